This design comes from an exercise in tuning for small area and a short achievable clock period on the open sky130 flow, not from production work. Function was checked by simulation only, so behaviour that the tests miss may differ from the original. Order is by start time. A run may have started before the one above it ended, and the first run may already hold edits. The series may have gaps, and a smaller design here may also do less where the tests do not look.

==> flow/run.sh <==
#!/bin/bash
# synth_recipe.tcl (not shown) runs the flow's synth.tcl, then flattens the netlist and writes it again
# the make line also repeats each setting of config.mk as NAME=value (left out here)
make -C /OpenROAD-flow-scripts/flow DESIGN_CONFIG=/design/flow/config.mk WORK_HOME=/design/flow/orfs CLKGATE_MAP_FILE= SYNTH_SCRIPT=/design/flow/synth_recipe.tcl finish
==> flow/config.mk <==
export PLATFORM = sky130hd
export DESIGN_NAME = dit_fft_8
export DESIGN_NICKNAME = dit_fft_8
export VERILOG_FILES = /design/flow/design.v
export SDC_FILE = /design/flow/constraint.sdc
export NUM_CORES = 4
export LEC_CHECK = 0
export CAP_MARGIN = 20
export CORE_MARGIN = 2
export CORE_UTILIZATION = 40
export PLACE_DENSITY = 0.6
export SLEW_MARGIN = 20
==> flow/constraint.sdc <==
create_clock -name core_clock -period 10.0 [get_ports {clk}]
set_input_delay 2.0000 -clock core_clock [delete_from_list [all_inputs] [get_ports {clk}]]
set_output_delay 2.0000 -clock core_clock [all_outputs]
set_load 0.01 [all_outputs]
==> flow/design.v <==
`timescale 1ns/1ps
module dit_fft_8 (
    input [15:0] in0_r, in1_r, in2_r, in3_r, in4_r, in5_r, in6_r, in7_r,             
    input [15:0] in0_i, in1_i, in2_i, in3_i, in4_i, in5_i, in6_i, in7_i,             
    input clk, RST_N, write, start,                                                  
    output [15:0] out0_r, out1_r, out2_r, out3_r, out4_r, out5_r, out6_r, out7_r,    
    output [15:0] out0_i, out1_i, out2_i, out3_i, out4_i, out5_i, out6_i, out7_i,    
    output ready                                                                     
);
    reg [15:0] input_r[0:7];
    reg [15:0] input_i[0:7];
    reg [15:0] in_r[0:7];
    reg [15:0] in_i[0:7];
    wire [15:0] pp1o_r[0:7];
    wire [15:0] pp1o_i[0:7];
    reg [15:0] pp2i_r[0:7];
    reg [15:0] pp2i_i[0:7];
    wire [15:0] pp2o_r[0:7];
    wire [15:0] pp2o_i[0:7];
    reg [15:0] pp3i_r[0:7];
    reg [15:0] pp3i_i[0:7];
    reg ready_stage0, ready_stage1, ready_stage2, ready_stage3;
    wire [15:0] w_r[0:7];
    wire [15:0] w_i[0:7];
    reg [15:0] out_r[0:7];
    reg [15:0] out_i[0:7];
    wire [15:0] tmp_r1[0:7];
    wire [15:0] tmp_i1[0:7];
    wire [15:0] tmp_r2[0:7];
    wire [15:0] tmp_i2[0:7];
    integer i;
    always @(posedge clk) begin
      if (RST_N == 1'b0) begin
        ready_stage0 <= 0;
        ready_stage1 <= 0;
        ready_stage2 <= 0;
        ready_stage3 <= 0;
        for (i = 0; i < 8; i = i + 1) begin      
          in_r[i] <= 0;
          in_i[i] <= 0;
        end
      end 
      else begin                                       
        if (write == 1'b1) begin
          input_r[0] <= in0_r;
          input_r[1] <= in1_r;
          input_r[2] <= in2_r;
          input_r[3] <= in3_r;
          input_r[4] <= in4_r;
          input_r[5] <= in5_r;
          input_r[6] <= in6_r;
          input_r[7] <= in7_r;
          input_i[0] <= in0_i;
          input_i[1] <= in1_i;
          input_i[2] <= in2_i;
          input_i[3] <= in3_i;
          input_i[4] <= in4_i;
          input_i[5] <= in5_i;
          input_i[6] <= in6_i;
          input_i[7] <= in7_i;
        end
        if (start == 1'b0) begin
          ready_stage0 <= 0;
        end  
        else begin
          ready_stage0 <= 1;
        end
        ready_stage1 <= ready_stage0;
        ready_stage2 <= ready_stage1;
        ready_stage3 <= ready_stage2;
        for (i = 0; i < 8; i = i + 1) begin      
          in_r[i] <= input_r[i];
          in_i[i] <= input_i[i];
          pp2i_r[i] <= pp1o_r[i];
          pp2i_i[i] <= pp1o_i[i];
          pp3i_r[i] <= pp2o_r[i];
          pp3i_i[i] <= pp2o_i[i];
          out_r[i] <= w_r[i];
          out_i[i] <= w_i[i];
        end
      end
    end 
    assign out0_r = out_r[0];
    assign out1_r = out_r[1];
    assign out2_r = out_r[2];
    assign out3_r = out_r[3];
    assign out4_r = out_r[4];
    assign out5_r = out_r[5];
    assign out6_r = out_r[6];
    assign out7_r = out_r[7];
    assign out0_i = out_i[0];
    assign out1_i = out_i[1];
    assign out2_i = out_i[2];
    assign out3_i = out_i[3];
    assign out4_i = out_i[4];
    assign out5_i = out_i[5];
    assign out6_i = out_i[6];
    assign out7_i = out_i[7];
    assign ready = ready_stage3;
        butterfly_stage_1 B1(.in_r0(in_r[0]), .in_r1(in_r[4]), .in_r2(in_r[2]), .in_r3(in_r[6]), .in_r4(in_r[1]), .in_r5(in_r[5]), .in_r6(in_r[3]), .in_r7(in_r[7]), 
                          .in_i0(in_i[0]), .in_i1(in_i[4]), .in_i2(in_i[2]), .in_i3(in_i[6]), .in_i4(in_i[1]), .in_i5(in_i[5]), .in_i6(in_i[3]), .in_i7(in_i[7]), 
                          .out_r0(pp1o_r[0]), .out_r1(pp1o_r[1]), .out_r2(pp1o_r[2]), .out_r3(pp1o_r[3]), .out_r4(pp1o_r[4]), .out_r5(pp1o_r[5]), .out_r6(pp1o_r[6]), .out_r7(pp1o_r[7]),  
                          .out_i0(pp1o_i[0]), .out_i1(pp1o_i[1]), .out_i2(pp1o_i[2]), .out_i3(pp1o_i[3]), .out_i4(pp1o_i[4]), .out_i5(pp1o_i[5]), .out_i6(pp1o_i[6]), .out_i7(pp1o_i[7]));
        butterfly_stage_2 B2(.in_r0(pp2i_r[0]), .in_r1(pp2i_r[1]), .in_r2(pp2i_r[2]), .in_r3(pp2i_r[3]), .in_r4(pp2i_r[4]), .in_r5(pp2i_r[5]), .in_r6(pp2i_r[6]), .in_r7(pp2i_r[7]), 
                          .in_i0(pp2i_i[0]), .in_i1(pp2i_i[1]), .in_i2(pp2i_i[2]), .in_i3(pp2i_i[3]), .in_i4(pp2i_i[4]), .in_i5(pp2i_i[5]), .in_i6(pp2i_i[6]), .in_i7(pp2i_i[7]), 
                          .out_r0(pp2o_r[0]), .out_r1(pp2o_r[1]), .out_r2(pp2o_r[2]), .out_r3(pp2o_r[3]), .out_r4(pp2o_r[4]), .out_r5(pp2o_r[5]), .out_r6(pp2o_r[6]), .out_r7(pp2o_r[7]),  
                          .out_i0(pp2o_i[0]), .out_i1(pp2o_i[1]), .out_i2(pp2o_i[2]), .out_i3(pp2o_i[3]), .out_i4(pp2o_i[4]), .out_i5(pp2o_i[5]), .out_i6(pp2o_i[6]), .out_i7(pp2o_i[7]));
        butterfly_stage_3 B3(.in_r0(pp3i_r[0]), .in_r1(pp3i_r[1]), .in_r2(pp3i_r[2]), .in_r3(pp3i_r[3]), .in_r4(pp3i_r[4]), .in_r5(pp3i_r[5]), .in_r6(pp3i_r[6]), .in_r7(pp3i_r[7]), 
                          .in_i0(pp3i_i[0]), .in_i1(pp3i_i[1]), .in_i2(pp3i_i[2]), .in_i3(pp3i_i[3]), .in_i4(pp3i_i[4]), .in_i5(pp3i_i[5]), .in_i6(pp3i_i[6]), .in_i7(pp3i_i[7]), 
                          .out_r0(w_r[0]), .out_r1(w_r[1]), .out_r2(w_r[2]), .out_r3(w_r[3]), .out_r4(w_r[4]), .out_r5(w_r[5]), .out_r6(w_r[6]), .out_r7(w_r[7]),  
                          .out_i0(w_i[0]), .out_i1(w_i[1]), .out_i2(w_i[2]), .out_i3(w_i[3]), .out_i4(w_i[4]), .out_i5(w_i[5]), .out_i6(w_i[6]), .out_i7(w_i[7]));       
endmodule
module butterfly_stage_3(input [15:0] in_r0, in_r1, in_r2, in_r3, in_r4, in_r5, in_r6, in_r7, 
                         input [15:0] in_i0, in_i1, in_i2, in_i3, in_i4, in_i5, in_i6, in_i7, 
                         output [15:0] out_r0, out_r1, out_r2, out_r3, out_r4, out_r5, out_r6, out_r7,  
                         output [15:0] out_i0, out_i1, out_i2, out_i3, out_i4, out_i5, out_i6, out_i7);
    butterfly_8_ip B8(.a_r0(in_r0), .b_r1(in_r1), .c_r2(in_r2), .d_r3(in_r3), .e_r4(in_r4), .f_r5(in_r5), .g_r6(in_r6), .h_r7(in_r7), 
                   .a_i0(in_i0), .b_i1(in_i1), .c_i2(in_i2), .d_i3(in_i3), .e_i4(in_i4), .f_i5(in_i5), .g_i6(in_i6), .h_i7(in_i7), 
                   .A_r0(out_r0), .B_r1(out_r1), .C_r2(out_r2), .D_r3(out_r3), .E_r4(out_r4), .F_r5(out_r5), .G_r6(out_r6), .H_r7(out_r7), 
                   .A_i0(out_i0), .B_i1(out_i1), .C_i2(out_i2), .D_i3(out_i3), .E_i4(out_i4), .F_i5(out_i5), .G_i6(out_i6), .H_i7(out_i7));
endmodule
module butterfly_8_ip(input [15:0] a_r0, b_r1, c_r2, d_r3, e_r4, f_r5, g_r6, h_r7 
                                        , a_i0, b_i1, c_i2, d_i3, e_i4, f_i5, g_i6, h_i7, 
                      output [15:0] A_r0, B_r1, C_r2, D_r3, E_r4, F_r5, G_r6, H_r7, 
                                           A_i0, B_i1, C_i2, D_i3, E_i4, F_i5, G_i6, H_i7);
  wire [15:0] f_tmp_r, f_tmp_i, h_tmp_r, h_tmp_i;
  adder add0(.in0(a_r0), .in1(e_r4), .out(A_r0));
  adder add1(.in0(a_i0), .in1(e_i4), .out(A_i0));
  complex_multiplier_pn mult0(.in_r1(f_r5), .in_i1(f_i5), .out_r(f_tmp_r), .out_i(f_tmp_i));
  adder add2(.in0(b_r1), .in1(f_tmp_r), .out(B_r1));
  adder add3(.in0(b_i1), .in1(f_tmp_i), .out(B_i1));
  adder add4(.in0(c_r2), .in1(g_i6), .out(C_r2));
  subtractor sub0(.in0(c_i2), .in1(g_r6), .out(C_i2));
  complex_multiplier_nn mult1(.in_r1(h_r7), .in_i1(h_i7), .out_r(h_tmp_r), .out_i(h_tmp_i));
  adder add5(.in0(d_r3), .in1(h_tmp_r), .out(D_r3));
  adder add6(.in0(d_i3), .in1(h_tmp_i), .out(D_i3));
  subtractor sub1(.in0(a_r0), .in1(e_r4), .out(E_r4));
  subtractor sub2(.in0(a_i0), .in1(e_i4), .out(E_i4));
  subtractor sub3(.in0(b_r1), .in1(f_tmp_r), .out(F_r5));
  subtractor sub4(.in0(b_i1), .in1(f_tmp_i), .out(F_i5));
  subtractor sub5(.in0(c_r2), .in1(g_i6), .out(G_i6));
  adder add7(.in0(c_i2), .in1(g_r6), .out(G_r6));
  subtractor sub6(.in0(d_r3), .in1(h_tmp_r), .out(H_r7));
  subtractor sub7(.in0(d_i3), .in1(h_tmp_i), .out(H_i7));
endmodule
module butterfly_stage_2(input [15:0] in_r0, in_r1, in_r2, in_r3, in_r4, in_r5, in_r6, in_r7, 
                         input [15:0] in_i0, in_i1, in_i2, in_i3, in_i4, in_i5, in_i6, in_i7, 
                         output [15:0] out_r0, out_r1, out_r2, out_r3, out_r4, out_r5, out_r6, out_r7,  
                         output [15:0] out_i0, out_i1, out_i2, out_i3, out_i4, out_i5, out_i6, out_i7);
  butterfly_4_ip b0(.in_r0(in_r0), .in_r1(in_r1), .in_r2(in_r2), .in_r3(in_r3), .in_i0(in_i0), .in_i1(in_i1), .in_i2(in_i2), .in_i3(in_i3), .out_r0(out_r0), .out_r1(out_r1), .out_r2(out_r2), .out_r3(out_r3), .out_i0(out_i0), .out_i1(out_i1), .out_i2(out_i2), .out_i3(out_i3));
  butterfly_4_ip b1(.in_r0(in_r4), .in_r1(in_r5), .in_r2(in_r6), .in_r3(in_r7), .in_i0(in_i4), .in_i1(in_i5), .in_i2(in_i6), .in_i3(in_i7), .out_r0(out_r4), .out_r1(out_r5), .out_r2(out_r6), .out_r3(out_r7), .out_i0(out_i4), .out_i1(out_i5), .out_i2(out_i6), .out_i3(out_i7));
endmodule
module butterfly_4_ip(input [15:0] in_r0, in_r1, in_r2, in_r3, in_i0, in_i1, in_i2, in_i3, 
                      output [15:0] out_r0, out_r1, out_r2, out_r3, out_i0, out_i1, out_i2, out_i3);
  adder add0(.in0(in_r0), .in1(in_r2), .out(out_r0));
  adder add1(.in0(in_i0), .in1(in_i2), .out(out_i0));
  adder add2(.in0(in_r1), .in1(in_i3), .out(out_r1));
  subtractor sub0(.in0(in_i1), .in1(in_r3), .out(out_i1));
  subtractor sub1(.in0(in_r0), .in1(in_r2), .out(out_r2));
  subtractor sub2(.in0(in_i0), .in1(in_i2), .out(out_i2));
  subtractor sub3(.in0(in_r1), .in1(in_i3), .out(out_r3));
  adder add3(.in0(in_i1), .in1(in_r3), .out(out_i3));
endmodule
module butterfly_stage_1(input [15:0] in_r0, in_r1, in_r2, in_r3, in_r4, in_r5, in_r6, in_r7, 
                         input [15:0] in_i0, in_i1, in_i2, in_i3, in_i4, in_i5, in_i6, in_i7, 
                         output [15:0] out_r0, out_r1, out_r2, out_r3, out_r4, out_r5, out_r6, out_r7,  
                         output [15:0] out_i0, out_i1, out_i2, out_i3, out_i4, out_i5, out_i6, out_i7);
  butterfly_2_ip b0(.in_r0(in_r0), .in_r1(in_r1), .in_i0(in_i0), .in_i1(in_i1), .out_r0(out_r0), .out_r1(out_r1), .out_i0(out_i0), .out_i1(out_i1));
  butterfly_2_ip b1(.in_r0(in_r2), .in_r1(in_r3), .in_i0(in_i2), .in_i1(in_i3), .out_r0(out_r2), .out_r1(out_r3), .out_i0(out_i2), .out_i1(out_i3));
  butterfly_2_ip b2(.in_r0(in_r4), .in_r1(in_r5), .in_i0(in_i4), .in_i1(in_i5), .out_r0(out_r4), .out_r1(out_r5), .out_i0(out_i4), .out_i1(out_i5));
  butterfly_2_ip b3(.in_r0(in_r6), .in_r1(in_r7), .in_i0(in_i6), .in_i1(in_i7), .out_r0(out_r6), .out_r1(out_r7), .out_i0(out_i6), .out_i1(out_i7));
endmodule
module butterfly_2_ip(input [15:0] in_r0, in_r1, in_i0, in_i1, output [15:0] out_r0, out_r1, out_i0, out_i1);
  adder add0(.in0(in_r0), .in1(in_r1), .out(out_r0));
  adder add1(.in0(in_i0), .in1(in_i1), .out(out_i0));
  subtractor sub0(.in0(in_r0), .in1(in_r1), .out(out_r1));
  subtractor sub1(.in0(in_i0), .in1(in_i1), .out(out_i1));
endmodule
module complex_multiplier_pn(input [15:0] in_r1, in_i1, output [15:0] out_r, out_i);
  wire [15:0] tmp_A, tmp_B, tmp_C, tmp_D;
  mult_pos mp0(.in(in_r1) ,.out(tmp_A));
  mult_pos mp1(.in(in_i1) ,.out(tmp_B));
  mult_neg mp2(.in(in_r1) ,.out(tmp_C));
  mult_pos mp3(.in(in_i1) ,.out(tmp_D));
  adder add0(.in0(tmp_A), .in1(tmp_B), .out(out_r));
  adder add1(.in0(tmp_C), .in1(tmp_D), .out(out_i));
endmodule
module complex_multiplier_nn(input [15:0] in_r1, in_i1, output [15:0] out_r, out_i);
  wire [15:0] tmp_A, tmp_B, tmp_C, tmp_D;
  mult_pos mp0(.in(in_i1) ,.out(tmp_B));   
  mult_neg mp1(.in(in_r1) ,.out(tmp_A));
  mult_neg mp2(.in(in_i1) ,.out(tmp_C));
  mult_neg mp3(.in(in_r1) ,.out(tmp_D));
  adder add0(.in0(tmp_A), .in1(tmp_B), .out(out_r));
  adder add1(.in0(tmp_C), .in1(tmp_D), .out(out_i));
endmodule
module adder(input [15:0] in0, in1, output [15:0] out);
  wire [15:0] temp1, temp2;
  reg [15:0] temp_out;
  always @* begin
      if(in0[15] == in1[15]) 
          begin       
            temp_out = in0[15]==0 ? {(in0[14:0] + in1[14:0])& 16'h7fff}: {16'h8000 | ((in0[14:0] + in1[14:0])& 16'h7fff)};
            end
        else  
            begin
                if(in0[14:0]>in1[14:0])      
                    begin
                        temp_out = in0[15]==0 ? {(in0[14:0] - in1[14:0])& 16'h7fff} : {16'h8000 | ((in0[14:0] - in1[14:0])& 16'h7fff)};
                    end
                else if (in1[14:0]>in0[14:0])
                    begin
                        temp_out = in1[15]==0 ? {(in1[14:0] - in0[14:0])& 16'h7fff} : {16'h8000 | ((in1[14:0] - in0[14:0])& 16'h7fff)};
                    end
                else 
                    begin
                        temp_out = 16'h0000;
                    end
            end
  end
  assign out = temp_out;  
endmodule
module subtractor(input [15:0] in0, in1, output [15:0] out);
  wire [15:0] temp1, temp2;
  reg [15:0] temp_out;
  adder a1(.in0(in0), .in1({~in1[15], in1[14:0]}), .out(out)); 
endmodule
module mult_pos(input [15:0] in, output [15:0] out);
    assign out[15] = in[15];
    assign out[14:0] = (in[14:0]>>1)+(in[14:0]>>3)+(in[14:0]>>4)+(in[14:0]>>6)+(in[14:0]>>8)+ (in[14:0]>>14);
endmodule
module mult_neg(input [15:0] in, output [15:0] out);
    assign out[15] = ~in[15];
    assign out[14:0] = (in[14:0]>>1)+(in[14:0]>>3)+(in[14:0]>>4)+(in[14:0]>>6)+(in[14:0]>>8) + (in[14:0]>>14);
endmodule
==> impl_metrics.py, run 1 <==
metrics = {
    "placed_design": {
        "dp.cells": 16000,
        "dpl.hpwl_um": 294000,
        "dp_slack_ps": 208,
        "io_buffer_count": 516,
        "gp_congestion": 0.967,
    },
    "clock_tree": {
        "cts_max_path_buffers": 4,
        "cts-buffers-inserted": 158,
        "htreeDepth": 4,
        "cts_tree": "done",
        "clock-root-buffer": "clkbuf_16",
        "numClockSinks": 1280,
        "clock_latency_ps": 850,
        "cts-hold-fix-buffers": 0,
        "clk_pin_slew_ps": 60,
    },
    "timing": {
        "final_hold_viol_count": 0,
        "finalMaxSlewViolations": 0,
        "relSlewSlack_pct": 17.8,
        "tightest_slew_ps": 1220,
        "finClkSkew_ps": 35.1,
        "finalWorstSetupSlack_ps": 571,
        "fmax_mhz": 106,
        "final-setup-viol-count": 0,
        "tns_ps": 0,
        "hold-worst-slack_ps": 421,
        "layout_min_cycle_time_ps": 9430,
        "timing.final.crit_share_pct": 94.3,
    },
    "synth": {
        "yosys_register_bits": 1280,
        "synth.distinct_cells": 100,
        "synth_area_mm2": 0.109,
        "async_flop_share_pct": 0,
        "synth_edf_count": 1020,
        "yosys_warnings": 22,
        "synth_cells": 12100,
        "synth_seq_area_share_pct": 32.8,
        "ys.flop_type": "edfxtp_1",
        "syn_avg_cell_area_um2": 9.00,
        "syn_nets": 13800,
    },
    "critical_path": {
        "critPathMaxStageDelay_ps": 460,
        "cp_slowest_cell": "fa_1",
        "start_kind": "flop",
        "arrival_ps": 10000,
        "path_max_fanout": 12,
        "crit_top_cell": "inv_1",
        "crit_type": "reg -> reg",
        "endpoint_kind": "flop",
        "cp_data_required_time_ps": 10570,
    },
    "detailed_routing": {
        "first_pass_iters": 7,
        "ant_nets": 0,
        "route.detailed.drc": 0,
        "wl_um": 359000,
        "drt-wirelength-per-cell_um": 22.1,
        "drt_iter0_drc": 8111,
        "num_vias": 91700,
        "via_per_inst": 5.64,
    },
    "run": {
        "drv_cap": 0,
    },
    "grt": {
        "grt_pass1_wl_um": 539000,
        "grt.total_usage_pct": 24.9,
        "grt_max_degree": 154,
        "overflow": 0,
        "grt_pass1_vias": 88300,
        "antenna_found_initial": 19,
    },
    "worst_hold_path": {
        "hp-class": "reg -> reg",
    },
    "floorplan": {
        "start_util_pct": 40.3,
        "dieArea_mm2": 0.277,
        "die_w_um": 527,
        "core_mm2": 0.271,
        "ioPinCount": 517,
        "rows": 191,
        "die-height_um": 527,
    },
    "finish": {
        "layout-drive-gt1-share_pct": 6.80,
        "area_growth_syn_to_layout_pct": 14.2,
        "layout.nets": 14300,
        "final_cells": 16300,
    },
    "status": {
        "status": "timing/DRC/antenna clean",
    },
}
[registers in the layout, indices dropped and copies added (netlist names), 126 cells and up]
| name | count |
|---|---|
| pp2i_r | 128 |
| pp2i_i | 128 |
| out_r | 128 |
| in_i | 128 |
| out_i | 128 |
| pp3i_r | 126 |
| input_r | 128 |
| pp3i_i | 126 |
| input_i | 128 |
| in_r | 128 |
[cell usage after synthesis (all sizes together), types with 30 or more instances]
library cell,number,area (um2)
a31oi,115,719
a211o,30,263
nand2,619,2320
a21boi,33,248
o22ai,111,694
a211oi,58,450
nand3,141,706
xor2,111,991
ha,1252,15700
a22o,44,385
buf,95,478
edfxtp,1020,30600
o22a,39,342
o21bai,282,2120
o221ai,113,990
fa,186,3720
xnor2,326,2870
nor2,956,3590
nand4,56,350
and2,335,2100
clkbuf,467,1750
a21oi,1044,5230
a221o,111,1110
mux2i,319,3190
o211ai,80,601
inv,1426,5350
o31ai,70,526
nand2b,136,851
o41ai,36,315
o21a,91,683
and3,64,400
nor2b,144,903
dfxtp,260,5200
o21ai,637,3200
or3,49,307
a21o,331,2480
a221oi,114,998
o31a,34,298
nor3,220,1110
a22oi,64,480
or2,76,475
mux2,61,687
[through the flow]
stage	cell area (um2)	utilization (%)
floorplan	109000	-
global placement	119000	44.0
detailed placement	119000	44.0
CTS	124000	45.9
global route	125000	46.0
finish	125000	46.0
[per-layer routing]
layer	vias to the layer above	GRT usage [%]	routed length (um)
met5	-	0	0
met4	0	9.34	14300
met3	490	2.38	18900
met2	2977	40.8	165000
met1	44300	33.9	161000
li1	44000	-	-
[cells by family (layout without fill, tap and decap cells)]
family,count (synthesis),in the layout,share of synthesized area [%]
AOI/OAI and AO/OA,3721,3721,22.8
and+or+nand+nor,2889,2890,12.6
buffers and inverters,1993,2534,6.96
adders and majority gates,1438,1438,17.7
DFF,1280,1280,32.8
xor gates and xnor gates,437,437,3.53
muxes,380,380,3.55
other,0,9,0
[what timing repair did]
item | in CTS | in global routing
buffers inserted | 0 | 5
resized for setup | 0 | 55
endpoints found under the setup margin | 0 | 121
hold endpoints to repair | 0 | 0
[worst max-delay path, delay by kind of cell, from the launching register on]
family          cells  cell delay, ps
xor+xnor            1             280
buf+inv             9            1200
simple gates        7            1400
mux                 2             360
flops               1             370
fa+ha+maj           7            2690
compound gates     16            2880
[final cells by class]
cell class,instances,area [um2]
Inverter,1431,5370
Multi-Input combinational cell,8866,66500
Tap cell,3570,4470
Antenna cell,9,22.5
Sequential cell,1280,35800
Fill cell,25800,146000
Clock inverter,72,633
Timing Repair Buffer,815,7540
Clock buffer,216,4470
[worst paths after layout]
kind | startpoint | to | slack (ps) | cells past startpoint
worst max-delay path | pp3i_i[7][4] | out_r[3][14] | 570 | 42
worst min-delay path | input_i[2][9] | in_i[2][9] | 420 | 1
worst max register to register | pp3i_i[7][4] | out_r[3][14] | 570 | 42
worst min register to register | input_i[2][9] | in_i[2][9] | 420 | 1
[cells in the final DEF, fill, tap and decap left out, types with 49 or more instances in the layout]
master | Yosys | layout
a211oi_1 | 55 | 54
a21o_1 | 331 | 331
a21oi_1 | 1043 | 1035
a221o_1 | 111 | 111
a221oi_1 | 114 | 112
a22oi_1 | 64 | 64
a31oi_1 | 115 | 113
and2_1 | 332 | 331
and3_1 | 64 | 64
buf_4 | 7 | 288
clkbuf_16 | 0 | 165
clkdlybuf4s50_1 | 0 | 515
dfxtp_1 | 260 | 260
edfxtp_1 | 1020 | 1020
fa_1 | 186 | 186
ha_1 | 1252 | 1247
inv_1 | 1422 | 1420
mux2_2 | 60 | 60
mux2i_1 | 319 | 319
nand2_1 | 619 | 618
nand2b_1 | 136 | 136
nand3_1 | 141 | 141
nand4_1 | 56 | 56
nor2_1 | 955 | 951
nor2b_1 | 143 | 141
nor3_1 | 219 | 217
o211ai_1 | 80 | 80
o21a_1 | 91 | 89
o21ai_0 | 614 | 608
o21bai_1 | 281 | 281
o221ai_1 | 113 | 113
o22ai_1 | 111 | 111
o31ai_1 | 70 | 68
or2_2 | 71 | 70
or3_1 | 49 | 49
xnor2_1 | 324 | 305
xor2_1 | 110 | 86
Power of run 1 is left out: the tool's default activity adds up to more than one toggle a clock period on the data nets, which glitch-free logic cannot reach.
==> run 2: changes to the inputs <==
==> flow/design.v (replaced) <==
`timescale 1ns/1ps
module dit_fft_8 (
    input [15:0] in0_r, in1_r, in2_r, in3_r, in4_r, in5_r, in6_r, in7_r,
    input [15:0] in0_i, in1_i, in2_i, in3_i, in4_i, in5_i, in6_i, in7_i,
    input clk, RST_N, write, start,
    output [15:0] out0_r, out1_r, out2_r, out3_r, out4_r, out5_r, out6_r, out7_r,
    output [15:0] out0_i, out1_i, out2_i, out3_i, out4_i, out5_i, out6_i, out7_i,
    output ready
);
    reg  [15:0] x_r [0:7];
    reg  [15:0] x_i [0:7];
    reg         w1;
    reg  [15:0] a_r [0:7];      
    reg  [15:0] a_i [0:7];
    reg  [15:0] b_r [0:7];      
    reg  [15:0] b_i [0:7];
    reg  [15:0] c_r [0:7];      
    reg  [15:0] c_i [0:7];
    reg  [15:0] o_r [0:7];      
    reg  [15:0] o_i [0:7];
    reg  [3:0]  rdy;
    wire [15:0] s1_r [0:7];
    wire [15:0] s1_i [0:7];
    wire [15:0] s2_r [0:7];
    wire [15:0] s2_i [0:7];
    wire [15:0] tw_r [0:7];
    wire [15:0] tw_i [0:7];
    wire [15:0] s3_r [0:7];
    wire [15:0] s3_i [0:7];
    integer k;
    always @(posedge clk) begin
        x_r[0] <= in0_r; x_r[1] <= in1_r; x_r[2] <= in2_r; x_r[3] <= in3_r;
        x_r[4] <= in4_r; x_r[5] <= in5_r; x_r[6] <= in6_r; x_r[7] <= in7_r;
        x_i[0] <= in0_i; x_i[1] <= in1_i; x_i[2] <= in2_i; x_i[3] <= in3_i;
        x_i[4] <= in4_i; x_i[5] <= in5_i; x_i[6] <= in6_i; x_i[7] <= in7_i;
        w1 <= write & RST_N;
        for (k = 0; k < 8; k = k + 1) begin
            if (w1) begin
                a_r[k] <= s1_r[k];
                a_i[k] <= s1_i[k];
            end
            b_r[k] <= s2_r[k];
            b_i[k] <= s2_i[k];
            c_r[k] <= tw_r[k];
            c_i[k] <= tw_i[k];
            o_r[k] <= s3_r[k];
            o_i[k] <= s3_i[k];
        end
        if (RST_N == 1'b0)
            rdy <= 4'b0000;
        else
            rdy <= {rdy[2:0], start};
    end
    assign ready = rdy[3];
    bfly u10r (x_r[0], x_r[4], s1_r[0], s1_r[1]);
    bfly u10i (x_i[0], x_i[4], s1_i[0], s1_i[1]);
    bfly u11r (x_r[2], x_r[6], s1_r[2], s1_r[3]);
    bfly u11i (x_i[2], x_i[6], s1_i[2], s1_i[3]);
    bfly u12r (x_r[1], x_r[5], s1_r[4], s1_r[5]);
    bfly u12i (x_i[1], x_i[5], s1_i[4], s1_i[5]);
    bfly u13r (x_r[3], x_r[7], s1_r[6], s1_r[7]);
    bfly u13i (x_i[3], x_i[7], s1_i[6], s1_i[7]);
    bfly u20a (a_r[0], a_r[2], s2_r[0], s2_r[2]);
    bfly u20b (a_i[0], a_i[2], s2_i[0], s2_i[2]);
    bfly u20c (a_r[1], a_i[3], s2_r[1], s2_r[3]);
    bfly u20d (a_i[1], a_r[3], s2_i[3], s2_i[1]);
    bfly u21a (a_r[4], a_r[6], s2_r[4], s2_r[6]);
    bfly u21b (a_i[4], a_i[6], s2_i[4], s2_i[6]);
    bfly u21c (a_r[5], a_i[7], s2_r[5], s2_r[7]);
    bfly u21d (a_i[5], a_r[7], s2_i[7], s2_i[5]);
    wire [14:0] kfr, kfi, khr, khi;
    twk ukfr (b_r[5][14:0], kfr);
    twk ukfi (b_i[5][14:0], kfi);
    twk ukhr (b_r[7][14:0], khr);
    twk ukhi (b_i[7][14:0], khi);
    bfly ucf ({b_i[5][15], kfi}, {b_r[5][15], kfr}, tw_r[5], tw_i[5]);
    bfly uch ({~b_r[7][15], khr}, {b_i[7][15], khi}, tw_r[7], tw_i[7]);
    genvar g;
    generate
        for (g = 0; g < 8; g = g + 1) begin : pass
            if (g != 5 && g != 7) begin : p
                assign tw_r[g] = b_r[g];
                assign tw_i[g] = b_i[g];
            end
        end
    endgenerate
    bfly u30r (c_r[0], c_r[4], s3_r[0], s3_r[4]);
    bfly u30i (c_i[0], c_i[4], s3_i[0], s3_i[4]);
    bfly u31r (c_r[1], c_r[5], s3_r[1], s3_r[5]);
    bfly u31i (c_i[1], c_i[5], s3_i[1], s3_i[5]);
    bfly u32r (c_r[2], c_i[6], s3_r[2], s3_i[6]);
    bfly u32i (c_i[2], c_r[6], s3_r[6], s3_i[2]);
    bfly u33r (c_r[3], c_r[7], s3_r[3], s3_r[7]);
    bfly u33i (c_i[3], c_i[7], s3_i[3], s3_i[7]);
    assign out0_r = o_r[0]; assign out1_r = o_r[1]; assign out2_r = o_r[2]; assign out3_r = o_r[3];
    assign out4_r = o_r[4]; assign out5_r = o_r[5]; assign out6_r = o_r[6]; assign out7_r = o_r[7];
    assign out0_i = o_i[0]; assign out1_i = o_i[1]; assign out2_i = o_i[2]; assign out3_i = o_i[3];
    assign out4_i = o_i[4]; assign out5_i = o_i[5]; assign out6_i = o_i[6]; assign out7_i = o_i[7];
endmodule
module bfly (input [15:0] x, input [15:0] y, output [15:0] p, output [15:0] m);
    wire        sx = x[15];
    wire        sy = y[15];
    wire [14:0] mx = x[14:0];
    wire [14:0] my = y[14:0];
    wire [14:0] sum = mx + my;
    wire [14:0] pp = ~(mx ^ my);
    wire [14:0] gg = mx & ~my;
    wire [14:0] G, P;            
    prefix15 upf (gg, pp, G, P);
    wire [14:0] cin0 = {G[13:0], 1'b0};             
    wire [14:0] cin1 = {G[13:0] | P[13:0], 1'b1};   
    wire        gt  = G[14];
    wire        lt  = ~G[14] & ~P[14];
    wire [14:0] dif = gt ? (pp ^ cin1) : ~(pp ^ cin0);
    wire        ds  = (gt & sx) | (lt & ~sx);
    wire eq = ~(sx ^ sy);
    assign p = eq ? {sx, sum} : {ds, dif};
    assign m = eq ? {ds, dif} : {sx, sum};
endmodule
module prefix15 (input [14:0] g, input [14:0] p, output [14:0] G, output [14:0] P);
    wire [14:0] g1, p1, g2, p2, g3, p3, g4, p4;
    genvar i;
    generate
        for (i = 0; i < 15; i = i + 1) begin : l1
            if (i % 2 == 1) begin : c
                assign g1[i] = g[i] | (p[i] & g[i-1]);
                assign p1[i] = p[i] & p[i-1];
            end else begin : n
                assign g1[i] = g[i];
                assign p1[i] = p[i];
            end
        end
        for (i = 0; i < 15; i = i + 1) begin : l2
            if (i % 4 >= 2) begin : c
                assign g2[i] = g1[i] | (p1[i] & g1[(i/4)*4+1]);
                assign p2[i] = p1[i] & p1[(i/4)*4+1];
            end else begin : n
                assign g2[i] = g1[i];
                assign p2[i] = p1[i];
            end
        end
        for (i = 0; i < 15; i = i + 1) begin : l3
            if (i % 8 >= 4) begin : c
                assign g3[i] = g2[i] | (p2[i] & g2[(i/8)*8+3]);
                assign p3[i] = p2[i] & p2[(i/8)*8+3];
            end else begin : n
                assign g3[i] = g2[i];
                assign p3[i] = p2[i];
            end
        end
        for (i = 0; i < 15; i = i + 1) begin : l4
            if (i >= 8) begin : c
                assign g4[i] = g3[i] | (p3[i] & g3[7]);
                assign p4[i] = p3[i] & p3[7];
            end else begin : n
                assign g4[i] = g3[i];
                assign p4[i] = p3[i];
            end
        end
    endgenerate
    assign G = g4;
    assign P = p4;
endmodule
module twk (input [14:0] m, output [14:0] q);
    wire [14:0] a = m >> 1;
    wire [14:0] b = m >> 3;
    wire [14:0] c = m >> 4;
    wire [14:0] d = m >> 6;
    wire [14:0] e = m >> 8;
    wire [14:0] f = m >> 14;
    wire [14:0] s1 = a ^ b ^ c;
    wire [14:0] c1 = ((a & b) | (a & c) | (b & c)) << 1;
    wire [14:0] s2 = d ^ e ^ f;
    wire [14:0] c2 = ((d & e) | (d & f) | (e & f)) << 1;
    wire [14:0] s3 = s1 ^ c1 ^ s2;
    wire [14:0] c3 = ((s1 & c1) | (s1 & s2) | (c1 & s2)) << 1;
    wire [14:0] s4 = s3 ^ c3 ^ c2;
    wire [14:0] c4 = ((s3 & c3) | (s3 & c2) | (c3 & c2)) << 1;
    assign q = s4 + c4;
endmodule
==> impl_metrics.py, run 2 <==
metrics = {
    "clock_tree": {
        "numClockSinks": 1251,
        "cts_tree": "done",
        "clock_latency_ps": 820,
        "post_cts_resized": 0,
        "post_cts_buffers": 0,
        "cts_max_path_buffers": 3,
        "clock-root-buffer": "clkbuf_16",
        "htreeDepth": 4,
        "clk_pin_slew_ps": 60,
        "cts-buffers-inserted": 140,
        "cts-hold-fix-buffers": 0,
    },
    "timing": {
        "tns_ps": 0,
        "final-setup-viol-count": 0,
        "tightest_slew_ps": 1120,
        "rsz0062_at_grt": "no",
        "timing.final.crit_share_pct": 67.3,
        "relSlewSlack_pct": 25.1,
        "finClkSkew_ps": 39.0,
        "fmax_mhz": 149,
        "layout_min_cycle_time_ps": 6730,
        "final_hold_viol_count": 0,
        "finalMaxSlewViolations": 0,
    },
    "finish": {
        "most-common-layout-cells": "inv_1 (1,020), dfxtp_1 (1,002), ha_1 (893)",
        "layout-drive-gt1-share_pct": 4.53,
        "layout.nets": 11300,
        "area_growth_syn_to_layout_pct": 14.8,
        "final_common_cell": "inv_1",
        "largestRegisters": "x_i: 128 flops, x_r: 128 flops",
    },
    "synth": {
        "yosys_register_bits": 1251,
        "synth_cells": 9680,
        "ys.flop_type": "dfxtp_1",
        "syn_avg_cell_area_um2": 8.93,
        "yosysTopAreaCell": "dfxtp_1",
        "synth_edf_count": 248,
        "async_flop_share_pct": 0,
        "synth_top_area_share_pct": 23.2,
        "yosys_warnings": 21,
        "syn_nets": 11100,
        "synth.distinct_cells": 97,
        "synth_most_common_cell": "inv_1",
        "ys_top_cells_by_area": "dfxtp_1 (23%), ha_1 (13%), edfxtp_1 (8.6%)",
        "synth_area_mm2": 0.0864,
        "synth_top_cells_by_count": "inv_1 (1,020), dfxtp_1 (1,003), ha_1 (893)",
        "synth_seq_area_share_pct": 31.9,
    },
    "critical_path": {
        "crit_top_cell": "a21oi_1",
        "crit_start": "b_i[5][6]",
        "path_buf_inv": 3,
        "crit_chain": "fa_1 -> fa_1 -> inv_1 -> fa_1 -> inv_1 -> ha_1 -> a21o_1 -> a21oi_1 -> o21bai_1 -> a21o_1 -> a21oi_1 -> inv_1 -> a21oi_1 -> xnor2_1 -> ha_1 -> a21o_1 -> a21oi_1 -> and2_1 -> mux2_2 -> or3_1 -> nand3_1 -> mux2_2 -> a21oi_1",
        "path_max_fanout": 12,
        "start_kind": "flop",
        "critPathMaxStageDelay_ps": 590,
        "ff2ff_setup_slack_ps": 3270,
        "crit_family": "adder cells",
        "r2r_cells": 23,
        "endpoint_kind": "flop",
        "crit_cells": 23,
        "r2r-end": "c_r[5][1]",
        "arrival_ps": 7460,
        "crit_type": "reg -> reg",
        "cp_data_required_time_ps": 10730,
        "cp-endpoint": "c_r[5][1]",
        "cp_slowest_cell": "nand3_1",
        "r2r-start": "b_i[5][6]",
    },
    "grt": {
        "antenna_found_initial": 24,
        "grt_max_degree": 85,
        "grt_pass1_vias": 68400,
        "overflow": 0,
        "grt.total_usage_pct": 23.8,
        "grt_pass1_wl_um": 407000,
    },
    "detailed_routing": {
        "via_per_inst": 5.48,
        "ant_nets": 0,
        "wl_um": 268000,
        "drt_iter0_drc": 5482,
        "route.detailed.drc": 0,
        "drt-wirelength-per-cell_um": 20.8,
        "first_pass_iters": 8,
        "num_vias": 70700,
    },
    "placed_design": {
        "gp_congestion": 0.926,
        "dpl.hpwl_um": 217000,
        "io_buffer_count": 516,
    },
    "floorplan": {
        "dieArea_mm2": 0.220,
        "start_util_pct": 40.3,
        "die-height_um": 469,
        "core_mm2": 0.215,
        "ioPinCount": 517,
        "die_w_um": 469,
        "rows": 170,
    },
    "run": {
        "drv_cap": 0,
    },
    "status": {
        "status": "timing/DRC/antenna clean",
    },
    "worst_hold_path": {
        "hp-class": "reg -> reg",
    },
}
## run 2: cell count changes after synthesis, moves of 217 or more
cell and delta:
a21oi_1 -355, a31oi_1 +217, and2_1 -291, dfxtp_1 +743, edfxtp_1 -772, ha_1 -359
inv_1 -402, nand2_1 -337, o21ai_0 -397
## run 2: worst min path at each step
stage | start | end | depth (start not counted)
finish | b_i[3][3] | c_i[3][3] | 0
global route | b_i[3][3] | c_i[3][3] | 0
CTS | b_i[3][3] | c_i[3][3] | 0
detailed placement | b_i[3][11] | c_i[3][11] | 0
global placement | b_r[1][8] | c_r[1][8] | 0
floorplan | b_i[0][10] | c_i[0][10] | 0
## run 2: area by class of cell
| class | instances | area, um2 |
|---|---|---|
| Sequential cell | 1251 | 27500 |
| Tap cell | 2838 | 3550 |
| Inverter | 1027 | 3850 |
| Timing Repair Buffer | 582 | 5660 |
| Multi-Input combinational cell | 6919 | 53700 |
| Clock inverter | 79 | 957 |
| Antenna cell | 11 | 27.5 |
| Fill cell | 20300 | 115000 |
| Clock buffer | 178 | 3900 |
## run 2: layer usage
metal  up-vias  track usage, %  wire, um
li1      34300               -         -
met1     33700            31.9    120000
met2      2166            38.5    122000
met3       421            2.99     14000
met4         8            10.0     12300
met5         -               0        48
## run 2: metrics by stage
stage	hold WS [ps]	util [%]	setup slack, ps	area, um2	cells
3_3_place_gp	311	43.9	3320	94100	12600
3_5_place_dp	312	43.9	3290	94100	12600
5_1_grt	308	46.2	2880	99200	12900
2_1_floorplan	310	-	3660	86400	9680
6_report	295	46.2	3270	99200	12900
4_1_cts	296	46.1	3270	99000	12900
## run 2: logic make-up (layout without fill, tap and decap cells)
family	count (synthesis)	count (layout)	synth area share (%)
xor gates and xnor gates	722	722	7.32
and+or+nand+nor	2159	2159	12.0
AOI/OAI and AO/OA	2521	2521	19.1
adders and majority gates	1135	1135	18.5
other	0	11	0
muxes	382	382	4.46
buffers and inverters	1510	1866	6.66
DFF	1251	1251	31.9
Power of run 2 is left out for the same reason.
==> run 3: changes to the inputs <==
--- a/flow/design.v
+++ b/flow/design.v
@@ -7,42 +7,48 @@
     output [15:0] out0_i, out1_i, out2_i, out3_i, out4_i, out5_i, out6_i, out7_i,
     output ready
 );
-    reg  [15:0] x_r [0:7];
-    reg  [15:0] x_i [0:7];
-    reg         w1;
     reg  [15:0] a_r [0:7];      
     reg  [15:0] a_i [0:7];
+    reg  [2:0]  w;              
     reg  [15:0] b_r [0:7];      
     reg  [15:0] b_i [0:7];
     reg  [15:0] c_r [0:7];      
     reg  [15:0] c_i [0:7];
+    reg  [15:0] d_r [0:7];      
+    reg  [15:0] d_i [0:7];
     reg  [15:0] o_r [0:7];      
     reg  [15:0] o_i [0:7];
     reg  [3:0]  rdy;
+    wire [15:0] x_r [0:7];
+    wire [15:0] x_i [0:7];
     wire [15:0] s1_r [0:7];
     wire [15:0] s1_i [0:7];
     wire [15:0] s2_r [0:7];
     wire [15:0] s2_i [0:7];
+    wire [15:0] k_r [0:7];
+    wire [15:0] k_i [0:7];
     wire [15:0] tw_r [0:7];
     wire [15:0] tw_i [0:7];
     wire [15:0] s3_r [0:7];
     wire [15:0] s3_i [0:7];
+    assign x_r[0] = in0_r; assign x_r[1] = in1_r; assign x_r[2] = in2_r; assign x_r[3] = in3_r;
+    assign x_r[4] = in4_r; assign x_r[5] = in5_r; assign x_r[6] = in6_r; assign x_r[7] = in7_r;
+    assign x_i[0] = in0_i; assign x_i[1] = in1_i; assign x_i[2] = in2_i; assign x_i[3] = in3_i;
+    assign x_i[4] = in4_i; assign x_i[5] = in5_i; assign x_i[6] = in6_i; assign x_i[7] = in7_i;
     integer k;
     always @(posedge clk) begin
-        x_r[0] <= in0_r; x_r[1] <= in1_r; x_r[2] <= in2_r; x_r[3] <= in3_r;
-        x_r[4] <= in4_r; x_r[5] <= in5_r; x_r[6] <= in6_r; x_r[7] <= in7_r;
-        x_i[0] <= in0_i; x_i[1] <= in1_i; x_i[2] <= in2_i; x_i[3] <= in3_i;
-        x_i[4] <= in4_i; x_i[5] <= in5_i; x_i[6] <= in6_i; x_i[7] <= in7_i;
-        w1 <= write & RST_N;
+        w <= {w[1:0], write & RST_N};
         for (k = 0; k < 8; k = k + 1) begin
-            if (w1) begin
-                a_r[k] <= s1_r[k];
-                a_i[k] <= s1_i[k];
-            end
+            a_r[k] <= s1_r[k];
+            a_i[k] <= s1_i[k];
             b_r[k] <= s2_r[k];
             b_i[k] <= s2_i[k];
-            c_r[k] <= tw_r[k];
-            c_i[k] <= tw_i[k];
+            c_r[k] <= k_r[k];
+            c_i[k] <= k_i[k];
+            if (w[2]) begin
+                d_r[k] <= tw_r[k];
+                d_i[k] <= tw_i[k];
+            end
             o_r[k] <= s3_r[k];
             o_i[k] <= s3_i[k];
         end
@@ -68,30 +74,35 @@
     bfly u21b (a_i[4], a_i[6], s2_i[4], s2_i[6]);
     bfly u21c (a_r[5], a_i[7], s2_r[5], s2_r[7]);
     bfly u21d (a_i[5], a_r[7], s2_i[7], s2_i[5]);
-    wire [14:0] kfr, kfi, khr, khi;
-    twk ukfr (b_r[5][14:0], kfr);
-    twk ukfi (b_i[5][14:0], kfi);
-    twk ukhr (b_r[7][14:0], khr);
-    twk ukhi (b_i[7][14:0], khi);
-    bfly ucf ({b_i[5][15], kfi}, {b_r[5][15], kfr}, tw_r[5], tw_i[5]);
-    bfly uch ({~b_r[7][15], khr}, {b_i[7][15], khi}, tw_r[7], tw_i[7]);
+    twk ukfr (b_r[5][14:0], k_r[5][14:0]);
+    twk ukfi (b_i[5][14:0], k_i[5][14:0]);
+    twk ukhr (b_r[7][14:0], k_r[7][14:0]);
+    twk ukhi (b_i[7][14:0], k_i[7][14:0]);
+    assign k_r[5][15] = b_r[5][15];
+    assign k_i[5][15] = b_i[5][15];
+    assign k_r[7][15] = b_r[7][15];
+    assign k_i[7][15] = b_i[7][15];
+    bfly ucf (c_i[5], c_r[5], tw_r[5], tw_i[5]);
+    bfly uch ({~c_r[7][15], c_r[7][14:0]}, c_i[7], tw_r[7], tw_i[7]);
     genvar g;
     generate
         for (g = 0; g < 8; g = g + 1) begin : pass
             if (g != 5 && g != 7) begin : p
-                assign tw_r[g] = b_r[g];
-                assign tw_i[g] = b_i[g];
+                assign k_r[g] = b_r[g];
+                assign k_i[g] = b_i[g];
+                assign tw_r[g] = c_r[g];
+                assign tw_i[g] = c_i[g];
             end
         end
     endgenerate
-    bfly u30r (c_r[0], c_r[4], s3_r[0], s3_r[4]);
-    bfly u30i (c_i[0], c_i[4], s3_i[0], s3_i[4]);
-    bfly u31r (c_r[1], c_r[5], s3_r[1], s3_r[5]);
-    bfly u31i (c_i[1], c_i[5], s3_i[1], s3_i[5]);
-    bfly u32r (c_r[2], c_i[6], s3_r[2], s3_i[6]);
-    bfly u32i (c_i[2], c_r[6], s3_r[6], s3_i[2]);
-    bfly u33r (c_r[3], c_r[7], s3_r[3], s3_r[7]);
-    bfly u33i (c_i[3], c_i[7], s3_i[3], s3_i[7]);
+    bfly u30r (d_r[0], d_r[4], s3_r[0], s3_r[4]);
+    bfly u30i (d_i[0], d_i[4], s3_i[0], s3_i[4]);
+    bfly u31r (d_r[1], d_r[5], s3_r[1], s3_r[5]);
+    bfly u31i (d_i[1], d_i[5], s3_i[1], s3_i[5]);
+    bfly u32r (d_r[2], d_i[6], s3_r[2], s3_i[6]);
+    bfly u32i (d_i[2], d_r[6], s3_r[6], s3_i[2]);
+    bfly u33r (d_r[3], d_r[7], s3_r[3], s3_r[7]);
+    bfly u33i (d_i[3], d_i[7], s3_i[3], s3_i[7]);
     assign out0_r = o_r[0]; assign out1_r = o_r[1]; assign out2_r = o_r[2]; assign out3_r = o_r[3];
     assign out4_r = o_r[4]; assign out5_r = o_r[5]; assign out6_r = o_r[6]; assign out7_r = o_r[7];
     assign out0_i = o_i[0]; assign out1_i = o_i[1]; assign out2_i = o_i[2]; assign out3_i = o_i[3];
--- a/flow/config.mk
+++ b/flow/config.mk
@@ -7,6 +7,7 @@
 export LEC_CHECK = 0
 export CAP_MARGIN = 20
 export CORE_MARGIN = 2
-export CORE_UTILIZATION = 40
-export PLACE_DENSITY = 0.6
+export CORE_UTILIZATION = 55
+export PLACE_DENSITY = 0.65
+export SETUP_SLACK_MARGIN = 5
 export SLEW_MARGIN = 20
==> impl_metrics.py, run 3 <==
metrics = {
    "status": {
        "status": "timing/DRC/antenna clean",
    },
    "synth": {
        "syn_avg_cell_area_um2": 9.10,
        "yosys_warnings": 21,
        "ys.flop_type": "dfxtp_1",
        "synth_area_mm2": 0.0860,
        "yosysTopAreaCell": "dfxtp_1",
        "synth_seq_area_share_pct": 31.9,
        "synth_top_cells_by_count": "dfxtp_1 (999), inv_1 (961), ha_1 (896)",
        "synth_most_common_cell": "dfxtp_1",
        "synth_edf_count": 248,
        "async_flop_share_pct": 0,
        "yosys_register_bits": 1247,
        "ys_top_cells_by_area": "dfxtp_1 (23%), ha_1 (13%), edfxtp_1 (8.7%)",
        "syn_nets": 10800,
        "synth_cells": 9443,
        "synth.distinct_cells": 115,
        "synth_top_area_share_pct": 23.3,
    },
    "critical_path": {
        "start_kind": "primary input",
        "crit_type": "in -> reg",
        "endpoint_kind": "flop",
        "path_max_fanout": 19,
        "arrival_ps": 5460,
        "r2r_cells": 11,
        "cp_data_required_time_ps": 10700,
    },
    "grt": {
        "grt_pass1_wl_um": 375000,
        "overflow": 0,
        "grt_max_degree": 136,
        "antenna_found_initial": 32,
        "grt.total_usage_pct": 30.1,
        "grt_pass1_vias": 65300,
    },
    "clock_tree": {
        "cts_tree": "done",
        "clk_pin_slew_ps": 60,
        "cts_max_path_buffers": 3,
        "htreeDepth": 4,
        "clock_latency_ps": 800,
        "cts-buffers-inserted": 136,
        "clock-root-buffer": "clkbuf_16",
        "numClockSinks": 1247,
        "cts-hold-fix-buffers": 0,
    },
    "finish": {
        "most-common-layout-cells": "dfxtp_1 (998), inv_1 (961), ha_1 (896)",
        "layout-drive-gt1-share_pct": 5.01,
        "fillers": 13300,
        "final_cells": 11900,
        "layout.nets": 11100,
        "area_growth_syn_to_layout_pct": 13.4,
        "final_common_cell": "dfxtp_1",
    },
    "timing": {
        "finalMaxSlewViolations": 0,
        "relSlewSlack_pct": 19.1,
        "layout_min_cycle_time_ps": 4760,
        "final-setup-viol-count": 0,
        "finalWorstSetupSlack_ps": 5240,
        "timing.final.crit_share_pct": 47.6,
        "final_hold_viol_count": 0,
        "tns_ps": 0,
        "fmax_mhz": 210,
        "tightest_slew_ps": 1200,
        "rsz0062_at_grt": "no",
        "finClkSkew_ps": 46.0,
    },
    "floorplan": {
        "die_w_um": 399,
        "ioPinCount": 517,
        "core_mm2": 0.156,
        "start_util_pct": 55.2,
        "die-height_um": 399,
        "dieArea_mm2": 0.159,
        "rows": 145,
    },
    "placed_design": {
        "dpl.hpwl_um": 199000,
        "io_buffer_count": 516,
        "gp_congestion": 0.948,
        "dp_slack_ps": 4300,
        "dp.cells": 11600,
    },
    "worst_hold_path": {
        "hold_depth": 0,
        "hp-class": "reg -> reg",
    },
    "detailed_routing": {
        "via_per_inst": 5.77,
        "drt_iter0_drc": 5554,
        "wl_um": 247000,
        "route.detailed.drc": 0,
        "ant_nets": 0,
        "first_pass_iters": 7,
        "drt-wirelength-per-cell_um": 20.7,
        "num_vias": 68900,
    },
    "run": {
        "drv_cap": 0,
    },
}
run 3: changes by cell type in the layout (fill, tap and decap cells not counted), sizes merged, moves of 31 or more:
cell    change
or3        -34
xor2       -73
nor3       +85
o21ai      -42
a21oi      +49
diode      +32
a31oi     -189
inv        -76
nand2     +170
nor2      -167
nand2b     -31
nand3      -54
mux2i     +184
run 3: through the flow:
| step | hold slack (ps) | utilization [%] | area (um2) |
|---|---|---|---|
| after floorplan | 310 | - | 86000 |
| after global placement | 310 | 59.4 | 92500 |
| after detailed placement | 312 | 59.5 | 92600 |
| after CTS | 283 | 62.5 | 97300 |
| after global routing | 290 | 62.6 | 97400 |
| final | 283 | 62.6 | 97500 |
run 3: logic make-up after synthesis:
logic type | count (synthesis) | share of synthesized area (%)
AND/OR/NAND/NOR | 2129 | 11.8
XOR/XNOR | 679 | 6.92
adder cells (fa/ha/maj) | 1138 | 18.7
flip-flops | 1247 | 31.9
multiplexers | 566 | 6.63
buffers and inverters | 1407 | 6.59
AO/OA/AOI/OAI | 2277 | 17.4
run 3: worst max-delay path: stages:
cell and delay, ps:
clkdlybuf4s50_1 520, inv_1 60, ha_1 170, inv_1 70, fa_1 210, nand2b_1 150
a211oi_1 80, o21ai_1 460, clkinv_1 440, a21boi_4 590, or2_2 210, o22ai_1 80
o21ai_0 250, xnor2_1 170
run 3: cell type report:
class,count,area [um2],share of cell area [%]
diodes,43,108,0.110
clock buffers,173,3720,3.82
clock inverters,79,986,1.01
inverters,966,3630,3.72
multi-input cells,6789,53400,54.7
flip-flops and latches,1247,27500,28.2
well taps,2058,2570,2.64
repair buffers,577,5640,5.79
run 3: layer usage:
layer  track usage [%]  routed length, um  up-vias
li1                  -                  -    33400
met1              40.6             110000    33100
met2              48.3             112000     2065
met3              4.61              14200      372
met4              11.8               9940       12
met5                 0                 85        -
run 3: path summary, 6_finish.rpt:
path	start	end	slack (ps)
min reg2reg	b_i[6][6]	c_i[6][6]	280
max reg2reg	a_i[1][0]	b_i[1][12]	5750
max	in5_i[0]	a_i[5][10]	5240
min	b_i[6][6]	c_i[6][6]	280
run 3: what timing repair did:
action                     in CTS  in global routing
resized for setup               0                  1
setup buffers                   0                  0
setup endpoints to repair       0                 14
Power of run 3 is not shown: the default activity estimate is doubtful for this run.
==> run 4: changes to the inputs <==
==> flow/flow/run.sh (new file) <==
#!/bin/bash
# Standard layout, with the resizer's setup repair aimed below the clock period
# so that it works on the paths that set the achieved period.
set -euo pipefail
bash standard.sh SETUP_SLACK_MARGIN=6.4 finish > standard.log 2>&1
==> flow/standard.sh (new file) <==
#!/bin/bash
# synth_recipe.tcl (not shown) runs the flow's synth.tcl, then flattens the netlist and writes it again
# the make line also repeats each setting of config.mk as NAME=value (left out here)
make -C /OpenROAD-flow-scripts/flow DESIGN_CONFIG=/design/flow/config.mk WORK_HOME=/design/flow/orfs CLKGATE_MAP_FILE= SYNTH_SCRIPT=/design/flow/synth_recipe.tcl "${@:-finish}"
--- a/flow/config.mk
+++ b/flow/config.mk
@@ -9,5 +9,4 @@
 export CORE_MARGIN = 2
 export CORE_UTILIZATION = 55
 export PLACE_DENSITY = 0.65
-export SETUP_SLACK_MARGIN = 5
 export SLEW_MARGIN = 20
removed: flow/run.sh
==> impl_metrics.py, run 4 <==
metrics = {
    "clock_tree": {
        "clock-root-buffer": "clkbuf_16",
        "cts-buffers-inserted": 141,
        "clk_pin_slew_ps": 60,
        "numClockSinks": 1247,
        "cts_max_path_buffers": 3,
        "cts-hold-fix-buffers": 0,
        "cts_tree": "done",
        "htreeDepth": 4,
        "clock_latency_ps": 810,
    },
    "grt": {
        "overflow": 0,
        "grt_pass1_vias": 68300,
        "grt_pass1_wl_um": 396000,
        "grt.total_usage_pct": 31.9,
        "antenna_found_initial": 25,
        "grt_max_degree": 77,
    },
    "timing": {
        "timing.final.crit_share_pct": 38.6,
        "finalMaxSlewViolations": 0,
        "tns_ps": 0,
        "final-setup-viol-count": 0,
        "tightest_slew_ps": 1180,
        "finalWorstSetupSlack_ps": 6140,
        "finClkSkew_ps": 45.3,
        "fmax_mhz": 259,
        "layout_min_cycle_time_ps": 3860,
        "final_hold_viol_count": 0,
        "rsz0062_at_grt": "yes",
        "relSlewSlack_pct": 21.6,
    },
    "synth": {
        "synthXorXnorAreaFrac_pct": 6.92,
        "ys_top_cells_by_area": "dfxtp_1 (23%), ha_1 (13%), edfxtp_1 (8.7%)",
        "synth.distinct_cells": 115,
        "async_flop_share_pct": 0,
        "synth_edf_count": 248,
        "yosysTopAreaCell": "dfxtp_1",
        "syn_avg_cell_area_um2": 9.10,
        "synth_compound_area_share_pct": 17.4,
        "synthAdderAreaFrac_pct": 18.7,
        "synth_top_area_share_pct": 23.3,
        "synth_top_family_by_area": "adder cells",
        "synth_most_common_cell": "dfxtp_1",
        "yosys_warnings": 21,
        "syn_nets": 10800,
        "synth_top_cells_by_count": "dfxtp_1 (999), inv_1 (961), ha_1 (896)",
        "ys.flop_type": "dfxtp_1",
        "yosys_register_bits": 1247,
        "synthMuxAreaShare_pct": 6.63,
        "synth_area_mm2": 0.0860,
        "synth-simple-area-share_pct": 11.8,
        "synth_seq_area_share_pct": 31.9,
        "synth_cells": 9443,
    },
    "finish": {
        "layout-drive-gt1-share_pct": 16.7,
        "area_growth_syn_to_layout_pct": 21.9,
        "post-route-cell-area_mm2": 0.105,
        "final_common_cell": "dfxtp_1",
        "layout.nets": 11500,
        "most-common-layout-cells": "dfxtp_1 (954), inv_1 (850), ha_1 (753)",
    },
    "worst_hold_path": {
        "hp-class": "reg -> reg",
        "hold_depth": 0,
    },
    "floorplan": {
        "start_util_pct": 55.2,
        "rows": 145,
        "core_mm2": 0.156,
        "ioPinCount": 517,
        "dieArea_mm2": 0.159,
        "die-height_um": 399,
        "die_w_um": 399,
    },
    "critical_path": {
        "crit_cells": 15,
        "crit_type": "reg -> reg",
        "start_kind": "flop",
        "crit_family": "adder cells",
        "path_buf_inv": 2,
        "r2r_cells": 15,
        "critPathMaxStageDelay_ps": 560,
        "cp_data_required_time_ps": 10700,
        "arrival_ps": 4570,
        "crit_top_cell": "fa_1",
        "cp_slowest_cell": "fa_1",
        "path_max_fanout": 2,
        "crit_chain": "fa_1 -> inv_2 -> fa_1 -> fa_1 -> inv_2 -> ha_4 -> fa_2 -> a21o_1 -> a21oi_2 -> nor2b_2 -> o211ai_1 -> nand2_1 -> a41oi_2 -> nor2b_2 -> xnor2_1",
        "endpoint_kind": "flop",
    },
    "placed_design": {
        "dpl.hpwl_um": 206000,
        "gp_congestion": 0.984,
        "place_area_mm2": 0.0940,
        "io_buffer_count": 516,
        "dp_slack_ps": 4230,
    },
    "detailed_routing": {
        "first_pass_iters": 8,
        "ant_nets": 0,
        "num_vias": 71300,
        "route.detailed.drc": 0,
        "wl_um": 265000,
        "via_per_inst": 5.81,
        "drt-wirelength-per-cell_um": 21.6,
        "drt_iter0_drc": 5543,
    },
    "status": {
        "status": "timing/DRC/antenna clean",
    },
    "run": {
        "drv_cap": 0,
    },
}
run 4: final cells by class:
cell class | instances | area [um2]
Antenna cell | 17 | 42.5
Clock buffer | 180 | 3980
Clock inverter | 81 | 945
Fill cell | 12500 | 50900
Inverter | 966 | 3880
Multi-Input combinational cell | 6797 | 57800
Sequential cell | 1247 | 27500
Tap cell | 2058 | 2570
Timing Repair Buffer | 924 | 7990
run 4: path summary, 6_finish.rpt:
kind / endpoint / start / slack, ps
setup / recovery: c_r[5][12] / b_r[5][3] / 6140
hold / removal: c_r[4][2] / b_r[4][2] / 300
setup reg to reg: c_r[5][12] / b_r[5][3] / 6140
hold reg to reg: c_r[4][2] / b_r[4][2] / 300
run 4: repair_timing:
action,4_1_cts,5_1_grt
cloned,8,1
setup endpoints to repair,627,406
pin swaps,233,252
endpoints found under the hold margin,0,0
resized for setup,1064,465
setup buffers,236,106
run 4: metrics by stage:
stage               util, %  instances  hold WS, ps
floorplan                 -       9443          309
global placement       60.4      11600          311
detailed placement     60.4      11600          312
CTS                    65.8      12100          302
global route           67.3      12300          308
finish                 67.3      12300          303
run 4: cells by family after synthesis:
| family | Yosys count |
|---|---|
| mux | 566 |
| buf+inv | 1407 |
| fa+ha+maj | 1138 |
| compound gates | 2277 |
| flops | 1247 |
| simple gates | 2129 |
| xor+xnor | 679 |
run 4: worst reg2reg max path, delay by kind of cell (launching register included):
| kind | cells | cell delay [ps] |
|---|---|---|
| compound gates | 4 | 750 |
| xor+xnor | 1 | 130 |
| fa+ha+maj | 5 | 2070 |
| buf+inv | 2 | 100 |
| flops | 1 | 330 |
| simple gates | 3 | 400 |
run 4: routing by layer:
layer | share of wire, % | vias up | GRT usage, % | wire length (um)
li1 | - | 34100 | - | -
met1 | 43 | 34300 | 41.8 | 113000
met2 | 46 | 2479 | 52.2 | 122000
met3 | 6.7 | 472 | 5.56 | 17800
met4 | 4.3 | 16 | 12.6 | 11400
met5 | 0.036 | - | 0 | 94
Power of run 4 is not shown: the default activity estimate is doubtful for this run.
==> run 5: changes to the inputs <==
--- a/flow/design.v
+++ b/flow/design.v
@@ -14,6 +14,10 @@
     reg  [15:0] b_i [0:7];
     reg  [15:0] c_r [0:7];      
     reg  [15:0] c_i [0:7];
+    reg  [7:0]  kl [0:3];
+    reg         kc [0:3];
+    reg  [6:0]  kh0 [0:3];
+    reg  [6:0]  kh1 [0:3];
     reg  [15:0] d_r [0:7];      
     reg  [15:0] d_i [0:7];
     reg  [15:0] o_r [0:7];      
@@ -25,8 +29,11 @@
     wire [15:0] s1_i [0:7];
     wire [15:0] s2_r [0:7];
     wire [15:0] s2_i [0:7];
-    wire [15:0] k_r [0:7];
-    wire [15:0] k_i [0:7];
+    wire [7:0]  n_kl [0:3];
+    wire        n_kc [0:3];
+    wire [6:0]  n_kh0 [0:3];
+    wire [6:0]  n_kh1 [0:3];
+    wire [14:0] kv [0:3];
     wire [15:0] tw_r [0:7];
     wire [15:0] tw_i [0:7];
     wire [15:0] s3_r [0:7];
@@ -43,14 +50,20 @@
             a_i[k] <= s1_i[k];
             b_r[k] <= s2_r[k];
             b_i[k] <= s2_i[k];
-            c_r[k] <= k_r[k];
-            c_i[k] <= k_i[k];
+            c_r[k] <= b_r[k];
+            c_i[k] <= b_i[k];
             if (w[2]) begin
                 d_r[k] <= tw_r[k];
                 d_i[k] <= tw_i[k];
             end
             o_r[k] <= s3_r[k];
             o_i[k] <= s3_i[k];
+        end
+        for (k = 0; k < 4; k = k + 1) begin
+            kl[k]  <= n_kl[k];
+            kc[k]  <= n_kc[k];
+            kh0[k] <= n_kh0[k];
+            kh1[k] <= n_kh1[k];
         end
         if (RST_N == 1'b0)
             rdy <= 4'b0000;
@@ -74,22 +87,21 @@
     bfly u21b (a_i[4], a_i[6], s2_i[4], s2_i[6]);
     bfly u21c (a_r[5], a_i[7], s2_r[5], s2_r[7]);
     bfly u21d (a_i[5], a_r[7], s2_i[7], s2_i[5]);
-    twk ukfr (b_r[5][14:0], k_r[5][14:0]);
-    twk ukfi (b_i[5][14:0], k_i[5][14:0]);
-    twk ukhr (b_r[7][14:0], k_r[7][14:0]);
-    twk ukhi (b_i[7][14:0], k_i[7][14:0]);
-    assign k_r[5][15] = b_r[5][15];
-    assign k_i[5][15] = b_i[5][15];
-    assign k_r[7][15] = b_r[7][15];
-    assign k_i[7][15] = b_i[7][15];
-    bfly ucf (c_i[5], c_r[5], tw_r[5], tw_i[5]);
-    bfly uch ({~c_r[7][15], c_r[7][14:0]}, c_i[7], tw_r[7], tw_i[7]);
+    twk ukfr (b_r[5][14:0], n_kl[0], n_kc[0], n_kh0[0], n_kh1[0]);
+    twk ukfi (b_i[5][14:0], n_kl[1], n_kc[1], n_kh0[1], n_kh1[1]);
+    twk ukhr (b_r[7][14:0], n_kl[2], n_kc[2], n_kh0[2], n_kh1[2]);
+    twk ukhi (b_i[7][14:0], n_kl[3], n_kc[3], n_kh0[3], n_kh1[3]);
     genvar g;
+    generate
+        for (g = 0; g < 4; g = g + 1) begin : ksel
+            assign kv[g] = {kc[g] ? kh1[g] : kh0[g], kl[g]};
+        end
+    endgenerate
+    bfly ucf ({c_i[5][15], kv[1]}, {c_r[5][15], kv[0]}, tw_r[5], tw_i[5]);
+    bfly uch ({~c_r[7][15], kv[2]}, {c_i[7][15], kv[3]}, tw_r[7], tw_i[7]);
     generate
         for (g = 0; g < 8; g = g + 1) begin : pass
             if (g != 5 && g != 7) begin : p
-                assign k_r[g] = b_r[g];
-                assign k_i[g] = b_i[g];
                 assign tw_r[g] = c_r[g];
                 assign tw_i[g] = c_i[g];
             end
@@ -172,7 +184,7 @@
     assign G = g4;
     assign P = p4;
 endmodule
-module twk (input [14:0] m, output [14:0] q);
+module twk (input [14:0] m, output [7:0] lo, output co, output [6:0] hi0, output [6:0] hi1);
     wire [14:0] a = m >> 1;
     wire [14:0] b = m >> 3;
     wire [14:0] c = m >> 4;
@@ -187,5 +199,46 @@
     wire [14:0] c3 = ((s1 & c1) | (s1 & s2) | (c1 & s2)) << 1;
     wire [14:0] s4 = s3 ^ c3 ^ c2;
     wire [14:0] c4 = ((s3 & c3) | (s3 & c2) | (c3 & c2)) << 1;
-    assign q = s4 + c4;
-endmodule
+    wire [8:0]  l  = s4[7:0] + c4[7:0];
+    assign lo = l[7:0];
+    assign co = l[8];
+    wire [6:0] hp = s4[14:8] ^ c4[14:8];
+    wire [6:0] hg = s4[14:8] & c4[14:8];
+    wire [6:0] G, P;
+    prefix7 upf (hg, hp, G, P);
+    assign hi0 = hp ^ {G[5:0], 1'b0};
+    assign hi1 = hp ^ {G[5:0] | P[5:0], 1'b1};
+endmodule
+module prefix7 (input [6:0] g, input [6:0] p, output [6:0] G, output [6:0] P);
+    wire [6:0] g1, p1, g2, p2;
+    genvar i;
+    generate
+        for (i = 0; i < 7; i = i + 1) begin : l1
+            if (i % 2 == 1) begin : c
+                assign g1[i] = g[i] | (p[i] & g[i-1]);
+                assign p1[i] = p[i] & p[i-1];
+            end else begin : n
+                assign g1[i] = g[i];
+                assign p1[i] = p[i];
+            end
+        end
+        for (i = 0; i < 7; i = i + 1) begin : l2
+            if (i % 4 >= 2) begin : c
+                assign g2[i] = g1[i] | (p1[i] & g1[(i/4)*4+1]);
+                assign p2[i] = p1[i] & p1[(i/4)*4+1];
+            end else begin : n
+                assign g2[i] = g1[i];
+                assign p2[i] = p1[i];
+            end
+        end
+        for (i = 0; i < 7; i = i + 1) begin : l3
+            if (i >= 4) begin : c
+                assign G[i] = g2[i] | (p2[i] & g2[3]);
+                assign P[i] = p2[i] & p2[3];
+            end else begin : n
+                assign G[i] = g2[i];
+                assign P[i] = p2[i];
+            end
+        end
+    endgenerate
+endmodule
==> flow/flow/run.sh (replaced) <==
#!/bin/bash
# Standard layout, with the resizer's setup repair aimed below the clock period
# so that it works on the paths that set the achieved period.
set -euo pipefail
bash standard.sh SETUP_SLACK_MARGIN=6.8 finish > standard.log 2>&1
==> impl_metrics.py, run 5 <==
metrics = {
    "floorplan": {
        "core_mm2": 0.158,
        "dieArea_mm2": 0.162,
        "die-height_um": 403,
        "rows": 146,
        "start_util_pct": 55.3,
        "ioPinCount": 517,
        "die_w_um": 403,
    },
    "finish": {
        "final_cells": 12700,
        "post-route-cell-area_mm2": 0.113,
        "final_common_cell": "inv_1",
        "most-common-layout-cells": "inv_1 (894), dfxtp_1 (821), ha_1 (709)",
        "layout.nets": 11900,
        "layout-drive-gt1-share_pct": 27.3,
        "largestRegisters": "d_r: 125 flops, o_i: 125 flops",
        "final_util_pct": 71.3,
        "area_growth_syn_to_layout_pct": 28.9,
    },
    "critical_path": {
        "cp_slowest_cell": "fa_2",
        "path_max_fanout": 5,
        "crit_family": "compound AO/OA/AOI/OAI gates",
        "r2r-start": "a_r[1][0]",
        "r2r-end": "b_r[1][4]",
        "cp_data_required_time_ps": 10670,
        "start_kind": "primary input",
        "ff2ff_setup_slack_ps": 6720,
        "cp-endpoint": "a_r[7][3]",
        "endpoint_kind": "flop",
        "crit_start": "in7_r[0]",
        "critPathMaxStageDelay_ps": 360,
        "crit_chain": "buf_12 -> inv_12 -> ha_4 -> inv_2 -> fa_2 -> nor2b_2 -> o31a_1 -> o21a_4 -> a21oi_4 -> o31ai_4 -> buf_6 -> buf_16 -> mux2i_4 -> mux2i_1 -> xnor2_1",
        "crit_cells": 15,
        "arrival_ps": 4430,
        "r2r_cells": 14,
        "crit_type": "in -> reg",
        "path_buf_inv": 5,
    },
    "timing": {
        "final-setup-viol-count": 0,
        "rsz0062_at_grt": "yes",
        "tns_ps": 0,
        "timing.final.crit_share_pct": 37.6,
        "finalMaxSlewViolations": 0,
        "layout_min_cycle_time_ps": 3760,
        "relSlewSlack_pct": 24.9,
        "final_hold_viol_count": 0,
        "fmax_mhz": 266,
        "finClkSkew_ps": 37.0,
        "tightest_slew_ps": 1120,
    },
    "clock_tree": {
        "clock-root-buffer": "clkbuf_16",
        "clk_pin_slew_ps": 60,
        "clock_latency_ps": 790,
        "htreeDepth": 4,
        "cts_tree": "done",
        "numClockSinks": 1279,
        "cts-buffers-inserted": 139,
        "cts-hold-fix-buffers": 0,
        "cts_max_path_buffers": 3,
    },
    "detailed_routing": {
        "ant_nets": 0,
        "drt_iter0_drc": 6018,
        "route.detailed.drc": 0,
        "via_per_inst": 5.86,
        "drt-wirelength-per-cell_um": 21.4,
        "first_pass_iters": 7,
        "wl_um": 272000,
        "num_vias": 74500,
    },
    "grt": {
        "grt_pass1_wl_um": 406000,
        "grt_pass1_vias": 71400,
        "grt_max_degree": 74,
        "antenna_found_initial": 31,
        "grt.total_usage_pct": 31.7,
        "overflow": 0,
    },
    "synth": {
        "yosys_warnings": 29,
        "synth_cells": 9590,
        "synth_most_common_cell": "inv_1",
        "yosysTopAreaCell": "dfxtp_1",
        "ys_top_cells_by_area": "dfxtp_1 (24%), ha_1 (13%), edfxtp_1 (8.5%)",
        "async_flop_share_pct": 0,
        "syn_nets": 11000,
        "synth_area_mm2": 0.0875,
        "yosys_register_bits": 1279,
        "ys.flop_type": "dfxtp_1",
        "synth_top_area_share_pct": 23.6,
        "synth_top_cells_by_count": "inv_1 (1,047), dfxtp_1 (1,031), ha_1 (900)",
        "synth_edf_count": 248,
        "synth.distinct_cells": 108,
        "synth_seq_area_share_pct": 32.1,
        "syn_avg_cell_area_um2": 9.12,
    },
    "placed_design": {
        "dpl.hpwl_um": 201000,
        "io_buffer_count": 516,
        "place_area_mm2": 0.0958,
        "gp_congestion": 0.966,
        "dp.cells": 11800,
    },
    "run": {
        "drv_cap": 0,
    },
    "worst_hold_path": {
        "hp-start": "b_i[2][1]",
        "hp-class": "reg -> reg",
    },
    "status": {
        "status": "timing/DRC/antenna clean",
    },
}
-- run 5: worst register-to-register path: cells and delay by family, from the launching register on --
family / cells / cell delay, ps
compound gates: 5 / 1220
fa+ha+maj: 2 / 580
buf+inv: 5 / 620
flops: 1 / 400
simple gates: 2 / 280
-- run 5: area by class of cell --
class | instances | area (um2)
fill | 11800 | 45500
clock buffer | 184 | 3910
timing repair buffer | 1194 | 10600
sequential | 1279 | 28500
inverter | 1052 | 4180
antenna | 27 | 67.6
multi-input combinational | 6840 | 61800
tap | 2072 | 2590
clock inverter | 76 | 1080
-- run 5: through the flow --
| stage | hold WS, ps | worst slack, ps |
|---|---|---|
| 3_3_place_gp | 310 | 4530 |
| 2_1_floorplan | 309 | 5800 |
| 6_report | 300 | 6240 |
| 3_5_place_dp | 312 | 4510 |
| 5_1_grt | 312 | 6150 |
| 4_1_cts | 290 | 6290 |
-- run 5: cell families (layout without fill, tap and decap cells) --
| kind of cell | after synthesis | count (layout) | share of synthesized area, % |
|---|---|---|---|
| flops | 1279 | 1279 | 32.1 |
| other cells | 0 | 27 | 0 |
| xor+xnor | 682 | 682 | 6.83 |
| simple gates | 2073 | 2074 | 11.3 |
| compound gates | 2311 | 2325 | 17.4 |
| buf+inv | 1486 | 2506 | 6.67 |
| mux | 604 | 604 | 6.98 |
| fa+ha+maj | 1155 | 1155 | 18.7 |
-- run 5: how the worst min path moves through the flow --
| stage | slack (ps) | endpoint | depth (start not counted) |
|---|---|---|---|
| 6_report | 300 | c_i[2][1] | 0 |
| 5_1_grt | 310 | c_i[3][2] | 0 |
| 4_1_cts | 290 | c_i[2][1] | 0 |
| 3_5_place_dp | 310 | c_i[2][3] | 0 |
| 3_3_place_gp | 310 | w[2] | 0 |
| 2_1_floorplan | 310 | w[2] | 0 |
-- run 5: routing by layer --
layer	global-route usage, %	part of all wire (%)	vias to the layer above
li1	-	-	35200
met1	42.1	43	35900
met2	51.1	46	2805
met3	4.27	6.0	596
met4	15.1	5.2	14
met5	0	0.029	-
-- run 5: repair_timing --
action | CTS | global route
pin swaps | 466 | 407
buffers inserted | 445 | 166
gates resized for setup | 2802 | 771
gates cloned | 15 | 5
endpoints found under the setup margin | 994 | 845
Power of run 5 is not shown: the default activity estimate is doubtful for this run.
==> run 6: changes to the inputs <==
--- a/flow/design.v
+++ b/flow/design.v
@@ -7,8 +7,11 @@
     output [15:0] out0_i, out1_i, out2_i, out3_i, out4_i, out5_i, out6_i, out7_i,
     output ready
 );
-    reg  [15:0] a_r [0:7];      
-    reg  [15:0] a_i [0:7];
+    reg  [14:0] as [0:7];
+    reg  [14:0] ad [0:7];
+    reg         asx [0:7];
+    reg         ads [0:7];
+    reg         aeq [0:7];
     reg  [2:0]  w;              
     reg  [15:0] b_r [0:7];      
     reg  [15:0] b_i [0:7];
@@ -25,8 +28,13 @@
     reg  [3:0]  rdy;
     wire [15:0] x_r [0:7];
     wire [15:0] x_i [0:7];
-    wire [15:0] s1_r [0:7];
-    wire [15:0] s1_i [0:7];
+    wire [14:0] n_as [0:7];
+    wire [14:0] n_ad [0:7];
+    wire        n_asx [0:7];
+    wire        n_ads [0:7];
+    wire        n_aeq [0:7];
+    wire [15:0] a_r [0:7];
+    wire [15:0] a_i [0:7];
     wire [15:0] s2_r [0:7];
     wire [15:0] s2_i [0:7];
     wire [7:0]  n_kl [0:3];
@@ -46,8 +54,11 @@
     always @(posedge clk) begin
         w <= {w[1:0], write & RST_N};
         for (k = 0; k < 8; k = k + 1) begin
-            a_r[k] <= s1_r[k];
-            a_i[k] <= s1_i[k];
+            as[k]  <= n_as[k];
+            ad[k]  <= n_ad[k];
+            asx[k] <= n_asx[k];
+            ads[k] <= n_ads[k];
+            aeq[k] <= n_aeq[k];
             b_r[k] <= s2_r[k];
             b_i[k] <= s2_i[k];
             c_r[k] <= b_r[k];
@@ -71,14 +82,22 @@
             rdy <= {rdy[2:0], start};
     end
     assign ready = rdy[3];
-    bfly u10r (x_r[0], x_r[4], s1_r[0], s1_r[1]);
-    bfly u10i (x_i[0], x_i[4], s1_i[0], s1_i[1]);
-    bfly u11r (x_r[2], x_r[6], s1_r[2], s1_r[3]);
-    bfly u11i (x_i[2], x_i[6], s1_i[2], s1_i[3]);
-    bfly u12r (x_r[1], x_r[5], s1_r[4], s1_r[5]);
-    bfly u12i (x_i[1], x_i[5], s1_i[4], s1_i[5]);
-    bfly u13r (x_r[3], x_r[7], s1_r[6], s1_r[7]);
-    bfly u13i (x_i[3], x_i[7], s1_i[6], s1_i[7]);
+    bfly_ops u10r (x_r[0], x_r[4], n_as[0], n_ad[0], n_asx[0], n_ads[0], n_aeq[0]);
+    bfly_ops u10i (x_i[0], x_i[4], n_as[1], n_ad[1], n_asx[1], n_ads[1], n_aeq[1]);
+    bfly_ops u11r (x_r[2], x_r[6], n_as[2], n_ad[2], n_asx[2], n_ads[2], n_aeq[2]);
+    bfly_ops u11i (x_i[2], x_i[6], n_as[3], n_ad[3], n_asx[3], n_ads[3], n_aeq[3]);
+    bfly_ops u12r (x_r[1], x_r[5], n_as[4], n_ad[4], n_asx[4], n_ads[4], n_aeq[4]);
+    bfly_ops u12i (x_i[1], x_i[5], n_as[5], n_ad[5], n_asx[5], n_ads[5], n_aeq[5]);
+    bfly_ops u13r (x_r[3], x_r[7], n_as[6], n_ad[6], n_asx[6], n_ads[6], n_aeq[6]);
+    bfly_ops u13i (x_i[3], x_i[7], n_as[7], n_ad[7], n_asx[7], n_ads[7], n_aeq[7]);
+    bfly_swap v10r (as[0], ad[0], asx[0], ads[0], aeq[0], a_r[0], a_r[1]);
+    bfly_swap v10i (as[1], ad[1], asx[1], ads[1], aeq[1], a_i[0], a_i[1]);
+    bfly_swap v11r (as[2], ad[2], asx[2], ads[2], aeq[2], a_r[2], a_r[3]);
+    bfly_swap v11i (as[3], ad[3], asx[3], ads[3], aeq[3], a_i[2], a_i[3]);
+    bfly_swap v12r (as[4], ad[4], asx[4], ads[4], aeq[4], a_r[4], a_r[5]);
+    bfly_swap v12i (as[5], ad[5], asx[5], ads[5], aeq[5], a_i[4], a_i[5]);
+    bfly_swap v13r (as[6], ad[6], asx[6], ads[6], aeq[6], a_r[6], a_r[7]);
+    bfly_swap v13i (as[7], ad[7], asx[7], ads[7], aeq[7], a_i[6], a_i[7]);
     bfly u20a (a_r[0], a_r[2], s2_r[0], s2_r[2]);
     bfly u20b (a_i[0], a_i[2], s2_i[0], s2_i[2]);
     bfly u20c (a_r[1], a_i[3], s2_r[1], s2_r[3]);
@@ -121,11 +140,22 @@
     assign out4_i = o_i[4]; assign out5_i = o_i[5]; assign out6_i = o_i[6]; assign out7_i = o_i[7];
 endmodule
 module bfly (input [15:0] x, input [15:0] y, output [15:0] p, output [15:0] m);
-    wire        sx = x[15];
+    wire [14:0] sum, dif;
+    wire        sx, ds, eq;
+    bfly_ops  uo (x, y, sum, dif, sx, ds, eq);
+    bfly_swap us (sum, dif, sx, ds, eq, p, m);
+endmodule
+module bfly_ops (input [15:0] x, input [15:0] y, output [14:0] sum, output [14:0] dif,
+                 output sx, output ds, output eq);
     wire        sy = y[15];
     wire [14:0] mx = x[14:0];
     wire [14:0] my = y[14:0];
-    wire [14:0] sum = mx + my;
+    assign sx = x[15];
+    wire [14:0] hp = mx ^ my;
+    wire [14:0] hg = mx & my;
+    wire [14:0] HG, HP;
+    prefix15 ups (hg, hp, HG, HP);
+    assign sum = hp ^ {HG[13:0], 1'b0};
     wire [14:0] pp = ~(mx ^ my);
     wire [14:0] gg = mx & ~my;
     wire [14:0] G, P;            
@@ -134,9 +164,12 @@
     wire [14:0] cin1 = {G[13:0] | P[13:0], 1'b1};   
     wire        gt  = G[14];
     wire        lt  = ~G[14] & ~P[14];
-    wire [14:0] dif = gt ? (pp ^ cin1) : ~(pp ^ cin0);
-    wire        ds  = (gt & sx) | (lt & ~sx);
-    wire eq = ~(sx ^ sy);
+    assign dif = gt ? (pp ^ cin1) : ~(pp ^ cin0);
+    assign ds  = (gt & sx) | (lt & ~sx);
+    assign eq  = ~(sx ^ sy);
+endmodule
+module bfly_swap (input [14:0] sum, input [14:0] dif, input sx, input ds, input eq,
+                  output [15:0] p, output [15:0] m);
     assign p = eq ? {sx, sum} : {ds, dif};
     assign m = eq ? {ds, dif} : {sx, sum};
 endmodule
==> flow/flow/run.sh (replaced) <==
#!/bin/bash
# Standard layout, with the resizer's setup repair aimed below the clock period
# so that it works on the paths that set the achieved period, and plain
# buffers on the ports.
set -euo pipefail
bash standard.sh SETUP_SLACK_MARGIN=6.6 "BUFFER_PORTS_ARGS=-buffer_cell sky130_fd_sc_hd__buf_2" finish > standard.log 2>&1
==> impl_metrics.py, run 6 <==
metrics = {
    "placed_design": {
        "gp_congestion": 0.936,
        "dp.cells": 10500,
        "dpl.hpwl_um": 176000,
        "io_buffer_count": 516,
    },
    "grt": {
        "antenna_found_initial": 25,
        "overflow": 0,
        "grt.total_usage_pct": 29.2,
        "grt_pass1_wl_um": 343000,
        "grt_max_degree": 128,
        "grt_pass1_vias": 59400,
    },
    "timing": {
        "tightest_slew_ps": 1160,
        "finalMaxSlewViolations": 0,
        "rsz0062_at_grt": "yes",
        "final_hold_viol_count": 0,
        "fmax_mhz": 268,
        "relSlewSlack_pct": 21.4,
        "finClkSkew_ps": 38.7,
        "final-setup-viol-count": 0,
        "tns_ps": 0,
        "timing.final.crit_share_pct": 37.4,
        "layout_min_cycle_time_ps": 3740,
    },
    "detailed_routing": {
        "first_pass_iters": 6,
        "drt_iter0_drc": 3844,
        "num_vias": 61800,
        "drt-wirelength-per-cell_um": 20.8,
        "via_per_inst": 5.52,
        "route.detailed.drc": 0,
        "wl_um": 233000,
        "ant_nets": 0,
    },
    "clock_tree": {
        "htreeDepth": 4,
        "clock_latency_ps": 800,
        "cts_tree": "done",
        "cts-hold-fix-buffers": 0,
        "cts-buffers-inserted": 141,
        "clock-root-buffer": "clkbuf_16",
        "numClockSinks": 1287,
        "cts_max_path_buffers": 3,
        "clk_pin_slew_ps": 60,
    },
    "run": {
        "drv_cap": 0,
    },
    "finish": {
        "final_common_cell": "dfxtp_1",
        "largestRegisters": "d_r: 125 flops, o_i: 125 flops",
        "final_cells": 11200,
        "layout.nets": 10600,
        "area_growth_syn_to_layout_pct": 23.0,
        "layout-drive-gt1-share_pct": 25.2,
        "fillers": 11400,
        "most-common-layout-cells": "dfxtp_1 (985), inv_1 (926), ha_1 (737)",
    },
    "worst_hold_path": {
        "hp-class": "reg -> reg",
    },
    "synth": {
        "yosys_register_bits": 1287,
        "synth_top_cells_by_count": "dfxtp_1 (1,039), inv_1 (987), ha_1 (874)",
        "synth_top_area_share_pct": 25.5,
        "yosys_warnings": 35,
        "synth_area_mm2": 0.0816,
        "synth_top_family_by_area": "adder cells",
        "synth_edf_count": 248,
        "async_flop_share_pct": 0,
        "synth_compound_area_share_pct": 13.9,
        "synth_seq_area_share_pct": 34.6,
        "synthMuxAreaShare_pct": 7.52,
        "synth.distinct_cells": 95,
        "synth_most_common_cell": "dfxtp_1",
        "yosysTopAreaCell": "dfxtp_1",
        "syn_nets": 9862,
        "synthXorXnorAreaFrac_pct": 7.56,
        "synthAdderAreaFrac_pct": 21.6,
        "syn_avg_cell_area_um2": 9.72,
        "ys.flop_type": "dfxtp_1",
        "ys_top_cells_by_area": "dfxtp_1 (25%), ha_1 (13%), edfxtp_1 (9.1%)",
        "synth-simple-area-share_pct": 8.49,
        "synth_cells": 8396,
    },
    "floorplan": {
        "die-height_um": 389,
        "die_w_um": 389,
        "ioPinCount": 517,
        "core_mm2": 0.147,
        "dieArea_mm2": 0.151,
        "start_util_pct": 55.3,
        "rows": 141,
    },
    "critical_path": {
        "endpoint_kind": "flop",
        "arrival_ps": 4430,
        "start_kind": "primary input",
        "path_max_fanout": 7,
        "ff2ff_setup_slack_ps": 6460,
        "cp_data_required_time_ps": 10700,
        "crit_type": "in -> reg",
    },
    "status": {
        "status": "timing/DRC/antenna clean",
    },
}
-- run 6: worst max-delay path, cell delays in order --
cell      delay (ps)
buf_12            90
inv_12            30
ha_4             140
inv_2             50
fa_2             210
and3b_1          200
o21a_1           230
o41a_1           410
o41ai_4          260
buf_4            210
o21a_4           230
a211oi_2          70
a21oi_2          130
xnor2_1          140
-- run 6: routing by layer --
metal  routed length [um]  GRT usage (%)
met3                11100           3.87
met5                   74              0
met2               111000           49.0
met1               101000           38.7
met4                 8930           10.3
-- run 6: logic make-up after synthesis --
| family | Yosys count |
|---|---|
| flip-flops | 1287 |
| multiplexers | 594 |
| buffers and inverters | 1331 |
| AO/OA/AOI/OAI | 1774 |
| AND/OR/NAND/NOR | 1500 |
| adder cells (fa/ha/maj) | 1206 |
| XOR/XNOR | 704 |
-- run 6: path summary, 6_finish.rpt --
| path | from | endpoint | cells after the start |
|---|---|---|---|
| min | b_i[1][4] | c_i[1][4] | 0 |
| max reg2reg | aeq[5] | b_i[4][7] | 14 |
| min reg2reg | b_i[1][4] | c_i[1][4] | 0 |
| max | in6_r[0] | ad[2][5] | 14 |
-- run 6: layout make-up --
class / instances / area [um2] / share of cell area, %
clock buffer: 190 / 4070 / 4.05
antenna: 14 / 35.0 / 0.0349
inverter: 989 / 3850 / 3.83
timing repair buffer: 924 / 6770 / 6.75
tap: 1930 / 2410 / 2.41
clock inverter: 67 / 766 / 0.763
sequential: 1287 / 28400 / 28.3
multi-input combinational: 5800 / 54100 / 53.9
-- run 6: what timing repair did --
item / 4_1_cts / 5_1_grt
cloned: 28 / 8
gates resized for setup: 634 / 563
pin swaps: 191 / 241
endpoints found under the setup margin: 596 / 489
setup buffers: 187 / 168
-- run 6: through the flow --
| stage | hold slack [ps] | setup slack (ps) | util, % | cell area [um2] |
|---|---|---|---|---|
| final | 306 | 6260 | 68.0 | 100000 |
| after global routing | 318 | 6220 | 68.0 | 100000 |
| after CTS | 308 | 6280 | 65.3 | 96300 |
| after detailed placement | 312 | 4570 | 58.8 | 86700 |
| after global placement | 309 | 4590 | 58.7 | 86600 |
| after floorplan | 309 | 5720 | - | 83000 |
Power of run 6 is not shown: the default activity estimate is doubtful for this run.
==> run 7: changes to the inputs <==
==> flow/flow/run.sh (replaced) <==
#!/bin/bash
# Standard layout, with the resizer's setup repair aimed below the clock period
# so that it works on the paths that set the achieved period, and plain
# buffers on the ports.
set -euo pipefail
bash standard.sh SETUP_SLACK_MARGIN=6.1 "BUFFER_PORTS_ARGS=-buffer_cell sky130_fd_sc_hd__buf_2" finish > standard.log 2>&1
==> impl_metrics.py, run 7 <==
metrics = {
    "critical_path": {
        "r2r-start": "d_i[4][0]",
        "start_kind": "flop",
        "endpoint_kind": "flop",
        "crit_type": "reg -> reg",
        "cp_data_required_time_ps": 10590,
        "arrival_ps": 4510,
        "r2r-end": "o_r[2][11]",
        "ff2ff_setup_slack_ps": 6080,
        "path_max_fanout": 10,
        "r2r_cells": 13,
    },
    "placed_design": {
        "gp_congestion": 0.969,
        "io_buffer_count": 516,
        "dpl.hpwl_um": 175000,
    },
    "detailed_routing": {
        "wl_um": 215000,
        "drt_iter0_drc": 3578,
        "first_pass_iters": 5,
        "ant_nets": 0,
        "route.detailed.drc": 0,
        "drt-wirelength-per-cell_um": 19.8,
        "num_vias": 59200,
        "via_per_inst": 5.45,
    },
    "clock_tree": {
        "htreeDepth": 4,
        "cts-buffers-inserted": 136,
        "clock_latency_ps": 790,
        "clk_pin_slew_ps": 60,
        "numClockSinks": 1287,
        "clock-root-buffer": "clkbuf_16",
        "cts_max_path_buffers": 3,
        "cts_tree": "done",
    },
    "synth": {
        "synth_top_area_share_pct": 25.5,
        "syn_avg_cell_area_um2": 9.72,
        "yosys_warnings": 35,
        "synth_area_mm2": 0.0816,
        "ys.flop_type": "dfxtp_1",
        "synth_top_cells_by_count": "dfxtp_1 (1,039), inv_1 (987), ha_1 (874)",
        "synth_seq_area_share_pct": 34.6,
        "async_flop_share_pct": 0,
        "yosys_register_bits": 1287,
        "synth_edf_count": 248,
        "synth.distinct_cells": 95,
        "ys_top_cells_by_area": "dfxtp_1 (25%), ha_1 (13%), edfxtp_1 (9.1%)",
        "syn_nets": 9862,
        "synth_most_common_cell": "dfxtp_1",
        "synth_cells": 8396,
        "yosysTopAreaCell": "dfxtp_1",
    },
    "timing": {
        "rsz0062_at_grt": "yes",
        "finalMaxSlewViolations": 0,
        "fmax_mhz": 255,
        "tns_ps": 0,
        "relSlewSlack_pct": 30.5,
        "timing.final.crit_share_pct": 39.2,
        "finClkSkew_ps": 24.6,
        "final-setup-viol-count": 0,
        "layout_min_cycle_time_ps": 3920,
        "final_hold_viol_count": 0,
        "tightest_slew_ps": 1010,
    },
    "run": {
        "drv_cap": 0,
    },
    "worst_hold_path": {
        "hold_end": "c_r[4][10]",
        "hold_depth": 0,
        "hp-class": "reg -> reg",
        "hp-start": "b_r[4][10]",
    },
    "grt": {
        "overflow": 0,
        "grt.total_usage_pct": 27.6,
        "antenna_found_initial": 25,
        "grt_max_degree": 80,
        "grt_pass1_vias": 57000,
        "grt_pass1_wl_um": 325000,
    },
    "finish": {
        "final_common_cell": "dfxtp_1",
        "layout-drive-gt1-share_pct": 15.1,
        "fillers": 12300,
        "largestRegisters": "d_r: 125 flops, o_i: 125 flops",
        "layout.nets": 10300,
        "seqCellArea_mm2": 0.0283,
        "area_growth_syn_to_layout_pct": 13.2,
        "most-common-layout-cells": "dfxtp_1 (1,035), inv_1 (959), ha_1 (847)",
        "multi_input_area_mm2": 0.0499,
    },
    "floorplan": {
        "start_util_pct": 55.3,
        "rows": 141,
        "ioPinCount": 517,
        "die_w_um": 389,
        "dieArea_mm2": 0.151,
        "core_mm2": 0.147,
        "die-height_um": 389,
    },
    "status": {
        "status": "timing/DRC/antenna clean",
    },
}
run 7: worst max-delay path: stages, from the launching register on:
cell and delay (ps):
edfxtp_1 500, inv_1 150, ha_1 210, inv_1 60, fa_1 210, nor2b_1 60
o21ai_1 170, nand2_1 200, a21oi_1 510, inv_2 200, a21oi_4 400, mux2i_1 280
xnor2_1 110, mux2i_1 650
run 7: timing repair:
item / in CTS / in global routing
hold endpoints to repair: 0 / 0
setup buffers: 11 / 30
pin swaps: 6 / 21
endpoints found under the setup margin: 328 / 289
gates resized for setup: 86 / 72
cloned: 2 / 9
hold buffers: 0 / 0
run 7: kinds of logic (layout without fill, tap and decap cells):
group	count (synthesis)	in the layout	synth area share, %
other cells	0	17	0
xor+xnor	704	704	7.56
compound gates	1774	1785	13.9
fa+ha+maj	1206	1206	21.6
buf+inv	1331	1838	6.38
flops	1287	1287	34.6
mux	594	594	7.52
simple gates	1500	1500	8.49
run 7: stage by stage:
stage / setup WS [ps] / utilization (%) / area [um2] / cells / hold WS [ps]
4_1_cts: 6100 / 62.1 / 91500 / 10800 / 320
3_5_place_dp: 4710 / 58.6 / 86400 / 10500 / 312
2_1_floorplan: 5700 / - / 82600 / 8396 / 310
6_report: 6080 / 62.6 / 92300 / 10900 / 318
3_3_place_gp: 4780 / 58.6 / 86400 / 10500 / 310
5_1_grt: 6020 / 62.6 / 92300 / 10900 / 324
run 7: area by class of cell:
type,instances,share of cell area (%)
multi-input combinational,5789,54.0
sequential,1287,30.6
clock buffer,176,4.18
inverter,989,4.15
timing repair buffer,603,3.62
tap,1930,2.62
clock inverter,70,0.747
antenna,17,0.0461
run 7: worst max path at each step:
| stage | startpoint | to | slack [ps] | depth (start not counted) |
|---|---|---|---|---|
| after global routing | d_i[4][0] | o_r[2][11] | 6020 | 13 |
| after detailed placement | in6_r[0] | ad[2][10] | 4710 | 13 |
| after global placement | in6_r[0] | ad[2][10] | 4780 | 13 |
| final | d_i[4][0] | o_r[2][11] | 6080 | 13 |
| after CTS | kc[1] | d_r[5][13] | 6100 | 10 |
| after floorplan | in4_r[0] | ads[0] | 5700 | 12 |
run 7: layer usage:
layer  track usage, %  vias up  part of all wire (%)
li1                 -    29200                     -
met1             36.9    28300                    45
met2             46.3     1374                    47
met3             3.35      321                   4.4
met4             9.32        8                   3.4
met5                0        -                 0.024
Power of run 7 is not shown: the default activity estimate is doubtful for this run.
==> run 8: changes to the inputs <==
--- a/flow/design.v
+++ b/flow/design.v
@@ -7,13 +7,16 @@
     output [15:0] out0_i, out1_i, out2_i, out3_i, out4_i, out5_i, out6_i, out7_i,
     output ready
 );
-    reg  [14:0] as [0:7];
-    reg  [14:0] ad [0:7];
-    reg         asx [0:7];
-    reg         ads [0:7];
-    reg         aeq [0:7];
+    reg  [15:0] xa_r [0:3];
+    reg  [15:0] xa_i [0:3];
+    reg  [14:0] ps_sum [0:3];
+    reg  [14:0] ps_d1 [0:3];
+    reg  [14:0] ps_d0 [0:3];
+    reg  [1:0]  ps_sgn [0:3];
+    reg  [2:0]  ps_selp [0:3];
+    reg  [2:0]  ps_selm [0:3];
     reg  [2:0]  w;              
-    reg  [15:0] b_r [0:7];      
+    reg  [15:0] b_r [0:7];
     reg  [15:0] b_i [0:7];
     reg  [15:0] c_r [0:7];      
     reg  [15:0] c_i [0:7];
@@ -21,20 +24,21 @@
     reg         kc [0:3];
     reg  [6:0]  kh0 [0:3];
     reg  [6:0]  kh1 [0:3];
-    reg  [15:0] d_r [0:7];      
+    reg  [15:0] d_r [0:7];
     reg  [15:0] d_i [0:7];
-    reg  [15:0] o_r [0:7];      
+    reg  [15:0] o_r [0:7];
     reg  [15:0] o_i [0:7];
     reg  [3:0]  rdy;
-    wire [15:0] x_r [0:7];
-    wire [15:0] x_i [0:7];
-    wire [14:0] n_as [0:7];
-    wire [14:0] n_ad [0:7];
-    wire        n_asx [0:7];
-    wire        n_ads [0:7];
-    wire        n_aeq [0:7];
-    wire [15:0] a_r [0:7];
+    wire [14:0] n_sum [0:3];
+    wire [14:0] n_d1 [0:3];
+    wire [14:0] n_d0 [0:3];
+    wire [1:0]  n_sgn [0:3];
+    wire [2:0]  n_selp [0:3];
+    wire [2:0]  n_selm [0:3];
+    wire [15:0] a_r [0:7];      
     wire [15:0] a_i [0:7];
+    wire [15:0] s1_r [0:3];
+    wire [15:0] s1_i [0:3];
     wire [15:0] s2_r [0:7];
     wire [15:0] s2_i [0:7];
     wire [7:0]  n_kl [0:3];
@@ -46,35 +50,40 @@
     wire [15:0] tw_i [0:7];
     wire [15:0] s3_r [0:7];
     wire [15:0] s3_i [0:7];
-    assign x_r[0] = in0_r; assign x_r[1] = in1_r; assign x_r[2] = in2_r; assign x_r[3] = in3_r;
-    assign x_r[4] = in4_r; assign x_r[5] = in5_r; assign x_r[6] = in6_r; assign x_r[7] = in7_r;
-    assign x_i[0] = in0_i; assign x_i[1] = in1_i; assign x_i[2] = in2_i; assign x_i[3] = in3_i;
-    assign x_i[4] = in4_i; assign x_i[5] = in5_i; assign x_i[6] = in6_i; assign x_i[7] = in7_i;
     integer k;
     always @(posedge clk) begin
+        xa_r[0] <= in0_r; xa_r[1] <= in4_r; xa_r[2] <= in2_r; xa_r[3] <= in6_r;
+        xa_i[0] <= in0_i; xa_i[1] <= in4_i; xa_i[2] <= in2_i; xa_i[3] <= in6_i;
         w <= {w[1:0], write & RST_N};
-        for (k = 0; k < 8; k = k + 1) begin
-            as[k]  <= n_as[k];
-            ad[k]  <= n_ad[k];
-            asx[k] <= n_asx[k];
-            ads[k] <= n_ads[k];
-            aeq[k] <= n_aeq[k];
-            b_r[k] <= s2_r[k];
-            b_i[k] <= s2_i[k];
+        for (k = 0; k < 4; k = k + 1) begin
+            ps_sum[k]  <= n_sum[k];
+            ps_d1[k]   <= n_d1[k];
+            ps_d0[k]   <= n_d0[k];
+            ps_sgn[k]  <= n_sgn[k];
+            ps_selp[k] <= n_selp[k];
+            ps_selm[k] <= n_selm[k];
+            b_r[k]     <= s1_r[k];
+            b_i[k]     <= s1_i[k];
+            b_r[k+4]   <= s2_r[k+4];
+            b_i[k+4]   <= s2_i[k+4];
+            c_r[k]     <= s2_r[k];
+            c_i[k]     <= s2_i[k];
+            kl[k]      <= n_kl[k];
+            kc[k]      <= n_kc[k];
+            kh0[k]     <= n_kh0[k];
+            kh1[k]     <= n_kh1[k];
+        end
+        for (k = 4; k < 8; k = k + 1) begin
             c_r[k] <= b_r[k];
             c_i[k] <= b_i[k];
+        end
+        for (k = 0; k < 8; k = k + 1) begin
             if (w[2]) begin
                 d_r[k] <= tw_r[k];
                 d_i[k] <= tw_i[k];
             end
             o_r[k] <= s3_r[k];
             o_i[k] <= s3_i[k];
-        end
-        for (k = 0; k < 4; k = k + 1) begin
-            kl[k]  <= n_kl[k];
-            kc[k]  <= n_kc[k];
-            kh0[k] <= n_kh0[k];
-            kh1[k] <= n_kh1[k];
         end
         if (RST_N == 1'b0)
             rdy <= 4'b0000;
@@ -82,22 +91,20 @@
             rdy <= {rdy[2:0], start};
     end
     assign ready = rdy[3];
-    bfly_ops u10r (x_r[0], x_r[4], n_as[0], n_ad[0], n_asx[0], n_ads[0], n_aeq[0]);
-    bfly_ops u10i (x_i[0], x_i[4], n_as[1], n_ad[1], n_asx[1], n_ads[1], n_aeq[1]);
-    bfly_ops u11r (x_r[2], x_r[6], n_as[2], n_ad[2], n_asx[2], n_ads[2], n_aeq[2]);
-    bfly_ops u11i (x_i[2], x_i[6], n_as[3], n_ad[3], n_asx[3], n_ads[3], n_aeq[3]);
-    bfly_ops u12r (x_r[1], x_r[5], n_as[4], n_ad[4], n_asx[4], n_ads[4], n_aeq[4]);
-    bfly_ops u12i (x_i[1], x_i[5], n_as[5], n_ad[5], n_asx[5], n_ads[5], n_aeq[5]);
-    bfly_ops u13r (x_r[3], x_r[7], n_as[6], n_ad[6], n_asx[6], n_ads[6], n_aeq[6]);
-    bfly_ops u13i (x_i[3], x_i[7], n_as[7], n_ad[7], n_asx[7], n_ads[7], n_aeq[7]);
-    bfly_swap v10r (as[0], ad[0], asx[0], ads[0], aeq[0], a_r[0], a_r[1]);
-    bfly_swap v10i (as[1], ad[1], asx[1], ads[1], aeq[1], a_i[0], a_i[1]);
-    bfly_swap v11r (as[2], ad[2], asx[2], ads[2], aeq[2], a_r[2], a_r[3]);
-    bfly_swap v11i (as[3], ad[3], asx[3], ads[3], aeq[3], a_i[2], a_i[3]);
-    bfly_swap v12r (as[4], ad[4], asx[4], ads[4], aeq[4], a_r[4], a_r[5]);
-    bfly_swap v12i (as[5], ad[5], asx[5], ads[5], aeq[5], a_i[4], a_i[5]);
-    bfly_swap v13r (as[6], ad[6], asx[6], ads[6], aeq[6], a_r[6], a_r[7]);
-    bfly_swap v13i (as[7], ad[7], asx[7], ads[7], aeq[7], a_i[6], a_i[7]);
+    bfly u10r (xa_r[0], xa_r[1], s1_r[0], s1_r[1]);
+    bfly u10i (xa_i[0], xa_i[1], s1_i[0], s1_i[1]);
+    bfly u11r (xa_r[2], xa_r[3], s1_r[2], s1_r[3]);
+    bfly u11i (xa_i[2], xa_i[3], s1_i[2], s1_i[3]);
+    assign a_r[0] = b_r[0]; assign a_r[1] = b_r[1]; assign a_r[2] = b_r[2]; assign a_r[3] = b_r[3];
+    assign a_i[0] = b_i[0]; assign a_i[1] = b_i[1]; assign a_i[2] = b_i[2]; assign a_i[3] = b_i[3];
+    bfly_pre u12r (in1_r, in5_r, n_sum[0], n_d1[0], n_d0[0], n_sgn[0], n_selp[0], n_selm[0]);
+    bfly_pre u12i (in1_i, in5_i, n_sum[1], n_d1[1], n_d0[1], n_sgn[1], n_selp[1], n_selm[1]);
+    bfly_pre u13r (in3_r, in7_r, n_sum[2], n_d1[2], n_d0[2], n_sgn[2], n_selp[2], n_selm[2]);
+    bfly_pre u13i (in3_i, in7_i, n_sum[3], n_d1[3], n_d0[3], n_sgn[3], n_selp[3], n_selm[3]);
+    bfly_post v12r (ps_sum[0], ps_d1[0], ps_d0[0], ps_sgn[0], ps_selp[0], ps_selm[0], a_r[4], a_r[5]);
+    bfly_post v12i (ps_sum[1], ps_d1[1], ps_d0[1], ps_sgn[1], ps_selp[1], ps_selm[1], a_i[4], a_i[5]);
+    bfly_post v13r (ps_sum[2], ps_d1[2], ps_d0[2], ps_sgn[2], ps_selp[2], ps_selm[2], a_r[6], a_r[7]);
+    bfly_post v13i (ps_sum[3], ps_d1[3], ps_d0[3], ps_sgn[3], ps_selp[3], ps_selm[3], a_i[6], a_i[7]);
     bfly u20a (a_r[0], a_r[2], s2_r[0], s2_r[2]);
     bfly u20b (a_i[0], a_i[2], s2_i[0], s2_i[2]);
     bfly u20c (a_r[1], a_i[3], s2_r[1], s2_r[3]);
@@ -172,6 +179,36 @@
                   output [15:0] p, output [15:0] m);
     assign p = eq ? {sx, sum} : {ds, dif};
     assign m = eq ? {ds, dif} : {sx, sum};
+endmodule
+module bfly_pre (input [15:0] x, input [15:0] y, output [14:0] sum, output [14:0] d1,
+                 output [14:0] d0, output [1:0] sgn, output [2:0] selp, output [2:0] selm);
+    wire        sx = x[15];
+    wire        sy = y[15];
+    wire [14:0] mx = x[14:0];
+    wire [14:0] my = y[14:0];
+    wire [14:0] hp = mx ^ my;
+    wire [14:0] hg = mx & my;
+    wire [14:0] HG, HP;
+    prefix15 ups (hg, hp, HG, HP);
+    assign sum = hp ^ {HG[13:0], 1'b0};
+    wire [14:0] pp = ~(mx ^ my);
+    wire [14:0] gg = mx & ~my;
+    wire [14:0] G, P;
+    prefix15 upf (gg, pp, G, P);
+    assign d1 = pp ^ {G[13:0] | P[13:0], 1'b1};
+    assign d0 = ~(pp ^ {G[13:0], 1'b0});
+    wire gt = G[14];
+    wire lt = ~G[14] & ~P[14];
+    wire ds = (gt & sx) | (lt & ~sx);
+    wire eq = ~(sx ^ sy);
+    assign sgn  = {eq ? ds : sx, eq ? sx : ds};       
+    assign selp = {eq, ~eq & gt, ~eq & ~gt};
+    assign selm = {~eq, eq & gt, eq & ~gt};
+endmodule
+module bfly_post (input [14:0] sum, input [14:0] d1, input [14:0] d0, input [1:0] sgn,
+                  input [2:0] selp, input [2:0] selm, output [15:0] p, output [15:0] m);
+    assign p = {sgn[0], ({15{selp[2]}} & sum) | ({15{selp[1]}} & d1) | ({15{selp[0]}} & d0)};
+    assign m = {sgn[1], ({15{selm[2]}} & sum) | ({15{selm[1]}} & d1) | ({15{selm[0]}} & d0)};
 endmodule
 module prefix15 (input [14:0] g, input [14:0] p, output [14:0] G, output [14:0] P);
     wire [14:0] g1, p1, g2, p2, g3, p3, g4, p4;
==> flow/flow/run.sh (replaced) <==
#!/bin/bash
# Standard layout, with the resizer's setup repair aimed below the clock period
# so that it works on the paths that set the achieved period, and plain
# buffers on the ports.
set -euo pipefail
bash standard.sh SETUP_SLACK_MARGIN=6.2 "BUFFER_PORTS_ARGS=-buffer_cell sky130_fd_sc_hd__buf_2" finish > standard.log 2>&1
==> impl_metrics.py, run 8 <==
metrics = {
    "status": {
        "status": "timing/DRC/antenna clean",
    },
    "finish": {
        "final_cells": 11400,
        "largestRegisters": "d_r: 125 flops, o_i: 125 flops",
        "most-common-layout-cells": "dfxtp_1 (1,077), inv_1 (1,041), ha_1 (841)",
        "layout-drive-gt1-share_pct": 13.9,
        "area_growth_syn_to_layout_pct": 14.0,
        "final_common_cell": "dfxtp_1",
        "layout.nets": 10700,
    },
    "clock_tree": {
        "numClockSinks": 1363,
        "clock_latency_ps": 790,
        "htreeDepth": 4,
        "cts_max_path_buffers": 3,
        "cts-hold-fix-buffers": 0,
        "clk_pin_slew_ps": 70,
        "cts-buffers-inserted": 147,
        "cts_tree": "done",
        "clock-root-buffer": "clkbuf_16",
    },
    "detailed_routing": {
        "drt_iter0_drc": 4843,
        "wl_um": 226000,
        "first_pass_iters": 10,
        "route.detailed.drc": 0,
        "ant_nets": 0,
        "via_per_inst": 5.49,
        "drt-wirelength-per-cell_um": 19.7,
        "num_vias": 62700,
    },
    "synth": {
        "yosys_register_bits": 1363,
        "synth_top_cells_by_count": "dfxtp_1 (1,115), inv_1 (1,059), ha_1 (874)",
        "synth.distinct_cells": 96,
        "ys_top_cells_by_area": "dfxtp_1 (27%), ha_1 (13%), edfxtp_1 (8.9%)",
        "yosysTopAreaCell": "dfxtp_1",
        "synth_cells": 8791,
        "synth_seq_area_share_pct": 35.4,
        "yosys_warnings": 41,
        "syn_avg_cell_area_um2": 9.56,
        "ys.flop_type": "dfxtp_1",
        "synth_most_common_cell": "dfxtp_1",
        "synth_area_mm2": 0.0841,
        "synth_edf_count": 248,
        "async_flop_share_pct": 0,
        "syn_nets": 10300,
        "synth_top_area_share_pct": 26.6,
    },
    "grt": {
        "grt.total_usage_pct": 28.3,
        "antenna_found_initial": 35,
        "grt_max_degree": 125,
        "grt_pass1_wl_um": 346000,
        "grt_pass1_vias": 61000,
        "overflow": 0,
    },
    "worst_hold_path": {
        "hold_end": "c_r[6][11]",
        "hold_depth": 0,
        "hp-start": "b_r[6][11]",
        "hp-class": "reg -> reg",
    },
    "timing": {
        "rsz0062_at_grt": "yes",
        "fmax_mhz": 261,
        "finClkSkew_ps": 45.6,
        "finalMaxSlewViolations": 0,
        "relSlewSlack_pct": 29.8,
        "hold-worst-slack_ps": 324,
        "final-setup-viol-count": 0,
        "timing.final.crit_share_pct": 38.3,
        "final_hold_viol_count": 0,
        "tns_ps": 0,
        "tightest_slew_ps": 1050,
        "layout_min_cycle_time_ps": 3830,
    },
    "critical_path": {
        "start_kind": "flop",
        "critPathMaxStageDelay_ps": 780,
        "r2r-start": "ps_selp[1][1]",
        "ff2ff_setup_slack_ps": 6170,
        "r2r-end": "b_i[4][5]",
        "cp_slowest_cell": "a222oi_1",
        "arrival_ps": 4540,
        "r2r_cells": 12,
        "crit_type": "reg -> reg",
        "endpoint_kind": "flop",
        "path_max_fanout": 12,
        "crit_chain": "a222oi_1 -> inv_1 -> ha_4 -> or4_4 -> or3_1 -> a211o_1 -> o211ai_2 -> o41ai_4 -> buf_6 -> mux2_4 -> mux2i_1 -> xnor2_1",
        "cp_data_required_time_ps": 10710,
    },
    "placed_design": {
        "gp_congestion": 0.925,
        "dpl.hpwl_um": 183000,
        "io_buffer_count": 516,
        "dp.cells": 11000,
    },
    "floorplan": {
        "die-height_um": 395,
        "core_mm2": 0.152,
        "rows": 143,
        "ioPinCount": 517,
        "start_util_pct": 55.3,
        "dieArea_mm2": 0.156,
        "die_w_um": 395,
    },
    "run": {
        "drv_cap": 0,
    },
}
==> run 8: cell types whose count changed after synthesis, sizes merged, moves of 31 or more <==
cell / change
xnor2: +52
mux2i: -97
a222oi: +111
dfxtp: +76
nand2: +80
inv: +72
nand4: -32
nand2b: +31
nor2: +82
a21oi: -36
mux2: -107
==> run 8: worst max-delay path by stage <==
| stage | startpoint | end | slack [ps] | cells after the start |
|---|---|---|---|---|
| after floorplan | in3_r[0] | ps_sum[2][14] | 5860 | 11 |
| after global placement | ps_selm[2][2] | b_i[5][12] | 5230 | 11 |
| after detailed placement | ps_selm[2][2] | b_i[5][12] | 5130 | 11 |
| after CTS | ps_selp[1][2] | b_i[6][5] | 6150 | 12 |
| after global routing | ps_selp[1][2] | b_i[4][5] | 6140 | 14 |
| final | ps_selp[1][1] | b_i[4][5] | 6170 | 12 |
==> run 8: cells by family after synthesis <==
kind of cell             count (synthesis)  share of synthesized area (%)
adder cells (fa/ha/maj)               1206                           20.9
AND/OR/NAND/NOR                       1765                           9.71
AO/OA/AOI/OAI                         1918                           15.0
buffers and inverters                 1404                           6.44
XOR/XNOR                               745                           7.76
multiplexers                           390                           4.72
flip-flops                            1363                           35.4
==> run 8: critical path: cells and delay by family, from the launching register on <==
kind / cells / cell delay [ps]
AOI/OAI and AO/OA: 4 / 1240
xor gates and xnor gates: 1 / 130
adders and majority gates: 1 / 270
buffers and inverters: 2 / 380
DFF: 1 / 390
muxes: 2 / 490
and+or+nand+nor: 2 / 840
==> run 8: area by class of cell <==
type	instances	area (um2)
timing repair buffer	656	3730
multi-input combinational	6025	50500
inverter	1061	4080
sequential	1363	29800
tap	2030	2540
clock buffer	199	4170
antenna	11	27.5
clock inverter	74	996
fill	12700	56100
==> run 8: per-layer routing <==
layer  vias to the layer above  share of wire [%]  GRT usage, %
met1                     29900                 45          38.6
li1                      30800                  -             -
met5                         -              0.067             0
met2                      1609                 47          46.5
met4                        24                3.4          9.39
met3                       321                4.9          3.85
==> run 8: metrics by stage <==
step           utilization [%]  setup WS (ps)  area [um2]
6_report                  63.1           6170       95900
3_3_place_gp              58.6           5230       89000
2_1_floorplan                -           5860       84800
5_1_grt                   63.1           6140       95800
3_5_place_dp              58.6           5130       89000
4_1_cts                   62.4           6150       94800
==> run 8: timing repair <==
action	CTS	global route
endpoints found under the setup margin	154	238
pin swaps	42	56
gates resized for setup	60	141
gates cloned	0	2
setup buffers	47	35
Power of run 8 is not shown: the default activity estimate is doubtful for this run.
==> run 9: changes to the inputs <==
==> flow/design.v: back to that of run 6 <==
==> flow/flow/run.sh (replaced) <==
#!/bin/bash
# Standard layout, with the resizer's setup repair aimed below the clock period
# so that it works on the paths that set the achieved period, and plain
# buffers on the ports.
set -euo pipefail
bash standard.sh SETUP_SLACK_MARGIN=6.1 "BUFFER_PORTS_ARGS=-buffer_cell sky130_fd_sc_hd__buf_2" finish > standard.log 2>&1
--- a/flow/config.mk
+++ b/flow/config.mk
@@ -8,5 +8,6 @@
 export CAP_MARGIN = 20
 export CORE_MARGIN = 2
 export CORE_UTILIZATION = 55
+export CTS_BUF_LIST = sky130_fd_sc_hd__clkbuf_8
 export PLACE_DENSITY = 0.65
 export SLEW_MARGIN = 20
==> impl_metrics.py, run 9 <==
metrics = {
    "critical_path": {
        "crit_type": "reg -> reg",
        "r2r_cells": 11,
        "crit_start": "aeq[3]",
        "path_max_fanout": 30,
        "r2r-end": "b_r[3][13]",
        "critPathMaxStageDelay_ps": 490,
        "arrival_ps": 4650,
        "ff2ff_setup_slack_ps": 6180,
        "cp_data_required_time_ps": 10830,
        "start_kind": "flop",
        "cp_slowest_cell": "mux2i_4",
        "r2r-start": "aeq[3]",
        "cp-endpoint": "b_r[3][13]",
        "crit_chain": "clkbuf_8 -> mux2i_4 -> inv_1 -> ha_1 -> o311ai_1 -> a211oi_1 -> o41a_1 -> a221o_1 -> a21oi_2 -> mux2i_1 -> xnor2_1",
        "endpoint_kind": "flop",
    },
    "clock_tree": {
        "cts_max_path_buffers": 3,
        "clock_latency_ps": 930,
        "numClockSinks": 1287,
        "cts-hold-fix-buffers": 0,
        "cts-buffers-inserted": 207,
        "clock-root-buffer": "clkbuf_8",
        "cts_tree": "done",
        "htreeDepth": 4,
        "clk_pin_slew_ps": 70,
    },
    "detailed_routing": {
        "route.detailed.drc": 0,
        "num_vias": 59300,
        "ant_nets": 0,
        "drt-wirelength-per-cell_um": 19.5,
        "via_per_inst": 5.40,
        "drt_iter0_drc": 3580,
        "wl_um": 214000,
        "first_pass_iters": 6,
    },
    "finish": {
        "layout.nets": 10300,
        "most-common-layout-cells": "dfxtp_1 (1,035), inv_1 (1,021), ha_1 (847)",
        "final_common_cell": "dfxtp_1",
        "largestRegisters": "d_r: 125 flops, o_i: 125 flops",
        "area_growth_syn_to_layout_pct": 13.0,
        "layout-drive-gt1-share_pct": 15.7,
        "fillers": 12300,
    },
    "synth": {
        "syn_nets": 9862,
        "ys_top_cells_by_area": "dfxtp_1 (25%), ha_1 (13%), edfxtp_1 (9.1%)",
        "ys.flop_type": "dfxtp_1",
        "yosysTopAreaCell": "dfxtp_1",
        "synth_top_area_share_pct": 25.5,
        "synth_most_common_cell": "dfxtp_1",
        "yosys_register_bits": 1287,
        "synth_area_mm2": 0.0816,
        "synth.distinct_cells": 95,
        "async_flop_share_pct": 0,
        "yosys_warnings": 35,
        "synth_cells": 8396,
        "synth_seq_area_share_pct": 34.6,
        "synth_top_cells_by_count": "dfxtp_1 (1,039), inv_1 (987), ha_1 (874)",
        "synth_edf_count": 248,
        "syn_avg_cell_area_um2": 9.72,
    },
    "run": {
        "drv_cap": 0,
    },
    "timing": {
        "rsz0062_at_grt": "yes",
        "tns_ps": 0,
        "timing.final.crit_share_pct": 38.2,
        "finalMaxSlewViolations": 0,
        "finClkSkew_ps": 48.6,
        "tightest_slew_ps": 1010,
        "layout_min_cycle_time_ps": 3820,
        "final_hold_viol_count": 0,
        "final-setup-viol-count": 0,
        "relSlewSlack_pct": 32.2,
        "fmax_mhz": 262,
    },
    "grt": {
        "use_met2_pct": 46.2,
        "grt_max_degree": 80,
        "grt-busiest-layer": "met2",
        "met3_usage_pct": 3.76,
        "grt_pass1_vias": 57700,
        "grt_pass1_wl_um": 325000,
        "overflow": 0,
        "met1_usage_pct": 36.5,
        "grt.total_usage_pct": 27.6,
        "antenna_found_initial": 27,
    },
    "floorplan": {
        "start_util_pct": 55.3,
        "core_mm2": 0.147,
        "ioPinCount": 517,
        "die_w_um": 389,
        "rows": 141,
        "die-height_um": 389,
        "dieArea_mm2": 0.151,
    },
    "placed_design": {
        "io_buffer_count": 516,
        "dpl.hpwl_um": 175000,
        "gp_congestion": 0.969,
    },
    "worst_hold_path": {
        "hp-class": "reg -> reg",
    },
    "status": {
        "status": "timing/DRC/antenna clean",
    },
}
run 9: changes by cell type after synthesis, sizes merged, moves of 72 or more:
cell,before,now
nor2,644,562
inv,1060,988
mux2i,345,442
dfxtp,1115,1039
nand2,468,388
a222oi,112,1
mux2,45,152
run 9: per-layer routing:
layer | vias up | wire length, um
met2 | 1460 | 100000
met4 | 8 | 7880
met5 | - | 48
li1 | 29300 | -
met1 | 28200 | 96100
met3 | 324 | 9750
run 9: worst min path at each step:
stage	startpoint	endpoint	slack (ps)	cells after the start
2_1_floorplan	w[1]	w[2]	310	0
3_3_place_gp	b_r[1][12]	c_r[1][12]	310	0
3_5_place_dp	b_i[2][6]	c_i[2][6]	310	0
4_1_cts	b_i[1][13]	c_i[1][13]	310	0
5_1_grt	b_i[1][13]	c_i[1][13]	320	0
6_report	b_i[1][12]	c_i[1][12]	320	0
run 9: per-stage QoR:
step | hold WS (ps) | worst slack, ps | instance area, um2 | instances | utilization, %
2_1_floorplan | 310 | 5700 | 82600 | 8396 | -
3_3_place_gp | 310 | 4780 | 86400 | 10500 | 58.6
3_5_place_dp | 312 | 4710 | 86400 | 10500 | 58.6
4_1_cts | 314 | 6100 | 91700 | 10900 | 62.1
5_1_grt | 318 | 6060 | 92200 | 11000 | 62.5
6_report | 321 | 6180 | 92200 | 11000 | 62.5
run 9: worst max-delay path, delay by kind of cell, from the launching register on:
family	cells	cell delay, ps
buffers and inverters	2	530
AOI/OAI and AO/OA	5	1650
muxes	2	630
adders and majority gates	1	250
xor gates and xnor gates	1	300
DFF	1	320
run 9: cells by family (layout without fill, tap and decap cells):
group	count (synthesis)	after routing	share of synthesized area, %
muxes	594	594	7.52
DFF	1287	1287	34.6
adders and majority gates	1206	1206	21.6
buffers and inverters	1331	1967	6.38
xor gates and xnor gates	704	704	7.56
and+or+nand+nor	1500	1500	8.49
AOI/OAI and AO/OA	1774	1778	13.9
other	0	21	0
run 9: repair_timing:
| item | 4_1_cts | 5_1_grt |
|---|---|---|
| setup buffers | 9 | 20 |
| resized for setup | 81 | 55 |
| pin swaps | 3 | 12 |
| endpoints found under the setup margin | 306 | 247 |
| gates cloned | 1 | 3 |
run 9: final cells by class:
| type | instances | area [um2] | share of cell area (%) |
|---|---|---|---|
| clock buffers | 244 | 3360 | 3.64 |
| inverters | 989 | 3830 | 4.15 |
| clock inverters | 143 | 1370 | 1.49 |
| well taps | 1930 | 2410 | 2.62 |
| flip-flops and latches | 1287 | 28300 | 30.6 |
| repair buffers | 591 | 3240 | 3.52 |
| multi-input cells | 5782 | 49700 | 53.9 |
| diodes | 21 | 52.6 | 0.0570 |
Power of run 9 is not shown: the default activity estimate is doubtful for this run.
==> run 10: changes to the inputs <==
--- a/flow/config.mk
+++ b/flow/config.mk
@@ -7,7 +7,8 @@
 export LEC_CHECK = 0
 export CAP_MARGIN = 20
 export CORE_MARGIN = 2
-export CORE_UTILIZATION = 55
-export CTS_BUF_LIST = sky130_fd_sc_hd__clkbuf_8
-export PLACE_DENSITY = 0.65
+export CORE_UTILIZATION = 60
+export CTS_CLUSTER_DIAMETER = 100
+export CTS_CLUSTER_SIZE = 30
+export PLACE_DENSITY = 0.7
 export SLEW_MARGIN = 20
==> impl_metrics.py, run 10 <==
metrics = {
    "synth": {
        "synth_area_mm2": 0.0816,
        "yosysTopAreaCell": "dfxtp_1",
        "synth_edf_count": 248,
        "syn_avg_cell_area_um2": 9.72,
        "synth.distinct_cells": 95,
        "synth_compound_area_share_pct": 13.9,
        "yosys_register_bits": 1287,
        "synth_top_area_share_pct": 25.5,
        "synth_top_cells_by_count": "dfxtp_1 (1,039), inv_1 (987), ha_1 (874)",
        "synthAdderAreaFrac_pct": 21.6,
        "synth_top_family_by_area": "adder cells",
        "synth-simple-area-share_pct": 8.49,
        "async_flop_share_pct": 0,
        "synth_cells": 8396,
        "synth_seq_area_share_pct": 34.6,
        "ys_top_cells_by_area": "dfxtp_1 (25%), ha_1 (13%), edfxtp_1 (9.1%)",
        "syn_nets": 9862,
        "synthMuxAreaShare_pct": 7.52,
        "synthXorXnorAreaFrac_pct": 7.56,
        "synth_most_common_cell": "dfxtp_1",
        "ys.flop_type": "dfxtp_1",
        "yosys_warnings": 35,
    },
    "timing": {
        "fmax_mhz": 254,
        "timing.final.crit_share_pct": 39.3,
        "finClkSkew_ps": 39.6,
        "finalMaxSlewViolations": 0,
        "layout_min_cycle_time_ps": 3930,
        "final-setup-viol-count": 0,
        "tightest_slew_ps": 1100,
        "rsz0062_at_grt": "yes",
        "tns_ps": 0,
        "hold-worst-slack_ps": 317,
        "final_hold_viol_count": 0,
        "relSlewSlack_pct": 24.8,
    },
    "grt": {
        "grt_pass1_vias": 57300,
        "grt_pass1_wl_um": 321000,
        "grt.total_usage_pct": 29.3,
        "antenna_found_initial": 22,
        "grt_max_degree": 126,
        "overflow": 0,
    },
    "critical_path": {
        "endpoint_kind": "flop",
        "critPathMaxStageDelay_ps": 460,
        "start_kind": "primary input",
        "cp_data_required_time_ps": 10610,
        "arrival_ps": 4540,
        "r2r-end": "o_r[2][9]",
        "ff2ff_setup_slack_ps": 6190,
        "path_max_fanout": 8,
        "crit_type": "in -> reg",
        "crit_cells": 14,
        "r2r_cells": 13,
        "crit_family": "compound AO/OA/AOI/OAI gates",
        "crit_top_cell": "buf_4",
        "r2r-start": "d_i[4][0]",
        "cp_slowest_cell": "o41ai_4",
        "cp-endpoint": "ad[1][1]",
        "path_buf_inv": 4,
        "crit_chain": "buf_2 -> ha_4 -> inv_2 -> fa_2 -> nand3b_1 -> a21oi_2 -> o41a_1 -> o41ai_4 -> o21ai_2 -> a21o_4 -> buf_4 -> buf_4 -> nor2_1 -> a21oi_1",
        "crit_start": "in0_i[0]",
    },
    "detailed_routing": {
        "drt-wirelength-per-cell_um": 19.9,
        "wl_met3_um": 9300,
        "drt_iter0_drc": 3748,
        "ant_nets": 0,
        "wl_um": 210000,
        "routed-wl-met2_um": 99700,
        "via_per_inst": 5.61,
        "first_pass_iters": 6,
        "num_vias": 59400,
        "drt-met1-wl_um": 94200,
        "top_layer": "met5",
        "route.detailed.drc": 0,
    },
    "floorplan": {
        "dieArea_mm2": 0.139,
        "die-height_um": 373,
        "ioPinCount": 517,
        "rows": 135,
        "core_mm2": 0.135,
        "start_util_pct": 60.4,
        "die_w_um": 373,
    },
    "clock_tree": {
        "numClockSinks": 1287,
        "cts-buffers-inserted": 54,
        "clock-root-buffer": "clkbuf_16",
        "clk_pin_slew_ps": 120,
        "cts-hold-fix-buffers": 0,
        "cts_tree": "done",
        "cts_max_path_buffers": 3,
        "htreeDepth": 2,
        "clock_latency_ps": 700,
    },
    "worst_hold_path": {
        "hp-class": "reg -> reg",
        "hold_depth": 0,
    },
    "finish": {
        "fillers": 11000,
        "final_common_cell": "dfxtp_1",
        "layout.nets": 10200,
        "layout-drive-gt1-share_pct": 14.2,
        "area_growth_syn_to_layout_pct": 9.97,
        "most-common-layout-cells": "dfxtp_1 (1,029), inv_1 (959), ha_1 (839)",
        "largestRegisters": "d_r: 125 flops, o_i: 125 flops",
    },
    "placed_design": {
        "dpl.hpwl_um": 173000,
        "gp_congestion": 0.945,
        "io_buffer_count": 516,
    },
    "run": {
        "drv_cap": 0,
    },
    "status": {
        "status": "timing/DRC/antenna clean",
    },
}
[run 10: cell types whose count changed in the layout (fill, tap and decap cells not counted), sizes merged, moves of 2 or more]
cell      before  now
o221ai         8    6
buf          589  645
diode         21    8
clkinv        35    8
o21a          48   55
clkbuf       246   80
bufinv        25    2
clkinvlp      11    0
inv         1061  999
[run 10: per-layer routing]
| metal | vias to the layer above | GRT usage [%] |
|---|---|---|
| met5 | - | 0 |
| met4 | 14 | 9.17 |
| met3 | 293 | 2.56 |
| met2 | 1478 | 49.8 |
| met1 | 28600 | 39.6 |
| li1 | 29000 | - |
[run 10: repair_timing]
action	CTS	global route
setup endpoints to repair	309	324
setup buffers	21	61
pin swaps	13	42
cloned	5	6
gates resized for setup	68	124
[run 10: logic make-up after synthesis]
kind of cell,Yosys count
compound gates,1774
simple gates,1500
buf+inv,1331
flops,1287
fa+ha+maj,1206
xor+xnor,704
mux,594
[run 10: layout make-up]
type | count | area, um2 | share of cell area, %
Multi-Input combinational cell | 5788 | 49900 | 55.6
Inverter | 989 | 3830 | 4.27
Antenna cell | 8 | 20.0 | 0.0223
Sequential cell | 1287 | 28300 | 31.5
Tap cell | 1781 | 2230 | 2.48
Clock inverter | 20 | 273 | 0.304
Timing Repair Buffer | 645 | 3700 | 4.12
Clock buffer | 80 | 1500 | 1.67
[run 10: stage by stage]
step	std cells	setup WS, ps	cell area (um2)	util (%)
floorplan	8396	5700	82600	-
global placement	10400	4790	86200	63.8
detailed placement	10400	4720	86200	63.8
CTS	10500	6070	88500	65.5
global route	10600	5980	89700	66.4
finish	10600	6070	89700	66.4
[run 10: how the worst min path moves through the flow]
stage / start / end / slack [ps]
2_1_floorplan: w[1] / w[2] / 310
3_3_place_gp: w[0] / w[1] / 310
3_5_place_dp: b_i[2][0] / c_i[2][0] / 310
4_1_cts: b_i[6][6] / c_i[6][6] / 320
5_1_grt: b_i[6][6] / c_i[6][6] / 330
6_report: b_i[6][6] / c_i[6][6] / 320
Power of run 10 is not shown: the default activity estimate is doubtful for this run.
==> run 11: changes to the inputs <==
--- a/flow/design.v
+++ b/flow/design.v
@@ -7,13 +7,16 @@
     output [15:0] out0_i, out1_i, out2_i, out3_i, out4_i, out5_i, out6_i, out7_i,
     output ready
 );
-    reg  [14:0] as [0:7];
-    reg  [14:0] ad [0:7];
-    reg         asx [0:7];
-    reg         ads [0:7];
-    reg         aeq [0:7];
+    reg  [15:0] xa_r [0:3];
+    reg  [15:0] xa_i [0:3];
+    reg  [14:0] ps_sum [0:3];
+    reg  [14:0] ps_d1 [0:3];
+    reg  [14:0] ps_d0 [0:3];
+    reg  [1:0]  ps_sgn [0:3];
+    reg         ps_gt [0:3];
+    reg         ps_eq [0:3];
     reg  [2:0]  w;              
-    reg  [15:0] b_r [0:7];      
+    reg  [15:0] b_r [0:7];
     reg  [15:0] b_i [0:7];
     reg  [15:0] c_r [0:7];      
     reg  [15:0] c_i [0:7];
@@ -21,20 +24,21 @@
     reg         kc [0:3];
     reg  [6:0]  kh0 [0:3];
     reg  [6:0]  kh1 [0:3];
-    reg  [15:0] d_r [0:7];      
+    reg  [15:0] d_r [0:7];
     reg  [15:0] d_i [0:7];
-    reg  [15:0] o_r [0:7];      
+    reg  [15:0] o_r [0:7];
     reg  [15:0] o_i [0:7];
     reg  [3:0]  rdy;
-    wire [15:0] x_r [0:7];
-    wire [15:0] x_i [0:7];
-    wire [14:0] n_as [0:7];
-    wire [14:0] n_ad [0:7];
-    wire        n_asx [0:7];
-    wire        n_ads [0:7];
-    wire        n_aeq [0:7];
-    wire [15:0] a_r [0:7];
+    wire [14:0] n_sum [0:3];
+    wire [14:0] n_d1 [0:3];
+    wire [14:0] n_d0 [0:3];
+    wire [1:0]  n_sgn [0:3];
+    wire        n_gt [0:3];
+    wire        n_eq [0:3];
+    wire [15:0] a_r [0:7];      
     wire [15:0] a_i [0:7];
+    wire [15:0] s1_r [0:3];
+    wire [15:0] s1_i [0:3];
     wire [15:0] s2_r [0:7];
     wire [15:0] s2_i [0:7];
     wire [7:0]  n_kl [0:3];
@@ -46,35 +50,40 @@
     wire [15:0] tw_i [0:7];
     wire [15:0] s3_r [0:7];
     wire [15:0] s3_i [0:7];
-    assign x_r[0] = in0_r; assign x_r[1] = in1_r; assign x_r[2] = in2_r; assign x_r[3] = in3_r;
-    assign x_r[4] = in4_r; assign x_r[5] = in5_r; assign x_r[6] = in6_r; assign x_r[7] = in7_r;
-    assign x_i[0] = in0_i; assign x_i[1] = in1_i; assign x_i[2] = in2_i; assign x_i[3] = in3_i;
-    assign x_i[4] = in4_i; assign x_i[5] = in5_i; assign x_i[6] = in6_i; assign x_i[7] = in7_i;
     integer k;
     always @(posedge clk) begin
+        xa_r[0] <= in0_r; xa_r[1] <= in4_r; xa_r[2] <= in2_r; xa_r[3] <= in6_r;
+        xa_i[0] <= in0_i; xa_i[1] <= in4_i; xa_i[2] <= in2_i; xa_i[3] <= in6_i;
         w <= {w[1:0], write & RST_N};
-        for (k = 0; k < 8; k = k + 1) begin
-            as[k]  <= n_as[k];
-            ad[k]  <= n_ad[k];
-            asx[k] <= n_asx[k];
-            ads[k] <= n_ads[k];
-            aeq[k] <= n_aeq[k];
-            b_r[k] <= s2_r[k];
-            b_i[k] <= s2_i[k];
+        for (k = 0; k < 4; k = k + 1) begin
+            ps_sum[k]  <= n_sum[k];
+            ps_d1[k]   <= n_d1[k];
+            ps_d0[k]   <= n_d0[k];
+            ps_sgn[k]  <= n_sgn[k];
+            ps_gt[k]   <= n_gt[k];
+            ps_eq[k]   <= n_eq[k];
+            b_r[k]     <= s1_r[k];
+            b_i[k]     <= s1_i[k];
+            b_r[k+4]   <= s2_r[k+4];
+            b_i[k+4]   <= s2_i[k+4];
+            c_r[k]     <= s2_r[k];
+            c_i[k]     <= s2_i[k];
+            kl[k]      <= n_kl[k];
+            kc[k]      <= n_kc[k];
+            kh0[k]     <= n_kh0[k];
+            kh1[k]     <= n_kh1[k];
+        end
+        for (k = 4; k < 8; k = k + 1) begin
             c_r[k] <= b_r[k];
             c_i[k] <= b_i[k];
+        end
+        for (k = 0; k < 8; k = k + 1) begin
             if (w[2]) begin
                 d_r[k] <= tw_r[k];
                 d_i[k] <= tw_i[k];
             end
             o_r[k] <= s3_r[k];
             o_i[k] <= s3_i[k];
-        end
-        for (k = 0; k < 4; k = k + 1) begin
-            kl[k]  <= n_kl[k];
-            kc[k]  <= n_kc[k];
-            kh0[k] <= n_kh0[k];
-            kh1[k] <= n_kh1[k];
         end
         if (RST_N == 1'b0)
             rdy <= 4'b0000;
@@ -82,22 +91,20 @@
             rdy <= {rdy[2:0], start};
     end
     assign ready = rdy[3];
-    bfly_ops u10r (x_r[0], x_r[4], n_as[0], n_ad[0], n_asx[0], n_ads[0], n_aeq[0]);
-    bfly_ops u10i (x_i[0], x_i[4], n_as[1], n_ad[1], n_asx[1], n_ads[1], n_aeq[1]);
-    bfly_ops u11r (x_r[2], x_r[6], n_as[2], n_ad[2], n_asx[2], n_ads[2], n_aeq[2]);
-    bfly_ops u11i (x_i[2], x_i[6], n_as[3], n_ad[3], n_asx[3], n_ads[3], n_aeq[3]);
-    bfly_ops u12r (x_r[1], x_r[5], n_as[4], n_ad[4], n_asx[4], n_ads[4], n_aeq[4]);
-    bfly_ops u12i (x_i[1], x_i[5], n_as[5], n_ad[5], n_asx[5], n_ads[5], n_aeq[5]);
-    bfly_ops u13r (x_r[3], x_r[7], n_as[6], n_ad[6], n_asx[6], n_ads[6], n_aeq[6]);
-    bfly_ops u13i (x_i[3], x_i[7], n_as[7], n_ad[7], n_asx[7], n_ads[7], n_aeq[7]);
-    bfly_swap v10r (as[0], ad[0], asx[0], ads[0], aeq[0], a_r[0], a_r[1]);
-    bfly_swap v10i (as[1], ad[1], asx[1], ads[1], aeq[1], a_i[0], a_i[1]);
-    bfly_swap v11r (as[2], ad[2], asx[2], ads[2], aeq[2], a_r[2], a_r[3]);
-    bfly_swap v11i (as[3], ad[3], asx[3], ads[3], aeq[3], a_i[2], a_i[3]);
-    bfly_swap v12r (as[4], ad[4], asx[4], ads[4], aeq[4], a_r[4], a_r[5]);
-    bfly_swap v12i (as[5], ad[5], asx[5], ads[5], aeq[5], a_i[4], a_i[5]);
-    bfly_swap v13r (as[6], ad[6], asx[6], ads[6], aeq[6], a_r[6], a_r[7]);
-    bfly_swap v13i (as[7], ad[7], asx[7], ads[7], aeq[7], a_i[6], a_i[7]);
+    bfly u10r (xa_r[0], xa_r[1], s1_r[0], s1_r[1]);
+    bfly u10i (xa_i[0], xa_i[1], s1_i[0], s1_i[1]);
+    bfly u11r (xa_r[2], xa_r[3], s1_r[2], s1_r[3]);
+    bfly u11i (xa_i[2], xa_i[3], s1_i[2], s1_i[3]);
+    assign a_r[0] = b_r[0]; assign a_r[1] = b_r[1]; assign a_r[2] = b_r[2]; assign a_r[3] = b_r[3];
+    assign a_i[0] = b_i[0]; assign a_i[1] = b_i[1]; assign a_i[2] = b_i[2]; assign a_i[3] = b_i[3];
+    bfly_pre u12r (in1_r, in5_r, n_sum[0], n_d1[0], n_d0[0], n_sgn[0], n_gt[0], n_eq[0]);
+    bfly_pre u12i (in1_i, in5_i, n_sum[1], n_d1[1], n_d0[1], n_sgn[1], n_gt[1], n_eq[1]);
+    bfly_pre u13r (in3_r, in7_r, n_sum[2], n_d1[2], n_d0[2], n_sgn[2], n_gt[2], n_eq[2]);
+    bfly_pre u13i (in3_i, in7_i, n_sum[3], n_d1[3], n_d0[3], n_sgn[3], n_gt[3], n_eq[3]);
+    bfly_post v12r (ps_sum[0], ps_d1[0], ps_d0[0], ps_sgn[0], ps_gt[0], ps_eq[0], a_r[4], a_r[5]);
+    bfly_post v12i (ps_sum[1], ps_d1[1], ps_d0[1], ps_sgn[1], ps_gt[1], ps_eq[1], a_i[4], a_i[5]);
+    bfly_post v13r (ps_sum[2], ps_d1[2], ps_d0[2], ps_sgn[2], ps_gt[2], ps_eq[2], a_r[6], a_r[7]);
+    bfly_post v13i (ps_sum[3], ps_d1[3], ps_d0[3], ps_sgn[3], ps_gt[3], ps_eq[3], a_i[6], a_i[7]);
     bfly u20a (a_r[0], a_r[2], s2_r[0], s2_r[2]);
     bfly u20b (a_i[0], a_i[2], s2_i[0], s2_i[2]);
     bfly u20c (a_r[1], a_i[3], s2_r[1], s2_r[3]);
@@ -172,6 +179,35 @@
                   output [15:0] p, output [15:0] m);
     assign p = eq ? {sx, sum} : {ds, dif};
     assign m = eq ? {ds, dif} : {sx, sum};
+endmodule
+module bfly_pre (input [15:0] x, input [15:0] y, output [14:0] sum, output [14:0] d1,
+                 output [14:0] d0, output [1:0] sgn, output gt, output eq);
+    wire        sx = x[15];
+    wire        sy = y[15];
+    wire [14:0] mx = x[14:0];
+    wire [14:0] my = y[14:0];
+    wire [14:0] hp = mx ^ my;
+    wire [14:0] hg = mx & my;
+    wire [14:0] HG, HP;
+    prefix15 ups (hg, hp, HG, HP);
+    assign sum = hp ^ {HG[13:0], 1'b0};
+    wire [14:0] pp = ~(mx ^ my);
+    wire [14:0] gg = mx & ~my;
+    wire [14:0] G, P;
+    prefix15 upf (gg, pp, G, P);
+    assign d1 = pp ^ {G[13:0] | P[13:0], 1'b1};
+    assign d0 = ~(pp ^ {G[13:0], 1'b0});
+    assign gt = G[14];
+    wire lt = ~G[14] & ~P[14];
+    wire ds = (gt & sx) | (lt & ~sx);
+    assign eq = ~(sx ^ sy);
+    assign sgn = {eq ? ds : sx, eq ? sx : ds};       
+endmodule
+module bfly_post (input [14:0] sum, input [14:0] d1, input [14:0] d0, input [1:0] sgn,
+                  input gt, input eq, output [15:0] p, output [15:0] m);
+    wire [14:0] dif = gt ? d1 : d0;
+    assign p = {sgn[0], eq ? sum : dif};
+    assign m = {sgn[1], eq ? dif : sum};
 endmodule
 module prefix15 (input [14:0] g, input [14:0] p, output [14:0] G, output [14:0] P);
     wire [14:0] g1, p1, g2, p2, g3, p3, g4, p4;
==> flow/flow/run.sh (replaced) <==
#!/bin/bash
# Standard layout, with the resizer's setup repair aimed below the clock period
# so that it works on the paths that set the achieved period, and plain
# buffers on the ports.
set -euo pipefail
bash standard.sh SETUP_SLACK_MARGIN=6.2 "BUFFER_PORTS_ARGS=-buffer_cell sky130_fd_sc_hd__buf_2" finish > standard.log 2>&1
--- a/flow/config.mk
+++ b/flow/config.mk
@@ -7,8 +7,7 @@
 export LEC_CHECK = 0
 export CAP_MARGIN = 20
 export CORE_MARGIN = 2
-export CORE_UTILIZATION = 60
-export CTS_CLUSTER_DIAMETER = 100
-export CTS_CLUSTER_SIZE = 30
-export PLACE_DENSITY = 0.7
+export CORE_UTILIZATION = 55
+export CTS_BUF_LIST = sky130_fd_sc_hd__clkbuf_8
+export PLACE_DENSITY = 0.65
 export SLEW_MARGIN = 20
==> impl_metrics.py, run 11 <==
metrics = {
    "grt": {
        "grt_max_degree": 85,
        "met3_usage_pct": 3.49,
        "grt_pass1_vias": 60300,
        "grt_pass1_wl_um": 344000,
        "overflow": 0,
        "grt.total_usage_pct": 28.1,
        "antenna_found_initial": 31,
        "met1_usage_pct": 38.3,
        "grt-busiest-layer": "met2",
        "use_met2_pct": 46.2,
    },
    "clock_tree": {
        "clock_latency_ps": 950,
        "numClockSinks": 1347,
        "cts_max_path_buffers": 3,
        "cts_tree": "done",
        "cts-hold-fix-buffers": 0,
        "clk_pin_slew_ps": 70,
        "cts-buffers-inserted": 216,
        "htreeDepth": 4,
        "clock-root-buffer": "clkbuf_8",
    },
    "synth": {
        "synth_top_cells_by_count": "dfxtp_1 (1,099), inv_1 (1,046), ha_1 (874)",
        "syn_nets": 10400,
        "async_flop_share_pct": 0,
        "yosys_register_bits": 1347,
        "ys.flop_type": "dfxtp_1",
        "synth_area_mm2": 0.0844,
        "ys_top_cells_by_area": "dfxtp_1 (26%), ha_1 (13%), edfxtp_1 (8.8%)",
        "yosys_warnings": 41,
        "synth_most_common_cell": "dfxtp_1",
        "synth_edf_count": 248,
        "syn_avg_cell_area_um2": 9.47,
        "synth_top_area_share_pct": 26.1,
        "synth_cells": 8908,
        "synth.distinct_cells": 92,
        "yosysTopAreaCell": "dfxtp_1",
        "synth_seq_area_share_pct": 34.9,
    },
    "detailed_routing": {
        "wl_um": 226000,
        "route.detailed.drc": 0,
        "num_vias": 62700,
        "drt-wirelength-per-cell_um": 19.5,
        "first_pass_iters": 6,
        "ant_nets": 0,
        "via_per_inst": 5.41,
        "drt_iter0_drc": 4007,
    },
    "finish": {
        "fillers": 12900,
        "layout.nets": 10800,
        "post-route-cell-area_mm2": 0.0948,
        "most-common-layout-cells": "inv_1 (1,089), dfxtp_1 (1,077), ha_1 (854)",
        "multi_input_area_mm2": 0.0506,
        "area_growth_syn_to_layout_pct": 12.4,
        "largestRegisters": "d_r: 125 flops, o_i: 125 flops",
        "layout-drive-gt1-share_pct": 13.3,
        "final_common_cell": "inv_1",
        "seqCellArea_mm2": 0.0295,
        "final_util_pct": 62.4,
    },
    "floorplan": {
        "ioPinCount": 517,
        "core_mm2": 0.152,
        "rows": 143,
        "die_w_um": 396,
        "start_util_pct": 55.5,
        "dieArea_mm2": 0.157,
        "die-height_um": 396,
    },
    "timing": {
        "timing.final.crit_share_pct": 37.4,
        "final_hold_viol_count": 0,
        "finClkSkew_ps": 81.1,
        "relSlewSlack_pct": 29.0,
        "tightest_slew_ps": 1060,
        "layout_min_cycle_time_ps": 3740,
        "final-setup-viol-count": 0,
        "finalMaxSlewViolations": 0,
        "tns_ps": 0,
        "fmax_mhz": 268,
        "rsz0062_at_grt": "yes",
    },
    "critical_path": {
        "endpoint_kind": "flop",
        "path_max_fanout": 11,
        "crit_type": "reg -> reg",
        "cp_data_required_time_ps": 10770,
        "start_kind": "flop",
        "arrival_ps": 4510,
    },
    "placed_design": {
        "gp_congestion": 0.952,
        "io_buffer_count": 516,
        "place_area_mm2": 0.0890,
        "dpl.hpwl_um": 184000,
    },
    "status": {
        "status": "timing/DRC/antenna clean",
    },
    "worst_hold_path": {
        "hp-class": "reg -> reg",
    },
    "run": {
        "drv_cap": 0,
    },
}
[run 11: logic make-up after synthesis]
kind of cell / Yosys count / share of synthesized area [%]
compound gates: 1911 / 14.1
xor+xnor: 724 / 7.52
fa+ha+maj: 1206 / 20.8
buf+inv: 1418 / 6.44
flops: 1347 / 34.9
mux: 532 / 6.43
simple gates: 1770 / 9.74
[run 11: layout make-up]
type	count	area share, %
tap	2030	2.68
clock inverter	138	1.39
sequential	1347	31.1
inverter	1053	4.20
multi-input combinational	6144	53.3
clock buffer	266	3.86
timing repair buffer	587	3.39
timing repair inverter	1	0.00791
antenna	20	0.0528
[run 11: path summary, 6_finish.rpt]
| kind | startpoint | to | slack [ps] | cells past startpoint |
|---|---|---|---|---|
| setup / recovery | b_i[3][0] | c_r[3][13] | 6260 | 12 |
| hold / removal | b_i[4][3] | c_i[4][3] | 280 | 0 |
| setup reg to reg | b_i[3][0] | c_r[3][13] | 6260 | 12 |
| hold reg to reg | b_i[4][3] | c_i[4][3] | 280 | 0 |
[run 11: worst max-delay path, cell delays in order, from the launching register on]
cell and delay, ps:
dfxtp_1 300, buf_4 170, inv_1 230, ha_1 210
inv_1 50, fa_1 410, nor2b_1 230, o31a_1 180
o211ai_1 200, a31oi_4 510, mux2_2 270, mux2i_1 80
xnor2_1 730
[run 11: per-stage QoR]
step | setup slack (ps) | hold slack (ps) | instances
6_report | 6260 | 281 | 11600
5_1_grt | 6190 | 287 | 11600
4_1_cts | 6190 | 282 | 11500
3_5_place_dp | 5140 | 312 | 11100
3_3_place_gp | 5270 | 312 | 11100
2_1_floorplan | 5960 | 310 | 8908
[run 11: routing by layer]
| layer | routed length (um) | vias to the layer above | part of all wire, % |
|---|---|---|---|
| li1 | - | 30900 | - |
| met1 | 102000 | 29800 | 45 |
| met2 | 105000 | 1613 | 46 |
| met3 | 11400 | 333 | 5.0 |
| met4 | 7640 | 16 | 3.4 |
| met5 | 98 | - | 0.043 |
[run 11: timing repair]
| action | in CTS | in global routing |
|---|---|---|
| pin swaps | 0 | 10 |
| buffers inserted | 0 | 17 |
| endpoints found under the hold margin | 0 | 0 |
| gates resized for setup | 56 | 81 |
| gates cloned | 1 | 2 |
| endpoints found under the setup margin | 166 | 159 |
Power of run 11 is not shown: the default activity estimate is doubtful for this run.
==> run 12: changes to the inputs <==
==> flow/design.v: back to that of run 6 <==
==> flow/flow/run.sh (replaced) <==
#!/bin/bash
# Standard layout, with the resizer's setup repair aimed below the clock period
# so that it works on the paths that set the achieved period, and plain
# buffers on the ports.
set -euo pipefail
bash standard.sh SETUP_SLACK_MARGIN=6.3 "BUFFER_PORTS_ARGS=-buffer_cell sky130_fd_sc_hd__buf_2" finish > standard.log 2>&1
==> impl_metrics.py, run 12 <==
metrics = {
    "timing": {
        "final_hold_viol_count": 0,
        "fmax_mhz": 270,
        "rsz0062_at_grt": "yes",
        "tightest_slew_ps": 1050,
        "final-setup-viol-count": 0,
        "finalMaxSlewViolations": 0,
        "relSlewSlack_pct": 29.9,
        "finClkSkew_ps": 52.9,
        "timing.final.crit_share_pct": 37.0,
        "layout_min_cycle_time_ps": 3700,
        "tns_ps": 0,
    },
    "finish": {
        "final_cells": 11000,
        "most-common-layout-cells": "dfxtp_1 (1,011), inv_1 (996), ha_1 (830)",
        "fillers": 12300,
        "layout-drive-gt1-share_pct": 17.7,
        "final_common_cell": "dfxtp_1",
        "largestRegisters": "d_r: 125 flops, o_i: 125 flops",
        "layout.nets": 10400,
        "area_growth_syn_to_layout_pct": 14.6,
    },
    "placed_design": {
        "dp.cells": 10500,
        "gp_congestion": 0.935,
        "io_buffer_count": 516,
        "dpl.hpwl_um": 175000,
    },
    "detailed_routing": {
        "drt_iter0_drc": 3482,
        "drt-wirelength-per-cell_um": 19.6,
        "ant_nets": 0,
        "route.detailed.drc": 0,
        "num_vias": 59900,
        "via_per_inst": 5.43,
        "wl_um": 216000,
        "first_pass_iters": 5,
    },
    "grt": {
        "grt_pass1_vias": 57800,
        "grt_max_degree": 148,
        "antenna_found_initial": 23,
        "grt_pass1_wl_um": 327000,
        "overflow": 0,
        "grt.total_usage_pct": 27.8,
    },
    "status": {
        "status": "timing/DRC/antenna clean",
    },
    "critical_path": {
        "cp_data_required_time_ps": 10840,
        "crit_cells": 10,
        "path_max_fanout": 6,
        "critPathMaxStageDelay_ps": 610,
        "endpoint_kind": "flop",
        "r2r_cells": 12,
        "start_kind": "primary input",
        "crit_family": "compound AO/OA/AOI/OAI gates",
        "crit_top_cell": "a21o_1",
        "cp_slowest_cell": "o41ai_4",
        "arrival_ps": 4540,
        "path_buf_inv": 1,
        "crit_chain": "buf_2 -> ha_1 -> a21oi_1 -> a21o_1 -> a31oi_2 -> o41ai_4 -> nand2_1 -> a21o_1 -> mux2i_1 -> xnor2_1",
        "crit_type": "in -> reg",
    },
    "synth": {
        "synth_top_area_share_pct": 25.5,
        "syn_nets": 9862,
        "async_flop_share_pct": 0,
        "synth_most_common_cell": "dfxtp_1",
        "yosys_warnings": 35,
        "synth_area_mm2": 0.0816,
        "synth_top_cells_by_count": "dfxtp_1 (1,039), inv_1 (987), ha_1 (874)",
        "yosys_register_bits": 1287,
        "synth_cells": 8396,
        "yosysTopAreaCell": "dfxtp_1",
        "syn_avg_cell_area_um2": 9.72,
        "synth_edf_count": 248,
        "ys_top_cells_by_area": "dfxtp_1 (25%), ha_1 (13%), edfxtp_1 (9.1%)",
        "synth_seq_area_share_pct": 34.6,
        "synth.distinct_cells": 95,
        "ys.flop_type": "dfxtp_1",
    },
    "worst_hold_path": {
        "hp-class": "reg -> reg",
        "hold_depth": 0,
    },
    "run": {
        "drv_cap": 0,
    },
    "floorplan": {
        "rows": 141,
        "start_util_pct": 55.3,
        "die-height_um": 389,
        "ioPinCount": 517,
        "dieArea_mm2": 0.151,
        "die_w_um": 389,
        "core_mm2": 0.147,
    },
    "clock_tree": {
        "cts-buffers-inserted": 209,
        "numClockSinks": 1287,
        "cts-hold-fix-buffers": 0,
        "clk_pin_slew_ps": 70,
        "clock-root-buffer": "clkbuf_8",
        "cts_max_path_buffers": 3,
        "clock_latency_ps": 950,
        "htreeDepth": 4,
        "cts_tree": "done",
    },
}
run 12: final timing paths:
check	slack, ps	startpoint	end
setup / recovery	6300	in3_i[3]	ad[7][13]
hold / removal	310	b_r[0][15]	c_r[0][15]
setup reg to reg	6360	aeq[6]	b_r[4][10]
hold reg to reg	310	b_r[0][15]	c_r[0][15]
run 12: layer usage:
layer  global-route usage, %  vias up  share of wire [%]
met4                    8.55        4                2.7
met5                       0        -              0.012
met3                    3.85      277                4.7
met1                    37.5    28700                 45
li1                        -    29500                  -
met2                    46.3     1454                 47
run 12: cell type report:
cell class / instances / area (um2) / share of cell area, %
Tap cell: 1930 / 2410 / 2.58
Inverter: 989 / 3830 / 4.10
Clock buffer: 257 / 3540 / 3.78
Multi-Input combinational cell: 5790 / 50400 / 54.0
Antenna cell: 22 / 55.1 / 0.0589
Clock inverter: 137 / 1280 / 1.37
Sequential cell: 1287 / 28300 / 30.3
Timing Repair Buffer: 619 / 3620 / 3.87
run 12: repair_timing:
action,CTS,global route
setup endpoints to repair,370,329
pin swaps,13,38
gates cloned,4,10
resized for setup,128,176
buffers inserted,17,38
run 12: cell families (layout without fill, tap and decap cells):
kind of cell / count (synthesis) / count (layout) / synth area share, %
AOI/OAI and AO/OA: 1774 / 1785 / 13.9
other: 0 / 22 / 0
DFF: 1287 / 1287 / 34.6
muxes: 594 / 594 / 7.52
and+or+nand+nor: 1500 / 1501 / 8.49
adders and majority gates: 1206 / 1206 / 21.6
xor gates and xnor gates: 704 / 704 / 7.56
buffers and inverters: 1331 / 2002 / 6.38
run 12: per-stage QoR:
step	worst slack (ps)	instance area (um2)	utilization (%)	hold WS [ps]
2_1_floorplan	5700	82700	-	310
5_1_grt	6240	93500	63.4	300
3_3_place_gp	4790	86500	58.7	311
3_5_place_dp	4700	86500	58.7	312
4_1_cts	6210	92200	62.5	300
6_report	6300	93500	63.4	309
Power of run 12 is not shown: the default activity estimate is doubtful for this run.
==> run 13: changes to the inputs <==
--- a/flow/design.v
+++ b/flow/design.v
@@ -7,13 +7,15 @@
     output [15:0] out0_i, out1_i, out2_i, out3_i, out4_i, out5_i, out6_i, out7_i,
     output ready
 );
-    reg  [14:0] as [0:7];
-    reg  [14:0] ad [0:7];
-    reg         asx [0:7];
-    reg         ads [0:7];
-    reg         aeq [0:7];
+    reg  [15:0] xa_r [0:3];
+    reg  [15:0] xa_i [0:3];
+    reg  [14:0] ps_sum [0:3];
+    reg  [14:0] ps_dif [0:3];
+    reg         ps_sx [0:3];
+    reg         ps_ds [0:3];
+    reg         ps_eq [0:3];
     reg  [2:0]  w;              
-    reg  [15:0] b_r [0:7];      
+    reg  [15:0] b_r [0:7];
     reg  [15:0] b_i [0:7];
     reg  [15:0] c_r [0:7];      
     reg  [15:0] c_i [0:7];
@@ -21,20 +23,20 @@
     reg         kc [0:3];
     reg  [6:0]  kh0 [0:3];
     reg  [6:0]  kh1 [0:3];
-    reg  [15:0] d_r [0:7];      
+    reg  [15:0] d_r [0:7];
     reg  [15:0] d_i [0:7];
-    reg  [15:0] o_r [0:7];      
+    reg  [15:0] o_r [0:7];
     reg  [15:0] o_i [0:7];
     reg  [3:0]  rdy;
-    wire [15:0] x_r [0:7];
-    wire [15:0] x_i [0:7];
-    wire [14:0] n_as [0:7];
-    wire [14:0] n_ad [0:7];
-    wire        n_asx [0:7];
-    wire        n_ads [0:7];
-    wire        n_aeq [0:7];
-    wire [15:0] a_r [0:7];
+    wire [14:0] n_sum [0:3];
+    wire [14:0] n_dif [0:3];
+    wire        n_sx [0:3];
+    wire        n_ds [0:3];
+    wire        n_eq [0:3];
+    wire [15:0] a_r [0:7];      
     wire [15:0] a_i [0:7];
+    wire [15:0] s1_r [0:3];
+    wire [15:0] s1_i [0:3];
     wire [15:0] s2_r [0:7];
     wire [15:0] s2_i [0:7];
     wire [7:0]  n_kl [0:3];
@@ -46,35 +48,39 @@
     wire [15:0] tw_i [0:7];
     wire [15:0] s3_r [0:7];
     wire [15:0] s3_i [0:7];
-    assign x_r[0] = in0_r; assign x_r[1] = in1_r; assign x_r[2] = in2_r; assign x_r[3] = in3_r;
-    assign x_r[4] = in4_r; assign x_r[5] = in5_r; assign x_r[6] = in6_r; assign x_r[7] = in7_r;
-    assign x_i[0] = in0_i; assign x_i[1] = in1_i; assign x_i[2] = in2_i; assign x_i[3] = in3_i;
-    assign x_i[4] = in4_i; assign x_i[5] = in5_i; assign x_i[6] = in6_i; assign x_i[7] = in7_i;
     integer k;
     always @(posedge clk) begin
+        xa_r[0] <= in0_r; xa_r[1] <= in4_r; xa_r[2] <= in2_r; xa_r[3] <= in6_r;
+        xa_i[0] <= in0_i; xa_i[1] <= in4_i; xa_i[2] <= in2_i; xa_i[3] <= in6_i;
         w <= {w[1:0], write & RST_N};
-        for (k = 0; k < 8; k = k + 1) begin
-            as[k]  <= n_as[k];
-            ad[k]  <= n_ad[k];
-            asx[k] <= n_asx[k];
-            ads[k] <= n_ads[k];
-            aeq[k] <= n_aeq[k];
-            b_r[k] <= s2_r[k];
-            b_i[k] <= s2_i[k];
+        for (k = 0; k < 4; k = k + 1) begin
+            ps_sum[k]  <= n_sum[k];
+            ps_dif[k]  <= n_dif[k];
+            ps_sx[k]   <= n_sx[k];
+            ps_ds[k]   <= n_ds[k];
+            ps_eq[k]   <= n_eq[k];
+            b_r[k]     <= s1_r[k];
+            b_i[k]     <= s1_i[k];
+            b_r[k+4]   <= s2_r[k+4];
+            b_i[k+4]   <= s2_i[k+4];
+            c_r[k]     <= s2_r[k];
+            c_i[k]     <= s2_i[k];
+            kl[k]      <= n_kl[k];
+            kc[k]      <= n_kc[k];
+            kh0[k]     <= n_kh0[k];
+            kh1[k]     <= n_kh1[k];
+        end
+        for (k = 4; k < 8; k = k + 1) begin
             c_r[k] <= b_r[k];
             c_i[k] <= b_i[k];
+        end
+        for (k = 0; k < 8; k = k + 1) begin
             if (w[2]) begin
                 d_r[k] <= tw_r[k];
                 d_i[k] <= tw_i[k];
             end
             o_r[k] <= s3_r[k];
             o_i[k] <= s3_i[k];
-        end
-        for (k = 0; k < 4; k = k + 1) begin
-            kl[k]  <= n_kl[k];
-            kc[k]  <= n_kc[k];
-            kh0[k] <= n_kh0[k];
-            kh1[k] <= n_kh1[k];
         end
         if (RST_N == 1'b0)
             rdy <= 4'b0000;
@@ -82,22 +88,20 @@
             rdy <= {rdy[2:0], start};
     end
     assign ready = rdy[3];
-    bfly_ops u10r (x_r[0], x_r[4], n_as[0], n_ad[0], n_asx[0], n_ads[0], n_aeq[0]);
-    bfly_ops u10i (x_i[0], x_i[4], n_as[1], n_ad[1], n_asx[1], n_ads[1], n_aeq[1]);
-    bfly_ops u11r (x_r[2], x_r[6], n_as[2], n_ad[2], n_asx[2], n_ads[2], n_aeq[2]);
-    bfly_ops u11i (x_i[2], x_i[6], n_as[3], n_ad[3], n_asx[3], n_ads[3], n_aeq[3]);
-    bfly_ops u12r (x_r[1], x_r[5], n_as[4], n_ad[4], n_asx[4], n_ads[4], n_aeq[4]);
-    bfly_ops u12i (x_i[1], x_i[5], n_as[5], n_ad[5], n_asx[5], n_ads[5], n_aeq[5]);
-    bfly_ops u13r (x_r[3], x_r[7], n_as[6], n_ad[6], n_asx[6], n_ads[6], n_aeq[6]);
-    bfly_ops u13i (x_i[3], x_i[7], n_as[7], n_ad[7], n_asx[7], n_ads[7], n_aeq[7]);
-    bfly_swap v10r (as[0], ad[0], asx[0], ads[0], aeq[0], a_r[0], a_r[1]);
-    bfly_swap v10i (as[1], ad[1], asx[1], ads[1], aeq[1], a_i[0], a_i[1]);
-    bfly_swap v11r (as[2], ad[2], asx[2], ads[2], aeq[2], a_r[2], a_r[3]);
-    bfly_swap v11i (as[3], ad[3], asx[3], ads[3], aeq[3], a_i[2], a_i[3]);
-    bfly_swap v12r (as[4], ad[4], asx[4], ads[4], aeq[4], a_r[4], a_r[5]);
-    bfly_swap v12i (as[5], ad[5], asx[5], ads[5], aeq[5], a_i[4], a_i[5]);
-    bfly_swap v13r (as[6], ad[6], asx[6], ads[6], aeq[6], a_r[6], a_r[7]);
-    bfly_swap v13i (as[7], ad[7], asx[7], ads[7], aeq[7], a_i[6], a_i[7]);
+    bfly u10r (xa_r[0], xa_r[1], s1_r[0], s1_r[1]);
+    bfly u10i (xa_i[0], xa_i[1], s1_i[0], s1_i[1]);
+    bfly u11r (xa_r[2], xa_r[3], s1_r[2], s1_r[3]);
+    bfly u11i (xa_i[2], xa_i[3], s1_i[2], s1_i[3]);
+    assign a_r[0] = b_r[0]; assign a_r[1] = b_r[1]; assign a_r[2] = b_r[2]; assign a_r[3] = b_r[3];
+    assign a_i[0] = b_i[0]; assign a_i[1] = b_i[1]; assign a_i[2] = b_i[2]; assign a_i[3] = b_i[3];
+    bfly_ops u12r (in1_r, in5_r, n_sum[0], n_dif[0], n_sx[0], n_ds[0], n_eq[0]);
+    bfly_ops u12i (in1_i, in5_i, n_sum[1], n_dif[1], n_sx[1], n_ds[1], n_eq[1]);
+    bfly_ops u13r (in3_r, in7_r, n_sum[2], n_dif[2], n_sx[2], n_ds[2], n_eq[2]);
+    bfly_ops u13i (in3_i, in7_i, n_sum[3], n_dif[3], n_sx[3], n_ds[3], n_eq[3]);
+    bfly_swap v12r (ps_sum[0], ps_dif[0], ps_sx[0], ps_ds[0], ps_eq[0], a_r[4], a_r[5]);
+    bfly_swap v12i (ps_sum[1], ps_dif[1], ps_sx[1], ps_ds[1], ps_eq[1], a_i[4], a_i[5]);
+    bfly_swap v13r (ps_sum[2], ps_dif[2], ps_sx[2], ps_ds[2], ps_eq[2], a_r[6], a_r[7]);
+    bfly_swap v13i (ps_sum[3], ps_dif[3], ps_sx[3], ps_ds[3], ps_eq[3], a_i[6], a_i[7]);
     bfly u20a (a_r[0], a_r[2], s2_r[0], s2_r[2]);
     bfly u20b (a_i[0], a_i[2], s2_i[0], s2_i[2]);
     bfly u20c (a_r[1], a_i[3], s2_r[1], s2_r[3]);
==> flow/flow/run.sh (replaced) <==
#!/bin/bash
# Standard layout, with the resizer's setup repair aimed below the clock period
# so that it works on the paths that set the achieved period, and plain
# buffers on the ports.
set -euo pipefail
bash standard.sh SETUP_SLACK_MARGIN=6.1 "BUFFER_PORTS_ARGS=-buffer_cell sky130_fd_sc_hd__buf_2" finish > standard.log 2>&1
==> impl_metrics.py, run 13 <==
metrics = {
    "timing": {
        "final-setup-viol-count": 0,
        "timing.final.crit_share_pct": 37.5,
        "finClkSkew_ps": 50.6,
        "tns_ps": 0,
        "relSlewSlack_pct": 26.1,
        "fmax_mhz": 267,
        "layout_min_cycle_time_ps": 3750,
        "hold-worst-slack_ps": 309,
        "tightest_slew_ps": 1100,
        "final_hold_viol_count": 0,
        "rsz0062_at_grt": "no",
        "finalMaxSlewViolations": 0,
    },
    "floorplan": {
        "start_util_pct": 55.4,
        "rows": 141,
        "ioPinCount": 517,
        "die_w_um": 390,
        "dieArea_mm2": 0.152,
        "die-height_um": 390,
        "core_mm2": 0.148,
    },
    "synth": {
        "ys.flop_type": "dfxtp_1",
        "synthAdderAreaFrac_pct": 21.5,
        "yosys_warnings": 39,
        "synth_top_area_share_pct": 25.4,
        "synth_cells": 8575,
        "synth_edf_count": 248,
        "synth_top_cells_by_count": "dfxtp_1 (1,039), inv_1 (1,012), ha_1 (874)",
        "yosys_register_bits": 1287,
        "synthXorXnorAreaFrac_pct": 7.50,
        "synth_seq_area_share_pct": 34.5,
        "yosysTopAreaCell": "dfxtp_1",
        "synthMuxAreaShare_pct": 6.84,
        "synth.distinct_cells": 90,
        "ys_top_cells_by_area": "dfxtp_1 (25%), ha_1 (13%), edfxtp_1 (9.1%)",
        "async_flop_share_pct": 0,
        "synth_most_common_cell": "dfxtp_1",
        "synth-simple-area-share_pct": 9.20,
        "synth_compound_area_share_pct": 14.1,
        "synth_area_mm2": 0.0819,
        "syn_nets": 10000,
        "syn_avg_cell_area_um2": 9.55,
        "synth_top_family_by_area": "adder cells",
    },
    "critical_path": {
        "crit_type": "reg -> reg",
        "arrival_ps": 4540,
        "crit_chain": "inv_1 -> ha_1 -> nor2_1 -> o311ai_0 -> a211oi_1 -> o31a_1 -> o41ai_1 -> o31a_1 -> xnor2_1 -> mux2i_1",
        "endpoint_kind": "flop",
        "cp_slowest_cell": "o41ai_1",
        "critPathMaxStageDelay_ps": 730,
        "crit_top_cell": "o31a_1",
        "start_kind": "flop",
        "path_max_fanout": 5,
        "cp_data_required_time_ps": 10800,
    },
    "clock_tree": {
        "cts_tree": "done",
        "clk_pin_slew_ps": 70,
        "htreeDepth": 4,
        "clock-root-buffer": "clkbuf_8",
        "clock_latency_ps": 940,
        "numClockSinks": 1287,
        "cts-buffers-inserted": 209,
        "cts-hold-fix-buffers": 0,
        "cts_max_path_buffers": 3,
    },
    "run": {
        "drv_cap": 0,
    },
    "placed_design": {
        "gp_congestion": 0.949,
        "dp.cells": 10700,
        "io_buffer_count": 516,
        "dpl.hpwl_um": 174000,
        "place_area_mm2": 0.0866,
    },
    "finish": {
        "largestRegisters": "d_r: 125 flops, o_i: 125 flops",
        "area_growth_syn_to_layout_pct": 12.0,
        "final_common_cell": "inv_1",
        "layout.nets": 10500,
        "most-common-layout-cells": "inv_1 (1,045), dfxtp_1 (1,033), ha_1 (860)",
        "post-route-cell-area_mm2": 0.0917,
        "layout-drive-gt1-share_pct": 13.7,
        "final_cells": 11100,
    },
    "detailed_routing": {
        "via_per_inst": 5.42,
        "drt_iter0_drc": 3730,
        "route.detailed.drc": 0,
        "wl_um": 213000,
        "drt-wirelength-per-cell_um": 19.1,
        "first_pass_iters": 6,
        "ant_nets": 0,
        "num_vias": 60500,
    },
    "grt": {
        "grt.total_usage_pct": 27.7,
        "overflow": 0,
        "grt_pass1_vias": 58900,
        "antenna_found_initial": 22,
        "grt_pass1_wl_um": 328000,
        "grt_max_degree": 145,
    },
    "worst_hold_path": {
        "hp-class": "reg -> reg",
    },
    "status": {
        "status": "timing/DRC/antenna clean",
    },
}
-- run 13: cell count changes in the layout (fill, tap and decap cells not counted), sizes merged, moves of 34 or more --
cell	change
a21oi	+40
o21ai	+58
mux2	-46
inv	+35
buf	-34
nand2	+64
-- run 13: per-stage QoR --
step                setup slack, ps  utilization (%)
finish                         6250             62.1
global route                   6100             62.0
CTS                            6110             61.9
detailed placement             5370             58.6
global placement               5430             58.6
floorplan                      5880                -
-- run 13: cells by family after synthesis --
| family | Yosys count |
|---|---|
| adder cells (fa/ha/maj) | 1206 |
| AND/OR/NAND/NOR | 1633 |
| XOR/XNOR | 701 |
| AO/OA/AOI/OAI | 1843 |
| multiplexers | 546 |
| flip-flops | 1287 |
| buffers and inverters | 1359 |
-- run 13: final cells by class --
| class | instances | area (um2) |
|---|---|---|
| antenna | 15 | 37.5 |
| clock buffer | 252 | 3470 |
| clock inverter | 138 | 1330 |
| fill | 12600 | 56100 |
| inverter | 1013 | 3870 |
| multi-input combinational | 5929 | 49200 |
| sequential | 1287 | 28300 |
| tap | 1930 | 2410 |
| timing repair buffer | 581 | 3130 |
-- run 13: per-layer routing --
layer / global-route usage, % / vias up / part of all wire [%]
li1: - / 29900 / -
met5: 0 / - / 0.044
met2: 46.1 / 1508 / 47
met4: 8.53 / 14 / 3.1
met3: 3.99 / 305 / 5.1
met1: 37.1 / 28700 / 45
-- run 13: final timing paths --
path	startpoint	endpoint	slack (ps)	depth (start not counted)
max	b_r[2][2]	c_r[0][14]	6250	10
min	b_i[4][10]	c_i[4][10]	310	0
max reg2reg	b_r[2][2]	c_r[0][14]	6250	10
min reg2reg	b_i[4][10]	c_i[4][10]	310	0
-- run 13: critical path, delay by kind of cell (launching register included) --
family                     cells  cell delay (ps)
buffers and inverters          1              120
AOI/OAI and AO/OA              5             1980
DFF                            1              460
and+or+nand+nor                1               70
xor gates and xnor gates       1              110
adders and majority gates      1              400
muxes                          1              480
-- run 13: timing repair --
action                                  CTS  global route
endpoints found under the hold margin     0             0
resized for setup                        16            33
buffers inserted                          7             1
pin swaps                                 2             0
endpoints found under the setup margin  121           133
Power of run 13 is not shown: the default activity estimate is doubtful for this run.
==> run 14: changes to the inputs <==
==> flow/flow/run.sh (replaced) <==
#!/bin/bash
# Standard layout, with the resizer's setup repair aimed below the clock period
# so that it works on the paths that set the achieved period, and plain
# buffers on the ports.
set -euo pipefail
bash standard.sh SETUP_SLACK_MARGIN=6.2 "BUFFER_PORTS_ARGS=-buffer_cell sky130_fd_sc_hd__buf_2" finish > standard.log 2>&1
--- a/flow/config.mk
+++ b/flow/config.mk
@@ -7,7 +7,8 @@
 export LEC_CHECK = 0
 export CAP_MARGIN = 20
 export CORE_MARGIN = 2
-export CORE_UTILIZATION = 55
-export CTS_BUF_LIST = sky130_fd_sc_hd__clkbuf_8
-export PLACE_DENSITY = 0.65
+export CORE_UTILIZATION = 60
+export CTS_CLUSTER_DIAMETER = 90
+export CTS_CLUSTER_SIZE = 24
+export PLACE_DENSITY = 0.7
 export SLEW_MARGIN = 20
==> impl_metrics.py, run 14 <==
metrics = {
    "synth": {
        "yosys_warnings": 39,
        "yosysTopAreaCell": "dfxtp_1",
        "ys_top_cells_by_area": "dfxtp_1 (25%), ha_1 (13%), edfxtp_1 (9.1%)",
        "synth.distinct_cells": 90,
        "synth_area_mm2": 0.0819,
        "synth_most_common_cell": "dfxtp_1",
        "synth_top_cells_by_count": "dfxtp_1 (1,039), inv_1 (1,012), ha_1 (874)",
        "yosys_register_bits": 1287,
        "ys.flop_type": "dfxtp_1",
        "synth_edf_count": 248,
        "synth_cells": 8575,
        "syn_avg_cell_area_um2": 9.55,
        "async_flop_share_pct": 0,
        "synth_top_area_share_pct": 25.4,
        "synth_seq_area_share_pct": 34.5,
        "syn_nets": 10000,
    },
    "timing": {
        "fmax_mhz": 269,
        "final-setup-viol-count": 0,
        "layout_min_cycle_time_ps": 3710,
        "relSlewSlack_pct": 29.0,
        "tightest_slew_ps": 1040,
        "timing.final.crit_share_pct": 37.1,
        "final_hold_viol_count": 0,
        "finClkSkew_ps": 36.8,
        "tns_ps": 0,
        "finalMaxSlewViolations": 0,
        "rsz0062_at_grt": "no",
    },
    "run": {
        "drv_cap": 0,
    },
    "critical_path": {
        "ff2ff_setup_slack_ps": 6330,
        "r2r-end": "b_i[4][6]",
        "arrival_ps": 4300,
        "path_max_fanout": 7,
        "r2r-start": "ps_eq[1]",
        "endpoint_kind": "flop",
        "r2r_cells": 13,
        "start_kind": "primary input",
        "crit_type": "in -> reg",
        "cp_data_required_time_ps": 10590,
    },
    "detailed_routing": {
        "num_vias": 60200,
        "wl_um": 213000,
        "first_pass_iters": 6,
        "drt-wirelength-per-cell_um": 19.8,
        "drt_iter0_drc": 4246,
        "route.detailed.drc": 0,
        "ant_nets": 0,
        "via_per_inst": 5.60,
    },
    "worst_hold_path": {
        "hp-class": "reg -> reg",
        "hold_end": "c_r[4][8]",
        "hold_depth": 0,
        "hp-start": "b_r[4][8]",
    },
    "floorplan": {
        "rows": 135,
        "die-height_um": 373,
        "start_util_pct": 60.5,
        "ioPinCount": 517,
        "die_w_um": 373,
        "core_mm2": 0.135,
        "dieArea_mm2": 0.139,
    },
    "clock_tree": {
        "numClockSinks": 1287,
        "cts_tree": "done",
        "clock_latency_ps": 720,
        "cts_max_path_buffers": 3,
        "cts-buffers-inserted": 68,
        "clk_pin_slew_ps": 100,
        "clock-root-buffer": "clkbuf_16",
        "htreeDepth": 3,
    },
    "grt": {
        "grt_max_degree": 144,
        "overflow": 0,
        "grt_pass1_wl_um": 325000,
        "grt_pass1_vias": 57700,
        "antenna_found_initial": 23,
        "grt.total_usage_pct": 29.7,
    },
    "finish": {
        "most-common-layout-cells": "dfxtp_1 (1,018), inv_1 (994), ha_1 (860)",
        "fillers": 11100,
        "largestRegisters": "d_r: 125 flops, o_i: 125 flops",
        "layout-drive-gt1-share_pct": 12.2,
        "layout.nets": 10400,
        "area_growth_syn_to_layout_pct": 9.25,
        "final_common_cell": "dfxtp_1",
    },
    "placed_design": {
        "gp_congestion": 0.962,
        "dpl.hpwl_um": 174000,
        "io_buffer_count": 516,
    },
    "status": {
        "status": "timing/DRC/antenna clean",
    },
}
## run 14: cell counts after synthesis
No cell type changed its count.
## run 14: worst max-delay path: stages
cell	delay, ps
buf_2	110
inv_1	70
ha_1	390
and4_1	220
a21bo_4	200
a31oi_4	110
o41ai_4	480
nand2_1	220
a211oi_2	300
a21oi_2	60
xor2_1	140
## run 14: worst max path at each step
stage | from | to | slack [ps]
detailed placement | in5_i[0] | ps_dif[1][7] | 5350
global placement | in5_i[0] | ps_dif[1][7] | 5450
floorplan | in7_i[5] | ps_ds[3] | 5880
global route | in5_i[0] | ps_dif[1][9] | 6170
CTS | ps_eq[0] | b_r[5][10] | 6200
finish | in5_r[4] | ps_dif[0][13] | 6290
## run 14: area by class of cell
cell class / instances / area (um2) / area share [%]
diodes: 5 / 12.5 / 0.0140
clock buffers: 95 / 1840 / 2.06
inverters: 1013 / 3870 / 4.33
clock inverters: 23 / 337 / 0.376
well taps: 1781 / 2230 / 2.49
multi-input cells: 5932 / 49500 / 55.3
repair buffers: 602 / 3380 / 3.77
flip-flops and latches: 1287 / 28300 / 31.6
## run 14: metal layers
metal / part of all wire [%] / vias up / track usage, %
met1: 45 / 28900 / 40.1
met4: 3.3 / 8 / 9.30
met5: 0.024 / - / 0
li1: - / 29500 / -
met3: 4.6 / 251 / 2.71
met2: 48 / 1490 / 50.3
## run 14: cell families (layout without fill, tap and decap cells)
group | Yosys count | after routing | share of synthesized area, %
AO/OA/AOI/OAI | 1843 | 1846 | 14.1
XOR/XNOR | 701 | 701 | 7.50
adder cells (fa/ha/maj) | 1206 | 1206 | 21.5
buffers and inverters | 1359 | 1733 | 6.39
flip-flops | 1287 | 1287 | 34.5
multiplexers | 546 | 546 | 6.84
other | 0 | 5 | 0
AND/OR/NAND/NOR | 1633 | 1633 | 9.20
## run 14: stage by stage
stage	cells	utilization, %	setup slack (ps)	hold slack [ps]	area (um2)
floorplan	8575	-	5880	310	82500
global placement	10600	63.8	5450	310	86400
detailed placement	10600	63.8	5350	313	86400
CTS	10700	65.5	6200	323	88800
global route	10700	66.0	6170	341	89500
finish	10700	66.0	6290	325	89500
## run 14: repair_timing
action,in CTS,in global routing
buffers inserted,8,17
pin swaps,2,18
endpoints found under the setup margin,163,212
hold buffers,0,0
gates resized for setup,26,87
hold endpoints to repair,0,0
gates cloned,0,7
Power of run 14 is not shown: the default activity estimate is doubtful for this run.
==> run 15: changes to the inputs <==
==> flow/flow/run.sh (replaced) <==
#!/bin/bash
# Standard layout, with the resizer's setup repair aimed below the clock period
# so that it works on the paths that set the achieved period, and plain
# buffers on the ports.
set -euo pipefail
bash standard.sh SETUP_SLACK_MARGIN=6.4 "BUFFER_PORTS_ARGS=-buffer_cell sky130_fd_sc_hd__buf_2" finish > standard.log 2>&1
==> impl_metrics.py, run 15 <==
metrics = {
    "floorplan": {
        "start_util_pct": 60.5,
        "die-height_um": 373,
        "dieArea_mm2": 0.139,
        "rows": 135,
        "die_w_um": 373,
        "core_mm2": 0.135,
        "ioPinCount": 517,
    },
    "critical_path": {
        "crit_type": "in -> reg",
        "r2r_cells": 14,
        "start_kind": "primary input",
        "cp_data_required_time_ps": 10600,
        "endpoint_kind": "flop",
        "arrival_ps": 4320,
        "path_max_fanout": 6,
    },
    "finish": {
        "multi_input_area_mm2": 0.0503,
        "largestRegisters": "d_r: 125 flops, o_i: 125 flops",
        "area_growth_syn_to_layout_pct": 10.8,
        "most-common-layout-cells": "dfxtp_1 (1,001), inv_1 (991), ha_1 (837)",
        "layout.nets": 10400,
        "fillers": 11000,
        "layout-drive-gt1-share_pct": 14.1,
        "seqCellArea_mm2": 0.0283,
        "final_util_pct": 67.0,
        "final_common_cell": "dfxtp_1",
    },
    "timing": {
        "rsz0062_at_grt": "yes",
        "final-setup-viol-count": 0,
        "fmax_mhz": 268,
        "finalMaxSlewViolations": 0,
        "tns_ps": 0,
        "relSlewSlack_pct": 28.8,
        "final_hold_viol_count": 0,
        "finClkSkew_ps": 40.8,
        "layout_min_cycle_time_ps": 3730,
        "tightest_slew_ps": 1040,
        "finalWorstSetupSlack_ps": 6270,
        "timing.final.crit_share_pct": 37.3,
    },
    "clock_tree": {
        "clk_pin_slew_ps": 100,
        "clock_latency_ps": 710,
        "cts_tree": "done",
        "cts-hold-fix-buffers": 0,
        "clock-root-buffer": "clkbuf_16",
        "cts-buffers-inserted": 67,
        "numClockSinks": 1287,
        "htreeDepth": 3,
        "cts_max_path_buffers": 3,
    },
    "synth": {
        "syn_avg_cell_area_um2": 9.55,
        "synth_top_family_by_area": "adder cells",
        "synth_area_mm2": 0.0819,
        "synth.distinct_cells": 90,
        "synth_seq_area_share_pct": 34.5,
        "yosys_warnings": 39,
        "synth_compound_area_share_pct": 14.1,
        "syn_nets": 10000,
        "synth_cells": 8575,
        "yosys_register_bits": 1287,
        "yosysTopAreaCell": "dfxtp_1",
        "synth_most_common_cell": "dfxtp_1",
        "synth_top_cells_by_count": "dfxtp_1 (1,039), inv_1 (1,012), ha_1 (874)",
        "synth_top_area_share_pct": 25.4,
        "synthMuxAreaShare_pct": 6.84,
        "synthAdderAreaFrac_pct": 21.5,
        "ys_top_cells_by_area": "dfxtp_1 (25%), ha_1 (13%), edfxtp_1 (9.1%)",
        "async_flop_share_pct": 0,
        "synthXorXnorAreaFrac_pct": 7.50,
        "synth_edf_count": 248,
        "synth-simple-area-share_pct": 9.20,
        "ys.flop_type": "dfxtp_1",
    },
    "detailed_routing": {
        "route.detailed.drc": 0,
        "drt-wirelength-per-cell_um": 19.6,
        "first_pass_iters": 6,
        "via_per_inst": 5.59,
        "wl_um": 212000,
        "num_vias": 60500,
        "drt_iter0_drc": 4038,
        "ant_nets": 0,
    },
    "worst_hold_path": {
        "hold_depth": 0,
        "hp-class": "reg -> reg",
    },
    "run": {
        "drv_cap": 0,
    },
    "placed_design": {
        "io_buffer_count": 516,
        "dp_slack_ps": 5100,
        "dpl.hpwl_um": 172000,
        "gp_congestion": 0.924,
    },
    "status": {
        "status": "timing/DRC/antenna clean",
    },
    "grt": {
        "grt.total_usage_pct": 29.6,
        "antenna_found_initial": 23,
        "grt_pass1_vias": 58300,
        "grt_pass1_wl_um": 325000,
        "overflow": 0,
        "grt_max_degree": 151,
    },
}
==> run 15: critical path, stage by stage <==
cell and delay (ps):
buf_8 90, inv_4 30, ha_4 140, inv_2 60, fa_2 210, nand3b_1 170, a21o_1 210, a31oi_4 120
o41ai_4 570, o21a_4 300, mux2i_2 260, xnor2_1 170
==> run 15: logic make-up after synthesis <==
family                   Yosys count
adder cells (fa/ha/maj)         1206
AO/OA/AOI/OAI                   1843
multiplexers                     546
buffers and inverters           1359
flip-flops                      1287
AND/OR/NAND/NOR                 1633
XOR/XNOR                         701
==> run 15: metrics by stage <==
stage | std cells | hold slack (ps) | cell area [um2]
6_report | 10800 | 321 | 90800
5_1_grt | 10800 | 330 | 90700
4_1_cts | 10700 | 326 | 89400
3_5_place_dp | 10600 | 312 | 86500
2_1_floorplan | 8575 | 309 | 82500
3_3_place_gp | 10600 | 311 | 86400
==> run 15: timing repair <==
item                                    in CTS  in global routing
pin swaps                                   25                 56
endpoints found under the setup margin     277                298
setup buffers                               28                 60
cloned                                       6                  5
resized for setup                          108                203
endpoints found under the hold margin        0                  0
==> run 15: layout make-up <==
class | instances | area share [%]
multi-input cells | 5935 | 55.4
flip-flops and latches | 1287 | 31.2
repair buffers | 664 | 4.40
inverters | 1013 | 4.27
well taps | 1781 | 2.45
clock buffers | 96 | 2.02
clock inverters | 19 | 0.243
diodes | 12 | 0.0331
==> run 15: path summary, 6_finish.rpt <==
check	start	to	slack, ps
worst min-delay path	b_r[4][12]	c_r[4][12]	320
worst max-delay path	in7_i[0]	ps_dif[3][12]	6270
worst max register to register	ps_eq[0]	b_r[7][9]	6470
worst min register to register	b_r[4][12]	c_r[4][12]	320
==> run 15: metal layers <==
| layer | GRT usage [%] | share of wire (%) | up-vias | routed length [um] |
|---|---|---|---|---|
| li1 | - | - | 29600 | - |
| met2 | 50.0 | 47 | 1519 | 101000 |
| met5 | 0 | 0.017 | - | 37 |
| met1 | 40.1 | 44 | 29000 | 94500 |
| met3 | 2.74 | 4.9 | 269 | 10300 |
| met4 | 9.29 | 3.2 | 6 | 6900 |
Power of run 15 is not shown: the default activity estimate is doubtful for this run.
==> run 16: changes to the inputs <==
==> flow/flow/run.sh (replaced) <==
#!/bin/bash
# Standard layout, with the resizer's setup repair aimed below the clock period
# so that it works on the paths that set the achieved period, plain buffers on
# the ports, and a clock tree without dummy loads.
set -euo pipefail
bash standard.sh SETUP_SLACK_MARGIN=6.2 "BUFFER_PORTS_ARGS=-buffer_cell sky130_fd_sc_hd__buf_1" \
  "CTS_ARGS=-sink_clustering_enable -repair_clock_nets -sink_clustering_size 24 -sink_clustering_max_diameter 90 -dont_use_dummy_load" \
  finish > standard.log 2>&1
==> impl_metrics.py, run 16 <==
metrics = {
    "status": {
        "status": "timing/DRC/antenna clean",
    },
    "clock_tree": {
        "clock-root-buffer": "clkbuf_16",
        "clock_latency_ps": 710,
        "clk_pin_slew_ps": 100,
        "cts_max_path_buffers": 3,
        "cts_tree": "done",
        "htreeDepth": 3,
        "numClockSinks": 1287,
        "cts-buffers-inserted": 69,
    },
    "floorplan": {
        "dieArea_mm2": 0.139,
        "ioPinCount": 517,
        "die_w_um": 373,
        "rows": 135,
        "start_util_pct": 60.5,
        "die-height_um": 373,
        "core_mm2": 0.135,
    },
    "timing": {
        "finalMaxSlewViolations": 0,
        "finalWorstSetupSlack_ps": 6190,
        "rsz0062_at_grt": "yes",
        "timing.final.crit_share_pct": 38.1,
        "relSlewSlack_pct": 25.3,
        "final_hold_viol_count": 0,
        "tns_ps": 0,
        "finClkSkew_ps": 83.3,
        "hold-worst-slack_ps": 294,
        "tightest_slew_ps": 1110,
        "layout_min_cycle_time_ps": 3810,
        "final-setup-viol-count": 0,
        "fmax_mhz": 263,
    },
    "synth": {
        "yosys_warnings": 39,
        "syn_nets": 10000,
        "synth_edf_count": 248,
        "ys_top_cells_by_area": "dfxtp_1 (25%), ha_1 (13%), edfxtp_1 (9.1%)",
        "async_flop_share_pct": 0,
        "yosys_register_bits": 1287,
        "yosysTopAreaCell": "dfxtp_1",
        "ys.flop_type": "dfxtp_1",
        "synth_most_common_cell": "dfxtp_1",
        "synth_top_area_share_pct": 25.4,
        "synth_cells": 8575,
        "synth_top_cells_by_count": "dfxtp_1 (1,039), inv_1 (1,012), ha_1 (874)",
        "synth_seq_area_share_pct": 34.5,
        "synth.distinct_cells": 90,
        "synth_area_mm2": 0.0819,
        "syn_avg_cell_area_um2": 9.55,
    },
    "placed_design": {
        "place_area_mm2": 0.0858,
        "dp_slack_ps": 4900,
        "gp_congestion": 0.955,
        "io_buffer_count": 516,
        "dpl.hpwl_um": 172000,
    },
    "detailed_routing": {
        "num_vias": 60000,
        "wl_um": 211000,
        "ant_nets": 0,
        "route.detailed.drc": 0,
        "drt_iter0_drc": 4111,
        "via_per_inst": 5.60,
        "drt-wirelength-per-cell_um": 19.7,
        "first_pass_iters": 6,
    },
    "critical_path": {
        "endpoint_kind": "flop",
        "crit_type": "in -> reg",
        "start_kind": "primary input",
        "path_max_fanout": 8,
        "arrival_ps": 4350,
        "cp_data_required_time_ps": 10550,
    },
    "finish": {
        "largestRegisters": "d_r: 125 flops, o_i: 125 flops",
        "most-common-layout-cells": "dfxtp_1 (1,022), inv_1 (993), ha_1 (856)",
        "final_common_cell": "dfxtp_1",
        "layout-drive-gt1-share_pct": 6.66,
        "fillers": 11200,
        "post-route-cell-area_mm2": 0.0886,
        "area_growth_syn_to_layout_pct": 8.24,
        "layout.nets": 10400,
    },
    "grt": {
        "grt_pass1_wl_um": 323000,
        "grt_max_degree": 86,
        "grt.total_usage_pct": 29.4,
        "overflow": 0,
        "grt_pass1_vias": 58000,
        "antenna_found_initial": 20,
    },
    "run": {
        "drv_cap": 0,
    },
    "worst_hold_path": {
        "hp-class": "reg -> reg",
    },
}
[run 16: path summary, 6_finish.rpt]
check / startpoint / end / slack [ps] / cells past startpoint
max reg2reg: b_r[1][0] / c_r[0][4] / 6260 / 10
min: b_r[4][10] / c_r[4][10] / 290 / 0
max: in5_r[0] / ps_dif[0][13] / 6190 / 14
min reg2reg: b_r[4][10] / c_r[4][10] / 290 / 0
[run 16: logic make-up (layout without fill, tap and decap cells)]
kind of cell / count (synthesis) / in the layout / synth area share [%]
simple gates: 1633 / 1633 / 9.20
buf+inv: 1359 / 1700 / 6.39
compound gates: 1843 / 1845 / 14.1
other cells: 0 / 9 / 0
flops: 1287 / 1287 / 34.5
xor+xnor: 701 / 701 / 7.50
fa+ha+maj: 1206 / 1206 / 21.5
mux: 546 / 546 / 6.84
[run 16: metal layers]
| layer | wire [um] | global-route usage (%) |
|---|---|---|
| met5 | 28 | 0 |
| met4 | 6120 | 8.44 |
| met3 | 10600 | 2.65 |
| met2 | 100000 | 50.1 |
| met1 | 94100 | 40.0 |
[run 16: cell type report]
type | count | area, um2 | share of cell area (%)
Multi-Input combinational cell | 5931 | 49600 | 56.0
Tap cell | 1781 | 2230 | 2.51
Antenna cell | 9 | 22.5 | 0.0254
Inverter | 1013 | 3870 | 4.37
Timing Repair Buffer | 618 | 2880 | 3.25
Clock buffer | 69 | 1730 | 1.95
Sequential cell | 1287 | 28300 | 31.9
[run 16: repair_timing]
item | in CTS | in global routing
gates cloned | 2 | 1
pin swaps | 10 | 28
endpoints found under the setup margin | 217 | 180
hold endpoints to repair | 0 | 0
hold buffers | 0 | 0
gates resized for setup | 44 | 129
buffers inserted | 15 | 28
[run 16: per-stage QoR]
step / std cells / utilization, %
floorplan: 8575 / -
global placement: 10600 / 63.3
detailed placement: 10600 / 63.3
CTS: 10700 / 64.9
global route: 10700 / 65.4
finish: 10700 / 65.4
[run 16: worst max-delay path, cell delays in order]
cell and delay, ps:
buf_12 110, inv_12 40, ha_4 110, inv_2 30, fa_2 360, nand3b_1 240, a21bo_4 260, a31oi_4 220
o41ai_4 100, buf_4 170, o21a_4 250, a211oi_2 250, a21oi_2 60, xor2_1 150
Power of run 16 is not shown: the default activity estimate is doubtful for this run.
==> run 17: changes to the inputs <==
--- a/flow/config.mk
+++ b/flow/config.mk
@@ -7,8 +7,8 @@
 export LEC_CHECK = 0
 export CAP_MARGIN = 20
 export CORE_MARGIN = 2
-export CORE_UTILIZATION = 60
+export CORE_UTILIZATION = 68
 export CTS_CLUSTER_DIAMETER = 90
 export CTS_CLUSTER_SIZE = 24
-export PLACE_DENSITY = 0.7
+export PLACE_DENSITY = 0.78
 export SLEW_MARGIN = 20
==> impl_metrics.py, run 17 <==
metrics = {
    "status": {
        "status": "timing/DRC/antenna clean",
    },
    "clock_tree": {
        "cts_max_path_buffers": 3,
        "clock-root-buffer": "clkbuf_16",
        "htreeDepth": 3,
        "clock_latency_ps": 690,
        "cts_tree": "done",
        "clk_pin_slew_ps": 100,
        "numClockSinks": 1287,
        "cts-buffers-inserted": 66,
    },
    "timing": {
        "finalMaxSlewViolations": 0,
        "relSlewSlack_pct": 27.2,
        "timing.final.crit_share_pct": 37.6,
        "finClkSkew_ps": 78.0,
        "fmax_mhz": 266,
        "layout_min_cycle_time_ps": 3760,
        "tns_ps": 0,
        "tightest_slew_ps": 1080,
        "final-setup-viol-count": 0,
        "rsz0062_at_grt": "yes",
        "final_hold_viol_count": 0,
    },
    "synth": {
        "synth_edf_count": 248,
        "yosysTopAreaCell": "dfxtp_1",
        "synth_top_area_share_pct": 25.4,
        "synth_top_cells_by_count": "dfxtp_1 (1,039), inv_1 (1,012), ha_1 (874)",
        "synth_seq_area_share_pct": 34.5,
        "syn_avg_cell_area_um2": 9.55,
        "synth_most_common_cell": "dfxtp_1",
        "ys.flop_type": "dfxtp_1",
        "synth_cells": 8575,
        "syn_nets": 10000,
        "yosys_register_bits": 1287,
        "synth_area_mm2": 0.0819,
        "synth.distinct_cells": 90,
        "async_flop_share_pct": 0,
        "yosys_warnings": 39,
        "ys_top_cells_by_area": "dfxtp_1 (25%), ha_1 (13%), edfxtp_1 (9.1%)",
    },
    "detailed_routing": {
        "drt_iter0_drc": 4413,
        "via_per_inst": 5.79,
        "first_pass_iters": 6,
        "route.detailed.drc": 0,
        "num_vias": 60900,
        "wl_um": 206000,
        "drt-wirelength-per-cell_um": 19.6,
        "ant_nets": 0,
    },
    "placed_design": {
        "gp_congestion": 0.978,
        "io_buffer_count": 516,
        "dpl.hpwl_um": 167000,
        "dp.cells": 10400,
        "place_area_mm2": 0.0856,
    },
    "floorplan": {
        "die_w_um": 351,
        "start_util_pct": 68.4,
        "die-height_um": 351,
        "rows": 127,
        "dieArea_mm2": 0.123,
        "ioPinCount": 517,
        "core_mm2": 0.120,
    },
    "critical_path": {
        "r2r_cells": 12,
        "cp-endpoint": "ps_ds[3]",
        "critPathMaxStageDelay_ps": 350,
        "r2r-start": "ps_eq[1]",
        "crit_cells": 13,
        "start_kind": "primary input",
        "crit_chain": "clkbuf_2 -> inv_2 -> ha_4 -> inv_2 -> fa_2 -> nand3b_1 -> a21o_1 -> a31oi_4 -> o41ai_4 -> buf_6 -> o21a_2 -> buf_4 -> mux2_4",
        "r2r-end": "b_i[6][14]",
        "crit_top_cell": "inv_2",
        "crit_type": "in -> reg",
        "arrival_ps": 4310,
        "path_buf_inv": 5,
        "crit_family": "compound AO/OA/AOI/OAI gates",
        "cp_slowest_cell": "fa_2",
        "cp_data_required_time_ps": 10550,
        "path_max_fanout": 6,
        "ff2ff_setup_slack_ps": 6280,
        "endpoint_kind": "flop",
        "crit_start": "in7_i[0]",
    },
    "grt": {
        "grt_pass1_wl_um": 316000,
        "grt_max_degree": 151,
        "grt_pass1_vias": 58600,
        "overflow": 0,
        "grt.total_usage_pct": 32.7,
        "antenna_found_initial": 21,
    },
    "worst_hold_path": {
        "hold_depth": 0,
        "hp-class": "reg -> reg",
        "hp-start": "b_i[4][7]",
    },
    "finish": {
        "final_common_cell": "dfxtp_1",
        "layout.nets": 10400,
        "largestRegisters": "d_r: 125 flops, o_i: 125 flops",
        "area_growth_syn_to_layout_pct": 7.70,
        "post-route-cell-area_mm2": 0.0882,
        "final_cells": 10500,
        "layout-drive-gt1-share_pct": 6.55,
        "most-common-layout-cells": "dfxtp_1 (1,022), inv_1 (994), ha_1 (855)",
    },
    "run": {
        "drv_cap": 0,
    },
}
[run 17: kinds of logic after synthesis]
logic type,share of synthesized area (%)
AO/OA/AOI/OAI,14.1
AND/OR/NAND/NOR,9.20
buffers and inverters,6.39
flip-flops,34.5
adder cells (fa/ha/maj),21.5
XOR/XNOR,7.50
multiplexers,6.84
[run 17: layer usage]
layer / part of all wire (%) / up-vias / GRT usage [%]
li1: - / 29500 / -
met1: 43 / 29300 / 43.6
met2: 47 / 1788 / 54.5
met3: 6.1 / 323 / 3.52
met4: 4.4 / 8 / 13.1
met5: 0.023 / - / 0
[run 17: through the flow]
step | setup slack (ps) | hold slack [ps] | util, %
6_report | 6240 | 312 | 73.7
2_1_floorplan | 5880 | 310 | -
3_3_place_gp | 5310 | 310 | 71.5
3_5_place_dp | 5180 | 314 | 71.5
5_1_grt | 6120 | 316 | 73.7
4_1_cts | 6200 | 314 | 73.1
[run 17: worst min path at each step]
stage | endpoint | slack [ps]
floorplan | w[2] | 310
global placement | c_i[4][14] | 310
detailed placement | c_r[4][14] | 310
CTS | c_i[4][7] | 310
global route | c_i[4][7] | 320
finish | c_i[4][7] | 310
[run 17: timing repair]
action,in CTS,in global routing
hold buffers,0,0
resized for setup,32,136
gates cloned,2,4
setup endpoints to repair,183,252
setup buffers,10,21
pin swaps,11,28
[run 17: area by class of cell]
type	count	area [um2]
tap	1612	2020
sequential	1287	28300
timing repair buffer	604	2730
clock buffer	66	1650
antenna	3	7.51
fill	8936	31500
inverter	1013	3870
multi-input combinational	5933	49700
[run 17: worst register-to-register path, stage by stage (launching register included)]
cell	delay, ps
dfxtp_1	360
buf_8	240
mux2i_4	380
inv_1	120
fa_1	440
a21oi_1	270
o21bai_1	200
nor4bb_1	660
o31ai_1	220
a21oi_1	240
a311oi_1	120
o32ai_1	180
mux2_2	230
Power of run 17 is not shown: the default activity estimate is doubtful for this run.
==> run 18: changes to the inputs <==
==> flow/flow/run.sh (replaced) <==
#!/bin/bash
# Standard layout, with the resizer's setup repair aimed below the clock period
# so that it works on the paths that set the achieved period, plain buffers on
# the ports, and a clock tree without dummy loads.
set -euo pipefail
bash standard.sh SETUP_SLACK_MARGIN=6.3 "BUFFER_PORTS_ARGS=-buffer_cell sky130_fd_sc_hd__buf_1" \
  "CTS_ARGS=-sink_clustering_enable -repair_clock_nets -sink_clustering_size 28 -sink_clustering_max_diameter 95 -dont_use_dummy_load" \
  finish > standard.log 2>&1
--- a/flow/config.mk
+++ b/flow/config.mk
@@ -7,8 +7,8 @@
 export LEC_CHECK = 0
 export CAP_MARGIN = 20
 export CORE_MARGIN = 2
-export CORE_UTILIZATION = 68
+export CORE_UTILIZATION = 60
 export CTS_CLUSTER_DIAMETER = 90
 export CTS_CLUSTER_SIZE = 24
-export PLACE_DENSITY = 0.78
+export PLACE_DENSITY = 0.7
 export SLEW_MARGIN = 20
==> impl_metrics.py, run 18 <==
metrics = {
    "status": {
        "status": "timing/DRC/antenna clean",
    },
    "clock_tree": {
        "htreeDepth": 2,
        "numClockSinks": 1287,
        "cts-buffers-inserted": 57,
        "clock_latency_ps": 750,
        "cts-hold-fix-buffers": 0,
        "clk_pin_slew_ps": 110,
        "clock-root-buffer": "clkbuf_16",
        "cts_tree": "done",
        "cts_max_path_buffers": 3,
    },
    "finish": {
        "layout-drive-gt1-share_pct": 7.26,
        "final_common_cell": "dfxtp_1",
        "area_growth_syn_to_layout_pct": 8.37,
        "most-common-layout-cells": "dfxtp_1 (1,011), inv_1 (992), ha_1 (852)",
        "layout.nets": 10400,
        "post-route-cell-area_mm2": 0.0887,
        "largestRegisters": "d_r: 125 flops, o_i: 125 flops",
    },
    "grt": {
        "grt.total_usage_pct": 29.4,
        "grt_pass1_vias": 58000,
        "overflow": 0,
        "grt_pass1_wl_um": 323000,
        "grt_max_degree": 156,
        "antenna_found_initial": 19,
    },
    "timing": {
        "finalWorstSetupSlack_ps": 6190,
        "final-setup-viol-count": 0,
        "relSlewSlack_pct": 27.9,
        "tightest_slew_ps": 1050,
        "fmax_mhz": 263,
        "tns_ps": 0,
        "hold-worst-slack_ps": 251,
        "finClkSkew_ps": 103,
        "timing.final.crit_share_pct": 38.1,
        "layout_min_cycle_time_ps": 3810,
        "rsz0062_at_grt": "yes",
        "finalMaxSlewViolations": 0,
        "final_hold_viol_count": 0,
    },
    "critical_path": {
        "cp_data_required_time_ps": 10530,
        "path_max_fanout": 5,
        "endpoint_kind": "flop",
        "crit_type": "in -> reg",
        "ff2ff_setup_slack_ps": 6420,
        "r2r-start": "d_i[4][0]",
        "arrival_ps": 4340,
        "r2r_cells": 13,
        "r2r-end": "o_i[4][7]",
        "start_kind": "primary input",
    },
    "synth": {
        "yosys_register_bits": 1287,
        "async_flop_share_pct": 0,
        "synth_most_common_cell": "dfxtp_1",
        "syn_nets": 10000,
        "ys.flop_type": "dfxtp_1",
        "synth_area_mm2": 0.0819,
        "synth_cells": 8575,
        "syn_avg_cell_area_um2": 9.55,
        "synth_top_area_share_pct": 25.4,
        "yosys_warnings": 39,
        "yosysTopAreaCell": "dfxtp_1",
        "ys_top_cells_by_area": "dfxtp_1 (25%), ha_1 (13%), edfxtp_1 (9.1%)",
        "synth_edf_count": 248,
        "synth_seq_area_share_pct": 34.5,
        "synth_top_cells_by_count": "dfxtp_1 (1,039), inv_1 (1,012), ha_1 (874)",
        "synth.distinct_cells": 90,
    },
    "worst_hold_path": {
        "hp-start": "b_i[4][9]",
        "hold_depth": 0,
        "hold_end": "c_i[4][9]",
        "hp-class": "reg -> reg",
    },
    "detailed_routing": {
        "wl_um": 211000,
        "first_pass_iters": 5,
        "drt_iter0_drc": 4062,
        "num_vias": 60100,
        "via_per_inst": 5.61,
        "route.detailed.drc": 0,
        "ant_nets": 0,
        "drt-wirelength-per-cell_um": 19.7,
    },
    "placed_design": {
        "dpl.hpwl_um": 173000,
        "dp_slack_ps": 5030,
        "io_buffer_count": 516,
        "place_area_mm2": 0.0858,
        "gp_congestion": 0.938,
    },
    "floorplan": {
        "start_util_pct": 60.5,
        "die-height_um": 373,
        "dieArea_mm2": 0.139,
        "rows": 135,
        "die_w_um": 373,
        "core_mm2": 0.135,
        "ioPinCount": 517,
    },
    "run": {
        "drv_cap": 0,
    },
}
==> run 18: layer usage <==
| layer | GRT usage, % | wire length [um] | vias to the layer above |
|---|---|---|---|
| met3 | 2.80 | 10200 | 248 |
| met1 | 39.5 | 93300 | 28900 |
| met5 | 0 | 25 | - |
| met4 | 8.39 | 6610 | 4 |
| li1 | - | - | 29500 |
| met2 | 50.6 | 101000 | 1429 |
==> run 18: cell families (layout without fill, tap and decap cells) <==
kind of cell,after synthesis,count (layout),share of synthesized area (%)
other,0,2,0
DFF,1287,1287,34.5
AOI/OAI and AO/OA,1843,1848,14.1
muxes,546,546,6.84
and+or+nand+nor,1633,1633,9.20
adders and majority gates,1206,1206,21.5
xor gates and xnor gates,701,701,7.50
buffers and inverters,1359,1699,6.39
==> run 18: worst max-delay path, cell delays in order <==
cell	delay (ps)
buf_12	110
inv_12	40
ha_4	110
inv_2	30
fa_2	370
nand3b_1	190
a21o_1	250
a31oi_4	240
o41ai_4	80
buf_6	140
buf_6	110
o21ai_4	290
mux2i_1	280
xnor2_1	90
==> run 18: layout make-up <==
cell class	count	area, um2
diodes	2	5.00
well taps	1781	2230
flip-flops and latches	1287	28300
repair buffers	629	3030
inverters	1013	3870
fillers	11200	46700
multi-input cells	5934	49900
clock buffers	57	1430
==> run 18: metrics by stage <==
step                      utilization (%)  cells
final                                65.5  10700
after global routing                 65.5  10700
after CTS                            64.8  10700
after detailed placement             63.3  10600
after global placement               63.3  10600
after floorplan                         -   8575
==> run 18: how the worst max path moves through the flow <==
stage / startpoint / endpoint / cells past startpoint
CTS: in7_r[0] / ps_dif[2][12] / 14
finish: in7_r[0] / ps_dif[2][10] / 14
global route: in7_r[0] / ps_dif[2][9] / 14
global placement: in3_r[0] / ps_dif[2][7] / 11
detailed placement: in3_r[0] / ps_dif[2][5] / 11
floorplan: in7_i[5] / ps_ds[3] / 10
==> run 18: what timing repair did <==
| item | 4_1_cts | 5_1_grt |
|---|---|---|
| buffers inserted | 26 | 29 |
| endpoints found under the setup margin | 251 | 259 |
| gates resized for setup | 66 | 185 |
| pin swaps | 17 | 49 |
| gates cloned | 5 | 2 |
Power of run 18 is not shown: the default activity estimate is doubtful for this run.
==> run 19: changes to the inputs <==
==> flow/flow/run.sh (replaced) <==
#!/bin/bash
# Standard layout, with the resizer's setup repair aimed below the clock period
# so that it works on the paths that set the achieved period, plain buffers on
# the ports, and a clock tree without dummy loads.
set -euo pipefail
bash standard.sh SETUP_SLACK_MARGIN=6.0 "BUFFER_PORTS_ARGS=-buffer_cell sky130_fd_sc_hd__buf_1" \
  "CTS_ARGS=-sink_clustering_enable -repair_clock_nets -sink_clustering_size 24 -sink_clustering_max_diameter 90 -dont_use_dummy_load" \
  finish > standard.log 2>&1
--- a/flow/config.mk
+++ b/flow/config.mk
@@ -7,8 +7,8 @@
 export LEC_CHECK = 0
 export CAP_MARGIN = 20
 export CORE_MARGIN = 2
-export CORE_UTILIZATION = 60
+export CORE_UTILIZATION = 68
 export CTS_CLUSTER_DIAMETER = 90
 export CTS_CLUSTER_SIZE = 24
-export PLACE_DENSITY = 0.7
+export PLACE_DENSITY = 0.78
 export SLEW_MARGIN = 20
==> impl_metrics.py, run 19 <==
metrics = {
    "synth": {
        "synth_cells": 8575,
        "async_flop_share_pct": 0,
        "synth_most_common_cell": "dfxtp_1",
        "synth_edf_count": 248,
        "syn_nets": 10000,
        "ys_top_cells_by_area": "dfxtp_1 (25%), ha_1 (13%), edfxtp_1 (9.1%)",
        "synth_area_mm2": 0.0819,
        "synthMuxAreaShare_pct": 6.84,
        "synthXorXnorAreaFrac_pct": 7.50,
        "synth_top_area_share_pct": 25.4,
        "synth.distinct_cells": 90,
        "syn_avg_cell_area_um2": 9.55,
        "synth_top_cells_by_count": "dfxtp_1 (1,039), inv_1 (1,012), ha_1 (874)",
        "synth_top_family_by_area": "adder cells",
        "yosys_register_bits": 1287,
        "synth_compound_area_share_pct": 14.1,
        "synth-simple-area-share_pct": 9.20,
        "synth_seq_area_share_pct": 34.5,
        "ys.flop_type": "dfxtp_1",
        "yosys_warnings": 39,
        "synthAdderAreaFrac_pct": 21.5,
        "yosysTopAreaCell": "dfxtp_1",
    },
    "critical_path": {
        "crit_chain": "ha_1 -> inv_1 -> fa_1 -> nor2_1 -> o311ai_0 -> a211oi_1 -> o31a_1 -> o41ai_1 -> nand2_1 -> o21ai_0 -> xor2_1",
        "start_kind": "flop",
        "critPathMaxStageDelay_ps": 740,
        "endpoint_kind": "flop",
        "cp_data_required_time_ps": 10500,
        "crit_type": "reg -> reg",
        "path_max_fanout": 5,
        "crit_family": "compound AO/OA/AOI/OAI gates",
        "arrival_ps": 4440,
        "cp_slowest_cell": "xor2_1",
        "path_buf_inv": 1,
    },
    "detailed_routing": {
        "route.detailed.drc": 0,
        "num_vias": 60600,
        "first_pass_iters": 7,
        "wl_um": 202000,
        "via_per_inst": 5.77,
        "drt-wirelength-per-cell_um": 19.3,
        "drt_iter0_drc": 4294,
        "ant_nets": 0,
    },
    "finish": {
        "layout-drive-gt1-share_pct": 5.25,
        "layout.nets": 10400,
        "most-common-layout-cells": "dfxtp_1 (1,036), inv_1 (1,001), ha_1 (865)",
        "largestRegisters": "d_r: 125 flops, o_i: 125 flops",
        "fillers": 8920,
        "final_common_cell": "dfxtp_1",
        "area_growth_syn_to_layout_pct": 6.97,
    },
    "placed_design": {
        "dpl.hpwl_um": 165000,
        "gp_congestion": 0.973,
        "io_buffer_count": 516,
    },
    "timing": {
        "tightest_slew_ps": 1120,
        "tns_ps": 0,
        "rsz0062_at_grt": "yes",
        "layout_min_cycle_time_ps": 3940,
        "finalMaxSlewViolations": 0,
        "relSlewSlack_pct": 23.2,
        "final_hold_viol_count": 0,
        "finClkSkew_ps": 71.0,
        "fmax_mhz": 254,
        "final-setup-viol-count": 0,
        "timing.final.crit_share_pct": 39.4,
    },
    "floorplan": {
        "dieArea_mm2": 0.123,
        "die_w_um": 351,
        "ioPinCount": 517,
        "core_mm2": 0.120,
        "rows": 127,
        "die-height_um": 351,
        "start_util_pct": 68.4,
    },
    "clock_tree": {
        "htreeDepth": 3,
        "cts_max_path_buffers": 3,
        "clock_latency_ps": 690,
        "numClockSinks": 1287,
        "clk_pin_slew_ps": 90,
        "cts-hold-fix-buffers": 0,
        "clock-root-buffer": "clkbuf_16",
        "cts-buffers-inserted": 69,
        "cts_tree": "done",
    },
    "status": {
        "status": "timing/DRC/antenna clean",
    },
    "grt": {
        "antenna_found_initial": 15,
        "grt_max_degree": 153,
        "grt_pass1_vias": 58100,
        "grt_pass1_wl_um": 313000,
        "grt.total_usage_pct": 32.3,
        "overflow": 0,
    },
    "run": {
        "drv_cap": 0,
    },
    "worst_hold_path": {
        "hp-class": "reg -> reg",
    },
}
run 19: cell counts after synthesis:
No cell type changed its count.
run 19: final timing paths:
| check | startpoint | to | slack, ps | cells past startpoint |
|---|---|---|---|---|
| hold / removal | b_i[6][14] | c_i[6][14] | 330 | 0 |
| hold reg to reg | b_i[6][14] | c_i[6][14] | 330 | 0 |
| setup / recovery | b_r[1][0] | c_r[0][12] | 6060 | 11 |
| setup reg to reg | b_r[1][0] | c_r[0][12] | 6060 | 11 |
run 19: area by class of cell:
cell class / count / area (um2) / area share, %
Inverter: 1013 / 3860 / 4.41
Antenna cell: 5 / 12.5 / 0.0143
Sequential cell: 1287 / 28300 / 32.3
Tap cell: 1612 / 2020 / 2.30
Clock buffer: 69 / 1730 / 1.97
Multi-Input combinational cell: 5931 / 49200 / 56.2
Timing Repair Buffer: 584 / 2520 / 2.88
run 19: logic make-up after synthesis:
family,after synthesis
AO/OA/AOI/OAI,1843
XOR/XNOR,701
adder cells (fa/ha/maj),1206
buffers and inverters,1359
flip-flops,1287
multiplexers,546
AND/OR/NAND/NOR,1633
run 19: metrics by stage:
step | area (um2) | cells | setup slack (ps) | hold WS (ps) | utilization, %
final | 87600 | 10500 | 6060 | 326 | 73.2
after global routing | 87600 | 10500 | 5970 | 331 | 73.2
after CTS | 87200 | 10500 | 6010 | 329 | 72.9
after detailed placement | 85400 | 10400 | 5160 | 312 | 71.4
after global placement | 85400 | 10400 | 5220 | 311 | 71.4
after floorplan | 82400 | 8575 | 5880 | 310 | -
run 19: worst register-to-register path, stage by stage (launching register included):
cell and delay [ps]:
dfxtp_1 410, ha_1 240, inv_1 70, fa_1 190
nor2_1 70, o311ai_0 640, a211oi_1 220, o31a_1 330
o41ai_1 670, nand2_1 100, o21ai_0 120, xor2_1 740
run 19: routing by layer:
| layer | up-vias | global-route usage [%] | wire [um] |
|---|---|---|---|
| met1 | 29100 | 42.9 | 87400 |
| met2 | 1764 | 54.2 | 94900 |
| met5 | - | 0 | 36 |
| met3 | 335 | 3.66 | 11400 |
| met4 | 6 | 12.3 | 8510 |
| li1 | 29400 | - | - |
run 19: what timing repair did:
action                                  in CTS  in global routing
gates resized for setup                     12                 38
pin swaps                                    1                 10
gates cloned                                 0                  3
buffers inserted                             2                 10
endpoints found under the setup margin      95                184
Power of run 19 is not shown: the default activity estimate is doubtful for this run.
==> run 20: changes to the inputs <==
==> flow/flow/run.sh (replaced) <==
#!/bin/bash
# Standard layout, with the resizer's setup repair aimed below the clock period
# so that it works on the paths that set the achieved period, plain buffers on
# the ports, and a clock tree without dummy loads.
set -euo pipefail
bash standard.sh SETUP_SLACK_MARGIN=6.4 "BUFFER_PORTS_ARGS=-buffer_cell sky130_fd_sc_hd__buf_1" \
  "CTS_ARGS=-sink_clustering_enable -repair_clock_nets -sink_clustering_size 24 -sink_clustering_max_diameter 90 -dont_use_dummy_load" \
  finish > standard.log 2>&1
==> impl_metrics.py, run 20 <==
metrics = {
    "status": {
        "status": "timing/DRC/antenna clean",
    },
    "synth": {
        "syn_nets": 10000,
        "ys_top_cells_by_area": "dfxtp_1 (25%), ha_1 (13%), edfxtp_1 (9.1%)",
        "synth_cells": 8575,
        "synth_top_area_share_pct": 25.4,
        "yosysTopAreaCell": "dfxtp_1",
        "yosys_register_bits": 1287,
        "synth_area_mm2": 0.0819,
        "synth_top_cells_by_count": "dfxtp_1 (1,039), inv_1 (1,012), ha_1 (874)",
        "syn_avg_cell_area_um2": 9.55,
        "yosys_warnings": 39,
        "synth_edf_count": 248,
        "synth.distinct_cells": 90,
        "synth_most_common_cell": "dfxtp_1",
        "synth_seq_area_share_pct": 34.5,
        "async_flop_share_pct": 0,
        "ys.flop_type": "dfxtp_1",
    },
    "grt": {
        "grt_max_degree": 153,
        "overflow": 0,
        "grt_pass1_wl_um": 318000,
        "grt.total_usage_pct": 32.8,
        "grt_pass1_vias": 58500,
        "antenna_found_initial": 19,
    },
    "clock_tree": {
        "cts_max_path_buffers": 3,
        "cts-buffers-inserted": 68,
        "numClockSinks": 1287,
        "clk_pin_slew_ps": 100,
        "clock_latency_ps": 680,
        "htreeDepth": 3,
        "cts_tree": "done",
        "clock-root-buffer": "clkbuf_16",
    },
    "timing": {
        "finClkSkew_ps": 71.4,
        "relSlewSlack_pct": 22.9,
        "layout_min_cycle_time_ps": 3730,
        "tightest_slew_ps": 1120,
        "final_hold_viol_count": 0,
        "fmax_mhz": 268,
        "finalMaxSlewViolations": 0,
        "final-setup-viol-count": 0,
        "timing.final.crit_share_pct": 37.3,
        "tns_ps": 0,
        "rsz0062_at_grt": "yes",
    },
    "detailed_routing": {
        "ant_nets": 0,
        "wl_um": 209000,
        "drt_iter0_drc": 4638,
        "route.detailed.drc": 0,
        "num_vias": 61500,
        "drt-wirelength-per-cell_um": 19.8,
        "via_per_inst": 5.81,
        "first_pass_iters": 9,
    },
    "finish": {
        "final_cells": 10600,
        "most-common-layout-cells": "dfxtp_1 (1,005), inv_1 (989), ha_1 (842)",
        "largestRegisters": "d_r: 125 flops, o_i: 125 flops",
        "area_growth_syn_to_layout_pct": 9.74,
        "layout.nets": 10400,
        "fillers": 8589,
        "post-route-cell-area_mm2": 0.0899,
        "final_common_cell": "dfxtp_1",
        "layout-drive-gt1-share_pct": 8.80,
    },
    "placed_design": {
        "gp_congestion": 0.970,
        "dp.cells": 10400,
        "io_buffer_count": 516,
        "dpl.hpwl_um": 167000,
        "place_area_mm2": 0.0856,
    },
    "critical_path": {
        "cp_data_required_time_ps": 10530,
        "endpoint_kind": "flop",
        "start_kind": "primary input",
        "path_max_fanout": 7,
        "crit_type": "in -> reg",
        "arrival_ps": 4260,
    },
    "worst_hold_path": {
        "hp-class": "reg -> reg",
    },
    "floorplan": {
        "die_w_um": 351,
        "core_mm2": 0.120,
        "rows": 127,
        "dieArea_mm2": 0.123,
        "start_util_pct": 68.4,
        "die-height_um": 351,
        "ioPinCount": 517,
    },
    "run": {
        "drv_cap": 0,
    },
}
run 20: cells by family after synthesis:
group	after synthesis	synth area share, %
mux	546	6.84
simple gates	1633	9.20
buf+inv	1359	6.39
compound gates	1843	14.1
xor+xnor	701	7.50
flops	1287	34.5
fa+ha+maj	1206	21.5
run 20: stage by stage:
step           worst slack (ps)  utilization [%]  hold WS, ps
2_1_floorplan              5880                -          309
3_3_place_gp               5140             71.5          312
3_5_place_dp               5060             71.5          312
4_1_cts                    6310             74.0          261
5_1_grt                    6210             75.1          260
6_report                   6270             75.1          259
run 20: layer usage:
metal | wire length [um] | track usage [%]
met5 | 0 | 0
met4 | 7980 | 12.0
met3 | 13700 | 3.12
met2 | 99100 | 55.3
met1 | 88600 | 44.0
run 20: final timing paths:
| kind | startpoint | end | slack, ps | depth (start not counted) |
|---|---|---|---|---|
| setup / recovery | in5_r[0] | ps_dif[0][13] | 6270 | 14 |
| hold / removal | b_i[4][13] | c_i[4][13] | 260 | 0 |
| setup reg to reg | d_i[4][0] | o_i[0][10] | 6440 | 13 |
| hold reg to reg | b_i[4][13] | c_i[4][13] | 260 | 0 |
run 20: worst max-delay path: stages:
cell,delay [ps]
buf_12,110
inv_12,40
ha_4,120
inv_2,30
fa_2,350
nand3b_1,210
a21bo_4,260
a31oi_4,210
o41ai_4,90
buf_4,160
o21a_4,250
a211oi_2,210
a21oi_2,70
xor2_1,150
run 20: timing repair:
item,CTS,global route
resized for setup,174,219
cloned,6,4
buffers inserted,51,42
pin swaps,50,67
endpoints found under the setup margin,279,320
hold buffers,0,0
run 20: layout make-up:
| type | instances | area (um2) | share of cell area [%] |
|---|---|---|---|
| Multi-Input combinational cell | 5934 | 50400 | 56.1 |
| Sequential cell | 1287 | 28300 | 31.5 |
| Inverter | 1013 | 3870 | 4.31 |
| Timing Repair Buffer | 669 | 3490 | 3.89 |
| Tap cell | 1612 | 2020 | 2.24 |
| Clock buffer | 68 | 1700 | 1.89 |
| Antenna cell | 6 | 15.0 | 0.0167 |
Power of run 20 is not shown: the default activity estimate is doubtful for this run.
==> run 21: changes to the inputs <==
==> flow/flow/run.sh (replaced) <==
#!/bin/bash
# Standard layout, with the resizer's setup repair aimed below the clock period
# so that it works on the paths that set the achieved period, plain buffers on
# the ports, and a clock tree without dummy loads.
set -euo pipefail
bash standard.sh SETUP_SLACK_MARGIN=6.2 "BUFFER_PORTS_ARGS=-buffer_cell sky130_fd_sc_hd__buf_1" \
  "CTS_ARGS=-sink_clustering_enable -repair_clock_nets -sink_clustering_size 24 -sink_clustering_max_diameter 90 -dont_use_dummy_load" \
  finish > standard.log 2>&1
--- a/flow/config.mk
+++ b/flow/config.mk
@@ -7,8 +7,8 @@
 export LEC_CHECK = 0
 export CAP_MARGIN = 20
 export CORE_MARGIN = 2
-export CORE_UTILIZATION = 68
+export CORE_UTILIZATION = 74
 export CTS_CLUSTER_DIAMETER = 90
 export CTS_CLUSTER_SIZE = 24
-export PLACE_DENSITY = 0.78
+export PLACE_DENSITY = 0.84
 export SLEW_MARGIN = 20
==> impl_metrics.py, run 21 <==
metrics = {
    "clock_tree": {
        "htreeDepth": 3,
        "numClockSinks": 1287,
        "clk_pin_slew_ps": 90,
        "cts_tree": "done",
        "cts_max_path_buffers": 3,
        "cts-buffers-inserted": 67,
        "clock-root-buffer": "clkbuf_16",
        "clock_latency_ps": 700,
    },
    "detailed_routing": {
        "route.detailed.drc": 0,
        "via_per_inst": 6.04,
        "drt_iter0_drc": 5339,
        "num_vias": 62900,
        "drt-wirelength-per-cell_um": 20.9,
        "wl_um": 217000,
        "ant_nets": 0,
        "first_pass_iters": 6,
    },
    "synth": {
        "synth.distinct_cells": 90,
        "yosys_warnings": 39,
        "syn_avg_cell_area_um2": 9.55,
        "synth_top_area_share_pct": 25.4,
        "syn_nets": 10000,
        "synth_top_cells_by_count": "dfxtp_1 (1,039), inv_1 (1,012), ha_1 (874)",
        "async_flop_share_pct": 0,
        "ys.flop_type": "dfxtp_1",
        "synth_edf_count": 248,
        "synth_area_mm2": 0.0819,
        "synth_most_common_cell": "dfxtp_1",
        "synth_cells": 8575,
        "yosys_register_bits": 1287,
        "yosysTopAreaCell": "dfxtp_1",
        "ys_top_cells_by_area": "dfxtp_1 (25%), ha_1 (13%), edfxtp_1 (9.1%)",
        "synth_seq_area_share_pct": 34.5,
    },
    "floorplan": {
        "start_util_pct": 74.3,
        "rows": 122,
        "die_w_um": 337,
        "die-height_um": 337,
        "core_mm2": 0.110,
        "ioPinCount": 517,
        "dieArea_mm2": 0.113,
    },
    "finish": {
        "largestRegisters": "d_r: 125 flops, o_i: 125 flops",
        "area_growth_syn_to_layout_pct": 7.89,
        "layout-drive-gt1-share_pct": 7.03,
        "layout.nets": 10400,
        "final_common_cell": "dfxtp_1",
        "most-common-layout-cells": "dfxtp_1 (1,016), inv_1 (990), ha_1 (852)",
    },
    "critical_path": {
        "crit_type": "in -> reg",
        "cp_slowest_cell": "a2111oi_1",
        "cp_data_required_time_ps": 10580,
        "path_max_fanout": 7,
        "crit_chain": "clkbuf_4 -> inv_12 -> ha_4 -> a21oi_2 -> a21oi_2 -> o41a_1 -> o41ai_4 -> buf_4 -> inv_1 -> a2111oi_1 -> a21o_1",
        "endpoint_kind": "flop",
        "crit_top_cell": "a21oi_2",
        "start_kind": "primary input",
        "arrival_ps": 4460,
        "critPathMaxStageDelay_ps": 490,
    },
    "grt": {
        "grt-busiest-layer": "met2",
        "met3_usage_pct": 4.73,
        "grt_max_degree": 159,
        "grt_pass1_wl_um": 331000,
        "use_met2_pct": 62.5,
        "grt.total_usage_pct": 37.2,
        "met1_usage_pct": 46.7,
        "antenna_found_initial": 15,
        "overflow": 0,
        "grt_pass1_vias": 61400,
    },
    "placed_design": {
        "dpl.hpwl_um": 173000,
        "io_buffer_count": 516,
        "gp_congestion": 0.985,
    },
    "worst_hold_path": {
        "hp-class": "reg -> reg",
    },
    "run": {
        "drv_cap": 0,
    },
    "timing": {
        "finClkSkew_ps": 77.6,
        "tightest_slew_ps": 1030,
        "final_hold_viol_count": 0,
        "tns_ps": 0,
        "timing.final.crit_share_pct": 38.8,
        "final-setup-viol-count": 0,
        "layout_min_cycle_time_ps": 3880,
        "finalMaxSlewViolations": 0,
        "fmax_mhz": 258,
        "relSlewSlack_pct": 29.1,
        "rsz0062_at_grt": "yes",
    },
    "status": {
        "status": "timing/DRC/antenna clean",
    },
}
run 21: area by class of cell:
| type | instances | area [um2] |
|---|---|---|
| diodes | 8 | 20.0 |
| well taps | 1488 | 1860 |
| repair buffers | 607 | 2860 |
| multi-input cells | 5933 | 49800 |
| clock buffers | 67 | 1680 |
| flip-flops and latches | 1287 | 28300 |
| fillers | 7034 | 21900 |
| inverters | 1013 | 3870 |
run 21: worst max-delay path: cells and delay by family:
kind,cells,cell delay (ps)
compound gates,6,1710
fa+ha+maj,1,270
buf+inv,4,480
run 21: timing repair:
action	4_1_cts	5_1_grt
gates cloned	2	3
setup endpoints to repair	189	246
pin swaps	11	36
resized for setup	53	167
hold buffers	0	0
buffers inserted	11	26
run 21: path summary, 6_finish.rpt:
path              startpoint            end  slack, ps  depth (start not counted)
setup / recovery    in5_i[3]  ps_dif[1][14]       6120                         11
hold / removal    b_i[6][12]     c_i[6][12]        270                          0
setup reg to reg   d_i[4][0]     o_i[0][13]       6180                         12
hold reg to reg   b_i[6][12]     c_i[6][12]        270                          0
run 21: cells by family (layout without fill, tap and decap cells):
family          Yosys count  count (layout)  share of synthesized area [%]
fa+ha+maj              1206            1206                           21.5
other cells               0               8                              0
mux                     546             546                           6.84
xor+xnor                701             701                           7.50
buf+inv                1359            1687                           6.39
flops                  1287            1287                           34.5
compound gates         1843            1847                           14.1
simple gates           1633            1633                           9.20
run 21: metrics by stage:
stage               area (um2)  util, %  instances  worst slack, ps  hold WS (ps)
floorplan                82500        -       8575             5880           310
CTS                      87400     79.3      10400             6200           264
detailed placement       85400     77.5      10300             5160           312
global placement         85400     77.5      10300             5320           311
finish                   88400     80.2      10400             6120           267
global route             88300     80.2      10400             6050           265
run 21: routing by layer:
| metal | part of all wire [%] | wire length [um] |
|---|---|---|
| met3 | 7.0 | 15300 |
| met2 | 47 | 103000 |
| met4 | 6.1 | 13300 |
| met5 | 0.013 | 28 |
| met1 | 40 | 86100 |
Power of run 21 is left out: the tool's default activity adds up to more than one toggle a clock period on the data nets, which glitch-free logic cannot reach.

[what the ideal ports hide]
No port has a modelled driver above. Below, the same layouts with a new extraction and two added sets of constraints. Step 1 sets driving cells, clkbuf_16 on the clock port and buf_2 on the other inputs (assumed; they add their load-dependent delay and slew). Step 2 times the ports against the registers' clock, not the clock port: input delays grow and output delays shrink by t, the midpoint of the rising clock arrivals with the driver on. Three values: no drivers, after step 1, after step 2; two values: the first two.
run	shift t [ns]	setup slack, ns	worst setup path after step 2	worst slew at a driven data input, ns
run 1	0.935	0.571 / 0.571 / 0.571	register to register	0.13
run 2	0.891	3.267 / 3.267 / 3.267	register to register	0.11
run 3	0.867	5.242 / 5.301 / 4.434	input to register	0.25
run 4	0.867	6.136 / 6.136 / 5.490	input to register	0.13
run 5	0.863	6.239 / 6.275 / 5.412	input to register	0.16
run 6	0.859	6.263 / 6.278 / 5.419	input to register	0.11
run 7	0.851	6.077 / 6.077 / 5.387	input to register	0.10
run 8	0.861	6.168 / 6.168 / 5.463	input to register	0.11
run 9	0.994	6.182 / 6.182 / 5.264	input to register	0.10
run 10	0.772	6.066 / 6.117 / 5.345	input to register	0.08
run 11	0.997	6.262 / 6.262 / 5.464	input to register	0.11
run 12	1.002	6.299 / 6.308 / 5.312	input to register	0.09
run 13	1.010	6.253 / 6.208 / 5.349	input to register	0.08
run 14	0.779	6.287 / 6.326 / 5.547	input to register	0.09
run 15	0.774	6.273 / 6.258 / 5.484	input to register	0.10
run 16	0.756	6.192 / 6.228 / 5.472	input to register	0.09
run 17	0.740	6.241 / 6.284 / 5.547	input to register	0.08
run 18	0.784	6.193 / 6.232 / 5.447	input to register	0.09
run 19	0.736	6.060 / 6.060 / 5.381	input to register	0.10
run 20	0.730	6.274 / 6.309 / 5.579	input to register	0.09
run 21	0.730	6.124 / 6.163 / 5.433	input to register	0.10
After both steps every run listed still meets setup and hold. The setup slack of run 12, which loses most, moves by +0.009 ns with the drivers and by -0.987 ns with both steps.
